This is an optimization exercise on Yosys and OpenROAD, whose aim is small area, a short achievable clock period and few clock cycles per item, not a production implementation. Only simulation tests tie the RTL to the original design; equivalence was not proved. Runs are listed by start time; runs that overlapped did not see each other's results, and the first one shown may already differ from the original design. The series may have gaps, and a smaller design here may also do less where the tests do not look.

<file path="flow/design.v">
module fpu_s (
  input         clk,
  input         rst_n,
  input         req_valid,
  input  [6:0]  req_opcode,
  input  [6:0]  req_f7,
  input  [2:0]  req_rm,
  input  [4:0]  req_rs2,
  input  [31:0] req_v1,
  input  [31:0] req_v2,
  input  [31:0] req_v3,
  output        resp_valid,
  output [31:0] resp_value,
  output [4:0]  resp_fflags
);
  localparam K = 4;                  
  localparam NC = 6;                 
  localparam N = K * NC + 1;         
  localparam F = N + 1;              
  localparam WD = F + 3;
  wire [31:0] a = req_v1, b = req_v2, c = req_v3;
  wire op53 = req_opcode == 7'h53;
  wire is_fmadd = ~op53;
  wire d_add  = op53 & (req_f7 == 7'h00);
  wire d_sub  = op53 & (req_f7 == 7'h04);
  wire d_mul  = op53 & (req_f7 == 7'h08);
  wire d_div  = op53 & (req_f7 == 7'h0c);
  wire d_sqrt = op53 & (req_f7 == 7'h2c);
  wire d_i2f  = op53 & (req_f7 == 7'h68);
  wire d_f2i  = op53 & (req_f7 == 7'h60);
  wire d_addsub = d_add | d_sub;
  wire d_fma  = d_addsub | d_mul | is_fmadd | d_i2f;
  wire d_ds   = d_div | d_sqrt;
  wire d_misc = ~d_fma & ~d_ds;
  wire start = req_valid & rst_n;
  reg [2:0] brm;
  always @* case (req_rm) 3'd0: brm = 0; 3'd1: brm = 4; 3'd2: brm = 3; 3'd3: brm = 2; 3'd4: brm = 1; default: brm = 0; endcase
  reg        pend;           
  reg        slowm;          
  reg        v_misc;         
  reg [31:0] misc_res; reg [4:0] misc_fl;
  reg [WD-1:0] r_x, r_y;
  wire [27:0] f_x = r_x[27:0], f_y = r_y[27:0];
  reg f_abgt, f_eeq, f_sub;
  reg [7:0]  f_xe; reg [2:0] f_abfl; reg f_sgn, f_sgnc, f_acc, f_neg, f_spec, f_ssgn, f_snv;
  reg [1:0]  f_skind; reg [2:0] f_rm; reg [9:0] f_exp;
  reg        busy; reg [2:0] cnt; reg f_dmode;
  wire [WD-1:0] ds_ws = r_x, ds_wc = r_y; reg [N:0] ds_q, ds_qm; wire [N:0] ds_m; reg ds_sq; reg ds_s;
  wire [23:0] ds_d = misc_res[23:0];    
  wire [9:0]  ds_e = f_exp;             
  wire [31:0] oa = d_addsub ? {b[31] ^ d_sub, b[30:0]} : a;
  wire [31:0] ob = d_addsub ? 32'h3f800000 : b;
  wire acc = ~d_mul & ~d_i2f;
  wire [31:0] oc = d_addsub ? a : ~acc ? 32'd0 : {c[31] ^ req_opcode[2] ^ req_opcode[3], c[30:0]};
  wire neg = is_fmadd & req_opcode[3];
  wire [9:0] m_exp; wire m_sgn, m_spec, m_ssgn, m_snv, m_subab, m_zab; wire [1:0] m_skind;
  fma_spec u_spec (.a(oa), .b(ob), .c(oc), .acc(acc), .exp_ab(m_exp), .sgn_ab(m_sgn),
                   .spec(m_spec), .spec_kind(m_skind), .spec_sgn(m_ssgn), .spec_nv(m_snv),
                   .sub_ab(m_subab), .zero_ab(m_zab));
  wire [47:0] prod;
  mul24 u_prod (.a({a[30:23] != 0, a[22:0]}), .b({b[30:23] != 0, b[22:0]}), .p(prod));
  wire [31:0] cv_res, cv_norm; wire [4:0] cv_fl; wire [5:0] cv_lz; wire cv_neg, cv_rnd, cv_inc;
  fpu_cvt u_cvt (.a(a), .rm(req_rm), .uns(req_rs2[0]), .f2i(d_f2i), .i2f(d_i2f),
                 .f2i_res(cv_res), .f2i_fl(cv_fl), .f2i_rnd(cv_rnd), .f2i_inc(cv_inc),
                 .norm(cv_norm), .lz(cv_lz), .i2f_neg(cv_neg));
  wire [47:0] sp = {f_x, f_y[27:8]};
  wire signed [9:0] sx = f_exp;
  wire s_ovf46 = sx > 10'sd127;
  wire s_tiny = sx < -10'sd151;
  wire s_l = ~sp[47] & ~sp[46] & (sp != 0) & (sx > -10'sd126) & ~s_ovf46;
  wire s_r = (sp != 0) & ~s_tiny & (sp[47] ? (sx < -10'sd127) : (sx < -10'sd126));
  wire replay = slowm & ~s_l & ~s_r;
  wire [47:0] p_src = replay ? {f_x, f_y[27:8]} : d_i2f ? {1'b0, cv_norm, 15'd0}
                    : d_addsub ? {1'b0, b[30:23] != 0, b[22:0], 23'd0} : prod;
  wire [7:0]  xa_r = oa[30:23] | {7'd0, oa[30:23] == 0};
  wire [7:0]  xb_r = ob[30:23] | {7'd0, ob[30:23] == 0};
  wire [7:0]  xa_src = replay ? f_exp[7:0] + 8'd127 : xa_r;
  wire [7:0]  xb_src = replay ? 8'd127 : xb_r;
  wire [9:0]  e_src = replay ? f_exp : m_exp;
  wire [31:0] c_src = replay ? misc_res : oc;
  wire        a_src = replay ? f_acc : acc;
  wire [47:0] pr_dec; wire pr_ovf47, pr_ovf46, pr_tiny, pr_gt126, pr_r47, pr_r46;
  fma_pre u_pre (.xa(xa_src), .xb(xb_src), .ec(c_src[30:23]), .acc(a_src), .dec(pr_dec), .ovf47(pr_ovf47), .ovf46(pr_ovf46),
                 .tiny(pr_tiny), .gt126(pr_gt126), .r47(pr_r47), .r46(pr_r46));
  wire [27:0] al_x, al_y; wire al_abgt, al_eeq; wire [7:0] al_xe; wire [2:0] al_abfl;
  wire sub_src = replay ? (f_sgnc ^ f_sgn) : (oc[31] ^ m_sgn);
  wire i2f_now = start & d_i2f;
  fma_align u_align (.prod(p_src), .dec(pr_dec), .ovf47(pr_ovf47 & ~i2f_now), .ovf46(pr_ovf46 & ~i2f_now), .tiny(pr_tiny & ~i2f_now), .c(c_src),
                     .x(al_x), .y(al_y), .sub(sub_src), .ab_gt(al_abgt), .e_eq(al_eeq),
                     .xe(al_xe), .abfl(al_abfl));
  wire fma_go = (start & d_fma) | replay;
  wire go_slow = start & (d_mul | is_fmadd) & ~m_spec & ~m_zab & ~pr_tiny & (m_subab | pr_r46);
  wire [31:0] pf_res; wire [4:0] pf_fl;
  f2i_post u_post (.ip(cv_res), .inc(cv_inc), .s(a[31]), .uns(req_rs2[0]), .fl(cv_fl), .res(pf_res), .flags(pf_fl));
  wire [31:0] f2i_res = cv_rnd ? pf_res : cv_res;
  wire [4:0]  f2i_fl  = cv_rnd ? pf_fl : cv_fl;
  reg [2:0] msel;
  always @* begin
    case (req_f7)
      7'h10: msel = 3'd0;
      7'h14: msel = 3'd1;
      7'h50: msel = 3'd2;
      default: msel = 3'd4;
    endcase
  end
  wire [31:0] mi_res; wire [4:0] mi_fl;
  fpu_misc u_misc (.sel(msel), .rm(req_rm), .a(a), .b(b), .res(mi_res), .flags(mi_fl));
  wire [7:0] ea = a[30:23], eb = b[30:23];
  wire [23:0] sq_sig = (ea == 0) ? cv_norm[31:8] : {1'b1, a[22:0]};
  wire [9:0]  sq_e   = (ea == 0) ? -10'd127 - {4'd0, cv_lz} : {2'd0, ea} - 10'd127;
  wire        sq_odd = sq_e[0];
  wire [9:0]  sq_eh  = {sq_e[9], sq_e[9:1]};     
  wire        dv_lt  = a[22:0] < b[22:0];        
  wire [WD-1:0] ds_w0 = d_sqrt ? (({{(WD-24){1'b0}}, sq_sig} << (F - 26 + (sq_odd ? 1 : 0))) - ({{(WD-1){1'b0}}, 1'b1} << (F - 1)))
                               : ({{(WD-24){1'b0}}, 1'b1, a[22:0]} << (F - 25 + (dv_lt ? 1 : 0)));
  wire [WD-1:0] dd = {{(WD-24){1'b0}}, ds_d} << (F - 24);
  wire [WD-1:0] sws [0:K]; wire [WD-1:0] swc [0:K]; wire [N:0] qq [0:K]; wire [N:0] qm [0:K]; wire [N:0] mm [0:K];
  assign sws[0] = ds_ws; assign swc[0] = ds_wc; assign qq[0] = ds_q; assign qm[0] = ds_qm; assign mm[0] = ds_m;
  genvar g;
  generate for (g = 0; g <= N; g = g + 1) begin : mw
    if (g < N && (N - 1 - g) % K == 0) assign ds_m[g] = cnt == (N - 1 - g) / K;
    else assign ds_m[g] = 1'b0;
  end endgenerate
  generate for (g = 0; g < K; g = g + 1) begin : st
    srt_step #(.F(F), .N(N)) u (.sq(ds_sq), .ws(sws[g]), .wc(swc[g]), .q(qq[g]), .qm(qm[g]), .m(mm[g]), .d(dd),
                                .ws_n(sws[g+1]), .wc_n(swc[g+1]), .q_n(qq[g+1]), .qm_n(qm[g+1]), .m_n(mm[g+1]));
  end endgenerate
  wire ds_last = busy & (cnt == NC - 1);
  wire [WD-1:0] lws = sws[1], lwc = swc[1];      
  wire [N:0] lq = qq[1], lqm = qm[1];
  wire [WD-1:0] fw = lws + lwc;
  wire [WD-1:0] tend = ds_sq ? (({{(WD-N-1){1'b0}}, lqm} << (F - N)) | ({{(WD-1){1'b0}}, 1'b1} << (F - N - 1))) : dd;
  wire [WD-1:0] t3s = lws ^ lwc ^ tend;
  wire [WD-1:0] t3c = {((lws & lwc) | (lws & tend) | (lwc & tend)), 1'b0};
  wire [WD-1:0] o2 = {(lws[WD-2:0] | lwc[WD-2:0]), 1'b0};
  wire [WD-1:0] o3 = {(t3s[WD-2:0] | t3c[WD-2:0]), 1'b0};
  wire fw_z  = (lws ^ lwc) == o2;
  wire fw2_z = (t3s ^ t3c) == o3;
  wire fneg = fw[WD-1];
  wire [N:0] fq = fneg ? lqm : lq;
  wire ds_sticky = fneg ? ~fw2_z : ~fw_z;
  wire [47:0] pd = {1'b0, fq[N-1:0], ds_sticky, {(47-N-1){1'b0}}};
  always @(posedge clk) begin
    if (!rst_n) begin
      pend <= 1'b0; v_misc <= 1'b0; busy <= 1'b0; slowm <= 1'b0;
    end else begin
      v_misc <= start & d_misc;
      pend   <= (fma_go & ~go_slow) | ds_last;
      slowm  <= go_slow | (slowm & (s_l | s_r));
      if (start & d_ds) busy <= 1'b1;
      else if (ds_last) busy <= 1'b0;
    end
    misc_fl <= d_f2i ? f2i_fl : mi_fl;
    f_sub <= sub_src; f_abgt <= al_abgt; f_eeq <= al_eeq;
    f_xe <= (start & d_i2f) ? 8'd158 - {2'd0, cv_lz} : al_xe;
    if (start & d_ds) begin r_x <= ds_w0; r_y <= {WD{1'b0}}; end
    else if (busy) begin r_x <= sws[K]; r_y <= swc[K]; end
    else if (slowm & s_l) begin r_x <= {1'b0, sp[46:19]}; r_y <= {1'b0, sp[18:0], 1'b0, f_y[7:0]}; end
    else if (slowm & s_r) begin r_x <= {2'b00, sp[47:21]}; r_y <= {1'b0, sp[20:2], sp[1] | sp[0], f_y[7:0]}; end
    else if (go_slow) begin r_x <= {1'b0, p_src[47:20]}; r_y <= {1'b0, p_src[19:0], 8'd0}; end
    else begin r_x <= {1'b0, al_x}; r_y <= {1'b0, al_y}; end
    if (slowm & s_l) f_exp <= f_exp - 10'd1;
    else if (slowm & s_r) f_exp <= f_exp + 10'd1;
    else if (go_slow) f_exp <= e_src;
    if (start & ~d_fma) misc_res <= d_f2i ? f2i_res : mi_res;
    if (start & d_fma) begin
      f_sgn  <= d_i2f ? cv_neg : m_sgn;
      f_spec <= ~d_i2f & m_spec;
      f_skind <= m_skind; f_ssgn <= m_ssgn; f_snv <= m_snv;
      f_sgnc <= oc[31]; f_acc <= acc; f_neg <= neg; f_rm <= brm;
      misc_res <= oc;
    end
    if (fma_go & ~go_slow) f_abfl <= al_abfl;
    ds_q  <= start ? (d_sqrt ? {1'b1, {N{1'b0}}} : {(N+1){1'b0}}) : qq[K];
    ds_qm <= start ? {(N+1){1'b0}} : qm[K];
    if (start) begin
      cnt <= 3'd0;
      ds_sq <= d_sqrt;
      if (d_ds) begin
        misc_res <= {8'd0, 1'b1, b[22:0]};
        f_exp <= d_sqrt ? sq_eh : {2'd0, ea} - {2'd0, eb} - {9'd0, dv_lt};
      end
      ds_s <= d_sqrt ? 1'b0 : a[31] ^ b[31];
      f_dmode <= d_ds;
      if (d_ds) begin
        f_rm <= brm; f_abfl <= 3'd0; f_acc <= 1'b0; f_neg <= 1'b0; f_spec <= 1'b0;
      end
    end else if (busy) begin
      cnt <= cnt + 3'd1;
    end
  end
  wire [31:0] f_res; wire [4:0] f_fl;
  fma_add u_add (.x(f_x), .y(f_y), .sub(f_sub), .ab_gt(f_abgt), .e_eq(f_eeq),
                 .xe(f_xe), .abfl(f_abfl), .sgn_ab(f_sgn), .sgn_c(f_sgnc), .acc(f_acc), .rmode(f_rm),
                 .negres(f_neg), .spec(f_spec), .spec_kind(f_skind), .spec_sgn(f_ssgn), .spec_nv(f_snv),
                 .dmode(f_dmode), .d_e(ds_e[7:0] + 8'd127), .d_s(pd[45:23]), .d_g({pd[22], |pd[21:0]}), .d_sgn(ds_s),
                 .res(f_res), .flags(f_fl));
  assign resp_valid  = v_misc | pend;
  assign resp_value  = v_misc ? misc_res : f_res;
  assign resp_fflags = v_misc ? misc_fl : f_fl;
endmodule
module fma_spec (
  input  [31:0] a,           
  input  [31:0] b,           
  input  [31:0] c,           
  input         acc,         
  output [9:0]  exp_ab,      
  output        sgn_ab,
  output        spec,        
  output [1:0]  spec_kind,   
  output        spec_sgn,
  output        spec_nv,
  output        sub_ab,      
  output        zero_ab
);
  wire [7:0] ea = a[30:23], eb = b[30:23], ec = c[30:23];
  wire a_max = &ea, b_max = &eb, c_max = acc & (&ec);
  wire a_mz = a[22:0] == 0, b_mz = b[22:0] == 0, c_mz = c[22:0] == 0;
  wire a_nan = a_max & ~a_mz, b_nan = b_max & ~b_mz, c_nan = c_max & ~c_mz;
  wire a_inf = a_max & a_mz,  b_inf = b_max & b_mz,  c_inf = c_max & c_mz;
  wire a_zero = (ea == 0) & a_mz, b_zero = (eb == 0) & b_mz;
  wire c_zero = (ec == 0) & c_mz;
  wire sc = c[31];
  assign sgn_ab = a[31] ^ b[31];
  wire inf_ab = a_inf | b_inf;
  assign zero_ab = a_zero | b_zero;
  assign sub_ab = ~zero_ab & (((ea == 0) & ~a_mz) | ((eb == 0) & ~b_mz));
  wire any_nan = a_nan | b_nan | c_nan;
  wire inv = (a_inf & b_zero) | (a_zero & b_inf) | (c_inf & inf_ab & (sc != sgn_ab));
  assign spec_nv = (a_nan & ~a[22]) | (b_nan & ~b[22]) | (c_nan & ~c[22]) | (~any_nan & inv);
  assign spec = any_nan | inv | c_inf | inf_ab | (c_zero & zero_ab & (sc == sgn_ab));
  assign spec_kind = (any_nan | inv) ? 2'd2 : (c_inf | inf_ab) ? 2'd1 : 2'd0;
  assign spec_sgn = c_inf ? sc : inf_ab ? sgn_ab : sc;
  wire [9:0] xa = {2'b00, ea | {7'd0, ea == 0}};
  wire [9:0] xb = {2'b00, eb | {7'd0, eb == 0}};
  assign exp_ab = xa + xb - 10'd254;
endmodule
module fma_pre (
  input  [7:0]  xa, xb,
  input  [7:0]  ec,
  input         acc,
  output [47:0] dec,         
  output        ovf47, ovf46, tiny,
  output        gt126,       
  output        r47, r46     
);
  wire [8:0] s = {1'b0, xa} + {1'b0, xb};         
  assign ovf47 = s >= 9'd381;
  assign ovf46 = s > 9'd381;
  assign tiny  = s < 9'd103;
  assign gt126 = s > 9'd128;
  assign r47 = ~tiny & (s < 9'd127);
  assign r46 = ~tiny & (s < 9'd128);
  wire [7:0] ec1 = ec | {7'd0, ec == 0};
  wire [9:0] d46 = {2'b00, xa} + {2'b00, xb} - {2'b00, ec1} - 10'd127;
  wire [9:0] n46 = {2'b00, ec1} + 10'd127 - {2'b00, xa} - {2'b00, xb};
  wire [9:0] d47 = d46 + 10'd1;
  wire [9:0] n47 = n46 - 10'd1;
  wire [9:0] dhi = 10'd254 - {2'b00, ec1};
  wire [9:0] nhi = {2'b00, ec1} - 10'd254;
  wire [9:0] dlo = 10'd1 - {2'b00, ec1};
  wire [9:0] nlo = {2'b00, ec1} - 10'd1;
  function [15:0] cmp(input [7:0] ea1, input [9:0] d, input [9:0] n);
    reg gt, eq; reg [9:0] sh;
    begin
      eq = d == 0;
      gt = ~d[9] & ~eq;
      sh = gt ? d : n;
      cmp = {~acc | gt, eq & acc, sh >= 10'd28, sh[4:0], gt ? ea1 : ec1};
    end
  endfunction
  wire [15:0] c47 = ovf47 ? cmp(8'd254, dhi, nhi) : tiny ? cmp(8'd1, dlo, nlo) : cmp(s[7:0] - 8'd126, d47, n47);
  wire [15:0] c46 = ovf46 ? cmp(8'd254, dhi, nhi) : tiny ? cmp(8'd1, dlo, nlo) : cmp(s[7:0] - 8'd127, d46, n46);
  wire [15:0] c00 = ovf46 ? cmp(8'd254, dhi, nhi) : cmp(8'd1, dlo, nlo);
  assign dec = {c47, c46, c00};
endmodule
module fma_align (
  input  [47:0] prod,
  input  [47:0] dec,
  input         ovf47, ovf46, tiny,
  input  [31:0] c,           
  output [27:0] x,           
  output [27:0] y,           
  input         sub,
  output        ab_gt, e_eq,
  output [7:0]  xe,
  output [2:0]  abfl         
);
  wire p47 = prod[47], p46 = prod[46];
  wire [15:0] dk = p47 ? dec[47:32] : p46 ? dec[31:16] : dec[15:0];
  assign ab_gt = dk[15]; assign e_eq = dk[14];
  wire big = dk[13];
  wire [4:0] shamt = dk[12:8];
  assign xe = dk[7:0];
  wire ovf = p47 ? ovf47 : ovf46;
  wire pnz = prod != 0;
  wire [27:0] sab_p = p47 ? {1'b0, 1'b1, prod[46:24], prod[23], |prod[22:0], 1'b0}
                          : {1'b0, p46, prod[45:23], prod[22], |prod[21:0], 1'b0};
  wire [27:0] sab = ovf ? {2'b01, 23'h7fffff, 2'b11, 1'b0} : tiny ? {26'd0, pnz, 1'b0} : sab_p;
  wire ab0 = ~ovf & (tiny | (~p47 & ~p46));
  assign abfl = ovf ? 3'b101 : tiny ? {1'b0, pnz, pnz} : {1'b0, ab0 & (sab[2] | sab[1]), 1'b0};
  wire [27:0] sc = {1'b0, c[30:23] != 0, c[22:0], 3'b000};
  assign x = ab_gt ? sab : sc;
  wire [27:0] y0 = ab_gt ? sc : sab;
  wire [27:0] ysh = y0 >> shamt;
  wire yst = |(y0 & ~(28'hfffffff << shamt));
  wire [27:0] ya = big ? {27'd0, y0 != 0} : {ysh[27:1], ysh[0] | yst};
  assign y = sub ? ~ya : ya;
endmodule
module lzc32 (input [31:0] v, output [5:0] z);
  wire [15:0] v1; wire [15:0] z1;      
  genvar i;
  generate for (i = 0; i < 16; i = i + 1) begin : l1
    assign v1[i] = v[2*i+1] | v[2*i];
    assign z1[i] = ~v[2*i+1];
  end endgenerate
  wire [7:0] v2; wire [15:0] z2;       
  generate for (i = 0; i < 8; i = i + 1) begin : l2
    assign v2[i] = v1[2*i+1] | v1[2*i];
    assign z2[2*i+1 -: 2] = v1[2*i+1] ? {1'b0, z1[2*i+1]} : {1'b1, z1[2*i]};
  end endgenerate
  wire [3:0] v3; wire [11:0] z3;       
  generate for (i = 0; i < 4; i = i + 1) begin : l3
    assign v3[i] = v2[2*i+1] | v2[2*i];
    assign z3[3*i+2 -: 3] = v2[2*i+1] ? {1'b0, z2[4*i+3 -: 2]} : {1'b1, z2[4*i+1 -: 2]};
  end endgenerate
  wire [1:0] v4; wire [7:0] z4;        
  generate for (i = 0; i < 2; i = i + 1) begin : l4
    assign v4[i] = v3[2*i+1] | v3[2*i];
    assign z4[4*i+3 -: 4] = v3[2*i+1] ? {1'b0, z3[6*i+5 -: 3]} : {1'b1, z3[6*i+2 -: 3]};
  end endgenerate
  assign z = ~v4[1] & ~v4[0] ? 6'd32 : v4[1] ? {2'b00, z4[7:4]} : {2'b01, z4[3:0]};
endmodule
module fp_round2 (
  input  [2:0]  rmode,
  input         sgn,
  input  [7:0]  ein,
  input  [7:0]  ein1,        
  input  [22:0] sin,
  input  [1:0]  guard,
  output [30:0] res
);
  wire [24:0] s1 = {1'b0, ein != 0, sin} + 25'd1;
  reg [30:0] inc;
  always @* begin
    if (s1[24]) inc = (ein == 8'd254) ? 31'h7f800000 : {ein1, s1[23:1]};
    else inc = {(ein == 0) ? {7'd0, s1[23]} : ein, s1[22:0]};
  end
  reg up;
  always @* begin
    case (rmode)
      3'd0: up = guard[1] & (guard[0] | sin[0]);
      3'd1: up = guard != 0;
      3'd2: up = (guard != 0) & ~sgn;
      3'd3: up = (guard != 0) & sgn;
      default: up = 1'b0;
    endcase
  end
  assign res = up ? inc : {ein, sin};
endmodule
module fma_add (
  input  [27:0] x,
  input  [27:0] y,           
  input         sub,
  input         ab_gt, e_eq,
  input  [7:0]  xe,
  input  [2:0]  abfl,
  input         sgn_ab,
  input         sgn_c,
  input         acc,
  input  [2:0]  rmode,
  input         negres,
  input         spec,
  input  [1:0]  spec_kind,
  input         spec_sgn,
  input         spec_nv,
  input         dmode,       
  input  [7:0]  d_e,
  input  [22:0] d_s,
  input  [1:0]  d_g,
  input         d_sgn,
  output [31:0] res,
  output [4:0]  flags
);
  wire [28:0] mainsum = {1'b0, x} + {1'b0, y} + {28'd0, sub};
  wire borrow = sub & ~mainsum[28];
  wire [27:0] alt = ~(x + y);             
  wire swap = e_eq & borrow;
  wire [27:0] sum = swap ? alt : mainsum[27:0];
  wire xsgn = (ab_gt | swap) ? sgn_ab : sgn_c;
  wire [7:0] maxsh = xe - 8'd1;
  wire [7:0] xe1 = xe + 8'd1;
  wire [27:0] sent = (maxsh > 8'd26) ? 28'd0 : (28'd1 << (5'd26 - maxsh[4:0]));
  wire [5:0] zs;
  lzc32 u_lzc (.v({sum | sent, 4'b1111}), .z(zs));
  wire [28:0] slw = {1'b0, sum} << zs[4:0];
  wire [27:0] sl = slw[28:1];             
  wire szero = sum == 0;
  reg [7:0] ne, ne1; reg [22:0] ns; reg [1:0] ng; reg novf;
  always @* begin
    novf = 1'b0;
    if (sum[27]) begin
      novf = xe == 8'd254;
      ne = novf ? 8'd254 : xe1; ne1 = xe1 + 8'd1;
      ns = novf ? 23'h7fffff : sum[26:4];
      ng = novf ? 2'b11 : {sum[3], |sum[2:0]};
    end else if (sum[26]) begin
      ne = xe; ne1 = xe1; ns = sum[25:3]; ng = {sum[2], |sum[1:0]};
    end else begin
      ne = (sl[26] & ~szero) ? xe1 - {2'd0, zs} : 8'd0;
      ne1 = (sl[26] & ~szero) ? xe1 + 8'd1 - {2'd0, zs} : 8'd1;
      ns = sl[25:3]; ng = {sl[2], |sl[1:0]};
    end
  end
  wire [7:0] re = dmode ? d_e : ne;
  wire [7:0] re1 = dmode ? d_e + 8'd1 : ne1;
  wire [22:0] rs = dmode ? d_s : ns;
  wire [1:0] rg = dmode ? d_g : ng;
  wire rsgn = dmode ? d_sgn : xsgn;
  wire rovf = ~dmode & novf;
  wire [30:0] rr;
  fp_round2 rnd (.rmode(rmode), .sgn(rsgn), .ein(re), .ein1(re1), .sin(rs), .guard(rg), .res(rr));
  wire nx = abfl[0] | rovf | (rg != 0);
  wire is_inf = rr[30:23] == 8'hff;
  wire [4:0] fl = {2'b00, abfl[2] | rovf | is_inf, abfl[1] | ((re == 0) & (rg != 0)), nx};
  wire zrule = ~dmode & acc & sub & szero & ~abfl[0];
  wire zsgn = zrule ? (rmode == 3'd3) : rsgn;
  wire [31:0] sres = (spec_kind == 2'd2) ? 32'h7fc00000 :
                     {spec_sgn ^ negres, (spec_kind == 2'd1) ? 31'h7f800000 : 31'd0};
  assign res   = spec ? sres : {zsgn ^ negres, rr};
  assign flags = spec ? {spec_nv, 4'd0} : fl;
endmodule
module fpu_misc (
  input  [2:0]  sel,
  input  [2:0]  rm,
  input  [31:0] a,
  input  [31:0] b,
  output reg [31:0] res,
  output reg [4:0]  flags
);
  wire [7:0] ea = a[30:23], eb = b[30:23];
  wire a_max = &ea, b_max = &eb;
  wire a_nan = a_max & (a[22:0] != 0);
  wire b_nan = b_max & (b[22:0] != 0);
  wire a_q = a_max & a[22];
  wire b_q = b_max & b[22];
  wire a_snan = a_nan & ~a[22], b_snan = b_nan & ~b[22];
  wire a_inf = a_max & (a[22:0] == 0);
  wire a_zero = (a[30:0] == 0), b_zero = (b[30:0] == 0);
  wire [31:0] df = {1'b0, a[30:0]} - {1'b0, b[30:0]};
  wire mag_lt = df[31];
  wire mag_eq = a[30:0] == b[30:0];
  wire mag_gt = ~mag_lt & ~mag_eq;
  wire lt = ~(a_zero & b_zero) & ((a[31] & ~b[31]) | ((a[31] == b[31]) & (a[31] ? mag_gt : mag_lt)));
  wire eq = (mag_eq & (a[31] == b[31])) | (a_zero & b_zero);
  wire a_neg0 = a_zero & a[31], b_neg0 = b_zero & b[31];
  wire zz = a_zero & b_zero & (a[31] ^ b[31]);      
  reg [31:0] mm;
  always @* begin
    if (a_snan & b_snan) mm = 32'h7fc00000;
    else if (a_snan) mm = b;
    else if (b_snan) mm = a;
    else if (a_q & b_q) mm = 32'h7fc00000;
    else if (a_q) mm = b;
    else if (b_q) mm = a;
    else if (zz) mm = (a_neg0 ^ rm[0]) ? a : b;
    else mm = (lt ^ rm[0]) ? a : b;
  end
  wire [9:0] cls;
  wire a_sub = (ea == 0) & ~a_zero;
  wire a_nrm = (ea != 0) & ~a_max;
  assign cls = {a_q, a_nan & ~a[22], ~a[31] & a_inf, ~a[31] & a_nrm, ~a[31] & a_sub, ~a[31] & a_zero,
                a[31] & a_zero, a[31] & a_sub, a[31] & a_nrm, a[31] & a_inf};
  always @* begin
    res = 32'd0; flags = 5'd0;
    case (sel)
      3'd0: res = {rm[1] ? a[31] ^ b[31] : rm[0] ^ b[31], a[30:0]};
      3'd1: begin res = mm; flags = {a_snan | b_snan, 4'd0}; end
      3'd2: begin
        if (rm[1]) begin res = {31'd0, ~a_nan & ~b_nan & eq}; flags = {a_snan | b_snan, 4'd0}; end
        else begin res = {31'd0, ~a_nan & ~b_nan & (lt | (~rm[0] & eq))}; flags = {a_nan | b_nan, 4'd0}; end
      end
      default: res = rm[0] ? {22'd0, cls} : a;
    endcase
  end
endmodule
module fpu_cvt (
  input  [31:0] a,
  input  [2:0]  rm,
  input         uns,
  input         f2i,         
  input         i2f,         
  output reg [31:0] f2i_res,    
  output reg [4:0]  f2i_fl,
  output reg        f2i_rnd,    
  output            f2i_inc,
  output [31:0] norm,        
  output [5:0]  lz,          
  output        i2f_neg
);
  function [31:0] rev32(input [31:0] v);
    integer k;
    for (k = 0; k < 32; k = k + 1) rev32[k] = v[31-k];
  endfunction
  wire s = a[31];
  wire [7:0] e = a[30:23];
  assign i2f_neg = ~uns & s;
  wire [31:0] v = i2f ? (i2f_neg ? -a : a) : {a[22:0], 9'd0};
  wire [5:0] lzc;
  lzc32 u_lz (.v(v), .z(lzc));
  assign lz = lzc;
  wire [23:0] sig = {e != 0, a[22:0]};
  wire [8:0] rsh = 9'd158 - {1'b0, e};          
  wire [5:0] sh = f2i ? ((rsh > 9'd33) ? 6'd33 : rsh[5:0]) : lzc;
  wire [31:0] xin = f2i ? {sig, 8'd0} : rev32(v);
  wire [31:0] y = (sh >= 6'd32) ? 32'd0 : xin >> sh[4:0];
  assign norm = rev32(y);
  wire [63:0] xw = {32'd0, xin};
  wire [5:0] shm1 = sh - 6'd1;
  wire g1 = (sh != 0) & xw[shm1];
  wire [5:0] tz;      
  lzc32 u_tz (.v(rev32(xin)), .z(tz));
  wire g0 = (sh > 6'd1) & (tz < shm1);
  wire [31:0] ip = y;
  wire inexact = g1 | g0;
  reg minc;
  always @* begin
    case (rm)
      3'd1: minc = 1'b0;
      3'd2: minc = ~uns & s & inexact;
      3'd3: minc = ~s & inexact;
      3'd4: minc = ~uns & s & inexact;
      default: minc = g1 & (g0 | ip[0]);
    endcase
  end
  assign f2i_inc = minc;
  wire nan = (e == 8'hff) & (a[22:0] != 0);
  wire inf = (e == 8'hff) & (a[22:0] == 0);
  wire zero = (a[30:0] == 0);
  wire signed [8:0] sx = {1'b0, e} - 9'd127;
  always @* begin
    f2i_rnd = 1'b0;
    if (!uns) begin
      if (nan | (inf & ~s)) begin f2i_res = 32'h7fffffff; f2i_fl = 5'b10000; end
      else if (inf) begin f2i_res = 32'h80000000; f2i_fl = 5'b10000; end
      else if (zero) begin f2i_res = 32'd0; f2i_fl = 5'd0; end
      else if (sx == 9'sd31) begin
        if (s & (a[22:0] == 0)) begin f2i_res = 32'h80000000; f2i_fl = 5'd0; end
        else begin f2i_res = s ? 32'h80000000 : 32'h7fffffff; f2i_fl = 5'b10000; end
      end
      else if (sx > 9'sd31) begin f2i_res = s ? 32'h80000000 : 32'h7fffffff; f2i_fl = 5'b10000; end
      else if (sx < -9'sd2) begin f2i_res = 32'd0; f2i_fl = 5'b00001; end
      else begin f2i_res = ip; f2i_fl = {4'd0, inexact}; f2i_rnd = 1'b1; end
    end else begin
      if (nan | (inf & ~s)) begin f2i_res = 32'hffffffff; f2i_fl = 5'b10000; end
      else if (s) begin
        f2i_res = 32'd0;
        if (inf | zero | (sx > 9'sd31)) f2i_fl = 5'b10000;
        else if (sx < -9'sd1) f2i_fl = 5'b00001;
        else f2i_fl = inexact ? 5'b00001 : 5'b10000;
      end
      else if (zero) begin f2i_res = 32'd0; f2i_fl = 5'd0; end
      else if (sx > 9'sd31) begin f2i_res = 32'hffffffff; f2i_fl = 5'b10000; end
      else if (sx < -9'sd1) begin f2i_res = 32'd0; f2i_fl = 5'b00001; end
      else begin f2i_res = ip; f2i_fl = {4'd0, inexact}; f2i_rnd = 1'b1; end
    end
  end
endmodule
module f2i_post (
  input  [31:0] ip,
  input         inc,
  input         s,
  input         uns,
  input  [4:0]  fl,
  output [31:0] res,
  output [4:0]  flags
);
  wire [31:0] maxv = uns ? 32'hffffffff : 32'h7fffffff;
  wire ovr = ~s & inc & (ip == maxv);
  wire [31:0] sum = (s ? ~ip : ip) + {31'd0, s ? ~inc : inc};
  assign res = ovr ? maxv : sum;
  assign flags = ovr ? 5'b10001 : fl;
endmodule
module srt_step #(parameter F = 30, N = 28) (
  input             sq,
  input  [F+2:0]    ws, wc,
  input  [N:0]      q, qm, m,
  input  [F+2:0]    d,
  output [F+2:0]    ws_n, wc_n,
  output [N:0]      q_n, qm_n, m_n
);
  localparam WD = F + 3;
  wire [WD-1:0] a = {ws[WD-2:0], 1'b0};
  wire [WD-1:0] b = {wc[WD-2:0], 1'b0};
  wire [3:0] v = a[WD-1:WD-4] + b[WD-1:WD-4];
  wire pos = ~v[3];                  
  wire neg = v[3] & (v != 4'hf);     
  wire [WD-1:0] mf = {{(WD-N-1){1'b0}}, m} << (F - N);
  wire [WD-1:0] tq = ({{(WD-N-1){1'b0}}, pos ? q : qm} << (F - N)) | (mf >> 1) | (pos ? {WD{1'b0}} : mf);
  wire [WD-1:0] t = sq ? tq : d;
  wire [WD-1:0] c = pos ? ~t : neg ? t : {WD{1'b0}};
  assign ws_n = a ^ b ^ c;
  wire [WD-1:0] mj = (a & b) | (a & c) | (b & c);
  assign wc_n = {mj[WD-2:0], pos};
  assign q_n  = neg ? (qm | m) : pos ? (q | m) : q;
  assign qm_n = pos ? q : neg ? qm : (qm | m);
  assign m_n  = {1'b0, m[N:1]};
endmodule
module mul24 (
  input  [23:0] a,
  input  [23:0] b,
  output [47:0] p
);
  wire x0_0 = ~(a[0] & b[0]);
  wire x0_1 = ~(a[1] & b[0]);
  wire x0_2 = ~(a[2] & b[0]);
  wire x0_3 = ~(a[3] & b[0]);
  wire x0_4 = ~(a[4] & b[0]);
  wire x0_5 = ~(a[5] & b[0]);
  wire x0_6 = ~(a[6] & b[0]);
  wire x0_7 = ~(a[7] & b[0]);
  wire x0_8 = ~(a[8] & b[0]);
  wire x0_9 = ~(a[9] & b[0]);
  wire x0_10 = ~(a[10] & b[0]);
  wire x0_11 = ~(a[11] & b[0]);
  wire x0_12 = ~(a[12] & b[0]);
  wire x0_13 = ~(a[13] & b[0]);
  wire x0_14 = ~(a[14] & b[0]);
  wire x0_15 = ~(a[15] & b[0]);
  wire x0_16 = ~(a[16] & b[0]);
  wire x0_17 = ~(a[17] & b[0]);
  wire x0_18 = ~(a[18] & b[0]);
  wire x0_19 = ~(a[19] & b[0]);
  wire x0_20 = ~(a[20] & b[0]);
  wire x0_21 = ~(a[21] & b[0]);
  wire x0_22 = ~(a[22] & b[0]);
  wire x0_23 = ~(a[23] & b[0]);
  wire x1_0 = ~(a[0] & b[1]);
  wire x1_1 = ~(a[1] & b[1]);
  wire x1_2 = ~(a[2] & b[1]);
  wire x1_3 = ~(a[3] & b[1]);
  wire x1_4 = ~(a[4] & b[1]);
  wire x1_5 = ~(a[5] & b[1]);
  wire x1_6 = ~(a[6] & b[1]);
  wire x1_7 = ~(a[7] & b[1]);
  wire x1_8 = ~(a[8] & b[1]);
  wire x1_9 = ~(a[9] & b[1]);
  wire x1_10 = ~(a[10] & b[1]);
  wire x1_11 = ~(a[11] & b[1]);
  wire x1_12 = ~(a[12] & b[1]);
  wire x1_13 = ~(a[13] & b[1]);
  wire x1_14 = ~(a[14] & b[1]);
  wire x1_15 = ~(a[15] & b[1]);
  wire x1_16 = ~(a[16] & b[1]);
  wire x1_17 = ~(a[17] & b[1]);
  wire x1_18 = ~(a[18] & b[1]);
  wire x1_19 = ~(a[19] & b[1]);
  wire x1_20 = ~(a[20] & b[1]);
  wire x1_21 = ~(a[21] & b[1]);
  wire x1_22 = ~(a[22] & b[1]);
  wire x1_23 = ~(a[23] & b[1]);
  wire x2_0 = ~(a[0] & b[2]);
  wire x2_1 = ~(a[1] & b[2]);
  wire x2_2 = ~(a[2] & b[2]);
  wire x2_3 = ~(a[3] & b[2]);
  wire x2_4 = ~(a[4] & b[2]);
  wire x2_5 = ~(a[5] & b[2]);
  wire x2_6 = ~(a[6] & b[2]);
  wire x2_7 = ~(a[7] & b[2]);
  wire x2_8 = ~(a[8] & b[2]);
  wire x2_9 = ~(a[9] & b[2]);
  wire x2_10 = ~(a[10] & b[2]);
  wire x2_11 = ~(a[11] & b[2]);
  wire x2_12 = ~(a[12] & b[2]);
  wire x2_13 = ~(a[13] & b[2]);
  wire x2_14 = ~(a[14] & b[2]);
  wire x2_15 = ~(a[15] & b[2]);
  wire x2_16 = ~(a[16] & b[2]);
  wire x2_17 = ~(a[17] & b[2]);
  wire x2_18 = ~(a[18] & b[2]);
  wire x2_19 = ~(a[19] & b[2]);
  wire x2_20 = ~(a[20] & b[2]);
  wire x2_21 = ~(a[21] & b[2]);
  wire x2_22 = ~(a[22] & b[2]);
  wire x2_23 = ~(a[23] & b[2]);
  wire x3_0 = ~(a[0] & b[3]);
  wire x3_1 = ~(a[1] & b[3]);
  wire x3_2 = ~(a[2] & b[3]);
  wire x3_3 = ~(a[3] & b[3]);
  wire x3_4 = ~(a[4] & b[3]);
  wire x3_5 = ~(a[5] & b[3]);
  wire x3_6 = ~(a[6] & b[3]);
  wire x3_7 = ~(a[7] & b[3]);
  wire x3_8 = ~(a[8] & b[3]);
  wire x3_9 = ~(a[9] & b[3]);
  wire x3_10 = ~(a[10] & b[3]);
  wire x3_11 = ~(a[11] & b[3]);
  wire x3_12 = ~(a[12] & b[3]);
  wire x3_13 = ~(a[13] & b[3]);
  wire x3_14 = ~(a[14] & b[3]);
  wire x3_15 = ~(a[15] & b[3]);
  wire x3_16 = ~(a[16] & b[3]);
  wire x3_17 = ~(a[17] & b[3]);
  wire x3_18 = ~(a[18] & b[3]);
  wire x3_19 = ~(a[19] & b[3]);
  wire x3_20 = ~(a[20] & b[3]);
  wire x3_21 = ~(a[21] & b[3]);
  wire x3_22 = ~(a[22] & b[3]);
  wire x3_23 = ~(a[23] & b[3]);
  wire x4_0 = ~(a[0] & b[4]);
  wire x4_1 = ~(a[1] & b[4]);
  wire x4_2 = ~(a[2] & b[4]);
  wire x4_3 = ~(a[3] & b[4]);
  wire x4_4 = ~(a[4] & b[4]);
  wire x4_5 = ~(a[5] & b[4]);
  wire x4_6 = ~(a[6] & b[4]);
  wire x4_7 = ~(a[7] & b[4]);
  wire x4_8 = ~(a[8] & b[4]);
  wire x4_9 = ~(a[9] & b[4]);
  wire x4_10 = ~(a[10] & b[4]);
  wire x4_11 = ~(a[11] & b[4]);
  wire x4_12 = ~(a[12] & b[4]);
  wire x4_13 = ~(a[13] & b[4]);
  wire x4_14 = ~(a[14] & b[4]);
  wire x4_15 = ~(a[15] & b[4]);
  wire x4_16 = ~(a[16] & b[4]);
  wire x4_17 = ~(a[17] & b[4]);
  wire x4_18 = ~(a[18] & b[4]);
  wire x4_19 = ~(a[19] & b[4]);
  wire x4_20 = ~(a[20] & b[4]);
  wire x4_21 = ~(a[21] & b[4]);
  wire x4_22 = ~(a[22] & b[4]);
  wire x4_23 = ~(a[23] & b[4]);
  wire x5_0 = ~(a[0] & b[5]);
  wire x5_1 = ~(a[1] & b[5]);
  wire x5_2 = ~(a[2] & b[5]);
  wire x5_3 = ~(a[3] & b[5]);
  wire x5_4 = ~(a[4] & b[5]);
  wire x5_5 = ~(a[5] & b[5]);
  wire x5_6 = ~(a[6] & b[5]);
  wire x5_7 = ~(a[7] & b[5]);
  wire x5_8 = ~(a[8] & b[5]);
  wire x5_9 = ~(a[9] & b[5]);
  wire x5_10 = ~(a[10] & b[5]);
  wire x5_11 = ~(a[11] & b[5]);
  wire x5_12 = ~(a[12] & b[5]);
  wire x5_13 = ~(a[13] & b[5]);
  wire x5_14 = ~(a[14] & b[5]);
  wire x5_15 = ~(a[15] & b[5]);
  wire x5_16 = ~(a[16] & b[5]);
  wire x5_17 = ~(a[17] & b[5]);
  wire x5_18 = ~(a[18] & b[5]);
  wire x5_19 = ~(a[19] & b[5]);
  wire x5_20 = ~(a[20] & b[5]);
  wire x5_21 = ~(a[21] & b[5]);
  wire x5_22 = ~(a[22] & b[5]);
  wire x5_23 = ~(a[23] & b[5]);
  wire x6_0 = ~(a[0] & b[6]);
  wire x6_1 = ~(a[1] & b[6]);
  wire x6_2 = ~(a[2] & b[6]);
  wire x6_3 = ~(a[3] & b[6]);
  wire x6_4 = ~(a[4] & b[6]);
  wire x6_5 = ~(a[5] & b[6]);
  wire x6_6 = ~(a[6] & b[6]);
  wire x6_7 = ~(a[7] & b[6]);
  wire x6_8 = ~(a[8] & b[6]);
  wire x6_9 = ~(a[9] & b[6]);
  wire x6_10 = ~(a[10] & b[6]);
  wire x6_11 = ~(a[11] & b[6]);
  wire x6_12 = ~(a[12] & b[6]);
  wire x6_13 = ~(a[13] & b[6]);
  wire x6_14 = ~(a[14] & b[6]);
  wire x6_15 = ~(a[15] & b[6]);
  wire x6_16 = ~(a[16] & b[6]);
  wire x6_17 = ~(a[17] & b[6]);
  wire x6_18 = ~(a[18] & b[6]);
  wire x6_19 = ~(a[19] & b[6]);
  wire x6_20 = ~(a[20] & b[6]);
  wire x6_21 = ~(a[21] & b[6]);
  wire x6_22 = ~(a[22] & b[6]);
  wire x6_23 = ~(a[23] & b[6]);
  wire x7_0 = ~(a[0] & b[7]);
  wire x7_1 = ~(a[1] & b[7]);
  wire x7_2 = ~(a[2] & b[7]);
  wire x7_3 = ~(a[3] & b[7]);
  wire x7_4 = ~(a[4] & b[7]);
  wire x7_5 = ~(a[5] & b[7]);
  wire x7_6 = ~(a[6] & b[7]);
  wire x7_7 = ~(a[7] & b[7]);
  wire x7_8 = ~(a[8] & b[7]);
  wire x7_9 = ~(a[9] & b[7]);
  wire x7_10 = ~(a[10] & b[7]);
  wire x7_11 = ~(a[11] & b[7]);
  wire x7_12 = ~(a[12] & b[7]);
  wire x7_13 = ~(a[13] & b[7]);
  wire x7_14 = ~(a[14] & b[7]);
  wire x7_15 = ~(a[15] & b[7]);
  wire x7_16 = ~(a[16] & b[7]);
  wire x7_17 = ~(a[17] & b[7]);
  wire x7_18 = ~(a[18] & b[7]);
  wire x7_19 = ~(a[19] & b[7]);
  wire x7_20 = ~(a[20] & b[7]);
  wire x7_21 = ~(a[21] & b[7]);
  wire x7_22 = ~(a[22] & b[7]);
  wire x7_23 = ~(a[23] & b[7]);
  wire x8_0 = ~(a[0] & b[8]);
  wire x8_1 = ~(a[1] & b[8]);
  wire x8_2 = ~(a[2] & b[8]);
  wire x8_3 = ~(a[3] & b[8]);
  wire x8_4 = ~(a[4] & b[8]);
  wire x8_5 = ~(a[5] & b[8]);
  wire x8_6 = ~(a[6] & b[8]);
  wire x8_7 = ~(a[7] & b[8]);
  wire x8_8 = ~(a[8] & b[8]);
  wire x8_9 = ~(a[9] & b[8]);
  wire x8_10 = ~(a[10] & b[8]);
  wire x8_11 = ~(a[11] & b[8]);
  wire x8_12 = ~(a[12] & b[8]);
  wire x8_13 = ~(a[13] & b[8]);
  wire x8_14 = ~(a[14] & b[8]);
  wire x8_15 = ~(a[15] & b[8]);
  wire x8_16 = ~(a[16] & b[8]);
  wire x8_17 = ~(a[17] & b[8]);
  wire x8_18 = ~(a[18] & b[8]);
  wire x8_19 = ~(a[19] & b[8]);
  wire x8_20 = ~(a[20] & b[8]);
  wire x8_21 = ~(a[21] & b[8]);
  wire x8_22 = ~(a[22] & b[8]);
  wire x8_23 = ~(a[23] & b[8]);
  wire x9_0 = ~(a[0] & b[9]);
  wire x9_1 = ~(a[1] & b[9]);
  wire x9_2 = ~(a[2] & b[9]);
  wire x9_3 = ~(a[3] & b[9]);
  wire x9_4 = ~(a[4] & b[9]);
  wire x9_5 = ~(a[5] & b[9]);
  wire x9_6 = ~(a[6] & b[9]);
  wire x9_7 = ~(a[7] & b[9]);
  wire x9_8 = ~(a[8] & b[9]);
  wire x9_9 = ~(a[9] & b[9]);
  wire x9_10 = ~(a[10] & b[9]);
  wire x9_11 = ~(a[11] & b[9]);
  wire x9_12 = ~(a[12] & b[9]);
  wire x9_13 = ~(a[13] & b[9]);
  wire x9_14 = ~(a[14] & b[9]);
  wire x9_15 = ~(a[15] & b[9]);
  wire x9_16 = ~(a[16] & b[9]);
  wire x9_17 = ~(a[17] & b[9]);
  wire x9_18 = ~(a[18] & b[9]);
  wire x9_19 = ~(a[19] & b[9]);
  wire x9_20 = ~(a[20] & b[9]);
  wire x9_21 = ~(a[21] & b[9]);
  wire x9_22 = ~(a[22] & b[9]);
  wire x9_23 = ~(a[23] & b[9]);
  wire x10_0 = ~(a[0] & b[10]);
  wire x10_1 = ~(a[1] & b[10]);
  wire x10_2 = ~(a[2] & b[10]);
  wire x10_3 = ~(a[3] & b[10]);
  wire x10_4 = ~(a[4] & b[10]);
  wire x10_5 = ~(a[5] & b[10]);
  wire x10_6 = ~(a[6] & b[10]);
  wire x10_7 = ~(a[7] & b[10]);
  wire x10_8 = ~(a[8] & b[10]);
  wire x10_9 = ~(a[9] & b[10]);
  wire x10_10 = ~(a[10] & b[10]);
  wire x10_11 = ~(a[11] & b[10]);
  wire x10_12 = ~(a[12] & b[10]);
  wire x10_13 = ~(a[13] & b[10]);
  wire x10_14 = ~(a[14] & b[10]);
  wire x10_15 = ~(a[15] & b[10]);
  wire x10_16 = ~(a[16] & b[10]);
  wire x10_17 = ~(a[17] & b[10]);
  wire x10_18 = ~(a[18] & b[10]);
  wire x10_19 = ~(a[19] & b[10]);
  wire x10_20 = ~(a[20] & b[10]);
  wire x10_21 = ~(a[21] & b[10]);
  wire x10_22 = ~(a[22] & b[10]);
  wire x10_23 = ~(a[23] & b[10]);
  wire x11_0 = ~(a[0] & b[11]);
  wire x11_1 = ~(a[1] & b[11]);
  wire x11_2 = ~(a[2] & b[11]);
  wire x11_3 = ~(a[3] & b[11]);
  wire x11_4 = ~(a[4] & b[11]);
  wire x11_5 = ~(a[5] & b[11]);
  wire x11_6 = ~(a[6] & b[11]);
  wire x11_7 = ~(a[7] & b[11]);
  wire x11_8 = ~(a[8] & b[11]);
  wire x11_9 = ~(a[9] & b[11]);
  wire x11_10 = ~(a[10] & b[11]);
  wire x11_11 = ~(a[11] & b[11]);
  wire x11_12 = ~(a[12] & b[11]);
  wire x11_13 = ~(a[13] & b[11]);
  wire x11_14 = ~(a[14] & b[11]);
  wire x11_15 = ~(a[15] & b[11]);
  wire x11_16 = ~(a[16] & b[11]);
  wire x11_17 = ~(a[17] & b[11]);
  wire x11_18 = ~(a[18] & b[11]);
  wire x11_19 = ~(a[19] & b[11]);
  wire x11_20 = ~(a[20] & b[11]);
  wire x11_21 = ~(a[21] & b[11]);
  wire x11_22 = ~(a[22] & b[11]);
  wire x11_23 = ~(a[23] & b[11]);
  wire x12_0 = ~(a[0] & b[12]);
  wire x12_1 = ~(a[1] & b[12]);
  wire x12_2 = ~(a[2] & b[12]);
  wire x12_3 = ~(a[3] & b[12]);
  wire x12_4 = ~(a[4] & b[12]);
  wire x12_5 = ~(a[5] & b[12]);
  wire x12_6 = ~(a[6] & b[12]);
  wire x12_7 = ~(a[7] & b[12]);
  wire x12_8 = ~(a[8] & b[12]);
  wire x12_9 = ~(a[9] & b[12]);
  wire x12_10 = ~(a[10] & b[12]);
  wire x12_11 = ~(a[11] & b[12]);
  wire x12_12 = ~(a[12] & b[12]);
  wire x12_13 = ~(a[13] & b[12]);
  wire x12_14 = ~(a[14] & b[12]);
  wire x12_15 = ~(a[15] & b[12]);
  wire x12_16 = ~(a[16] & b[12]);
  wire x12_17 = ~(a[17] & b[12]);
  wire x12_18 = ~(a[18] & b[12]);
  wire x12_19 = ~(a[19] & b[12]);
  wire x12_20 = ~(a[20] & b[12]);
  wire x12_21 = ~(a[21] & b[12]);
  wire x12_22 = ~(a[22] & b[12]);
  wire x12_23 = ~(a[23] & b[12]);
  wire x13_0 = ~(a[0] & b[13]);
  wire x13_1 = ~(a[1] & b[13]);
  wire x13_2 = ~(a[2] & b[13]);
  wire x13_3 = ~(a[3] & b[13]);
  wire x13_4 = ~(a[4] & b[13]);
  wire x13_5 = ~(a[5] & b[13]);
  wire x13_6 = ~(a[6] & b[13]);
  wire x13_7 = ~(a[7] & b[13]);
  wire x13_8 = ~(a[8] & b[13]);
  wire x13_9 = ~(a[9] & b[13]);
  wire x13_10 = ~(a[10] & b[13]);
  wire x13_11 = ~(a[11] & b[13]);
  wire x13_12 = ~(a[12] & b[13]);
  wire x13_13 = ~(a[13] & b[13]);
  wire x13_14 = ~(a[14] & b[13]);
  wire x13_15 = ~(a[15] & b[13]);
  wire x13_16 = ~(a[16] & b[13]);
  wire x13_17 = ~(a[17] & b[13]);
  wire x13_18 = ~(a[18] & b[13]);
  wire x13_19 = ~(a[19] & b[13]);
  wire x13_20 = ~(a[20] & b[13]);
  wire x13_21 = ~(a[21] & b[13]);
  wire x13_22 = ~(a[22] & b[13]);
  wire x13_23 = ~(a[23] & b[13]);
  wire x14_0 = ~(a[0] & b[14]);
  wire x14_1 = ~(a[1] & b[14]);
  wire x14_2 = ~(a[2] & b[14]);
  wire x14_3 = ~(a[3] & b[14]);
  wire x14_4 = ~(a[4] & b[14]);
  wire x14_5 = ~(a[5] & b[14]);
  wire x14_6 = ~(a[6] & b[14]);
  wire x14_7 = ~(a[7] & b[14]);
  wire x14_8 = ~(a[8] & b[14]);
  wire x14_9 = ~(a[9] & b[14]);
  wire x14_10 = ~(a[10] & b[14]);
  wire x14_11 = ~(a[11] & b[14]);
  wire x14_12 = ~(a[12] & b[14]);
  wire x14_13 = ~(a[13] & b[14]);
  wire x14_14 = ~(a[14] & b[14]);
  wire x14_15 = ~(a[15] & b[14]);
  wire x14_16 = ~(a[16] & b[14]);
  wire x14_17 = ~(a[17] & b[14]);
  wire x14_18 = ~(a[18] & b[14]);
  wire x14_19 = ~(a[19] & b[14]);
  wire x14_20 = ~(a[20] & b[14]);
  wire x14_21 = ~(a[21] & b[14]);
  wire x14_22 = ~(a[22] & b[14]);
  wire x14_23 = ~(a[23] & b[14]);
  wire x15_0 = ~(a[0] & b[15]);
  wire x15_1 = ~(a[1] & b[15]);
  wire x15_2 = ~(a[2] & b[15]);
  wire x15_3 = ~(a[3] & b[15]);
  wire x15_4 = ~(a[4] & b[15]);
  wire x15_5 = ~(a[5] & b[15]);
  wire x15_6 = ~(a[6] & b[15]);
  wire x15_7 = ~(a[7] & b[15]);
  wire x15_8 = ~(a[8] & b[15]);
  wire x15_9 = ~(a[9] & b[15]);
  wire x15_10 = ~(a[10] & b[15]);
  wire x15_11 = ~(a[11] & b[15]);
  wire x15_12 = ~(a[12] & b[15]);
  wire x15_13 = ~(a[13] & b[15]);
  wire x15_14 = ~(a[14] & b[15]);
  wire x15_15 = ~(a[15] & b[15]);
  wire x15_16 = ~(a[16] & b[15]);
  wire x15_17 = ~(a[17] & b[15]);
  wire x15_18 = ~(a[18] & b[15]);
  wire x15_19 = ~(a[19] & b[15]);
  wire x15_20 = ~(a[20] & b[15]);
  wire x15_21 = ~(a[21] & b[15]);
  wire x15_22 = ~(a[22] & b[15]);
  wire x15_23 = ~(a[23] & b[15]);
  wire x16_0 = ~(a[0] & b[16]);
  wire x16_1 = ~(a[1] & b[16]);
  wire x16_2 = ~(a[2] & b[16]);
  wire x16_3 = ~(a[3] & b[16]);
  wire x16_4 = ~(a[4] & b[16]);
  wire x16_5 = ~(a[5] & b[16]);
  wire x16_6 = ~(a[6] & b[16]);
  wire x16_7 = ~(a[7] & b[16]);
  wire x16_8 = ~(a[8] & b[16]);
  wire x16_9 = ~(a[9] & b[16]);
  wire x16_10 = ~(a[10] & b[16]);
  wire x16_11 = ~(a[11] & b[16]);
  wire x16_12 = ~(a[12] & b[16]);
  wire x16_13 = ~(a[13] & b[16]);
  wire x16_14 = ~(a[14] & b[16]);
  wire x16_15 = ~(a[15] & b[16]);
  wire x16_16 = ~(a[16] & b[16]);
  wire x16_17 = ~(a[17] & b[16]);
  wire x16_18 = ~(a[18] & b[16]);
  wire x16_19 = ~(a[19] & b[16]);
  wire x16_20 = ~(a[20] & b[16]);
  wire x16_21 = ~(a[21] & b[16]);
  wire x16_22 = ~(a[22] & b[16]);
  wire x16_23 = ~(a[23] & b[16]);
  wire x17_0 = ~(a[0] & b[17]);
  wire x17_1 = ~(a[1] & b[17]);
  wire x17_2 = ~(a[2] & b[17]);
  wire x17_3 = ~(a[3] & b[17]);
  wire x17_4 = ~(a[4] & b[17]);
  wire x17_5 = ~(a[5] & b[17]);
  wire x17_6 = ~(a[6] & b[17]);
  wire x17_7 = ~(a[7] & b[17]);
  wire x17_8 = ~(a[8] & b[17]);
  wire x17_9 = ~(a[9] & b[17]);
  wire x17_10 = ~(a[10] & b[17]);
  wire x17_11 = ~(a[11] & b[17]);
  wire x17_12 = ~(a[12] & b[17]);
  wire x17_13 = ~(a[13] & b[17]);
  wire x17_14 = ~(a[14] & b[17]);
  wire x17_15 = ~(a[15] & b[17]);
  wire x17_16 = ~(a[16] & b[17]);
  wire x17_17 = ~(a[17] & b[17]);
  wire x17_18 = ~(a[18] & b[17]);
  wire x17_19 = ~(a[19] & b[17]);
  wire x17_20 = ~(a[20] & b[17]);
  wire x17_21 = ~(a[21] & b[17]);
  wire x17_22 = ~(a[22] & b[17]);
  wire x17_23 = ~(a[23] & b[17]);
  wire x18_0 = ~(a[0] & b[18]);
  wire x18_1 = ~(a[1] & b[18]);
  wire x18_2 = ~(a[2] & b[18]);
  wire x18_3 = ~(a[3] & b[18]);
  wire x18_4 = ~(a[4] & b[18]);
  wire x18_5 = ~(a[5] & b[18]);
  wire x18_6 = ~(a[6] & b[18]);
  wire x18_7 = ~(a[7] & b[18]);
  wire x18_8 = ~(a[8] & b[18]);
  wire x18_9 = ~(a[9] & b[18]);
  wire x18_10 = ~(a[10] & b[18]);
  wire x18_11 = ~(a[11] & b[18]);
  wire x18_12 = ~(a[12] & b[18]);
  wire x18_13 = ~(a[13] & b[18]);
  wire x18_14 = ~(a[14] & b[18]);
  wire x18_15 = ~(a[15] & b[18]);
  wire x18_16 = ~(a[16] & b[18]);
  wire x18_17 = ~(a[17] & b[18]);
  wire x18_18 = ~(a[18] & b[18]);
  wire x18_19 = ~(a[19] & b[18]);
  wire x18_20 = ~(a[20] & b[18]);
  wire x18_21 = ~(a[21] & b[18]);
  wire x18_22 = ~(a[22] & b[18]);
  wire x18_23 = ~(a[23] & b[18]);
  wire x19_0 = ~(a[0] & b[19]);
  wire x19_1 = ~(a[1] & b[19]);
  wire x19_2 = ~(a[2] & b[19]);
  wire x19_3 = ~(a[3] & b[19]);
  wire x19_4 = ~(a[4] & b[19]);
  wire x19_5 = ~(a[5] & b[19]);
  wire x19_6 = ~(a[6] & b[19]);
  wire x19_7 = ~(a[7] & b[19]);
  wire x19_8 = ~(a[8] & b[19]);
  wire x19_9 = ~(a[9] & b[19]);
  wire x19_10 = ~(a[10] & b[19]);
  wire x19_11 = ~(a[11] & b[19]);
  wire x19_12 = ~(a[12] & b[19]);
  wire x19_13 = ~(a[13] & b[19]);
  wire x19_14 = ~(a[14] & b[19]);
  wire x19_15 = ~(a[15] & b[19]);
  wire x19_16 = ~(a[16] & b[19]);
  wire x19_17 = ~(a[17] & b[19]);
  wire x19_18 = ~(a[18] & b[19]);
  wire x19_19 = ~(a[19] & b[19]);
  wire x19_20 = ~(a[20] & b[19]);
  wire x19_21 = ~(a[21] & b[19]);
  wire x19_22 = ~(a[22] & b[19]);
  wire x19_23 = ~(a[23] & b[19]);
  wire x20_0 = ~(a[0] & b[20]);
  wire x20_1 = ~(a[1] & b[20]);
  wire x20_2 = ~(a[2] & b[20]);
  wire x20_3 = ~(a[3] & b[20]);
  wire x20_4 = ~(a[4] & b[20]);
  wire x20_5 = ~(a[5] & b[20]);
  wire x20_6 = ~(a[6] & b[20]);
  wire x20_7 = ~(a[7] & b[20]);
  wire x20_8 = ~(a[8] & b[20]);
  wire x20_9 = ~(a[9] & b[20]);
  wire x20_10 = ~(a[10] & b[20]);
  wire x20_11 = ~(a[11] & b[20]);
  wire x20_12 = ~(a[12] & b[20]);
  wire x20_13 = ~(a[13] & b[20]);
  wire x20_14 = ~(a[14] & b[20]);
  wire x20_15 = ~(a[15] & b[20]);
  wire x20_16 = ~(a[16] & b[20]);
  wire x20_17 = ~(a[17] & b[20]);
  wire x20_18 = ~(a[18] & b[20]);
  wire x20_19 = ~(a[19] & b[20]);
  wire x20_20 = ~(a[20] & b[20]);
  wire x20_21 = ~(a[21] & b[20]);
  wire x20_22 = ~(a[22] & b[20]);
  wire x20_23 = ~(a[23] & b[20]);
  wire x21_0 = ~(a[0] & b[21]);
  wire x21_1 = ~(a[1] & b[21]);
  wire x21_2 = ~(a[2] & b[21]);
  wire x21_3 = ~(a[3] & b[21]);
  wire x21_4 = ~(a[4] & b[21]);
  wire x21_5 = ~(a[5] & b[21]);
  wire x21_6 = ~(a[6] & b[21]);
  wire x21_7 = ~(a[7] & b[21]);
  wire x21_8 = ~(a[8] & b[21]);
  wire x21_9 = ~(a[9] & b[21]);
  wire x21_10 = ~(a[10] & b[21]);
  wire x21_11 = ~(a[11] & b[21]);
  wire x21_12 = ~(a[12] & b[21]);
  wire x21_13 = ~(a[13] & b[21]);
  wire x21_14 = ~(a[14] & b[21]);
  wire x21_15 = ~(a[15] & b[21]);
  wire x21_16 = ~(a[16] & b[21]);
  wire x21_17 = ~(a[17] & b[21]);
  wire x21_18 = ~(a[18] & b[21]);
  wire x21_19 = ~(a[19] & b[21]);
  wire x21_20 = ~(a[20] & b[21]);
  wire x21_21 = ~(a[21] & b[21]);
  wire x21_22 = ~(a[22] & b[21]);
  wire x21_23 = ~(a[23] & b[21]);
  wire x22_0 = ~(a[0] & b[22]);
  wire x22_1 = ~(a[1] & b[22]);
  wire x22_2 = ~(a[2] & b[22]);
  wire x22_3 = ~(a[3] & b[22]);
  wire x22_4 = ~(a[4] & b[22]);
  wire x22_5 = ~(a[5] & b[22]);
  wire x22_6 = ~(a[6] & b[22]);
  wire x22_7 = ~(a[7] & b[22]);
  wire x22_8 = ~(a[8] & b[22]);
  wire x22_9 = ~(a[9] & b[22]);
  wire x22_10 = ~(a[10] & b[22]);
  wire x22_11 = ~(a[11] & b[22]);
  wire x22_12 = ~(a[12] & b[22]);
  wire x22_13 = ~(a[13] & b[22]);
  wire x22_14 = ~(a[14] & b[22]);
  wire x22_15 = ~(a[15] & b[22]);
  wire x22_16 = ~(a[16] & b[22]);
  wire x22_17 = ~(a[17] & b[22]);
  wire x22_18 = ~(a[18] & b[22]);
  wire x22_19 = ~(a[19] & b[22]);
  wire x22_20 = ~(a[20] & b[22]);
  wire x22_21 = ~(a[21] & b[22]);
  wire x22_22 = ~(a[22] & b[22]);
  wire x22_23 = ~(a[23] & b[22]);
  wire x23_0 = ~(a[0] & b[23]);
  wire x23_1 = ~(a[1] & b[23]);
  wire x23_2 = ~(a[2] & b[23]);
  wire x23_3 = ~(a[3] & b[23]);
  wire x23_4 = ~(a[4] & b[23]);
  wire x23_5 = ~(a[5] & b[23]);
  wire x23_6 = ~(a[6] & b[23]);
  wire x23_7 = ~(a[7] & b[23]);
  wire x23_8 = ~(a[8] & b[23]);
  wire x23_9 = ~(a[9] & b[23]);
  wire x23_10 = ~(a[10] & b[23]);
  wire x23_11 = ~(a[11] & b[23]);
  wire x23_12 = ~(a[12] & b[23]);
  wire x23_13 = ~(a[13] & b[23]);
  wire x23_14 = ~(a[14] & b[23]);
  wire x23_15 = ~(a[15] & b[23]);
  wire x23_16 = ~(a[16] & b[23]);
  wire x23_17 = ~(a[17] & b[23]);
  wire x23_18 = ~(a[18] & b[23]);
  wire x23_19 = ~(a[19] & b[23]);
  wire x23_20 = ~(a[20] & b[23]);
  wire x23_21 = ~(a[21] & b[23]);
  wire x23_22 = ~(a[22] & b[23]);
  wire x23_23 = ~(a[23] & b[23]);
  wire hs1 = ~(x0_19 ^ x1_18);
  wire hc2 = x0_19 | x1_18;
  wire fs3 = x0_20 ^ x1_19 ^ x2_18;
  wire fc4 = (x0_20 & x1_19) | (x0_20 & x2_18) | (x1_19 & x2_18);
  wire hs5 = ~(x3_17 ^ x4_16);
  wire hc6 = x3_17 | x4_16;
  wire fs7 = x0_21 ^ x1_20 ^ x2_19;
  wire fc8 = (x0_21 & x1_20) | (x0_21 & x2_19) | (x1_20 & x2_19);
  wire fs9 = x3_18 ^ x4_17 ^ x5_16;
  wire fc10 = (x3_18 & x4_17) | (x3_18 & x5_16) | (x4_17 & x5_16);
  wire hs11 = ~(x6_15 ^ x7_14);
  wire hc12 = x6_15 | x7_14;
  wire fs13 = x0_22 ^ x1_21 ^ x2_20;
  wire fc14 = (x0_22 & x1_21) | (x0_22 & x2_20) | (x1_21 & x2_20);
  wire fs15 = x3_19 ^ x4_18 ^ x5_17;
  wire fc16 = (x3_19 & x4_18) | (x3_19 & x5_17) | (x4_18 & x5_17);
  wire fs17 = x6_16 ^ x7_15 ^ x8_14;
  wire fc18 = (x6_16 & x7_15) | (x6_16 & x8_14) | (x7_15 & x8_14);
  wire hs19 = ~(x9_13 ^ x10_12);
  wire hc20 = x9_13 | x10_12;
  wire fs21 = x0_23 ^ x1_22 ^ x2_21;
  wire fc22 = (x0_23 & x1_22) | (x0_23 & x2_21) | (x1_22 & x2_21);
  wire fs23 = x3_20 ^ x4_19 ^ x5_18;
  wire fc24 = (x3_20 & x4_19) | (x3_20 & x5_18) | (x4_19 & x5_18);
  wire fs25 = x6_17 ^ x7_16 ^ x8_15;
  wire fc26 = (x6_17 & x7_16) | (x6_17 & x8_15) | (x7_16 & x8_15);
  wire fs27 = x9_14 ^ x10_13 ^ x11_12;
  wire fc28 = (x9_14 & x10_13) | (x9_14 & x11_12) | (x10_13 & x11_12);
  wire hs29 = ~(x12_11 ^ x13_10);
  wire hc30 = x12_11 | x13_10;
  wire fs31 = x1_23 ^ x2_22 ^ x3_21;
  wire fc32 = (x1_23 & x2_22) | (x1_23 & x3_21) | (x2_22 & x3_21);
  wire fs33 = x4_20 ^ x5_19 ^ x6_18;
  wire fc34 = (x4_20 & x5_19) | (x4_20 & x6_18) | (x5_19 & x6_18);
  wire fs35 = x7_17 ^ x8_16 ^ x9_15;
  wire fc36 = (x7_17 & x8_16) | (x7_17 & x9_15) | (x8_16 & x9_15);
  wire fs37 = x10_14 ^ x11_13 ^ x12_12;
  wire fc38 = (x10_14 & x11_13) | (x10_14 & x12_12) | (x11_13 & x12_12);
  wire hs39 = ~(x13_11 ^ x14_10);
  wire hc40 = x13_11 | x14_10;
  wire fs41 = x2_23 ^ x3_22 ^ x4_21;
  wire fc42 = (x2_23 & x3_22) | (x2_23 & x4_21) | (x3_22 & x4_21);
  wire fs43 = x5_20 ^ x6_19 ^ x7_18;
  wire fc44 = (x5_20 & x6_19) | (x5_20 & x7_18) | (x6_19 & x7_18);
  wire fs45 = x8_17 ^ x9_16 ^ x10_15;
  wire fc46 = (x8_17 & x9_16) | (x8_17 & x10_15) | (x9_16 & x10_15);
  wire fs47 = x11_14 ^ x12_13 ^ x13_12;
  wire fc48 = (x11_14 & x12_13) | (x11_14 & x13_12) | (x12_13 & x13_12);
  wire fs49 = x3_23 ^ x4_22 ^ x5_21;
  wire fc50 = (x3_23 & x4_22) | (x3_23 & x5_21) | (x4_22 & x5_21);
  wire fs51 = x6_20 ^ x7_19 ^ x8_18;
  wire fc52 = (x6_20 & x7_19) | (x6_20 & x8_18) | (x7_19 & x8_18);
  wire fs53 = x9_17 ^ x10_16 ^ x11_15;
  wire fc54 = (x9_17 & x10_16) | (x9_17 & x11_15) | (x10_16 & x11_15);
  wire fs55 = x4_23 ^ x5_22 ^ x6_21;
  wire fc56 = (x4_23 & x5_22) | (x4_23 & x6_21) | (x5_22 & x6_21);
  wire fs57 = x7_20 ^ x8_19 ^ x9_18;
  wire fc58 = (x7_20 & x8_19) | (x7_20 & x9_18) | (x8_19 & x9_18);
  wire fs59 = x5_23 ^ x6_22 ^ x7_21;
  wire fc60 = (x5_23 & x6_22) | (x5_23 & x7_21) | (x6_22 & x7_21);
  wire hs61 = ~(x0_13 ^ x1_12);
  wire hc62 = x0_13 | x1_12;
  wire fs63 = x0_14 ^ x1_13 ^ x2_12;
  wire fc64 = (x0_14 & x1_13) | (x0_14 & x2_12) | (x1_13 & x2_12);
  wire hs65 = ~(x3_11 ^ x4_10);
  wire hc66 = x3_11 | x4_10;
  wire fs67 = x0_15 ^ x1_14 ^ x2_13;
  wire fc68 = (x0_15 & x1_14) | (x0_15 & x2_13) | (x1_14 & x2_13);
  wire fs69 = x3_12 ^ x4_11 ^ x5_10;
  wire fc70 = (x3_12 & x4_11) | (x3_12 & x5_10) | (x4_11 & x5_10);
  wire hs71 = ~(x6_9 ^ x7_8);
  wire hc72 = x6_9 | x7_8;
  wire fs73 = x0_16 ^ x1_15 ^ x2_14;
  wire fc74 = (x0_16 & x1_15) | (x0_16 & x2_14) | (x1_15 & x2_14);
  wire fs75 = x3_13 ^ x4_12 ^ x5_11;
  wire fc76 = (x3_13 & x4_12) | (x3_13 & x5_11) | (x4_12 & x5_11);
  wire fs77 = x6_10 ^ x7_9 ^ x8_8;
  wire fc78 = (x6_10 & x7_9) | (x6_10 & x8_8) | (x7_9 & x8_8);
  wire hs79 = ~(x9_7 ^ x10_6);
  wire hc80 = x9_7 | x10_6;
  wire fs81 = x0_17 ^ x1_16 ^ x2_15;
  wire fc82 = (x0_17 & x1_16) | (x0_17 & x2_15) | (x1_16 & x2_15);
  wire fs83 = x3_14 ^ x4_13 ^ x5_12;
  wire fc84 = (x3_14 & x4_13) | (x3_14 & x5_12) | (x4_13 & x5_12);
  wire fs85 = x6_11 ^ x7_10 ^ x8_9;
  wire fc86 = (x6_11 & x7_10) | (x6_11 & x8_9) | (x7_10 & x8_9);
  wire fs87 = x9_8 ^ x10_7 ^ x11_6;
  wire fc88 = (x9_8 & x10_7) | (x9_8 & x11_6) | (x10_7 & x11_6);
  wire hs89 = ~(x12_5 ^ x13_4);
  wire hc90 = x12_5 | x13_4;
  wire fs91 = x0_18 ^ x1_17 ^ x2_16;
  wire fc92 = (x0_18 & x1_17) | (x0_18 & x2_16) | (x1_17 & x2_16);
  wire fs93 = x3_15 ^ x4_14 ^ x5_13;
  wire fc94 = (x3_15 & x4_14) | (x3_15 & x5_13) | (x4_14 & x5_13);
  wire fs95 = x6_12 ^ x7_11 ^ x8_10;
  wire fc96 = (x6_12 & x7_11) | (x6_12 & x8_10) | (x7_11 & x8_10);
  wire fs97 = x9_9 ^ x10_8 ^ x11_7;
  wire fc98 = (x9_9 & x10_8) | (x9_9 & x11_7) | (x10_8 & x11_7);
  wire fs99 = x12_6 ^ x13_5 ^ x14_4;
  wire fc100 = (x12_6 & x13_5) | (x12_6 & x14_4) | (x13_5 & x14_4);
  wire hs101 = ~(x15_3 ^ x16_2);
  wire hc102 = x15_3 | x16_2;
  wire fs103 = hs1 ^ x2_17 ^ x3_16;
  wire fc104 = (hs1 & x2_17) | (hs1 & x3_16) | (x2_17 & x3_16);
  wire fs105 = x4_15 ^ x5_14 ^ x6_13;
  wire fc106 = (x4_15 & x5_14) | (x4_15 & x6_13) | (x5_14 & x6_13);
  wire fs107 = x7_12 ^ x8_11 ^ x9_10;
  wire fc108 = (x7_12 & x8_11) | (x7_12 & x9_10) | (x8_11 & x9_10);
  wire fs109 = x10_9 ^ x11_8 ^ x12_7;
  wire fc110 = (x10_9 & x11_8) | (x10_9 & x12_7) | (x11_8 & x12_7);
  wire fs111 = x13_6 ^ x14_5 ^ x15_4;
  wire fc112 = (x13_6 & x14_5) | (x13_6 & x15_4) | (x14_5 & x15_4);
  wire fs113 = x16_3 ^ x17_2 ^ x18_1;
  wire fc114 = (x16_3 & x17_2) | (x16_3 & x18_1) | (x17_2 & x18_1);
  wire fs115 = hc2 ^ fs3 ^ hs5;
  wire fc116 = (hc2 & fs3) | (hc2 & hs5) | (fs3 & hs5);
  wire fs117 = x5_15 ^ x6_14 ^ x7_13;
  wire fc118 = (x5_15 & x6_14) | (x5_15 & x7_13) | (x6_14 & x7_13);
  wire fs119 = x8_12 ^ x9_11 ^ x10_10;
  wire fc120 = (x8_12 & x9_11) | (x8_12 & x10_10) | (x9_11 & x10_10);
  wire fs121 = x11_9 ^ x12_8 ^ x13_7;
  wire fc122 = (x11_9 & x12_8) | (x11_9 & x13_7) | (x12_8 & x13_7);
  wire fs123 = x14_6 ^ x15_5 ^ x16_4;
  wire fc124 = (x14_6 & x15_5) | (x14_6 & x16_4) | (x15_5 & x16_4);
  wire fs125 = x17_3 ^ x18_2 ^ x19_1;
  wire fc126 = (x17_3 & x18_2) | (x17_3 & x19_1) | (x18_2 & x19_1);
  wire fs127 = fc4 ^ hc6 ^ fs7;
  wire fc128 = (fc4 & hc6) | (fc4 & fs7) | (hc6 & fs7);
  wire fs129 = fs9 ^ hs11 ^ x8_13;
  wire fc130 = (fs9 & hs11) | (fs9 & x8_13) | (hs11 & x8_13);
  wire fs131 = x9_12 ^ x10_11 ^ x11_10;
  wire fc132 = (x9_12 & x10_11) | (x9_12 & x11_10) | (x10_11 & x11_10);
  wire fs133 = x12_9 ^ x13_8 ^ x14_7;
  wire fc134 = (x12_9 & x13_8) | (x12_9 & x14_7) | (x13_8 & x14_7);
  wire fs135 = x15_6 ^ x16_5 ^ x17_4;
  wire fc136 = (x15_6 & x16_5) | (x15_6 & x17_4) | (x16_5 & x17_4);
  wire fs137 = x18_3 ^ x19_2 ^ x20_1;
  wire fc138 = (x18_3 & x19_2) | (x18_3 & x20_1) | (x19_2 & x20_1);
  wire fs139 = fc8 ^ fc10 ^ hc12;
  wire fc140 = (fc8 & fc10) | (fc8 & hc12) | (fc10 & hc12);
  wire fs141 = fs13 ^ fs15 ^ fs17;
  wire fc142 = (fs13 & fs15) | (fs13 & fs17) | (fs15 & fs17);
  wire fs143 = hs19 ^ x11_11 ^ x12_10;
  wire fc144 = (hs19 & x11_11) | (hs19 & x12_10) | (x11_11 & x12_10);
  wire fs145 = x13_9 ^ x14_8 ^ x15_7;
  wire fc146 = (x13_9 & x14_8) | (x13_9 & x15_7) | (x14_8 & x15_7);
  wire fs147 = x16_6 ^ x17_5 ^ x18_4;
  wire fc148 = (x16_6 & x17_5) | (x16_6 & x18_4) | (x17_5 & x18_4);
  wire fs149 = x19_3 ^ x20_2 ^ x21_1;
  wire fc150 = (x19_3 & x20_2) | (x19_3 & x21_1) | (x20_2 & x21_1);
  wire fs151 = fc14 ^ fc16 ^ fc18;
  wire fc152 = (fc14 & fc16) | (fc14 & fc18) | (fc16 & fc18);
  wire fs153 = hc20 ^ fs21 ^ fs23;
  wire fc154 = (hc20 & fs21) | (hc20 & fs23) | (fs21 & fs23);
  wire fs155 = fs25 ^ fs27 ^ hs29;
  wire fc156 = (fs25 & fs27) | (fs25 & hs29) | (fs27 & hs29);
  wire fs157 = x14_9 ^ x15_8 ^ x16_7;
  wire fc158 = (x14_9 & x15_8) | (x14_9 & x16_7) | (x15_8 & x16_7);
  wire fs159 = x17_6 ^ x18_5 ^ x19_4;
  wire fc160 = (x17_6 & x18_5) | (x17_6 & x19_4) | (x18_5 & x19_4);
  wire fs161 = x20_3 ^ x21_2 ^ x22_1;
  wire fc162 = (x20_3 & x21_2) | (x20_3 & x22_1) | (x21_2 & x22_1);
  wire fs163 = fc22 ^ fc24 ^ fc26;
  wire fc164 = (fc22 & fc24) | (fc22 & fc26) | (fc24 & fc26);
  wire fs165 = fc28 ^ hc30 ^ fs31;
  wire fc166 = (fc28 & hc30) | (fc28 & fs31) | (hc30 & fs31);
  wire fs167 = fs33 ^ fs35 ^ fs37;
  wire fc168 = (fs33 & fs35) | (fs33 & fs37) | (fs35 & fs37);
  wire fs169 = hs39 ^ x15_9 ^ x16_8;
  wire fc170 = (hs39 & x15_9) | (hs39 & x16_8) | (x15_9 & x16_8);
  wire fs171 = x17_7 ^ x18_6 ^ x19_5;
  wire fc172 = (x17_7 & x18_6) | (x17_7 & x19_5) | (x18_6 & x19_5);
  wire fs173 = x20_4 ^ x21_3 ^ x22_2;
  wire fc174 = (x20_4 & x21_3) | (x20_4 & x22_2) | (x21_3 & x22_2);
  wire fs175 = fc32 ^ fc34 ^ fc36;
  wire fc176 = (fc32 & fc34) | (fc32 & fc36) | (fc34 & fc36);
  wire fs177 = fc38 ^ hc40 ^ fs41;
  wire fc178 = (fc38 & hc40) | (fc38 & fs41) | (hc40 & fs41);
  wire fs179 = fs43 ^ fs45 ^ fs47;
  wire fc180 = (fs43 & fs45) | (fs43 & fs47) | (fs45 & fs47);
  wire fs181 = x14_11 ^ x15_10 ^ x16_9;
  wire fc182 = (x14_11 & x15_10) | (x14_11 & x16_9) | (x15_10 & x16_9);
  wire fs183 = x17_8 ^ x18_7 ^ x19_6;
  wire fc184 = (x17_8 & x18_7) | (x17_8 & x19_6) | (x18_7 & x19_6);
  wire fs185 = x20_5 ^ x21_4 ^ x22_3;
  wire fc186 = (x20_5 & x21_4) | (x20_5 & x22_3) | (x21_4 & x22_3);
  wire fs187 = fc42 ^ fc44 ^ fc46;
  wire fc188 = (fc42 & fc44) | (fc42 & fc46) | (fc44 & fc46);
  wire fs189 = fc48 ^ fs49 ^ fs51;
  wire fc190 = (fc48 & fs49) | (fc48 & fs51) | (fs49 & fs51);
  wire fs191 = fs53 ^ x12_14 ^ x13_13;
  wire fc192 = (fs53 & x12_14) | (fs53 & x13_13) | (x12_14 & x13_13);
  wire fs193 = x14_12 ^ x15_11 ^ x16_10;
  wire fc194 = (x14_12 & x15_11) | (x14_12 & x16_10) | (x15_11 & x16_10);
  wire fs195 = x17_9 ^ x18_8 ^ x19_7;
  wire fc196 = (x17_9 & x18_8) | (x17_9 & x19_7) | (x18_8 & x19_7);
  wire fs197 = x20_6 ^ x21_5 ^ x22_4;
  wire fc198 = (x20_6 & x21_5) | (x20_6 & x22_4) | (x21_5 & x22_4);
  wire fs199 = fc50 ^ fc52 ^ fc54;
  wire fc200 = (fc50 & fc52) | (fc50 & fc54) | (fc52 & fc54);
  wire fs201 = fs55 ^ fs57 ^ x10_17;
  wire fc202 = (fs55 & fs57) | (fs55 & x10_17) | (fs57 & x10_17);
  wire fs203 = x11_16 ^ x12_15 ^ x13_14;
  wire fc204 = (x11_16 & x12_15) | (x11_16 & x13_14) | (x12_15 & x13_14);
  wire fs205 = x14_13 ^ x15_12 ^ x16_11;
  wire fc206 = (x14_13 & x15_12) | (x14_13 & x16_11) | (x15_12 & x16_11);
  wire fs207 = x17_10 ^ x18_9 ^ x19_8;
  wire fc208 = (x17_10 & x18_9) | (x17_10 & x19_8) | (x18_9 & x19_8);
  wire fs209 = x20_7 ^ x21_6 ^ x22_5;
  wire fc210 = (x20_7 & x21_6) | (x20_7 & x22_5) | (x21_6 & x22_5);
  wire fs211 = fc56 ^ fc58 ^ fs59;
  wire fc212 = (fc56 & fc58) | (fc56 & fs59) | (fc58 & fs59);
  wire fs213 = x8_20 ^ x9_19 ^ x10_18;
  wire fc214 = (x8_20 & x9_19) | (x8_20 & x10_18) | (x9_19 & x10_18);
  wire fs215 = x11_17 ^ x12_16 ^ x13_15;
  wire fc216 = (x11_17 & x12_16) | (x11_17 & x13_15) | (x12_16 & x13_15);
  wire fs217 = x14_14 ^ x15_13 ^ x16_12;
  wire fc218 = (x14_14 & x15_13) | (x14_14 & x16_12) | (x15_13 & x16_12);
  wire fs219 = x17_11 ^ x18_10 ^ x19_9;
  wire fc220 = (x17_11 & x18_10) | (x17_11 & x19_9) | (x18_10 & x19_9);
  wire fs221 = x20_8 ^ x21_7 ^ x22_6;
  wire fc222 = (x20_8 & x21_7) | (x20_8 & x22_6) | (x21_7 & x22_6);
  wire fs223 = fc60 ^ x6_23 ^ x7_22;
  wire fc224 = (fc60 & x6_23) | (fc60 & x7_22) | (x6_23 & x7_22);
  wire fs225 = x8_21 ^ x9_20 ^ x10_19;
  wire fc226 = (x8_21 & x9_20) | (x8_21 & x10_19) | (x9_20 & x10_19);
  wire fs227 = x11_18 ^ x12_17 ^ x13_16;
  wire fc228 = (x11_18 & x12_17) | (x11_18 & x13_16) | (x12_17 & x13_16);
  wire fs229 = x14_15 ^ x15_14 ^ x16_13;
  wire fc230 = (x14_15 & x15_14) | (x14_15 & x16_13) | (x15_14 & x16_13);
  wire fs231 = x17_12 ^ x18_11 ^ x19_10;
  wire fc232 = (x17_12 & x18_11) | (x17_12 & x19_10) | (x18_11 & x19_10);
  wire fs233 = x20_9 ^ x21_8 ^ x22_7;
  wire fc234 = (x20_9 & x21_8) | (x20_9 & x22_7) | (x21_8 & x22_7);
  wire fs235 = x7_23 ^ x8_22 ^ x9_21;
  wire fc236 = (x7_23 & x8_22) | (x7_23 & x9_21) | (x8_22 & x9_21);
  wire fs237 = x10_20 ^ x11_19 ^ x12_18;
  wire fc238 = (x10_20 & x11_19) | (x10_20 & x12_18) | (x11_19 & x12_18);
  wire fs239 = x13_17 ^ x14_16 ^ x15_15;
  wire fc240 = (x13_17 & x14_16) | (x13_17 & x15_15) | (x14_16 & x15_15);
  wire fs241 = x16_14 ^ x17_13 ^ x18_12;
  wire fc242 = (x16_14 & x17_13) | (x16_14 & x18_12) | (x17_13 & x18_12);
  wire fs243 = x19_11 ^ x20_10 ^ x21_9;
  wire fc244 = (x19_11 & x20_10) | (x19_11 & x21_9) | (x20_10 & x21_9);
  wire fs245 = x8_23 ^ x9_22 ^ x10_21;
  wire fc246 = (x8_23 & x9_22) | (x8_23 & x10_21) | (x9_22 & x10_21);
  wire fs247 = x11_20 ^ x12_19 ^ x13_18;
  wire fc248 = (x11_20 & x12_19) | (x11_20 & x13_18) | (x12_19 & x13_18);
  wire fs249 = x14_17 ^ x15_16 ^ x16_15;
  wire fc250 = (x14_17 & x15_16) | (x14_17 & x16_15) | (x15_16 & x16_15);
  wire fs251 = x17_14 ^ x18_13 ^ x19_12;
  wire fc252 = (x17_14 & x18_13) | (x17_14 & x19_12) | (x18_13 & x19_12);
  wire fs253 = x9_23 ^ x10_22 ^ x11_21;
  wire fc254 = (x9_23 & x10_22) | (x9_23 & x11_21) | (x10_22 & x11_21);
  wire fs255 = x12_20 ^ x13_19 ^ x14_18;
  wire fc256 = (x12_20 & x13_19) | (x12_20 & x14_18) | (x13_19 & x14_18);
  wire fs257 = x15_17 ^ x16_16 ^ x17_15;
  wire fc258 = (x15_17 & x16_16) | (x15_17 & x17_15) | (x16_16 & x17_15);
  wire fs259 = x10_23 ^ x11_22 ^ x12_21;
  wire fc260 = (x10_23 & x11_22) | (x10_23 & x12_21) | (x11_22 & x12_21);
  wire fs261 = x13_20 ^ x14_19 ^ x15_18;
  wire fc262 = (x13_20 & x14_19) | (x13_20 & x15_18) | (x14_19 & x15_18);
  wire fs263 = x11_23 ^ x12_22 ^ x13_21;
  wire fc264 = (x11_23 & x12_22) | (x11_23 & x13_21) | (x12_22 & x13_21);
  wire hs265 = ~(x0_9 ^ x1_8);
  wire hc266 = x0_9 | x1_8;
  wire fs267 = x0_10 ^ x1_9 ^ x2_8;
  wire fc268 = (x0_10 & x1_9) | (x0_10 & x2_8) | (x1_9 & x2_8);
  wire hs269 = ~(x3_7 ^ x4_6);
  wire hc270 = x3_7 | x4_6;
  wire fs271 = x0_11 ^ x1_10 ^ x2_9;
  wire fc272 = (x0_11 & x1_10) | (x0_11 & x2_9) | (x1_10 & x2_9);
  wire fs273 = x3_8 ^ x4_7 ^ x5_6;
  wire fc274 = (x3_8 & x4_7) | (x3_8 & x5_6) | (x4_7 & x5_6);
  wire hs275 = ~(x6_5 ^ x7_4);
  wire hc276 = x6_5 | x7_4;
  wire fs277 = x0_12 ^ x1_11 ^ x2_10;
  wire fc278 = (x0_12 & x1_11) | (x0_12 & x2_10) | (x1_11 & x2_10);
  wire fs279 = x3_9 ^ x4_8 ^ x5_7;
  wire fc280 = (x3_9 & x4_8) | (x3_9 & x5_7) | (x4_8 & x5_7);
  wire fs281 = x6_6 ^ x7_5 ^ x8_4;
  wire fc282 = (x6_6 & x7_5) | (x6_6 & x8_4) | (x7_5 & x8_4);
  wire hs283 = ~(x9_3 ^ x10_2);
  wire hc284 = x9_3 | x10_2;
  wire fs285 = hs61 ^ x2_11 ^ x3_10;
  wire fc286 = (hs61 & x2_11) | (hs61 & x3_10) | (x2_11 & x3_10);
  wire fs287 = x4_9 ^ x5_8 ^ x6_7;
  wire fc288 = (x4_9 & x5_8) | (x4_9 & x6_7) | (x5_8 & x6_7);
  wire fs289 = x7_6 ^ x8_5 ^ x9_4;
  wire fc290 = (x7_6 & x8_5) | (x7_6 & x9_4) | (x8_5 & x9_4);
  wire fs291 = x10_3 ^ x11_2 ^ x12_1;
  wire fc292 = (x10_3 & x11_2) | (x10_3 & x12_1) | (x11_2 & x12_1);
  wire fs293 = hc62 ^ fs63 ^ hs65;
  wire fc294 = (hc62 & fs63) | (hc62 & hs65) | (fs63 & hs65);
  wire fs295 = x5_9 ^ x6_8 ^ x7_7;
  wire fc296 = (x5_9 & x6_8) | (x5_9 & x7_7) | (x6_8 & x7_7);
  wire fs297 = x8_6 ^ x9_5 ^ x10_4;
  wire fc298 = (x8_6 & x9_5) | (x8_6 & x10_4) | (x9_5 & x10_4);
  wire fs299 = x11_3 ^ x12_2 ^ x13_1;
  wire fc300 = (x11_3 & x12_2) | (x11_3 & x13_1) | (x12_2 & x13_1);
  wire fs301 = fc64 ^ hc66 ^ fs67;
  wire fc302 = (fc64 & hc66) | (fc64 & fs67) | (hc66 & fs67);
  wire fs303 = fs69 ^ hs71 ^ x8_7;
  wire fc304 = (fs69 & hs71) | (fs69 & x8_7) | (hs71 & x8_7);
  wire fs305 = x9_6 ^ x10_5 ^ x11_4;
  wire fc306 = (x9_6 & x10_5) | (x9_6 & x11_4) | (x10_5 & x11_4);
  wire fs307 = x12_3 ^ x13_2 ^ x14_1;
  wire fc308 = (x12_3 & x13_2) | (x12_3 & x14_1) | (x13_2 & x14_1);
  wire fs309 = fc68 ^ fc70 ^ hc72;
  wire fc310 = (fc68 & fc70) | (fc68 & hc72) | (fc70 & hc72);
  wire fs311 = fs73 ^ fs75 ^ fs77;
  wire fc312 = (fs73 & fs75) | (fs73 & fs77) | (fs75 & fs77);
  wire fs313 = hs79 ^ x11_5 ^ x12_4;
  wire fc314 = (hs79 & x11_5) | (hs79 & x12_4) | (x11_5 & x12_4);
  wire fs315 = x13_3 ^ x14_2 ^ x15_1;
  wire fc316 = (x13_3 & x14_2) | (x13_3 & x15_1) | (x14_2 & x15_1);
  wire fs317 = fc74 ^ fc76 ^ fc78;
  wire fc318 = (fc74 & fc76) | (fc74 & fc78) | (fc76 & fc78);
  wire fs319 = hc80 ^ fs81 ^ fs83;
  wire fc320 = (hc80 & fs81) | (hc80 & fs83) | (fs81 & fs83);
  wire fs321 = fs85 ^ fs87 ^ hs89;
  wire fc322 = (fs85 & fs87) | (fs85 & hs89) | (fs87 & hs89);
  wire fs323 = x14_3 ^ x15_2 ^ x16_1;
  wire fc324 = (x14_3 & x15_2) | (x14_3 & x16_1) | (x15_2 & x16_1);
  wire fs325 = fc82 ^ fc84 ^ fc86;
  wire fc326 = (fc82 & fc84) | (fc82 & fc86) | (fc84 & fc86);
  wire fs327 = fc88 ^ hc90 ^ fs91;
  wire fc328 = (fc88 & hc90) | (fc88 & fs91) | (hc90 & fs91);
  wire fs329 = fs93 ^ fs95 ^ fs97;
  wire fc330 = (fs93 & fs95) | (fs93 & fs97) | (fs95 & fs97);
  wire fs331 = fs99 ^ hs101 ^ x17_1;
  wire fc332 = (fs99 & hs101) | (fs99 & x17_1) | (hs101 & x17_1);
  wire fs333 = fc92 ^ fc94 ^ fc96;
  wire fc334 = (fc92 & fc94) | (fc92 & fc96) | (fc94 & fc96);
  wire fs335 = fc98 ^ fc100 ^ hc102;
  wire fc336 = (fc98 & fc100) | (fc98 & hc102) | (fc100 & hc102);
  wire fs337 = fs103 ^ fs105 ^ fs107;
  wire fc338 = (fs103 & fs105) | (fs103 & fs107) | (fs105 & fs107);
  wire fs339 = fs109 ^ fs111 ^ fs113;
  wire fc340 = (fs109 & fs111) | (fs109 & fs113) | (fs111 & fs113);
  wire fs341 = fc104 ^ fc106 ^ fc108;
  wire fc342 = (fc104 & fc106) | (fc104 & fc108) | (fc106 & fc108);
  wire fs343 = fc110 ^ fc112 ^ fc114;
  wire fc344 = (fc110 & fc112) | (fc110 & fc114) | (fc112 & fc114);
  wire fs345 = fs115 ^ fs117 ^ fs119;
  wire fc346 = (fs115 & fs117) | (fs115 & fs119) | (fs117 & fs119);
  wire fs347 = fs121 ^ fs123 ^ fs125;
  wire fc348 = (fs121 & fs123) | (fs121 & fs125) | (fs123 & fs125);
  wire fs349 = fc116 ^ fc118 ^ fc120;
  wire fc350 = (fc116 & fc118) | (fc116 & fc120) | (fc118 & fc120);
  wire fs351 = fc122 ^ fc124 ^ fc126;
  wire fc352 = (fc122 & fc124) | (fc122 & fc126) | (fc124 & fc126);
  wire fs353 = fs127 ^ fs129 ^ fs131;
  wire fc354 = (fs127 & fs129) | (fs127 & fs131) | (fs129 & fs131);
  wire fs355 = fs133 ^ fs135 ^ fs137;
  wire fc356 = (fs133 & fs135) | (fs133 & fs137) | (fs135 & fs137);
  wire fs357 = fc128 ^ fc130 ^ fc132;
  wire fc358 = (fc128 & fc130) | (fc128 & fc132) | (fc130 & fc132);
  wire fs359 = fc134 ^ fc136 ^ fc138;
  wire fc360 = (fc134 & fc136) | (fc134 & fc138) | (fc136 & fc138);
  wire fs361 = fs139 ^ fs141 ^ fs143;
  wire fc362 = (fs139 & fs141) | (fs139 & fs143) | (fs141 & fs143);
  wire fs363 = fs145 ^ fs147 ^ fs149;
  wire fc364 = (fs145 & fs147) | (fs145 & fs149) | (fs147 & fs149);
  wire fs365 = fc140 ^ fc142 ^ fc144;
  wire fc366 = (fc140 & fc142) | (fc140 & fc144) | (fc142 & fc144);
  wire fs367 = fc146 ^ fc148 ^ fc150;
  wire fc368 = (fc146 & fc148) | (fc146 & fc150) | (fc148 & fc150);
  wire fs369 = fs151 ^ fs153 ^ fs155;
  wire fc370 = (fs151 & fs153) | (fs151 & fs155) | (fs153 & fs155);
  wire fs371 = fs157 ^ fs159 ^ fs161;
  wire fc372 = (fs157 & fs159) | (fs157 & fs161) | (fs159 & fs161);
  wire fs373 = fc152 ^ fc154 ^ fc156;
  wire fc374 = (fc152 & fc154) | (fc152 & fc156) | (fc154 & fc156);
  wire fs375 = fc158 ^ fc160 ^ fc162;
  wire fc376 = (fc158 & fc160) | (fc158 & fc162) | (fc160 & fc162);
  wire fs377 = fs163 ^ fs165 ^ fs167;
  wire fc378 = (fs163 & fs165) | (fs163 & fs167) | (fs165 & fs167);
  wire fs379 = fs169 ^ fs171 ^ fs173;
  wire fc380 = (fs169 & fs171) | (fs169 & fs173) | (fs171 & fs173);
  wire fs381 = fc164 ^ fc166 ^ fc168;
  wire fc382 = (fc164 & fc166) | (fc164 & fc168) | (fc166 & fc168);
  wire fs383 = fc170 ^ fc172 ^ fc174;
  wire fc384 = (fc170 & fc172) | (fc170 & fc174) | (fc172 & fc174);
  wire fs385 = fs175 ^ fs177 ^ fs179;
  wire fc386 = (fs175 & fs177) | (fs175 & fs179) | (fs177 & fs179);
  wire fs387 = fs181 ^ fs183 ^ fs185;
  wire fc388 = (fs181 & fs183) | (fs181 & fs185) | (fs183 & fs185);
  wire fs389 = fc176 ^ fc178 ^ fc180;
  wire fc390 = (fc176 & fc178) | (fc176 & fc180) | (fc178 & fc180);
  wire fs391 = fc182 ^ fc184 ^ fc186;
  wire fc392 = (fc182 & fc184) | (fc182 & fc186) | (fc184 & fc186);
  wire fs393 = fs187 ^ fs189 ^ fs191;
  wire fc394 = (fs187 & fs189) | (fs187 & fs191) | (fs189 & fs191);
  wire fs395 = fs193 ^ fs195 ^ fs197;
  wire fc396 = (fs193 & fs195) | (fs193 & fs197) | (fs195 & fs197);
  wire fs397 = fc188 ^ fc190 ^ fc192;
  wire fc398 = (fc188 & fc190) | (fc188 & fc192) | (fc190 & fc192);
  wire fs399 = fc194 ^ fc196 ^ fc198;
  wire fc400 = (fc194 & fc196) | (fc194 & fc198) | (fc196 & fc198);
  wire fs401 = fs199 ^ fs201 ^ fs203;
  wire fc402 = (fs199 & fs201) | (fs199 & fs203) | (fs201 & fs203);
  wire fs403 = fs205 ^ fs207 ^ fs209;
  wire fc404 = (fs205 & fs207) | (fs205 & fs209) | (fs207 & fs209);
  wire fs405 = fc200 ^ fc202 ^ fc204;
  wire fc406 = (fc200 & fc202) | (fc200 & fc204) | (fc202 & fc204);
  wire fs407 = fc206 ^ fc208 ^ fc210;
  wire fc408 = (fc206 & fc208) | (fc206 & fc210) | (fc208 & fc210);
  wire fs409 = fs211 ^ fs213 ^ fs215;
  wire fc410 = (fs211 & fs213) | (fs211 & fs215) | (fs213 & fs215);
  wire fs411 = fs217 ^ fs219 ^ fs221;
  wire fc412 = (fs217 & fs219) | (fs217 & fs221) | (fs219 & fs221);
  wire fs413 = fc212 ^ fc214 ^ fc216;
  wire fc414 = (fc212 & fc214) | (fc212 & fc216) | (fc214 & fc216);
  wire fs415 = fc218 ^ fc220 ^ fc222;
  wire fc416 = (fc218 & fc220) | (fc218 & fc222) | (fc220 & fc222);
  wire fs417 = fs223 ^ fs225 ^ fs227;
  wire fc418 = (fs223 & fs225) | (fs223 & fs227) | (fs225 & fs227);
  wire fs419 = fs229 ^ fs231 ^ fs233;
  wire fc420 = (fs229 & fs231) | (fs229 & fs233) | (fs231 & fs233);
  wire fs421 = fc224 ^ fc226 ^ fc228;
  wire fc422 = (fc224 & fc226) | (fc224 & fc228) | (fc226 & fc228);
  wire fs423 = fc230 ^ fc232 ^ fc234;
  wire fc424 = (fc230 & fc232) | (fc230 & fc234) | (fc232 & fc234);
  wire fs425 = fs235 ^ fs237 ^ fs239;
  wire fc426 = (fs235 & fs237) | (fs235 & fs239) | (fs237 & fs239);
  wire fs427 = fs241 ^ fs243 ^ x22_8;
  wire fc428 = (fs241 & fs243) | (fs241 & x22_8) | (fs243 & x22_8);
  wire fs429 = fc236 ^ fc238 ^ fc240;
  wire fc430 = (fc236 & fc238) | (fc236 & fc240) | (fc238 & fc240);
  wire fs431 = fc242 ^ fc244 ^ fs245;
  wire fc432 = (fc242 & fc244) | (fc242 & fs245) | (fc244 & fs245);
  wire fs433 = fs247 ^ fs249 ^ fs251;
  wire fc434 = (fs247 & fs249) | (fs247 & fs251) | (fs249 & fs251);
  wire fs435 = x20_11 ^ x21_10 ^ x22_9;
  wire fc436 = (x20_11 & x21_10) | (x20_11 & x22_9) | (x21_10 & x22_9);
  wire fs437 = fc246 ^ fc248 ^ fc250;
  wire fc438 = (fc246 & fc248) | (fc246 & fc250) | (fc248 & fc250);
  wire fs439 = fc252 ^ fs253 ^ fs255;
  wire fc440 = (fc252 & fs253) | (fc252 & fs255) | (fs253 & fs255);
  wire fs441 = fs257 ^ x18_14 ^ x19_13;
  wire fc442 = (fs257 & x18_14) | (fs257 & x19_13) | (x18_14 & x19_13);
  wire fs443 = x20_12 ^ x21_11 ^ x22_10;
  wire fc444 = (x20_12 & x21_11) | (x20_12 & x22_10) | (x21_11 & x22_10);
  wire fs445 = fc254 ^ fc256 ^ fc258;
  wire fc446 = (fc254 & fc256) | (fc254 & fc258) | (fc256 & fc258);
  wire fs447 = fs259 ^ fs261 ^ x16_17;
  wire fc448 = (fs259 & fs261) | (fs259 & x16_17) | (fs261 & x16_17);
  wire fs449 = x17_16 ^ x18_15 ^ x19_14;
  wire fc450 = (x17_16 & x18_15) | (x17_16 & x19_14) | (x18_15 & x19_14);
  wire fs451 = x20_13 ^ x21_12 ^ x22_11;
  wire fc452 = (x20_13 & x21_12) | (x20_13 & x22_11) | (x21_12 & x22_11);
  wire fs453 = fc260 ^ fc262 ^ fs263;
  wire fc454 = (fc260 & fc262) | (fc260 & fs263) | (fc262 & fs263);
  wire fs455 = x14_20 ^ x15_19 ^ x16_18;
  wire fc456 = (x14_20 & x15_19) | (x14_20 & x16_18) | (x15_19 & x16_18);
  wire fs457 = x17_17 ^ x18_16 ^ x19_15;
  wire fc458 = (x17_17 & x18_16) | (x17_17 & x19_15) | (x18_16 & x19_15);
  wire fs459 = x20_14 ^ x21_13 ^ x22_12;
  wire fc460 = (x20_14 & x21_13) | (x20_14 & x22_12) | (x21_13 & x22_12);
  wire fs461 = fc264 ^ x12_23 ^ x13_22;
  wire fc462 = (fc264 & x12_23) | (fc264 & x13_22) | (x12_23 & x13_22);
  wire fs463 = x14_21 ^ x15_20 ^ x16_19;
  wire fc464 = (x14_21 & x15_20) | (x14_21 & x16_19) | (x15_20 & x16_19);
  wire fs465 = x17_18 ^ x18_17 ^ x19_16;
  wire fc466 = (x17_18 & x18_17) | (x17_18 & x19_16) | (x18_17 & x19_16);
  wire fs467 = x20_15 ^ x21_14 ^ x22_13;
  wire fc468 = (x20_15 & x21_14) | (x20_15 & x22_13) | (x21_14 & x22_13);
  wire fs469 = x13_23 ^ x14_22 ^ x15_21;
  wire fc470 = (x13_23 & x14_22) | (x13_23 & x15_21) | (x14_22 & x15_21);
  wire fs471 = x16_20 ^ x17_19 ^ x18_18;
  wire fc472 = (x16_20 & x17_19) | (x16_20 & x18_18) | (x17_19 & x18_18);
  wire fs473 = x19_17 ^ x20_16 ^ x21_15;
  wire fc474 = (x19_17 & x20_16) | (x19_17 & x21_15) | (x20_16 & x21_15);
  wire fs475 = x14_23 ^ x15_22 ^ x16_21;
  wire fc476 = (x14_23 & x15_22) | (x14_23 & x16_21) | (x15_22 & x16_21);
  wire fs477 = x17_20 ^ x18_19 ^ x19_18;
  wire fc478 = (x17_20 & x18_19) | (x17_20 & x19_18) | (x18_19 & x19_18);
  wire fs479 = x15_23 ^ x16_22 ^ x17_21;
  wire fc480 = (x15_23 & x16_22) | (x15_23 & x17_21) | (x16_22 & x17_21);
  wire hs481 = ~(x0_6 ^ x1_5);
  wire hc482 = x0_6 | x1_5;
  wire fs483 = x0_7 ^ x1_6 ^ x2_5;
  wire fc484 = (x0_7 & x1_6) | (x0_7 & x2_5) | (x1_6 & x2_5);
  wire hs485 = ~(x3_4 ^ x4_3);
  wire hc486 = x3_4 | x4_3;
  wire fs487 = x0_8 ^ x1_7 ^ x2_6;
  wire fc488 = (x0_8 & x1_7) | (x0_8 & x2_6) | (x1_7 & x2_6);
  wire fs489 = x3_5 ^ x4_4 ^ x5_3;
  wire fc490 = (x3_5 & x4_4) | (x3_5 & x5_3) | (x4_4 & x5_3);
  wire hs491 = ~(x6_2 ^ x7_1);
  wire hc492 = x6_2 | x7_1;
  wire fs493 = hs265 ^ x2_7 ^ x3_6;
  wire fc494 = (hs265 & x2_7) | (hs265 & x3_6) | (x2_7 & x3_6);
  wire fs495 = x4_5 ^ x5_4 ^ x6_3;
  wire fc496 = (x4_5 & x5_4) | (x4_5 & x6_3) | (x5_4 & x6_3);
  wire fs497 = x7_2 ^ x8_1 ^ x9_0;
  wire fc498 = (x7_2 & x8_1) | (x7_2 & x9_0) | (x8_1 & x9_0);
  wire fs499 = hc266 ^ fs267 ^ hs269;
  wire fc500 = (hc266 & fs267) | (hc266 & hs269) | (fs267 & hs269);
  wire fs501 = x5_5 ^ x6_4 ^ x7_3;
  wire fc502 = (x5_5 & x6_4) | (x5_5 & x7_3) | (x6_4 & x7_3);
  wire fs503 = x8_2 ^ x9_1 ^ x10_0;
  wire fc504 = (x8_2 & x9_1) | (x8_2 & x10_0) | (x9_1 & x10_0);
  wire fs505 = fc268 ^ hc270 ^ fs271;
  wire fc506 = (fc268 & hc270) | (fc268 & fs271) | (hc270 & fs271);
  wire fs507 = fs273 ^ hs275 ^ x8_3;
  wire fc508 = (fs273 & hs275) | (fs273 & x8_3) | (hs275 & x8_3);
  wire fs509 = x9_2 ^ x10_1 ^ x11_0;
  wire fc510 = (x9_2 & x10_1) | (x9_2 & x11_0) | (x10_1 & x11_0);
  wire fs511 = fc272 ^ fc274 ^ hc276;
  wire fc512 = (fc272 & fc274) | (fc272 & hc276) | (fc274 & hc276);
  wire fs513 = fs277 ^ fs279 ^ fs281;
  wire fc514 = (fs277 & fs279) | (fs277 & fs281) | (fs279 & fs281);
  wire fs515 = hs283 ^ x11_1 ^ x12_0;
  wire fc516 = (hs283 & x11_1) | (hs283 & x12_0) | (x11_1 & x12_0);
  wire fs517 = fc278 ^ fc280 ^ fc282;
  wire fc518 = (fc278 & fc280) | (fc278 & fc282) | (fc280 & fc282);
  wire fs519 = hc284 ^ fs285 ^ fs287;
  wire fc520 = (hc284 & fs285) | (hc284 & fs287) | (fs285 & fs287);
  wire fs521 = fs289 ^ fs291 ^ x13_0;
  wire fc522 = (fs289 & fs291) | (fs289 & x13_0) | (fs291 & x13_0);
  wire fs523 = fc286 ^ fc288 ^ fc290;
  wire fc524 = (fc286 & fc288) | (fc286 & fc290) | (fc288 & fc290);
  wire fs525 = fc292 ^ fs293 ^ fs295;
  wire fc526 = (fc292 & fs293) | (fc292 & fs295) | (fs293 & fs295);
  wire fs527 = fs297 ^ fs299 ^ x14_0;
  wire fc528 = (fs297 & fs299) | (fs297 & x14_0) | (fs299 & x14_0);
  wire fs529 = fc294 ^ fc296 ^ fc298;
  wire fc530 = (fc294 & fc296) | (fc294 & fc298) | (fc296 & fc298);
  wire fs531 = fc300 ^ fs301 ^ fs303;
  wire fc532 = (fc300 & fs301) | (fc300 & fs303) | (fs301 & fs303);
  wire fs533 = fs305 ^ fs307 ^ x15_0;
  wire fc534 = (fs305 & fs307) | (fs305 & x15_0) | (fs307 & x15_0);
  wire fs535 = fc302 ^ fc304 ^ fc306;
  wire fc536 = (fc302 & fc304) | (fc302 & fc306) | (fc304 & fc306);
  wire fs537 = fc308 ^ fs309 ^ fs311;
  wire fc538 = (fc308 & fs309) | (fc308 & fs311) | (fs309 & fs311);
  wire fs539 = fs313 ^ fs315 ^ x16_0;
  wire fc540 = (fs313 & fs315) | (fs313 & x16_0) | (fs315 & x16_0);
  wire fs541 = fc310 ^ fc312 ^ fc314;
  wire fc542 = (fc310 & fc312) | (fc310 & fc314) | (fc312 & fc314);
  wire fs543 = fc316 ^ fs317 ^ fs319;
  wire fc544 = (fc316 & fs317) | (fc316 & fs319) | (fs317 & fs319);
  wire fs545 = fs321 ^ fs323 ^ x17_0;
  wire fc546 = (fs321 & fs323) | (fs321 & x17_0) | (fs323 & x17_0);
  wire fs547 = fc318 ^ fc320 ^ fc322;
  wire fc548 = (fc318 & fc320) | (fc318 & fc322) | (fc320 & fc322);
  wire fs549 = fc324 ^ fs325 ^ fs327;
  wire fc550 = (fc324 & fs325) | (fc324 & fs327) | (fs325 & fs327);
  wire fs551 = fs329 ^ fs331 ^ x18_0;
  wire fc552 = (fs329 & fs331) | (fs329 & x18_0) | (fs331 & x18_0);
  wire fs553 = fc326 ^ fc328 ^ fc330;
  wire fc554 = (fc326 & fc328) | (fc326 & fc330) | (fc328 & fc330);
  wire fs555 = fc332 ^ fs333 ^ fs335;
  wire fc556 = (fc332 & fs333) | (fc332 & fs335) | (fs333 & fs335);
  wire fs557 = fs337 ^ fs339 ^ x19_0;
  wire fc558 = (fs337 & fs339) | (fs337 & x19_0) | (fs339 & x19_0);
  wire fs559 = fc334 ^ fc336 ^ fc338;
  wire fc560 = (fc334 & fc336) | (fc334 & fc338) | (fc336 & fc338);
  wire fs561 = fc340 ^ fs341 ^ fs343;
  wire fc562 = (fc340 & fs341) | (fc340 & fs343) | (fs341 & fs343);
  wire fs563 = fs345 ^ fs347 ^ x20_0;
  wire fc564 = (fs345 & fs347) | (fs345 & x20_0) | (fs347 & x20_0);
  wire fs565 = fc342 ^ fc344 ^ fc346;
  wire fc566 = (fc342 & fc344) | (fc342 & fc346) | (fc344 & fc346);
  wire fs567 = fc348 ^ fs349 ^ fs351;
  wire fc568 = (fc348 & fs349) | (fc348 & fs351) | (fs349 & fs351);
  wire fs569 = fs353 ^ fs355 ^ x21_0;
  wire fc570 = (fs353 & fs355) | (fs353 & x21_0) | (fs355 & x21_0);
  wire fs571 = fc350 ^ fc352 ^ fc354;
  wire fc572 = (fc350 & fc352) | (fc350 & fc354) | (fc352 & fc354);
  wire fs573 = fc356 ^ fs357 ^ fs359;
  wire fc574 = (fc356 & fs357) | (fc356 & fs359) | (fs357 & fs359);
  wire fs575 = fs361 ^ fs363 ^ x22_0;
  wire fc576 = (fs361 & fs363) | (fs361 & x22_0) | (fs363 & x22_0);
  wire fs577 = fc358 ^ fc360 ^ fc362;
  wire fc578 = (fc358 & fc360) | (fc358 & fc362) | (fc360 & fc362);
  wire fs579 = fc364 ^ fs365 ^ fs367;
  wire fc580 = (fc364 & fs365) | (fc364 & fs367) | (fs365 & fs367);
  wire fs581 = fs369 ^ fs371 ^ x23_0;
  wire fc582 = (fs369 & fs371) | (fs369 & x23_0) | (fs371 & x23_0);
  wire fs583 = fc366 ^ fc368 ^ fc370;
  wire fc584 = (fc366 & fc368) | (fc366 & fc370) | (fc368 & fc370);
  wire fs585 = fc372 ^ fs373 ^ fs375;
  wire fc586 = (fc372 & fs373) | (fc372 & fs375) | (fs373 & fs375);
  wire fs587 = fs377 ^ fs379 ^ x23_1;
  wire fc588 = (fs377 & fs379) | (fs377 & x23_1) | (fs379 & x23_1);
  wire fs589 = fc374 ^ fc376 ^ fc378;
  wire fc590 = (fc374 & fc376) | (fc374 & fc378) | (fc376 & fc378);
  wire fs591 = fc380 ^ fs381 ^ fs383;
  wire fc592 = (fc380 & fs381) | (fc380 & fs383) | (fs381 & fs383);
  wire fs593 = fs385 ^ fs387 ^ x23_2;
  wire fc594 = (fs385 & fs387) | (fs385 & x23_2) | (fs387 & x23_2);
  wire fs595 = fc382 ^ fc384 ^ fc386;
  wire fc596 = (fc382 & fc384) | (fc382 & fc386) | (fc384 & fc386);
  wire fs597 = fc388 ^ fs389 ^ fs391;
  wire fc598 = (fc388 & fs389) | (fc388 & fs391) | (fs389 & fs391);
  wire fs599 = fs393 ^ fs395 ^ x23_3;
  wire fc600 = (fs393 & fs395) | (fs393 & x23_3) | (fs395 & x23_3);
  wire fs601 = fc390 ^ fc392 ^ fc394;
  wire fc602 = (fc390 & fc392) | (fc390 & fc394) | (fc392 & fc394);
  wire fs603 = fc396 ^ fs397 ^ fs399;
  wire fc604 = (fc396 & fs397) | (fc396 & fs399) | (fs397 & fs399);
  wire fs605 = fs401 ^ fs403 ^ x23_4;
  wire fc606 = (fs401 & fs403) | (fs401 & x23_4) | (fs403 & x23_4);
  wire fs607 = fc398 ^ fc400 ^ fc402;
  wire fc608 = (fc398 & fc400) | (fc398 & fc402) | (fc400 & fc402);
  wire fs609 = fc404 ^ fs405 ^ fs407;
  wire fc610 = (fc404 & fs405) | (fc404 & fs407) | (fs405 & fs407);
  wire fs611 = fs409 ^ fs411 ^ x23_5;
  wire fc612 = (fs409 & fs411) | (fs409 & x23_5) | (fs411 & x23_5);
  wire fs613 = fc406 ^ fc408 ^ fc410;
  wire fc614 = (fc406 & fc408) | (fc406 & fc410) | (fc408 & fc410);
  wire fs615 = fc412 ^ fs413 ^ fs415;
  wire fc616 = (fc412 & fs413) | (fc412 & fs415) | (fs413 & fs415);
  wire fs617 = fs417 ^ fs419 ^ x23_6;
  wire fc618 = (fs417 & fs419) | (fs417 & x23_6) | (fs419 & x23_6);
  wire fs619 = fc414 ^ fc416 ^ fc418;
  wire fc620 = (fc414 & fc416) | (fc414 & fc418) | (fc416 & fc418);
  wire fs621 = fc420 ^ fs421 ^ fs423;
  wire fc622 = (fc420 & fs421) | (fc420 & fs423) | (fs421 & fs423);
  wire fs623 = fs425 ^ fs427 ^ x23_7;
  wire fc624 = (fs425 & fs427) | (fs425 & x23_7) | (fs427 & x23_7);
  wire fs625 = fc422 ^ fc424 ^ fc426;
  wire fc626 = (fc422 & fc424) | (fc422 & fc426) | (fc424 & fc426);
  wire fs627 = fc428 ^ fs429 ^ fs431;
  wire fc628 = (fc428 & fs429) | (fc428 & fs431) | (fs429 & fs431);
  wire fs629 = fs433 ^ fs435 ^ x23_8;
  wire fc630 = (fs433 & fs435) | (fs433 & x23_8) | (fs435 & x23_8);
  wire fs631 = fc430 ^ fc432 ^ fc434;
  wire fc632 = (fc430 & fc432) | (fc430 & fc434) | (fc432 & fc434);
  wire fs633 = fc436 ^ fs437 ^ fs439;
  wire fc634 = (fc436 & fs437) | (fc436 & fs439) | (fs437 & fs439);
  wire fs635 = fs441 ^ fs443 ^ x23_9;
  wire fc636 = (fs441 & fs443) | (fs441 & x23_9) | (fs443 & x23_9);
  wire fs637 = fc438 ^ fc440 ^ fc442;
  wire fc638 = (fc438 & fc440) | (fc438 & fc442) | (fc440 & fc442);
  wire fs639 = fc444 ^ fs445 ^ fs447;
  wire fc640 = (fc444 & fs445) | (fc444 & fs447) | (fs445 & fs447);
  wire fs641 = fs449 ^ fs451 ^ x23_10;
  wire fc642 = (fs449 & fs451) | (fs449 & x23_10) | (fs451 & x23_10);
  wire fs643 = fc446 ^ fc448 ^ fc450;
  wire fc644 = (fc446 & fc448) | (fc446 & fc450) | (fc448 & fc450);
  wire fs645 = fc452 ^ fs453 ^ fs455;
  wire fc646 = (fc452 & fs453) | (fc452 & fs455) | (fs453 & fs455);
  wire fs647 = fs457 ^ fs459 ^ x23_11;
  wire fc648 = (fs457 & fs459) | (fs457 & x23_11) | (fs459 & x23_11);
  wire fs649 = fc454 ^ fc456 ^ fc458;
  wire fc650 = (fc454 & fc456) | (fc454 & fc458) | (fc456 & fc458);
  wire fs651 = fc460 ^ fs461 ^ fs463;
  wire fc652 = (fc460 & fs461) | (fc460 & fs463) | (fs461 & fs463);
  wire fs653 = fs465 ^ fs467 ^ x23_12;
  wire fc654 = (fs465 & fs467) | (fs465 & x23_12) | (fs467 & x23_12);
  wire fs655 = fc462 ^ fc464 ^ fc466;
  wire fc656 = (fc462 & fc464) | (fc462 & fc466) | (fc464 & fc466);
  wire fs657 = fc468 ^ fs469 ^ fs471;
  wire fc658 = (fc468 & fs469) | (fc468 & fs471) | (fs469 & fs471);
  wire fs659 = fs473 ^ x22_14 ^ x23_13;
  wire fc660 = (fs473 & x22_14) | (fs473 & x23_13) | (x22_14 & x23_13);
  wire fs661 = fc470 ^ fc472 ^ fc474;
  wire fc662 = (fc470 & fc472) | (fc470 & fc474) | (fc472 & fc474);
  wire fs663 = fs475 ^ fs477 ^ x20_17;
  wire fc664 = (fs475 & fs477) | (fs475 & x20_17) | (fs477 & x20_17);
  wire fs665 = x21_16 ^ x22_15 ^ x23_14;
  wire fc666 = (x21_16 & x22_15) | (x21_16 & x23_14) | (x22_15 & x23_14);
  wire fs667 = fc476 ^ fc478 ^ fs479;
  wire fc668 = (fc476 & fc478) | (fc476 & fs479) | (fc478 & fs479);
  wire fs669 = x18_20 ^ x19_19 ^ x20_18;
  wire fc670 = (x18_20 & x19_19) | (x18_20 & x20_18) | (x19_19 & x20_18);
  wire fs671 = x21_17 ^ x22_16 ^ x23_15;
  wire fc672 = (x21_17 & x22_16) | (x21_17 & x23_15) | (x22_16 & x23_15);
  wire fs673 = fc480 ^ x16_23 ^ x17_22;
  wire fc674 = (fc480 & x16_23) | (fc480 & x17_22) | (x16_23 & x17_22);
  wire fs675 = x18_21 ^ x19_20 ^ x20_19;
  wire fc676 = (x18_21 & x19_20) | (x18_21 & x20_19) | (x19_20 & x20_19);
  wire fs677 = x21_18 ^ x22_17 ^ x23_16;
  wire fc678 = (x21_18 & x22_17) | (x21_18 & x23_16) | (x22_17 & x23_16);
  wire fs679 = x17_23 ^ x18_22 ^ x19_21;
  wire fc680 = (x17_23 & x18_22) | (x17_23 & x19_21) | (x18_22 & x19_21);
  wire fs681 = x20_20 ^ x21_19 ^ x22_18;
  wire fc682 = (x20_20 & x21_19) | (x20_20 & x22_18) | (x21_19 & x22_18);
  wire fs683 = x18_23 ^ x19_22 ^ x20_21;
  wire fc684 = (x18_23 & x19_22) | (x18_23 & x20_21) | (x19_22 & x20_21);
  wire hs685 = ~(x0_4 ^ x1_3);
  wire hc686 = x0_4 | x1_3;
  wire fs687 = x0_5 ^ x1_4 ^ x2_3;
  wire fc688 = (x0_5 & x1_4) | (x0_5 & x2_3) | (x1_4 & x2_3);
  wire hs689 = ~(x3_2 ^ x4_1);
  wire hc690 = x3_2 | x4_1;
  wire fs691 = hs481 ^ x2_4 ^ x3_3;
  wire fc692 = (hs481 & x2_4) | (hs481 & x3_3) | (x2_4 & x3_3);
  wire fs693 = x4_2 ^ x5_1 ^ x6_0;
  wire fc694 = (x4_2 & x5_1) | (x4_2 & x6_0) | (x5_1 & x6_0);
  wire fs695 = hc482 ^ fs483 ^ hs485;
  wire fc696 = (hc482 & fs483) | (hc482 & hs485) | (fs483 & hs485);
  wire fs697 = x5_2 ^ x6_1 ^ x7_0;
  wire fc698 = (x5_2 & x6_1) | (x5_2 & x7_0) | (x6_1 & x7_0);
  wire fs699 = fc484 ^ hc486 ^ fs487;
  wire fc700 = (fc484 & hc486) | (fc484 & fs487) | (hc486 & fs487);
  wire fs701 = fs489 ^ hs491 ^ x8_0;
  wire fc702 = (fs489 & hs491) | (fs489 & x8_0) | (hs491 & x8_0);
  wire fs703 = fc488 ^ fc490 ^ hc492;
  wire fc704 = (fc488 & fc490) | (fc488 & hc492) | (fc490 & hc492);
  wire fs705 = fs493 ^ fs495 ^ fs497;
  wire fc706 = (fs493 & fs495) | (fs493 & fs497) | (fs495 & fs497);
  wire fs707 = fc494 ^ fc496 ^ fc498;
  wire fc708 = (fc494 & fc496) | (fc494 & fc498) | (fc496 & fc498);
  wire fs709 = fs499 ^ fs501 ^ fs503;
  wire fc710 = (fs499 & fs501) | (fs499 & fs503) | (fs501 & fs503);
  wire fs711 = fc500 ^ fc502 ^ fc504;
  wire fc712 = (fc500 & fc502) | (fc500 & fc504) | (fc502 & fc504);
  wire fs713 = fs505 ^ fs507 ^ fs509;
  wire fc714 = (fs505 & fs507) | (fs505 & fs509) | (fs507 & fs509);
  wire fs715 = fc506 ^ fc508 ^ fc510;
  wire fc716 = (fc506 & fc508) | (fc506 & fc510) | (fc508 & fc510);
  wire fs717 = fs511 ^ fs513 ^ fs515;
  wire fc718 = (fs511 & fs513) | (fs511 & fs515) | (fs513 & fs515);
  wire fs719 = fc512 ^ fc514 ^ fc516;
  wire fc720 = (fc512 & fc514) | (fc512 & fc516) | (fc514 & fc516);
  wire fs721 = fs517 ^ fs519 ^ fs521;
  wire fc722 = (fs517 & fs519) | (fs517 & fs521) | (fs519 & fs521);
  wire fs723 = fc518 ^ fc520 ^ fc522;
  wire fc724 = (fc518 & fc520) | (fc518 & fc522) | (fc520 & fc522);
  wire fs725 = fs523 ^ fs525 ^ fs527;
  wire fc726 = (fs523 & fs525) | (fs523 & fs527) | (fs525 & fs527);
  wire fs727 = fc524 ^ fc526 ^ fc528;
  wire fc728 = (fc524 & fc526) | (fc524 & fc528) | (fc526 & fc528);
  wire fs729 = fs529 ^ fs531 ^ fs533;
  wire fc730 = (fs529 & fs531) | (fs529 & fs533) | (fs531 & fs533);
  wire fs731 = fc530 ^ fc532 ^ fc534;
  wire fc732 = (fc530 & fc532) | (fc530 & fc534) | (fc532 & fc534);
  wire fs733 = fs535 ^ fs537 ^ fs539;
  wire fc734 = (fs535 & fs537) | (fs535 & fs539) | (fs537 & fs539);
  wire fs735 = fc536 ^ fc538 ^ fc540;
  wire fc736 = (fc536 & fc538) | (fc536 & fc540) | (fc538 & fc540);
  wire fs737 = fs541 ^ fs543 ^ fs545;
  wire fc738 = (fs541 & fs543) | (fs541 & fs545) | (fs543 & fs545);
  wire fs739 = fc542 ^ fc544 ^ fc546;
  wire fc740 = (fc542 & fc544) | (fc542 & fc546) | (fc544 & fc546);
  wire fs741 = fs547 ^ fs549 ^ fs551;
  wire fc742 = (fs547 & fs549) | (fs547 & fs551) | (fs549 & fs551);
  wire fs743 = fc548 ^ fc550 ^ fc552;
  wire fc744 = (fc548 & fc550) | (fc548 & fc552) | (fc550 & fc552);
  wire fs745 = fs553 ^ fs555 ^ fs557;
  wire fc746 = (fs553 & fs555) | (fs553 & fs557) | (fs555 & fs557);
  wire fs747 = fc554 ^ fc556 ^ fc558;
  wire fc748 = (fc554 & fc556) | (fc554 & fc558) | (fc556 & fc558);
  wire fs749 = fs559 ^ fs561 ^ fs563;
  wire fc750 = (fs559 & fs561) | (fs559 & fs563) | (fs561 & fs563);
  wire fs751 = fc560 ^ fc562 ^ fc564;
  wire fc752 = (fc560 & fc562) | (fc560 & fc564) | (fc562 & fc564);
  wire fs753 = fs565 ^ fs567 ^ fs569;
  wire fc754 = (fs565 & fs567) | (fs565 & fs569) | (fs567 & fs569);
  wire fs755 = fc566 ^ fc568 ^ fc570;
  wire fc756 = (fc566 & fc568) | (fc566 & fc570) | (fc568 & fc570);
  wire fs757 = fs571 ^ fs573 ^ fs575;
  wire fc758 = (fs571 & fs573) | (fs571 & fs575) | (fs573 & fs575);
  wire fs759 = fc572 ^ fc574 ^ fc576;
  wire fc760 = (fc572 & fc574) | (fc572 & fc576) | (fc574 & fc576);
  wire fs761 = fs577 ^ fs579 ^ fs581;
  wire fc762 = (fs577 & fs579) | (fs577 & fs581) | (fs579 & fs581);
  wire fs763 = fc578 ^ fc580 ^ fc582;
  wire fc764 = (fc578 & fc580) | (fc578 & fc582) | (fc580 & fc582);
  wire fs765 = fs583 ^ fs585 ^ fs587;
  wire fc766 = (fs583 & fs585) | (fs583 & fs587) | (fs585 & fs587);
  wire fs767 = fc584 ^ fc586 ^ fc588;
  wire fc768 = (fc584 & fc586) | (fc584 & fc588) | (fc586 & fc588);
  wire fs769 = fs589 ^ fs591 ^ fs593;
  wire fc770 = (fs589 & fs591) | (fs589 & fs593) | (fs591 & fs593);
  wire fs771 = fc590 ^ fc592 ^ fc594;
  wire fc772 = (fc590 & fc592) | (fc590 & fc594) | (fc592 & fc594);
  wire fs773 = fs595 ^ fs597 ^ fs599;
  wire fc774 = (fs595 & fs597) | (fs595 & fs599) | (fs597 & fs599);
  wire fs775 = fc596 ^ fc598 ^ fc600;
  wire fc776 = (fc596 & fc598) | (fc596 & fc600) | (fc598 & fc600);
  wire fs777 = fs601 ^ fs603 ^ fs605;
  wire fc778 = (fs601 & fs603) | (fs601 & fs605) | (fs603 & fs605);
  wire fs779 = fc602 ^ fc604 ^ fc606;
  wire fc780 = (fc602 & fc604) | (fc602 & fc606) | (fc604 & fc606);
  wire fs781 = fs607 ^ fs609 ^ fs611;
  wire fc782 = (fs607 & fs609) | (fs607 & fs611) | (fs609 & fs611);
  wire fs783 = fc608 ^ fc610 ^ fc612;
  wire fc784 = (fc608 & fc610) | (fc608 & fc612) | (fc610 & fc612);
  wire fs785 = fs613 ^ fs615 ^ fs617;
  wire fc786 = (fs613 & fs615) | (fs613 & fs617) | (fs615 & fs617);
  wire fs787 = fc614 ^ fc616 ^ fc618;
  wire fc788 = (fc614 & fc616) | (fc614 & fc618) | (fc616 & fc618);
  wire fs789 = fs619 ^ fs621 ^ fs623;
  wire fc790 = (fs619 & fs621) | (fs619 & fs623) | (fs621 & fs623);
  wire fs791 = fc620 ^ fc622 ^ fc624;
  wire fc792 = (fc620 & fc622) | (fc620 & fc624) | (fc622 & fc624);
  wire fs793 = fs625 ^ fs627 ^ fs629;
  wire fc794 = (fs625 & fs627) | (fs625 & fs629) | (fs627 & fs629);
  wire fs795 = fc626 ^ fc628 ^ fc630;
  wire fc796 = (fc626 & fc628) | (fc626 & fc630) | (fc628 & fc630);
  wire fs797 = fs631 ^ fs633 ^ fs635;
  wire fc798 = (fs631 & fs633) | (fs631 & fs635) | (fs633 & fs635);
  wire fs799 = fc632 ^ fc634 ^ fc636;
  wire fc800 = (fc632 & fc634) | (fc632 & fc636) | (fc634 & fc636);
  wire fs801 = fs637 ^ fs639 ^ fs641;
  wire fc802 = (fs637 & fs639) | (fs637 & fs641) | (fs639 & fs641);
  wire fs803 = fc638 ^ fc640 ^ fc642;
  wire fc804 = (fc638 & fc640) | (fc638 & fc642) | (fc640 & fc642);
  wire fs805 = fs643 ^ fs645 ^ fs647;
  wire fc806 = (fs643 & fs645) | (fs643 & fs647) | (fs645 & fs647);
  wire fs807 = fc644 ^ fc646 ^ fc648;
  wire fc808 = (fc644 & fc646) | (fc644 & fc648) | (fc646 & fc648);
  wire fs809 = fs649 ^ fs651 ^ fs653;
  wire fc810 = (fs649 & fs651) | (fs649 & fs653) | (fs651 & fs653);
  wire fs811 = fc650 ^ fc652 ^ fc654;
  wire fc812 = (fc650 & fc652) | (fc650 & fc654) | (fc652 & fc654);
  wire fs813 = fs655 ^ fs657 ^ fs659;
  wire fc814 = (fs655 & fs657) | (fs655 & fs659) | (fs657 & fs659);
  wire fs815 = fc656 ^ fc658 ^ fc660;
  wire fc816 = (fc656 & fc658) | (fc656 & fc660) | (fc658 & fc660);
  wire fs817 = fs661 ^ fs663 ^ fs665;
  wire fc818 = (fs661 & fs663) | (fs661 & fs665) | (fs663 & fs665);
  wire fs819 = fc662 ^ fc664 ^ fc666;
  wire fc820 = (fc662 & fc664) | (fc662 & fc666) | (fc664 & fc666);
  wire fs821 = fs667 ^ fs669 ^ fs671;
  wire fc822 = (fs667 & fs669) | (fs667 & fs671) | (fs669 & fs671);
  wire fs823 = fc668 ^ fc670 ^ fc672;
  wire fc824 = (fc668 & fc670) | (fc668 & fc672) | (fc670 & fc672);
  wire fs825 = fs673 ^ fs675 ^ fs677;
  wire fc826 = (fs673 & fs675) | (fs673 & fs677) | (fs675 & fs677);
  wire fs827 = fc674 ^ fc676 ^ fc678;
  wire fc828 = (fc674 & fc676) | (fc674 & fc678) | (fc676 & fc678);
  wire fs829 = fs679 ^ fs681 ^ x23_17;
  wire fc830 = (fs679 & fs681) | (fs679 & x23_17) | (fs681 & x23_17);
  wire fs831 = fc680 ^ fc682 ^ fs683;
  wire fc832 = (fc680 & fc682) | (fc680 & fs683) | (fc682 & fs683);
  wire fs833 = x21_20 ^ x22_19 ^ x23_18;
  wire fc834 = (x21_20 & x22_19) | (x21_20 & x23_18) | (x22_19 & x23_18);
  wire fs835 = fc684 ^ x19_23 ^ x20_22;
  wire fc836 = (fc684 & x19_23) | (fc684 & x20_22) | (x19_23 & x20_22);
  wire fs837 = x21_21 ^ x22_20 ^ x23_19;
  wire fc838 = (x21_21 & x22_20) | (x21_21 & x23_19) | (x22_20 & x23_19);
  wire fs839 = x20_23 ^ x21_22 ^ x22_21;
  wire fc840 = (x20_23 & x21_22) | (x20_23 & x22_21) | (x21_22 & x22_21);
  wire hs841 = ~(x0_3 ^ x1_2);
  wire hc842 = x0_3 | x1_2;
  wire fs843 = hs685 ^ x2_2 ^ x3_1;
  wire fc844 = (hs685 & x2_2) | (hs685 & x3_1) | (x2_2 & x3_1);
  wire fs845 = hc686 ^ fs687 ^ hs689;
  wire fc846 = (hc686 & fs687) | (hc686 & hs689) | (fs687 & hs689);
  wire fs847 = fc688 ^ hc690 ^ fs691;
  wire fc848 = (fc688 & hc690) | (fc688 & fs691) | (hc690 & fs691);
  wire fs849 = fc692 ^ fc694 ^ fs695;
  wire fc850 = (fc692 & fc694) | (fc692 & fs695) | (fc694 & fs695);
  wire fs851 = fc696 ^ fc698 ^ fs699;
  wire fc852 = (fc696 & fc698) | (fc696 & fs699) | (fc698 & fs699);
  wire fs853 = fc700 ^ fc702 ^ fs703;
  wire fc854 = (fc700 & fc702) | (fc700 & fs703) | (fc702 & fs703);
  wire fs855 = fc704 ^ fc706 ^ fs707;
  wire fc856 = (fc704 & fc706) | (fc704 & fs707) | (fc706 & fs707);
  wire fs857 = fc708 ^ fc710 ^ fs711;
  wire fc858 = (fc708 & fc710) | (fc708 & fs711) | (fc710 & fs711);
  wire fs859 = fc712 ^ fc714 ^ fs715;
  wire fc860 = (fc712 & fc714) | (fc712 & fs715) | (fc714 & fs715);
  wire fs861 = fc716 ^ fc718 ^ fs719;
  wire fc862 = (fc716 & fc718) | (fc716 & fs719) | (fc718 & fs719);
  wire fs863 = fc720 ^ fc722 ^ fs723;
  wire fc864 = (fc720 & fc722) | (fc720 & fs723) | (fc722 & fs723);
  wire fs865 = fc724 ^ fc726 ^ fs727;
  wire fc866 = (fc724 & fc726) | (fc724 & fs727) | (fc726 & fs727);
  wire fs867 = fc728 ^ fc730 ^ fs731;
  wire fc868 = (fc728 & fc730) | (fc728 & fs731) | (fc730 & fs731);
  wire fs869 = fc732 ^ fc734 ^ fs735;
  wire fc870 = (fc732 & fc734) | (fc732 & fs735) | (fc734 & fs735);
  wire fs871 = fc736 ^ fc738 ^ fs739;
  wire fc872 = (fc736 & fc738) | (fc736 & fs739) | (fc738 & fs739);
  wire fs873 = fc740 ^ fc742 ^ fs743;
  wire fc874 = (fc740 & fc742) | (fc740 & fs743) | (fc742 & fs743);
  wire fs875 = fc744 ^ fc746 ^ fs747;
  wire fc876 = (fc744 & fc746) | (fc744 & fs747) | (fc746 & fs747);
  wire fs877 = fc748 ^ fc750 ^ fs751;
  wire fc878 = (fc748 & fc750) | (fc748 & fs751) | (fc750 & fs751);
  wire fs879 = fc752 ^ fc754 ^ fs755;
  wire fc880 = (fc752 & fc754) | (fc752 & fs755) | (fc754 & fs755);
  wire fs881 = fc756 ^ fc758 ^ fs759;
  wire fc882 = (fc756 & fc758) | (fc756 & fs759) | (fc758 & fs759);
  wire fs883 = fc760 ^ fc762 ^ fs763;
  wire fc884 = (fc760 & fc762) | (fc760 & fs763) | (fc762 & fs763);
  wire fs885 = fc764 ^ fc766 ^ fs767;
  wire fc886 = (fc764 & fc766) | (fc764 & fs767) | (fc766 & fs767);
  wire fs887 = fc768 ^ fc770 ^ fs771;
  wire fc888 = (fc768 & fc770) | (fc768 & fs771) | (fc770 & fs771);
  wire fs889 = fc772 ^ fc774 ^ fs775;
  wire fc890 = (fc772 & fc774) | (fc772 & fs775) | (fc774 & fs775);
  wire fs891 = fc776 ^ fc778 ^ fs779;
  wire fc892 = (fc776 & fc778) | (fc776 & fs779) | (fc778 & fs779);
  wire fs893 = fc780 ^ fc782 ^ fs783;
  wire fc894 = (fc780 & fc782) | (fc780 & fs783) | (fc782 & fs783);
  wire fs895 = fc784 ^ fc786 ^ fs787;
  wire fc896 = (fc784 & fc786) | (fc784 & fs787) | (fc786 & fs787);
  wire fs897 = fc788 ^ fc790 ^ fs791;
  wire fc898 = (fc788 & fc790) | (fc788 & fs791) | (fc790 & fs791);
  wire fs899 = fc792 ^ fc794 ^ fs795;
  wire fc900 = (fc792 & fc794) | (fc792 & fs795) | (fc794 & fs795);
  wire fs901 = fc796 ^ fc798 ^ fs799;
  wire fc902 = (fc796 & fc798) | (fc796 & fs799) | (fc798 & fs799);
  wire fs903 = fc800 ^ fc802 ^ fs803;
  wire fc904 = (fc800 & fc802) | (fc800 & fs803) | (fc802 & fs803);
  wire fs905 = fc804 ^ fc806 ^ fs807;
  wire fc906 = (fc804 & fc806) | (fc804 & fs807) | (fc806 & fs807);
  wire fs907 = fc808 ^ fc810 ^ fs811;
  wire fc908 = (fc808 & fc810) | (fc808 & fs811) | (fc810 & fs811);
  wire fs909 = fc812 ^ fc814 ^ fs815;
  wire fc910 = (fc812 & fc814) | (fc812 & fs815) | (fc814 & fs815);
  wire fs911 = fc816 ^ fc818 ^ fs819;
  wire fc912 = (fc816 & fc818) | (fc816 & fs819) | (fc818 & fs819);
  wire fs913 = fc820 ^ fc822 ^ fs823;
  wire fc914 = (fc820 & fc822) | (fc820 & fs823) | (fc822 & fs823);
  wire fs915 = fc824 ^ fc826 ^ fs827;
  wire fc916 = (fc824 & fc826) | (fc824 & fs827) | (fc826 & fs827);
  wire fs917 = fc828 ^ fc830 ^ fs831;
  wire fc918 = (fc828 & fc830) | (fc828 & fs831) | (fc830 & fs831);
  wire fs919 = fc832 ^ fc834 ^ fs835;
  wire fc920 = (fc832 & fc834) | (fc832 & fs835) | (fc834 & fs835);
  wire fs921 = fc836 ^ fc838 ^ fs839;
  wire fc922 = (fc836 & fc838) | (fc836 & fs839) | (fc838 & fs839);
  wire fs923 = fc840 ^ x21_23 ^ x22_22;
  wire fc924 = (fc840 & x21_23) | (fc840 & x22_22) | (x21_23 & x22_22);
  wire hs925 = ~(x0_2 ^ x1_1);
  wire hc926 = x0_2 | x1_1;
  wire fs927 = hs841 ^ x2_1 ^ x3_0;
  wire fc928 = (hs841 & x2_1) | (hs841 & x3_0) | (x2_1 & x3_0);
  wire fs929 = hc842 ^ fs843 ^ x4_0;
  wire fc930 = (hc842 & fs843) | (hc842 & x4_0) | (fs843 & x4_0);
  wire fs931 = fc844 ^ fs845 ^ x5_0;
  wire fc932 = (fc844 & fs845) | (fc844 & x5_0) | (fs845 & x5_0);
  wire fs933 = fc846 ^ fs847 ^ fs693;
  wire fc934 = (fc846 & fs847) | (fc846 & fs693) | (fs847 & fs693);
  wire fs935 = fc848 ^ fs849 ^ fs697;
  wire fc936 = (fc848 & fs849) | (fc848 & fs697) | (fs849 & fs697);
  wire fs937 = fc850 ^ fs851 ^ fs701;
  wire fc938 = (fc850 & fs851) | (fc850 & fs701) | (fs851 & fs701);
  wire fs939 = fc852 ^ fs853 ^ fs705;
  wire fc940 = (fc852 & fs853) | (fc852 & fs705) | (fs853 & fs705);
  wire fs941 = fc854 ^ fs855 ^ fs709;
  wire fc942 = (fc854 & fs855) | (fc854 & fs709) | (fs855 & fs709);
  wire fs943 = fc856 ^ fs857 ^ fs713;
  wire fc944 = (fc856 & fs857) | (fc856 & fs713) | (fs857 & fs713);
  wire fs945 = fc858 ^ fs859 ^ fs717;
  wire fc946 = (fc858 & fs859) | (fc858 & fs717) | (fs859 & fs717);
  wire fs947 = fc860 ^ fs861 ^ fs721;
  wire fc948 = (fc860 & fs861) | (fc860 & fs721) | (fs861 & fs721);
  wire fs949 = fc862 ^ fs863 ^ fs725;
  wire fc950 = (fc862 & fs863) | (fc862 & fs725) | (fs863 & fs725);
  wire fs951 = fc864 ^ fs865 ^ fs729;
  wire fc952 = (fc864 & fs865) | (fc864 & fs729) | (fs865 & fs729);
  wire fs953 = fc866 ^ fs867 ^ fs733;
  wire fc954 = (fc866 & fs867) | (fc866 & fs733) | (fs867 & fs733);
  wire fs955 = fc868 ^ fs869 ^ fs737;
  wire fc956 = (fc868 & fs869) | (fc868 & fs737) | (fs869 & fs737);
  wire fs957 = fc870 ^ fs871 ^ fs741;
  wire fc958 = (fc870 & fs871) | (fc870 & fs741) | (fs871 & fs741);
  wire fs959 = fc872 ^ fs873 ^ fs745;
  wire fc960 = (fc872 & fs873) | (fc872 & fs745) | (fs873 & fs745);
  wire fs961 = fc874 ^ fs875 ^ fs749;
  wire fc962 = (fc874 & fs875) | (fc874 & fs749) | (fs875 & fs749);
  wire fs963 = fc876 ^ fs877 ^ fs753;
  wire fc964 = (fc876 & fs877) | (fc876 & fs753) | (fs877 & fs753);
  wire fs965 = fc878 ^ fs879 ^ fs757;
  wire fc966 = (fc878 & fs879) | (fc878 & fs757) | (fs879 & fs757);
  wire fs967 = fc880 ^ fs881 ^ fs761;
  wire fc968 = (fc880 & fs881) | (fc880 & fs761) | (fs881 & fs761);
  wire fs969 = fc882 ^ fs883 ^ fs765;
  wire fc970 = (fc882 & fs883) | (fc882 & fs765) | (fs883 & fs765);
  wire fs971 = fc884 ^ fs885 ^ fs769;
  wire fc972 = (fc884 & fs885) | (fc884 & fs769) | (fs885 & fs769);
  wire fs973 = fc886 ^ fs887 ^ fs773;
  wire fc974 = (fc886 & fs887) | (fc886 & fs773) | (fs887 & fs773);
  wire fs975 = fc888 ^ fs889 ^ fs777;
  wire fc976 = (fc888 & fs889) | (fc888 & fs777) | (fs889 & fs777);
  wire fs977 = fc890 ^ fs891 ^ fs781;
  wire fc978 = (fc890 & fs891) | (fc890 & fs781) | (fs891 & fs781);
  wire fs979 = fc892 ^ fs893 ^ fs785;
  wire fc980 = (fc892 & fs893) | (fc892 & fs785) | (fs893 & fs785);
  wire fs981 = fc894 ^ fs895 ^ fs789;
  wire fc982 = (fc894 & fs895) | (fc894 & fs789) | (fs895 & fs789);
  wire fs983 = fc896 ^ fs897 ^ fs793;
  wire fc984 = (fc896 & fs897) | (fc896 & fs793) | (fs897 & fs793);
  wire fs985 = fc898 ^ fs899 ^ fs797;
  wire fc986 = (fc898 & fs899) | (fc898 & fs797) | (fs899 & fs797);
  wire fs987 = fc900 ^ fs901 ^ fs801;
  wire fc988 = (fc900 & fs901) | (fc900 & fs801) | (fs901 & fs801);
  wire fs989 = fc902 ^ fs903 ^ fs805;
  wire fc990 = (fc902 & fs903) | (fc902 & fs805) | (fs903 & fs805);
  wire fs991 = fc904 ^ fs905 ^ fs809;
  wire fc992 = (fc904 & fs905) | (fc904 & fs809) | (fs905 & fs809);
  wire fs993 = fc906 ^ fs907 ^ fs813;
  wire fc994 = (fc906 & fs907) | (fc906 & fs813) | (fs907 & fs813);
  wire fs995 = fc908 ^ fs909 ^ fs817;
  wire fc996 = (fc908 & fs909) | (fc908 & fs817) | (fs909 & fs817);
  wire fs997 = fc910 ^ fs911 ^ fs821;
  wire fc998 = (fc910 & fs911) | (fc910 & fs821) | (fs911 & fs821);
  wire fs999 = fc912 ^ fs913 ^ fs825;
  wire fc1000 = (fc912 & fs913) | (fc912 & fs825) | (fs913 & fs825);
  wire fs1001 = fc914 ^ fs915 ^ fs829;
  wire fc1002 = (fc914 & fs915) | (fc914 & fs829) | (fs915 & fs829);
  wire fs1003 = fc916 ^ fs917 ^ fs833;
  wire fc1004 = (fc916 & fs917) | (fc916 & fs833) | (fs917 & fs833);
  wire fs1005 = fc918 ^ fs919 ^ fs837;
  wire fc1006 = (fc918 & fs919) | (fc918 & fs837) | (fs919 & fs837);
  wire fs1007 = fc920 ^ fs921 ^ x23_20;
  wire fc1008 = (fc920 & fs921) | (fc920 & x23_20) | (fs921 & x23_20);
  wire fs1009 = fc922 ^ fs923 ^ x23_21;
  wire fc1010 = (fc922 & fs923) | (fc922 & x23_21) | (fs923 & x23_21);
  wire fs1011 = fc924 ^ x22_23 ^ x23_22;
  wire fc1012 = (fc924 & x22_23) | (fc924 & x23_22) | (x22_23 & x23_22);
  wire [47:0] r0 = {1'b1, fc1012, fc1010, fc1008, fc1006, fc1004, fc1002, fc1000, fc998, fc996, fc994, fc992, fc990, fc988, fc986, fc984, fc982, fc980, fc978, fc976, fc974, fc972, fc970, fc968, fc966, fc964, fc962, fc960, fc958, fc956, fc954, fc952, fc950, fc948, fc946, fc944, fc942, fc940, fc938, fc936, fc934, fc932, fc930, fc928, hc926, hs925, x0_1, x0_0};
  wire [47:0] r1 = {1'b1, x23_23, fs1011, fs1009, fs1007, fs1005, fs1003, fs1001, fs999, fs997, fs995, fs993, fs991, fs989, fs987, fs985, fs983, fs981, fs979, fs977, fs975, fs973, fs971, fs969, fs967, fs965, fs963, fs961, fs959, fs957, fs955, fs953, fs951, fs949, fs947, fs945, fs943, fs941, fs939, fs937, fs935, fs933, fs931, fs929, fs927, x2_0, x1_0, 1'b1};
  assign p = ~(r0 + r1 + 48'd1);
endmodule
</file>
<file path="flow/flow/run.sh">
#!/bin/bash
# Layout flow: the standard synthesis unchanged, then the standard ORFS
# steps (floorplan to finish) with timing repair aimed at a setup margin of
# 7.5 ns. The clock period and all constraints stay the design's.
# Each step's full output goes to a log file in this folder.
set -euo pipefail
bash standard.sh synth > synth.log 2>&1
bash standard.sh SETUP_SLACK_MARGIN=7.5 finish > layout.log 2>&1
</file>
<file path="flow/standard.sh">
#!/bin/bash
# synth_recipe.tcl (not shown) runs the flow's synth.tcl, then flattens the netlist and writes it again
# the make line also repeats each setting of config.mk as NAME=value (left out here)
make -C /OpenROAD-flow-scripts/flow DESIGN_CONFIG=/design/flow/config.mk WORK_HOME=/design/flow/orfs CLKGATE_MAP_FILE= SYNTH_SCRIPT=/design/flow/synth_recipe.tcl "${@:-finish}"
</file>
<file path="flow/config.mk">
export PLATFORM = sky130hd
export DESIGN_NAME = fpu_s
export DESIGN_NICKNAME = fpu_s
export VERILOG_FILES = /design/flow/design.v
export SDC_FILE = /design/flow/constraint.sdc
export NUM_CORES = 8
export LEC_CHECK = 0
export ABC_AREA = 1
export CAP_MARGIN = 20
export CORE_MARGIN = 2
export CORE_UTILIZATION = 50
export SLEW_MARGIN = 20
</file>
<file path="flow/constraint.sdc">
create_clock -name core_clock -period 20.0 [get_ports {clk}]
set_input_delay 4.0000 -clock core_clock [delete_from_list [all_inputs] [get_ports {clk}]]
set_output_delay 4.0000 -clock core_clock [all_outputs]
set_load 0.01 [all_outputs]
</file>
==> notes.md, run 1 <==
status=timing/DRC/antenna clean; unrepaired setup endpoints after global routing=true; crit end category=flip-flop; ys async rst share=0%; Inserted Clock Buffers=17; startpoint types=primary input; Crit Path Max Fanout=12; initial drt markers=13842; core outline area=137300 um^2; CP max-delay cell=a21oi_1; initial antenna violation count=32; Post-Syn Instances=11624; clock latency (worst-skew pair)=0.54 ns; Reg clk slew, reported paths=0.09 ns; drt first pass iters=10; PortBufs=153; setup violators final=0; fmax=78.51 MHz; synthesized area per cell=5.945 um^2; Syn-to-layout area delta=12.36%; maxcap violations=0; gr ovfl total=0; antenna-violating nets left=0; WP data required=20.39 ns; commonest register cell after synthesis=dfxtp_1; EDFF count, synth=9; TritonCTS Sinks=188; vias in the first global route=79760; worst slew pin tran=1.189 ns; top flop regs=misc_res (32), r_x (28), r_y (28); Layout Nets=12739; number of core rows=136; setup TNS=0 ns; Ports=159; Yosys cell types=86; #FFs+latches synth=188; crit-path max cell delay=0.67 ns; height of the die=375.8 um; CTS max path bufs=2; max reg flops=32; Max Clock Skew=0.02971 ns; Slew Limit Fails=0; global-route wire length before repair=534.3 mm; sequential share of the synthesized area=5.576%; final WL=377.2 mm; post-layout min period=12.74 ns; die width=375.8 um; DR vias/cell=6.361; Arr. time, crit path=13.13 ns; most used cell, CP=nand2_1; Top reg by flops=misc_res; Synth Warn #=6; DRC violations left=0; CTS HTree Levels=4; slew margin rel.=18.69%; WL/cell=27.99 um; CTS root buf=clkbuf_16; GPL Wtd Cong=1.144; Fin. Hold Viols=0; Worst Hold Class=flip-flop to flip-flop; die area=141200 um^2; Cell Area, Synth=69110 um^2; via count=85715; CTS Hold Bufs=0; largest net degree at the start of global routing=83; Initial Util=50.32%; share of layout cells above drive strength 1=10.38%; CTS tree=done; dpl hpwl=278.1 mm; kind of critical path=primary input to flip-flop; GRT Total Usage=51.31%; Tcrit/Tclk final=63.68%
==> worst paths after layout <==
check | slack (ns) | from | cells past startpoint | to
worst max-delay path | 7.26 | req_v1[29] | 45 | r_y[0]
worst min-delay path | 0.52 | f_neg | 2 | f_neg
worst max register to register | 8.06 | r_x[26] | 53 | r_x[12]
worst min register to register | 0.52 | f_neg | 2 | f_neg
==> kinds of logic (layout without fill, tap and decap cells) <==
| group | after synthesis | after routing | share of synthesized area, % |
|---|---|---|---|
| adder cells (fa/ha/maj) | 977 | 977 | 24.52 |
| AND/OR/NAND/NOR | 5140 | 5148 | 31.55 |
| XOR/XNOR | 259 | 259 | 3.283 |
| multiplexers | 14 | 14 | 0.2064 |
| other | 1 | 28 | 0.005426 |
| AO/OA/AOI/OAI | 2404 | 2404 | 19.84 |
| buffers and inverters | 2641 | 2663 | 15.02 |
| flip-flops | 188 | 188 | 5.576 |
==> critical path: cells and delay by family <==
family / cells / cell delay [ns]
xor gates and xnor gates: 1 / 0.19
buffers and inverters: 9 / 1.29
and+or+nand+nor: 22 / 2.69
AOI/OAI and AO/OA: 5 / 1.26
adders and majority gates: 8 / 3.66
==> synth_stat cells, types with 151 or more instances <==
master    count  share of area [%]
nand2_1    3053                 17
inv_1      1965                 11
o21ai_0    1037                7.5
nand3_1     838                6.1
nor2_1      758                4.1
a21oi_1     673                4.9
fa_1        629                 18
clkbuf_1    389                2.1
ha_1        348                6.3
xor2_1      187                2.4
dfxtp_1     179                5.2
o211ai_1    151                1.6
==> cell type report <==
class,instances,area [um^2]
antenna,27,67.56
sequential,188,3881
clock buffer,19,432.9
timing repair inverter,6,38.79
tap,1794,2245
fill,13764,59670
timing repair buffer,587,5628
clock inverter,13,111.4
inverter,2038,7839
multi-input combinational,8803,57400
==> what timing repair did <==
item / CTS / global route
gates cloned: 16 / 15
endpoints found under the setup margin: 194 / 117
hold endpoints to repair: 0 / 0
setup buffers: 122 / 95
pin swaps: 99 / 148
gates resized for setup: 405 / 460
==> cells in the final DEF, fill, tap and decap left out, types with 120 or more instances in the layout <==
master,count
a21oi_1,620
o21ai_0,927
nor2_1,728
xor2_1,178
inv_1,1930
nand4_1,120
o21ai_1,133
nand3_1,799
ha_1,319
buf_4,342
fa_1,601
o211ai_1,151
clkdlybuf4s50_1,125
dfxtp_1,163
nand2_1,2950
==> routing by layer <==
metal | vias up | global-route usage [%] | share of wire [%]
met5 | - | 0.6861 | 0.088
met4 | 24 | 43.11 | 11
met3 | 1938 | 16.17 | 14
met2 | 6856 | 75.66 | 41
met1 | 39562 | 60.63 | 34
li1 | 37335 | - | -
==> stage by stage <==
stage	worst slack, ns	util (%)	std cells	hold slack (ns)	instance area [um^2]
3_3_place_gp	4.098	52.25	13168	0.4864	71740
2_1_floorplan	7.809	-	11624	0.4440	69110
6_report	7.263	56.54	13475	0.5238	77650
3_5_place_dp	3.994	52.25	13168	0.5070	71740
4_1_cts	7.485	54.58	13338	0.5181	74950
5_1_grt	7.190	56.52	13460	0.5458	77610
Testbench counts, summed over its fixed seeds: cycles 3,250, ops 2,400.
Power of run 1 is left out: the tool's default activity adds up to more than one toggle a clock period on the data nets, which glitch-free logic cannot reach.
==> inputs of run 2 (changes only) <==
==> flow/flow/run.sh (replaced) <==
#!/bin/bash
# Layout flow: the standard synthesis unchanged, then the standard ORFS
# steps (floorplan to finish) with timing repair aimed at a setup margin of
# 7 ns. The clock period and all constraints stay the design's.
# Each step's full output goes to a log file in this folder.
set -euo pipefail
bash standard.sh synth > synth.log 2>&1
bash standard.sh SETUP_SLACK_MARGIN=7 finish > layout.log 2>&1
--- a/flow/config.mk
+++ b/flow/config.mk
@@ -10,3 +10,3 @@
 export CORE_MARGIN = 2
-export CORE_UTILIZATION = 50
+export CORE_UTILIZATION = 55
 export SLEW_MARGIN = 20
==> run 2 against run 1 <==
Effect of this change:
- register-to-register slack worse by 0.73 ns
- non-clock buffer count down 108
- worst setup slack lost 0.46 ns
- synthesized area is the same
- clock-buffer cell count grew 1
- die area shrank 9.0%
- flip-flop and latch count did not move
- global-route usage is 4.4 points higher
- routed wire length down 1.1%
- clock skew shrank 0.0097 ns
==> notes.md, run 2 <==
status=timing/DRC/antenna clean; crit-path max cell delay=0.56 ns; Layout Nets=12628; Initial Util=55.25%; CTS HTree Levels=4; adder-cell area share of the yosys netlist=24.52%; height of the die=358.5 um; Synth Warn #=6; share of the synthesized area in the top cell type=18.22%; Inserted Clock Buffers=17; synthesized area per cell=5.945 um^2; ys async rst share=0%; crit end category=flip-flop; setup TNS=0 ns; Tcrit/Tclk final=65.98%; Max Clock Skew=0.01996 ns; max reg flops=32; Crit Path Max Fanout=40; Post-Syn Instances=11624; met3 Usage GRT=21.17%; CTS Hold Bufs=0; startpoint types=primary input; maxcap violations=0; gr ovfl total=0; GPL Wtd Cong=1.139; sequential share of the synthesized area=5.576%; grt peak-use layer=met2; M2 GR Usage=79.46%; multiplexer area fraction after synthesis=0.2064%; DR vias/cell=6.610; EDFF count, synth=9; Yosys top cell by area=fa_1; WL/cell=28.21 um; Fin. Hold Viols=0; top flop regs=misc_res (32), r_x (28), r_y (28); die width=358.5 um; post-layout min period=13.20 ns; largest cells by area after synthesis=fa_1 (18%), nand2_1 (17%), inv_1 (11%), o21ai_0 (7.5%), ha_1 (6.3%); fmax=75.78 MHz; commonest non-fill, non-tap cell in the layout=nand2_1; Synth Area in Compound Gates=19.84%; Cell Area, Synth=69110 um^2; antenna-violating nets left=0; CP Buf/Inv Count=14; die area=128500 um^2; commonest register cell after synthesis=dfxtp_1; Worst Hold Class=flip-flop to flip-flop; final WL=373.0 mm; top post-synthesis cells by count=nand2_1 (3053), inv_1 (1965), o21ai_0 (1037), nand3_1 (838), nor2_1 (758); setup violators final=0; CP max-delay cell=fa_1; GRT met1 Usage=63.60%; share of layout cells above drive strength 1=8.022%; cell with the most instances after synthesis=nand2_1; TritonCTS Sinks=188; kind of critical path=primary input to flip-flop; dpl hpwl=276.0 mm; Arr. time, crit path=13.58 ns; DRC violations left=0; global-route wire length before repair=525.8 mm; clock latency (worst-skew pair)=0.54 ns; Slew Limit Fails=0; drt first pass iters=12; Crit path max-delay family=buffers and inverters; vias in the first global route=80999; core outline area=125100 um^2; Syn-to-layout area delta=9.071%; PortBufs=153; via count=87402; slew margin rel.=15.46%; worst slew pin tran=1.256 ns; Synth Area in XOR/XNOR=3.283%; most used cell, CP=inv_1; commonest cells after routing, fill and taps aside=nand2_1 (2992), inv_1 (1943), o21ai_0 (965), nand3_1 (821), nor2_1 (732); Reg clk slew, reported paths=0.09 ns; Top reg by flops=misc_res; CTS tree=done; largest family of logic cells by synthesized area=simple AND/OR/NAND/NOR gates; CTS root buf=clkbuf_16; # fillers=11842; Ports=159; Yosys cell types=86; largest net degree at the start of global routing=85; WP data required=20.38 ns; CTS max path bufs=2; initial antenna violation count=38; number of core rows=130; post-synthesis simple-gate area fraction=31.55%; initial drt markers=15415; GRT Total Usage=55.70%; #FFs+latches synth=188; unrepaired setup endpoints after global routing=true
-- run 2: per-layer routing --
| metal | up-vias | part of all wire [%] |
|---|---|---|
| li1 | 37112 | - |
| met1 | 39923 | 33 |
| met2 | 7739 | 39 |
| met3 | 2608 | 15 |
| met4 | 20 | 13 |
| met5 | - | 0.035 |
-- run 2: metrics by stage --
stage	cell area (um^2)	instances	hold WS, ns	worst slack [ns]	utilization [%]
final	75370	13222	0.5259	6.804	60.26
after floorplan	69110	11624	0.4440	7.809	-
after global routing	75330	13203	0.5484	6.615	60.22
after detailed placement	71440	13005	0.5008	3.725	57.11
after global placement	71440	13005	0.4904	3.901	57.11
after CTS	73610	13113	0.5143	7.001	58.85
-- run 2: path summary, 6_finish.rpt --
path,startpoint,endpoint,slack [ns],depth (start not counted)
setup / recovery,req_f7[1],r_y[25],6.80,46
hold / removal,f_acc,f_acc,0.53,2
setup reg to reg,r_y[26],r_x[19],7.33,59
hold reg to reg,f_acc,f_acc,0.53,2
-- run 2: cell type report --
| class | instances | area [um^2] | share of cell area [%] |
|---|---|---|---|
| Sequential cell | 188 | 3876 | 5.143 |
| Inverter | 2038 | 7759 | 10.29 |
| Timing Repair inverter | 2 | 12.51 | 0.01660 |
| Clock inverter | 12 | 100.1 | 0.1328 |
| Antenna cell | 29 | 72.57 | 0.09628 |
| Multi-Input combinational cell | 8804 | 56490 | 74.94 |
| Timing Repair Buffer | 479 | 4534 | 6.016 |
| Clock buffer | 20 | 467.9 | 0.6208 |
| Tap cell | 1650 | 2064 | 2.739 |
-- run 2: repair_timing --
item	4_1_cts	5_1_grt
pin swaps	34	78
setup buffers	62	73
setup endpoints to repair	144	115
cloned	14	7
resized for setup	244	284
-- run 2: tightest hold or removal path, delay by kind of cell (launching register included) --
| family | cells | cell delay (ns) |
|---|---|---|
| buf+inv | 1 | 0.10 |
| flops | 1 | 0.30 |
| compound gates | 1 | 0.08 |
-- run 2: logic make-up after synthesis --
| family | Yosys count |
|---|---|
| buffers and inverters | 2641 |
| multiplexers | 14 |
| AO/OA/AOI/OAI | 2404 |
| flip-flops | 188 |
| AND/OR/NAND/NOR | 5140 |
| XOR/XNOR | 259 |
| adder cells (fa/ha/maj) | 977 |
| other | 1 |
Power of run 2 is left out for the same reason.
==> inputs of run 3 (changes only) <==
--- a/flow/config.mk
+++ b/flow/config.mk
@@ -10,3 +10,3 @@
 export CORE_MARGIN = 2
-export CORE_UTILIZATION = 55
+export CORE_UTILIZATION = 45
 export SLEW_MARGIN = 20
==> run 3 against run 2 <==
Effect of this change:
- flip-flop and latch count is the same
- synthesized area is the same
- fmax grew 2.2%
- global-route usage shrank 8.8 points
- utilization shrank 10 points
- largest cell class unchanged
- synthesized cell count is the same
- highest routed layer unchanged
- cell count grew 2.8%
- hold slack gained 0.0058 ns
- clock-buffer cell count is the same
- critical path depth shrank 4
- final area grew 0.76%
==> notes.md, run 3 <==
slew margin rel.=12.74%; Initial Util=45.39%; crit end category=flip-flop; GRT Total Usage=46.91%; antenna-violating nets left=0; Yosys cell types=86; EDFF count, synth=9; cell count after placement=13404; WL/cell=28.00 um; kind of critical path=primary input to flip-flop; CTS tree=done; clock latency (worst-skew pair)=0.53 ns; maxcap violations=0; Arr. time, crit path=13.33 ns; DR vias/cell=6.134; sequential share of the synthesized area=5.576%; Slew Limit Fails=0; die area=156700 um^2; GPL Wtd Cong=1.100; gr ovfl total=0; startpoint types=primary input; Ports=159; crit-path max cell delay=1.14 ns; Seq. cell area=3881 um^2; commonest non-fill, non-tap cell in the layout=nand2_1; initial drt markers=11700; # fillers=16049; Reg clk slew, reported paths=0.09 ns; unrepaired setup endpoints after global routing=true; DRC violations left=0; initial antenna violation count=27; dpl hpwl=288.3 mm; status=timing/DRC/antenna clean; Fin. Hold Viols=0; Max Clock Skew=0.02559 ns; final std cells w/o fill=13592; max reg flops=32; final WL=380.6 mm; share of the synthesized area in the top cell type=18.22%; placed inst area=72030 um^2; ys async rst share=0%; global-route wire length before repair=537.8 mm; top flop regs=misc_res (32), r_x (28), r_y (28); height of the die=395.9 um; Multi-input gate area=56420 um^2; setup violators final=0; Crit Path Max Fanout=32; CTS max path bufs=2; Post-Syn Instances=11624; commonest cells after routing, fill and taps aside=nand2_1 (2999), inv_1 (1941), o21ai_0 (951), nand3_1 (818), nor2_1 (736); Tcrit/Tclk final=64.57%; WP data required=20.41 ns; number of core rows=143; vias in the first global route=77958; Inserted Clock Buffers=17; largest net degree at the start of global routing=67; top post-synthesis cells by count=nand2_1 (3053), inv_1 (1965), o21ai_0 (1037), nand3_1 (838), nor2_1 (758); CP max-delay cell=nor2_1; worst slew pin tran=1.304 ns; Top reg by flops=misc_res; cell with the most instances after synthesis=nand2_1; drt first pass iters=12; Yosys top cell by area=fa_1; fmax=77.43 MHz; Worst Hold Class=flip-flop to flip-flop; Layout Nets=12631; PortBufs=153; TritonCTS Sinks=188; CTS root buf=clkbuf_16; Syn-to-layout area delta=9.898%; setup TNS=0 ns; #FFs+latches synth=188; die width=395.9 um; share of layout cells above drive strength 1=8.220%; pre-CTS setup slack=3.838 ns; post-layout min period=12.91 ns; commonest register cell after synthesis=dfxtp_1; Synth Warn #=6; CTS HTree Levels=4; synthesized area per cell=5.945 um^2; largest cells by area after synthesis=fa_1 (18%), nand2_1 (17%), inv_1 (11%), o21ai_0 (7.5%), ha_1 (6.3%); via count=83368; Cell Area, Synth=69110 um^2; most used cell, CP=nand2_1; final worst setup slack=7.085 ns; core outline area=152300 um^2; design area=75950 um^2
## run 3: cell type report
cell class	instances	area share [%]
repair inverters	4	0.03954
clock inverters	11	0.1713
well taps	2030	3.344
clock buffers	20	0.6162
diodes	17	0.05601
repair buffers	485	6.076
multi-input cells	8799	74.29
inverters	2038	10.29
flip-flops and latches	188	5.110
## run 3: path summary, 6_finish.rpt
check	from	endpoint	slack, ns	cells past startpoint
min reg2reg	f_neg	f_neg	0.53	2
max reg2reg	r_x[27]	r_x[11]	7.51	57
max	req_v1[1]	misc_res[14]	7.09	42
min	f_neg	f_neg	0.53	2
## run 3: layer usage
layer | GRT usage [%] | routed length (um) | vias up
li1 | - | - | 37096
met4 | 36.70 | 38420 | 18
met5 | 0.7697 | 288 | -
met1 | 56.85 | 137800 | 39109
met2 | 70.37 | 157300 | 5721
met3 | 12.48 | 46750 | 1424
## run 3: repair_timing
| item | in CTS | in global routing |
|---|---|---|
| setup endpoints to repair | 177 | 119 |
| pin swaps | 38 | 78 |
| buffers inserted | 54 | 65 |
| hold buffers | 0 | 0 |
| cloned | 9 | 12 |
| resized for setup | 271 | 278 |
## run 3: critical path, delay by kind of cell
family	cells	cell delay, ns
AO/OA/AOI/OAI	4	1.51
AND/OR/NAND/NOR	26	5.04
adder cells (fa/ha/maj)	5	1.16
buffers and inverters	7	1.55
## run 3: cells by family after synthesis
family / share of synthesized area (%)
compound gates: 19.84
other cells: 0.005426
xor+xnor: 3.283
simple gates: 31.55
flops: 5.576
mux: 0.2064
fa+ha+maj: 24.52
buf+inv: 15.02
## run 3: metrics by stage
step | util (%) | hold WS (ns)
3_5_place_dp | 47.31 | 0.5138
2_1_floorplan | - | 0.4440
4_1_cts | 48.71 | 0.5275
5_1_grt | 49.86 | 0.5538
6_report | 49.88 | 0.5318
3_3_place_gp | 47.31 | 0.4925
Power of run 3 is left out for the same reason.
==> inputs of run 4 (changes only) <==
--- a/flow/config.mk
+++ b/flow/config.mk
@@ -11,2 +11,3 @@
 export CORE_UTILIZATION = 45
+export PLACE_DENSITY = 0.7
 export SLEW_MARGIN = 20
==> run 4 against run 3 <==
Effect of this change:
- register-to-register slack lost 0.06 ns
- final area grew 2.4%
- utilization grew 1.2 points
- clock-buffer cell count shrank 2
- largest cell class unchanged
- synthesized area is the same
- die area is the same
- critical endpoint is now r_y[0]
- worst setup slack lost 0.050 ns
==> notes.md, run 4 <==
status=timing/DRC/antenna clean; Tcrit/Tclk final=64.82%; Crit. Startpoint=req_v1[28]; Top reg by flops=misc_res; setup violators final=0; cell count after placement=13427; commonest non-fill, non-tap cell in the layout=nand2_1; Reg clk slew, reported paths=0.08 ns; global-route wire length before repair=553.3 mm; WP data required=20.49 ns; Worst Hold Class=flip-flop to flip-flop; via count=85724; antenna-violating nets left=0; largest net degree at the start of global routing=75; clock latency (worst-skew pair)=0.58 ns; CP Buf/Inv Count=10; GPL Wtd Cong=1.104; cell with the most instances after synthesis=nand2_1; Min-Delay Startpoint=f_abfl[1]; max reg flops=32; Crit path max-delay family=simple AND/OR/NAND/NOR gates; sequential share of the synthesized area=5.576%; slew margin rel.=13.35%; crit-path max cell delay=0.94 ns; setup TNS=0 ns; core outline area=152300 um^2; EDFF count, synth=9; number of core rows=143; # fillers=15842; Fin Hold WS=0.5101 ns; DR vias/cell=6.251; crit end category=flip-flop; CTS tree=done; Yosys cell types=86; Slew Limit Fails=0; gr ovfl total=0; Arr. time, crit path=13.45 ns; WP depth=49; maxcap violations=0; CTS max path bufs=2; share of the synthesized area in the top cell type=18.22%; GRT Total Usage=48.37%; Max Clock Skew=0.03002 ns; die width=395.9 um; vias in the first global route=79484; kind of critical path=primary input to flip-flop; FF-to-FF Start=r_x[26]; worst slew pin tran=1.286 ns; PortBufs=153; unrepaired setup endpoints after global routing=true; initial antenna violation count=27; Layout Nets=12744; commonest cells after routing, fill and taps aside=nand2_1 (2971), inv_1 (1937), o21ai_0 (954), nand3_1 (802), nor2_1 (721); most used cell, CP=nand2_2; DRC violations left=0; startpoint types=primary input; die area=156700 um^2; final WL=396.4 mm; hold path depth=2; share of layout cells above drive strength 1=10.06%; final std cells w/o fill=13714; Initial Util=45.39%; WL/cell=28.91 um; Synth Warn #=6; top flop regs=misc_res (32), r_x (28), r_y (28); CP max-delay cell=clkdlybuf4s50_1; fmax=77.13 MHz; utilization after layout=51.07%; TritonCTS Sinks=188; initial drt markers=12268; R2R cell count=55; Ports=159; Crit Path Max Fanout=10; CTS HTree Levels=4; synthesized area per cell=5.945 um^2; Cell Area, Synth=69110 um^2; largest cells by area after synthesis=fa_1 (18%), nand2_1 (17%), inv_1 (11%), o21ai_0 (7.5%), ha_1 (6.3%); top post-synthesis cells by count=nand2_1 (3053), inv_1 (1965), o21ai_0 (1037), nand3_1 (838), nor2_1 (758); Syn-to-layout area delta=12.52%; Inserted Clock Buffers=17; Yosys top cell by area=fa_1; Fin. Hold Viols=0; Post-Syn Instances=11624; dpl hpwl=300.2 mm; #FFs+latches synth=188; post-layout min period=12.96 ns; CTS root buf=clkbuf_16; commonest register cell after synthesis=dfxtp_1; drt first pass iters=10; height of the die=395.9 um; ys async rst share=0%; CTS Hold Bufs=0
[run 4: cell types whose count changed in the layout (fill, tap and decap cells not counted), moves of 12 or more]
cell,change
a21oi_1,-23
nand2_1,-28
buf_4,+90
buf_12,+15
nand3_2,+13
nor2_1,-15
a21oi_4,+12
nand3_1,-16
nand2_2,+16
[run 4: layout make-up]
class / instances / area, um^2 / area share, %
tap: 2030 / 2540 / 3.267
clock inverter: 14 / 161.4 / 0.2076
sequential: 188 / 3905 / 5.022
multi-input combinational: 8800 / 57080 / 73.42
timing repair inverter: 5 / 35.03 / 0.04506
antenna: 25 / 62.56 / 0.08046
timing repair buffer: 596 / 5727 / 7.365
inverter: 2038 / 7790 / 10.02
clock buffer: 18 / 450.4 / 0.5793
[run 4: metal layers]
layer  track usage (%)  vias up  wire (um)
met5                 0        -         87
met4             37.98       12      41030
met3             14.27     1751      50240
met2             71.68     6380     162800
met1             58.52    40244     142200
li1                  -    37337          -
[run 4: cells by family (layout without fill, tap and decap cells)]
family | count (synthesis) | in the layout | synth area share [%]
buffers and inverters | 2641 | 2671 | 15.02
XOR/XNOR | 259 | 259 | 3.283
AO/OA/AOI/OAI | 2404 | 2404 | 19.84
AND/OR/NAND/NOR | 5140 | 5145 | 31.55
flip-flops | 188 | 188 | 5.576
multiplexers | 14 | 14 | 0.2064
adder cells (fa/ha/maj) | 977 | 977 | 24.52
other | 1 | 26 | 0.005426
[run 4: worst paths after layout]
path	end	slack [ns]
worst max-delay path	r_y[0]	7.04
worst min-delay path	f_abfl[1]	0.51
worst max register to register	r_x[8]	7.45
worst min register to register	f_abfl[1]	0.51
[run 4: what timing repair did]
item / in CTS / in global routing
setup endpoints to repair: 153 / 115
gates cloned: 10 / 15
endpoints found under the hold margin: 0 / 0
setup buffers: 87 / 116
pin swaps: 40 / 112
resized for setup: 314 / 422
[run 4: stage by stage]
step / setup WS (ns) / instance area [um^2]
2_1_floorplan: 7.809 / 69110
3_3_place_gp: 3.973 / 72240
3_5_place_dp: 3.885 / 72240
4_1_cts: 6.997 / 74940
5_1_grt: 6.749 / 77720
6_report: 7.035 / 77760
[run 4: worst reg2reg max path: cells and delay by family, from the launching register on]
kind | cells | cell delay (ns)
fa+ha+maj | 8 | 3.53
buf+inv | 16 | 2.74
compound gates | 12 | 2.55
xor+xnor | 3 | 0.52
flops | 1 | 0.40
mux | 1 | 0.35
simple gates | 15 | 2.33
Power of run 4 is left out for the same reason.
==> inputs of run 5 (changes only) <==
--- a/flow/config.mk
+++ b/flow/config.mk
@@ -10,4 +10,3 @@
 export CORE_MARGIN = 2
-export CORE_UTILIZATION = 45
-export PLACE_DENSITY = 0.7
+export CORE_UTILIZATION = 48
 export SLEW_MARGIN = 20
==> run 5 against run 4 <==
Effect of this change:
- global-route usage is 1.5 points higher
- non-clock buffer count is 97 lower
- via count is 0.79% lower
==> notes.md, run 5 <==
clock latency (worst-skew pair)=0.55 ns; commonest register cell after synthesis=dfxtp_1; worst slew pin tran=1.406 ns; global-route wire length before repair=537.9 mm; crit end category=output pin; EDFF count, synth=9; post-layout min period=13.03 ns; Yosys top cell by area=fa_1; Syn-to-layout area delta=10.45%; Crit Path Max Fanout=41; crit-path max cell delay=0.60 ns; share of the synthesized area in the top cell type=18.22%; top post-synthesis cells by count=nand2_1 (3053), inv_1 (1965), o21ai_0 (1037), nand3_1 (838), nor2_1 (758); antenna-violating nets left=0; # fillers=14840; Yosys cell types=86; Fin. Hold Viols=0; largest net degree at the start of global routing=85; Initial Util=48.22%; ys async rst share=0%; synthesized area per cell=5.945 um^2; fmax=76.73 MHz; share of layout cells above drive strength 1=8.569%; maxcap violations=0; #FFs+latches synth=188; unrepaired setup endpoints after global routing=true; initial drt markers=12860; Post-Syn Instances=11624; startpoint types=flip-flop; vias in the first global route=79478; sequential share of the synthesized area=5.576%; commonest non-fill, non-tap cell in the layout=nand2_1; Reg clk slew, reported paths=0.10 ns; CTS HTree Levels=4; WL/cell=28.33 um; final std cells w/o fill=13484; slew margin rel.=5.305%; CTS root buf=clkbuf_16; commonest cells after routing, fill and taps aside=nand2_1 (2980), inv_1 (1943), o21ai_0 (952), nand3_1 (820), nor2_1 (737); Max Clock Skew=0.03098 ns; TritonCTS Sinks=188; max reg flops=32; setup TNS=0 ns; Synth Warn #=6; PortBufs=153; height of the die=383.4 um; die area=147000 um^2; WP data required=16.00 ns; setup violators final=0; cell with the most instances after synthesis=nand2_1; top flop regs=misc_res (32), r_x (28), r_y (28); number of core rows=139; Ports=159; die width=383.4 um; drt first pass iters=10; Cell Area, Synth=69110 um^2; dpl hpwl=285.5 mm; gr ovfl total=0; CP max-delay cell=clkdlybuf4s50_1; kind of critical path=flip-flop to output pin; CTS max path bufs=2; core outline area=143300 um^2; DRC violations left=0; Worst Hold Class=flip-flop to flip-flop; largest cells by area after synthesis=fa_1 (18%), nand2_1 (17%), inv_1 (11%), o21ai_0 (7.5%), ha_1 (6.3%); GPL Wtd Cong=1.093; Slew Limit Fails=0; via count=85047; Layout Nets=12650; final WL=382.0 mm; CTS Hold Bufs=0; Tcrit/Tclk final=65.16%; Top reg by flops=misc_res; GRT Total Usage=49.85%; Inserted Clock Buffers=17; initial antenna violation count=28; DR vias/cell=6.307; most used cell, CP=nand2_1; cell count after placement=13275; Arr. time, crit path=9.03 ns; CTS tree=done; status=timing/DRC/antenna clean
==> run 5: cell counts after synthesis <==
No cell type changed its count.
==> run 5: kinds of logic (layout without fill, tap and decap cells) <==
kind of cell	after synthesis	count (layout)	share of synthesized area, %
buffers and inverters	2641	2573	15.02
adders and majority gates	977	977	24.52
xor gates and xnor gates	259	259	3.283
muxes	14	14	0.2064
and+or+nand+nor	5140	5149	31.55
AOI/OAI and AO/OA	2404	2404	19.84
other	1	17	0.005426
DFF	188	188	5.576
==> run 5: path summary, 6_finish.rpt <==
kind | from | endpoint | slack [ns] | cells after the start
hold reg to reg | f_acc | f_acc | 0.50 | 2
setup / recovery | r_y[25] | resp_fflags[2] | 6.97 | 41
hold / removal | f_acc | f_acc | 0.50 | 2
setup reg to reg | r_y[25] | r_x[12] | 7.43 | 63
==> run 5: critical path: cells and delay by family (launching register included) <==
family | cells | cell delay (ns)
AO/OA/AOI/OAI | 7 | 1.64
adder cells (fa/ha/maj) | 3 | 1.27
buffers and inverters | 12 | 2.56
flip-flops | 1 | 0.46
AND/OR/NAND/NOR | 19 | 2.45
==> run 5: per-layer routing <==
| metal | track usage, % | vias to the layer above | wire, um |
|---|---|---|---|
| li1 | - | 37129 | - |
| met1 | 59.53 | 39694 | 133100 |
| met2 | 74.24 | 6419 | 157000 |
| met3 | 14.08 | 1785 | 50130 |
| met4 | 41.49 | 20 | 41600 |
| met5 | 0.3899 | - | 199 |
==> run 5: timing repair <==
action	in CTS	in global routing
gates cloned	12	21
pin swaps	33	89
endpoints found under the setup margin	178	118
buffers inserted	55	73
resized for setup	269	333
==> run 5: layout make-up <==
cell class	instances	area, um^2	share of cell area (%)
Antenna cell	16	40.04	0.05245
Clock buffer	17	425.4	0.5573
Clock inverter	15	222.7	0.2918
Inverter	2038	7792	10.21
Multi-Input combinational cell	8804	56680	74.25
Sequential cell	188	3872	5.073
Tap cell	1903	2381	3.119
Timing Repair Buffer	499	4891	6.408
Timing Repair inverter	4	27.53	0.03606
==> run 5: metrics by stage <==
| stage | area, um^2 | hold WS (ns) | util (%) | worst slack (ns) |
|---|---|---|---|---|
| final | 76330 | 0.5000 | 53.26 | 6.968 |
| after global routing | 76310 | 0.5234 | 53.25 | 6.810 |
| after CTS | 74130 | 0.4987 | 51.73 | 7.000 |
| after detailed placement | 71870 | 0.4838 | 50.15 | 3.938 |
| after global placement | 71850 | 0.4790 | 50.14 | 4.019 |
| after floorplan | 69110 | 0.4440 | - | 7.809 |
Power of run 5 is left out for the same reason.
==> inputs of run 6 (changes only) <==
==> flow/flow/run.sh (replaced) <==
#!/bin/bash
# Layout flow: the standard synthesis unchanged, then the standard ORFS
# steps (floorplan to finish) with timing repair aimed at a setup margin of
# 7.25 ns. The clock period and all constraints stay the design's.
# Each step's full output goes to a log file in this folder.
set -euo pipefail
bash standard.sh synth > synth.log 2>&1
bash standard.sh SETUP_SLACK_MARGIN=7.25 finish > layout.log 2>&1
--- a/flow/config.mk
+++ b/flow/config.mk
@@ -10,3 +10,3 @@
 export CORE_MARGIN = 2
-export CORE_UTILIZATION = 48
+export CORE_UTILIZATION = 45
 export SLEW_MARGIN = 20
==> run 6 against run 5 <==
Effect of this change:
- via count decreased by 1.5%
- clock skew increased by 0.0030 ns
- still clean on timing, DRC and antenna
- clock-buffer cell count rose by 3
- largest cell class unchanged
- hold slack improved by 0.030 ns
- worst setup slack better by 0.37 ns
- highest routed layer unchanged
==> notes.md, run 6 <==
Initial Util=45.39%; Inserted Clock Buffers=17; Ports=159; fmax=78.99 MHz; DRC violations left=0; GPL Wtd Cong=1.100; share of the synthesized area in the top cell type=18.22%; sequential share of the synthesized area=5.576%; share of layout cells above drive strength 1=9.601%; Yosys cell types=86; core outline area=152300 um^2; number of core rows=143; initial drt markers=11789; WP data required=16.00 ns; Tcrit/Tclk final=63.30%; initial antenna violation count=28; most used cell, CP=nand2_1; final WL=383.1 mm; slew margin rel.=15.06%; CTS root buf=clkbuf_16; Syn-to-layout area delta=11.63%; GRT Total Usage=47.08%; ys async rst share=0%; commonest non-fill, non-tap cell in the layout=nand2_1; Synth Warn #=6; unrepaired setup endpoints after global routing=false; commonest register cell after synthesis=dfxtp_1; largest net degree at the start of global routing=67; final worst setup slack=7.340 ns; pre-CTS setup slack=3.838 ns; worst slew pin tran=1.261 ns; CTS max path bufs=2; EDFF count, synth=9; # fillers=15961; height of the die=395.9 um; CTS tree=done; gr ovfl total=0; startpoint types=flip-flop; Arr. time, crit path=8.66 ns; Fin. Hold Viols=0; global-route wire length before repair=539.9 mm; CP max-delay cell=clkdlybuf4s50_1; top flop regs=misc_res (32), r_x (28), r_y (28); utilization after layout=50.66%; largest cells by area after synthesis=fa_1 (18%), nand2_1 (17%), inv_1 (11%), o21ai_0 (7.5%), ha_1 (6.3%); Fin Hold WS=0.5302 ns; setup TNS=0 ns; dpl hpwl=288.3 mm; die width=395.9 um; WL/cell=28.09 um; Cell Area, Synth=69110 um^2; DR vias/cell=6.144; Layout Nets=12678; PortBufs=153; crit-path max cell delay=0.57 ns; TritonCTS Sinks=188; CTS HTree Levels=4; commonest cells after routing, fill and taps aside=nand2_1 (2976), inv_1 (1933), o21ai_0 (938), nand3_1 (809), nor2_1 (721); cell with the most instances after synthesis=nand2_1; antenna-violating nets left=0; Max Clock Skew=0.03397 ns; Worst Hold Class=flip-flop to flip-flop; status=timing/DRC/antenna clean; Post-Syn Instances=11624; vias in the first global route=78323; kind of critical path=flip-flop to output pin; Yosys top cell by area=fa_1; Top reg by flops=misc_res; max reg flops=32; clock latency (worst-skew pair)=0.54 ns; setup violators final=0; Reg clk slew, reported paths=0.08 ns; drt first pass iters=9; crit end category=output pin; die area=156700 um^2; synthesized area per cell=5.945 um^2; post-layout min period=12.66 ns; maxcap violations=0; #FFs+latches synth=188; via count=83785; top post-synthesis cells by count=nand2_1 (3053), inv_1 (1965), o21ai_0 (1037), nand3_1 (838), nor2_1 (758); Slew Limit Fails=0; Crit Path Max Fanout=47
run 6: repair_timing:
item,CTS,global route
endpoints found under the setup margin,187,118
cloned,13,13
gates resized for setup,353,402
pin swaps,63,121
hold buffers,0,0
buffers inserted,74,86
run 6: critical path: cells and delay by family, from the launching register on:
kind | cells | cell delay, ns
buffers and inverters | 11 | 2.38
AND/OR/NAND/NOR | 17 | 2.17
AO/OA/AOI/OAI | 9 | 1.84
adder cells (fa/ha/maj) | 3 | 1.21
flip-flops | 1 | 0.36
run 6: routing by layer:
layer  GRT usage [%]  part of all wire (%)
met5          0.7697                 0.071
met3           12.83                    12
met4           37.03                    10
met1           56.82                    36
met2           70.59                    41
run 6: path summary, 6_finish.rpt:
check	start	end	slack (ns)	cells after the start
min reg2reg	f_neg	f_neg	0.53	2
max reg2reg	r_x[26]	r_x[11]	7.71	61
min	f_neg	f_neg	0.53	2
max	r_x[26]	resp_fflags[2]	7.34	40
run 6: per-stage QoR:
stage,area [um^2],instances
2_1_floorplan,69110,11624
3_3_place_gp,72030,13404
3_5_place_dp,72030,13404
4_1_cts,74690,13522
5_1_grt,77120,13628
6_report,77140,13637
run 6: logic make-up (layout without fill, tap and decap cells):
group                      after synthesis  in the layout  share of synthesized area [%]
AOI/OAI and AO/OA                     2404           2404                          19.84
xor gates and xnor gates               259            259                          3.283
adders and majority gates              977            977                          24.52
buffers and inverters                 2641           2600                          15.02
DFF                                    188            188                          5.576
muxes                                   14             14                         0.2064
other                                    1             16                       0.005426
and+or+nand+nor                       5140           5149                          31.55
run 6: area by class of cell:
type	instances	area, um^2	area share (%)
antenna	15	37.54	0.04866
clock buffer	20	467.9	0.6066
clock inverter	11	130.1	0.1687
inverter	2038	7844	10.17
multi-input combinational	8804	57140	74.07
sequential	188	3882	5.033
tap	2030	2540	3.293
timing repair buffer	527	5070	6.572
timing repair inverter	4	30.03	0.03893
Power of run 6 is left out for the same reason.
==> inputs of run 7 (changes only) <==
==> flow/flow/run.sh (replaced) <==
#!/bin/bash
# Layout flow: the standard synthesis unchanged, then the standard ORFS
# steps (floorplan to finish) with timing repair aimed at a setup margin of
# 7.5 ns. The clock period and all constraints stay the design's.
# Each step's full output goes to a log file in this folder.
set -euo pipefail
bash standard.sh synth > synth.log 2>&1
bash standard.sh SETUP_SLACK_MARGIN=7.5 finish > layout.log 2>&1
==> run 7 against run 6 <==
Effect of this change:
- via count is 0.79% higher
- utilization increased by 1.1 points
- critical path type is now primary input to flip-flop
- global-route usage increased by 0.18 points
- sequential share of layout area is 0.11 points lower
- hold slack hardly changed
- non-clock buffer count is 57 higher
- clock-buffer cell count unchanged
- flip-flop and latch count stayed put
==> notes.md, run 7 <==
status=timing/DRC/antenna clean; Inserted Clock Buffers=17; gr ovfl total=0; initial antenna violation count=27; max reg flops=32; crit-path max cell delay=0.57 ns; top post-synthesis cells by count=nand2_1 (3053), inv_1 (1965), o21ai_0 (1037), nand3_1 (838), nor2_1 (758); setup violators final=0; Fin. Hold Viols=0; slew margin rel.=12.15%; dpl hpwl=288.3 mm; Yosys top cell by area=fa_1; post-layout min period=12.42 ns; Post-Syn Instances=11624; Tcrit/Tclk final=62.12%; startpoint types=primary input; TritonCTS Sinks=188; crit end category=flip-flop; FF-to-FF Start=r_y[24]; EDFF count, synth=9; Crit Path Max Fanout=22; FF-to-FF End=r_x[14]; Seq. cell area=3882 um^2; antenna-violating nets left=0; initial drt markers=11753; kind of critical path=primary input to flip-flop; ys async rst share=0%; sequential share of the synthesized area=5.576%; worst slew pin tran=1.304 ns; synthesized area per cell=5.945 um^2; Multi-input gate area=58010 um^2; largest cells by area after synthesis=fa_1 (18%), nand2_1 (17%), inv_1 (11%), o21ai_0 (7.5%), ha_1 (6.3%); Layout Nets=12740; hold path depth=2; final WL=388.2 mm; global-route wire length before repair=541.8 mm; largest net degree at the start of global routing=67; DRC violations left=0; via count=84443; CTS root buf=clkbuf_16; Syn-to-layout area delta=14.07%; R2R cell count=53; Min-Delay Startpoint=f_neg; Max Clock Skew=0.03069 ns; share of layout cells above drive strength 1=11.41%; WHS Endpoint=f_neg; # fillers=15812; GRT Total Usage=47.25%; CTS HTree Levels=4; Yosys cell types=86; most used cell, CP=nand2_1; top flop regs=misc_res (32), r_x (28), r_y (28); CTS max path bufs=2; CTS Hold Bufs=0; Synth Warn #=6; drt first pass iters=9; Ports=159; Reg clk slew, reported paths=0.07 ns; commonest register cell after synthesis=dfxtp_1; Cell Area, Synth=69110 um^2; Initial Util=45.39%; clock latency (worst-skew pair)=0.54 ns; DR vias/cell=6.162; WP data required=20.37 ns; commonest cells after routing, fill and taps aside=nand2_1 (2942), inv_1 (1923), o21ai_0 (919), nand3_1 (785), nor2_1 (712); commonest non-fill, non-tap cell in the layout=nand2_1; vias in the first global route=78488; CP max-delay cell=a21oi_1; GPL Wtd Cong=1.100; height of the die=395.9 um; share of the synthesized area in the top cell type=18.22%; Arr. time, crit path=12.80 ns; R2R setup slack=8.05 ns; PortBufs=153; cell with the most instances after synthesis=nand2_1; WL/cell=28.33 um; die width=395.9 um; number of core rows=143; maxcap violations=0; die area=156700 um^2; fmax=80.49 MHz; #FFs+latches synth=188; core outline area=152300 um^2; setup TNS=0 ns; Top reg by flops=misc_res; Slew Limit Fails=0; CTS tree=done; Worst Hold Class=flip-flop to flip-flop; unrepaired setup endpoints after global routing=true
-- run 7: cell counts after synthesis --
No cell type changed its count.
-- run 7: timing repair --
action,in CTS,in global routing
pin swaps,96,233
buffers inserted,95,118
cloned,15,21
endpoints found under the setup margin,197,121
gates resized for setup,457,605
-- run 7: area by class of cell --
class	count	area share [%]
timing repair buffer	584	7.420
inverter	2038	9.958
timing repair inverter	7	0.07143
antenna	19	0.06031
multi-input combinational	8806	73.58
sequential	188	4.925
clock inverter	11	0.1651
clock buffer	20	0.5936
tap	2030	3.222
-- run 7: logic make-up after synthesis --
family / Yosys count / share of synthesized area, %
muxes: 14 / 0.2064
buffers and inverters: 2641 / 15.02
adders and majority gates: 977 / 24.52
AOI/OAI and AO/OA: 2404 / 19.84
xor gates and xnor gates: 259 / 3.283
DFF: 188 / 5.576
other: 1 / 0.005426
and+or+nand+nor: 5140 / 31.55
-- run 7: metrics by stage --
stage	instances	instance area, um^2	hold WS (ns)	util, %	setup WS [ns]
after global placement	13404	72030	0.4925	47.31	3.898
after floorplan	11624	69110	0.4440	-	7.809
after CTS	13545	75290	0.5275	49.45	7.500
after detailed placement	13404	72030	0.5138	47.31	3.838
after global routing	13690	78800	0.5536	51.75	7.263
final	13703	78830	0.5306	51.77	7.577
-- run 7: worst max-delay path by stage --
| stage | start | end | depth (start not counted) |
|---|---|---|---|
| 6_report | req_v1[9] | r_y[0] | 39 |
| 5_1_grt | req_opcode[1] | r_y[17] | 59 |
| 4_1_cts | req_v1[23] | r_y[21] | 46 |
| 3_5_place_dp | req_v1[24] | r_y[15] | 45 |
| 3_3_place_gp | req_v1[24] | r_y[15] | 45 |
| 2_1_floorplan | req_v1[23] | r_y[15] | 47 |
-- run 7: layer usage --
| metal | up-vias | part of all wire [%] | track usage, % |
|---|---|---|---|
| li1 | 37325 | - | - |
| met1 | 39783 | 36 | 57.46 |
| met2 | 5812 | 41 | 70.66 |
| met3 | 1507 | 12 | 12.23 |
| met4 | 16 | 10 | 37.54 |
| met5 | - | 0.073 | 0.7697 |
-- run 7: critical path: cells and delay by family --
kind	cells	cell delay [ns]
buffers and inverters	5	1.24
AND/OR/NAND/NOR	21	2.80
XOR/XNOR	1	0.14
AO/OA/AOI/OAI	5	1.17
adder cells (fa/ha/maj)	7	3.37
Power of run 7 is left out for the same reason.
==> inputs of run 8 (changes only) <==
==> flow/flow/run.sh (replaced) <==
#!/bin/bash
# Layout flow: the standard synthesis unchanged, then the standard ORFS
# steps (floorplan to finish) with timing repair aimed at a setup margin of
# 7.25 ns. The clock period and all constraints stay the design's.
# Each step's full output goes to a log file in this folder.
set -euo pipefail
bash standard.sh synth > synth.log 2>&1
bash standard.sh SETUP_SLACK_MARGIN=7.25 finish > layout.log 2>&1
--- a/flow/config.mk
+++ b/flow/config.mk
@@ -10,3 +10,3 @@
 export CORE_MARGIN = 2
-export CORE_UTILIZATION = 45
+export CORE_UTILIZATION = 42
 export SLEW_MARGIN = 20
==> run 8 against run 7 <==
Effect of this change:
- register-to-register slack worse by 0.32 ns
- cell count up 1.0%
- non-clock buffer count down 9
- synthesized cell count unchanged
- highest routed layer unchanged
- still clean
- utilization down 4.3 points
==> notes.md, run 8 <==
R2R setup slack=7.73 ns; Initial Util=42.36%; vias in the first global route=78739; number of core rows=148; die width=409.6 um; Layout Nets=12726; Syn-to-layout area delta=12.17%; largest net degree at the start of global routing=76; EDFF count, synth=9; DR vias/cell=6.111; PortBufs=153; clock latency (worst-skew pair)=0.54 ns; sequential share of the synthesized area=5.576%; setup TNS=0 ns; maxcap violations=0; cell with the most instances after synthesis=nand2_1; core outline area=163100 um^2; fmax=77.97 MHz; Tcrit/Tclk final=64.13%; CTS root buf=clkbuf_16; CP Buf/Inv Count=13; Yosys top cell by area=fa_1; Crit path max-delay family=adder cells; #FFs+latches synth=188; Inserted Clock Buffers=17; global-route wire length before repair=559.2 mm; max reg flops=32; slew margin rel.=12.82%; commonest register cell after synthesis=dfxtp_1; DRC violations left=0; commonest non-fill, non-tap cell in the layout=nand2_1; TritonCTS Sinks=188; crit end category=flip-flop; Cell Area, Synth=69110 um^2; status=timing/DRC/antenna clean; CTS HTree Levels=4; Crit Path Max Fanout=6; top post-synthesis cells by count=nand2_1 (3053), inv_1 (1965), o21ai_0 (1037), nand3_1 (838), nor2_1 (758); height of the die=409.6 um; dpl hpwl=301.8 mm; share of the synthesized area in the top cell type=18.22%; Slew Limit Fails=0; synthesized area per cell=5.945 um^2; ys async rst share=0%; Ports=159; GPL Wtd Cong=1.103; CP max-delay cell=fa_1; drt first pass iters=9; Fin. Hold Viols=0; kind of critical path=primary input to flip-flop; Max Clock Skew=0.01946 ns; gr ovfl total=0; antenna-violating nets left=0; CTS tree=done; unrepaired setup endpoints after global routing=true; most used cell, CP=inv_1; top flop regs=misc_res (32), r_x (28), r_y (28); initial drt markers=12439; Arr. time, crit path=13.20 ns; initial antenna violation count=45; final WL=399.3 mm; post-layout min period=12.83 ns; startpoint types=primary input; Yosys cell types=86; setup violators final=0; die area=167800 um^2; Synth Warn #=6; commonest cells after routing, fill and taps aside=nand2_1 (2997), inv_1 (1938), o21ai_0 (951), nand3_1 (823), nor2_1 (729); # fillers=17531; GRT Total Usage=45.78%; CTS max path bufs=2; Worst Hold Class=flip-flop to flip-flop; largest cells by area after synthesis=fa_1 (18%), nand2_1 (17%), inv_1 (11%), o21ai_0 (7.5%), ha_1 (6.3%); via count=84577; crit-path max cell delay=0.56 ns; WL/cell=28.85 um; worst slew pin tran=1.294 ns; Post-Syn Instances=11624; WP data required=20.38 ns; Reg clk slew, reported paths=0.08 ns; share of layout cells above drive strength 1=9.389%; Top reg by flops=misc_res
-- run 8: cell counts after synthesis --
No cell type changed its count.
-- run 8: metal layers --
layer	vias up	global-route usage, %	wire length (um)
met5	-	0	142
met4	22	34.66	37790
met3	1404	11.27	46320
met2	5678	68.76	167500
met1	40162	56.40	147600
li1	37311	-	-
-- run 8: cell families after synthesis --
| kind of cell | Yosys count | synth area share, % |
|---|---|---|
| other | 1 | 0.005426 |
| adders and majority gates | 977 | 24.52 |
| buffers and inverters | 2641 | 15.02 |
| AOI/OAI and AO/OA | 2404 | 19.84 |
| xor gates and xnor gates | 259 | 3.283 |
| muxes | 14 | 0.2064 |
| and+or+nand+nor | 5140 | 31.55 |
| DFF | 188 | 5.576 |
-- run 8: worst min-delay path, stage by stage, from the launching register on --
cell      delay, ns
dfxtp_1        0.30
inv_1          0.08
a211oi_1       0.08
-- run 8: final cells by class --
type | count | area, um^2 | share of cell area [%]
multi-input combinational | 8802 | 56760 | 73.23
inverter | 2038 | 7828 | 10.10
timing repair buffer | 575 | 5564 | 7.178
sequential | 188 | 3894 | 5.023
tap | 2175 | 2721 | 3.511
clock buffer | 17 | 425.4 | 0.5488
clock inverter | 15 | 209.0 | 0.2696
antenna | 24 | 60.06 | 0.07748
timing repair inverter | 6 | 51.30 | 0.06618
-- run 8: stage by stage --
step | area [um^2] | hold WS, ns | utilization (%) | setup WS (ns) | cells
after floorplan | 69110 | 0.4440 | - | 7.809 | 11624
after global placement | 72380 | 0.4782 | 44.37 | 3.584 | 13570
after detailed placement | 72390 | 0.4936 | 44.37 | 3.501 | 13570
after CTS | 75540 | 0.5048 | 46.30 | 7.205 | 13727
after global routing | 77480 | 0.5375 | 47.49 | 6.930 | 13827
final | 77510 | 0.5063 | 47.51 | 7.174 | 13840
-- run 8: what timing repair did --
| item | CTS | global route |
|---|---|---|
| hold buffers | 0 | 0 |
| resized for setup | 373 | 300 |
| pin swaps | 62 | 100 |
| setup endpoints to repair | 183 | 114 |
| gates cloned | 15 | 15 |
| setup buffers | 110 | 74 |
-- run 8: worst paths after layout --
kind	start	depth (start not counted)	endpoint
setup / recovery	req_v1[23]	54	r_y[0]
hold / removal	f_acc	2	f_acc
setup reg to reg	r_y[26]	62	r_x[19]
hold reg to reg	f_acc	2	f_acc
Power of run 8 is left out for the same reason.
==> inputs of run 9 (changes only) <==
--- a/flow/config.mk
+++ b/flow/config.mk
@@ -10,3 +10,3 @@
 export CORE_MARGIN = 2
-export CORE_UTILIZATION = 42
+export CORE_UTILIZATION = 46
 export SLEW_MARGIN = 20
==> run 9 against run 8 <==
Effect of this change:
- register-to-register slack better by 0.05 ns
- via count is 0.41% lower
- hold slack better by 0.011 ns
- global-route usage is 2.5 points higher
- synthesized area stayed put
- fmax is 0.70% higher
- clock skew is 0.0046 ns higher
- utilization is 4.5 points higher
- worst setup slack better by 0.089 ns
- final area is 0.21% higher
- still clean on timing, DRC and antenna
- cell count is 1.2% lower
==> notes.md, run 9 <==
core outline area=149400 um^2; EDFF count, synth=9; ys async rst share=0%; CP Buf/Inv Count=12; hold path depth=2; kind of critical path=flip-flop to output pin; Yosys top cell by area=fa_1; DR vias/cell=6.160; TritonCTS Sinks=188; CP max-delay cell=o211ai_1; Layout Nets=12725; commonest non-fill, non-tap cell in the layout=nand2_1; Fin. Hold Viols=0; PortBufs=153; placed inst area=72100 um^2; final worst setup slack=7.263 ns; post-layout min period=12.74 ns; largest family of logic cells by synthesized area=simple AND/OR/NAND/NOR gates; Reg clk slew, reported paths=0.09 ns; startpoint types=flip-flop; Worst Hold Class=flip-flop to flip-flop; WP data required=16.00 ns; fmax=78.51 MHz; adder-cell area share of the yosys netlist=24.52%; global-route wire length before repair=539.3 mm; Crit Path Max Fanout=29; setup TNS=0 ns; CTS tree=done; CTS HTree Levels=4; Top reg by flops=misc_res; Inserted Clock Buffers=17; vias in the first global route=78732; initial drt markers=11452; drt first pass iters=9; Arr. time, crit path=8.74 ns; Syn-to-layout area delta=12.40%; Synth Area in XOR/XNOR=3.283%; cell with the most instances after synthesis=nand2_1; post-synthesis simple-gate area fraction=31.55%; top flop regs=misc_res (32), r_x (28), r_y (28); Ports=159; design area=77680 um^2; Slew Limit Fails=0; Post-Syn Instances=11624; WL/cell=27.90 um; dpl hpwl=283.1 mm; Fin Hold WS=0.5168 ns; GRT Total Usage=48.27%; number of core rows=142; slew margin rel.=11.13%; R2R cell count=61; crit-path max cell delay=0.93 ns; #FFs+latches synth=188; DRC violations left=0; worst slew pin tran=1.323 ns; GPL Wtd Cong=1.133; CTS root buf=clkbuf_16; setup violators final=0; via count=84232; crit end category=output pin; clock latency (worst-skew pair)=0.54 ns; unrepaired setup endpoints after global routing=true; Yosys cell types=86; final WL=381.5 mm; Tcrit/Tclk final=63.68%; die width=391.6 um; die area=153300 um^2; top post-synthesis cells by count=nand2_1 (3053), inv_1 (1965), o21ai_0 (1037), nand3_1 (838), nor2_1 (758); antenna-violating nets left=0; Crit path max-delay family=compound AO/OA/AOI/OAI gates; Max Clock Skew=0.02409 ns; largest net degree at the start of global routing=85; sequential share of the synthesized area=5.576%; Seq. cell area=3881 um^2; gr ovfl total=0; WP depth=39; share of layout cells above drive strength 1=9.846%; height of the die=391.6 um; Initial Util=46.25%; Synth Warn #=6; max reg flops=32; CTS Hold Bufs=0; multiplexer area fraction after synthesis=0.2064%; share of the synthesized area in the top cell type=18.22%; pre-CTS setup slack=3.945 ns; R2R setup slack=7.78 ns; initial antenna violation count=31; status=timing/DRC/antenna clean; commonest cells after routing, fill and taps aside=nand2_1 (2977), inv_1 (1931), o21ai_0 (940), nand3_1 (807), nor2_1 (730); Cell Area, Synth=69110 um^2; # fillers=15676; CTS max path bufs=2; Synth Area in Compound Gates=19.84%; commonest register cell after synthesis=dfxtp_1; synthesized area per cell=5.945 um^2; Multi-input gate area=57060 um^2; largest cells by area after synthesis=fa_1 (18%), nand2_1 (17%), inv_1 (11%), o21ai_0 (7.5%), ha_1 (6.3%); maxcap violations=0
[run 9: metrics by stage]
stage	instances	util, %
after floorplan	11624	-
after global placement	13400	48.25
after detailed placement	13401	48.25
after CTS	13541	50.10
after global routing	13660	51.96
final	13674	51.99
[run 9: kinds of logic (layout without fill, tap and decap cells)]
| group | Yosys count | after routing |
|---|---|---|
| AOI/OAI and AO/OA | 2404 | 2405 |
| xor gates and xnor gates | 259 | 259 |
| adders and majority gates | 977 | 977 |
| buffers and inverters | 2641 | 2646 |
| DFF | 188 | 188 |
| muxes | 14 | 14 |
| other | 1 | 20 |
| and+or+nand+nor | 5140 | 5149 |
[run 9: final timing paths]
path | endpoint | start
worst max-delay path | resp_value[4] | r_x[26]
worst min-delay path | f_neg | f_neg
worst max register to register | r_x[12] | r_x[26]
worst min register to register | f_neg | f_neg
[run 9: final cells by class]
type	instances	area share [%]
inverters	2038	10.06
clock inverters	10	0.1337
repair inverters	5	0.05477
clock buffers	21	0.6073
flip-flops and latches	188	4.997
diodes	19	0.06121
multi-input cells	8805	73.46
repair buffers	572	7.382
well taps	2016	3.247
[run 9: metal layers]
metal  global-route usage (%)  wire length, um
met5                   0.7656              196
met4                    40.47            41520
met3                    14.81            49260
met2                    71.30           156100
met1                    57.19           134400
[run 9: repair_timing]
| item | 4_1_cts | 5_1_grt |
|---|---|---|
| setup endpoints to repair | 185 | 117 |
| pin swaps | 49 | 143 |
| buffers inserted | 91 | 98 |
| resized for setup | 313 | 491 |
| cloned | 18 | 16 |
[run 9: worst register-to-register path: cells and delay by family, from the launching register on]
kind	cells	cell delay, ns
multiplexers	1	0.17
flip-flops	1	0.39
adder cells (fa/ha/maj)	8	3.37
AND/OR/NAND/NOR	16	2.41
AO/OA/AOI/OAI	12	2.19
buffers and inverters	21	3.24
XOR/XNOR	3	0.36
Power of run 9 is left out for the same reason.
--- run 10: outline of the changes from run 9 ---
flow/design.v: 2205 -> 1577 lines; modules unchanged: 11
  mul24: edited, 1597 -> 969 lines, shown in part
==> module mul24 as of run 10, first 39 of 969 lines <==
module mul24 (
  input  [23:0] a,
  input  [23:0] b,
  output [47:0] p
);
  wire [26:0] bx = {2'b00, b, 1'b0};
  wire one0 = bx[1] ^ bx[0];
  wire two0 = (bx[2] & ~bx[1] & ~bx[0]) | (~bx[2] & bx[1] & bx[0]);
  wire s0 = bx[2];
  wire x0_0 = ((one0 & a[0]) | (two0 & 1'b0)) ^ s0;
  wire x0_1 = ((one0 & a[1]) | (two0 & a[0])) ^ s0;
  wire x0_2 = ((one0 & a[2]) | (two0 & a[1])) ^ s0;
  wire x0_3 = ((one0 & a[3]) | (two0 & a[2])) ^ s0;
  wire x0_4 = ((one0 & a[4]) | (two0 & a[3])) ^ s0;
  wire x0_5 = ((one0 & a[5]) | (two0 & a[4])) ^ s0;
  wire x0_6 = ((one0 & a[6]) | (two0 & a[5])) ^ s0;
  wire x0_7 = ((one0 & a[7]) | (two0 & a[6])) ^ s0;
  wire x0_8 = ((one0 & a[8]) | (two0 & a[7])) ^ s0;
  wire x0_9 = ((one0 & a[9]) | (two0 & a[8])) ^ s0;
  wire x0_10 = ((one0 & a[10]) | (two0 & a[9])) ^ s0;
  wire x0_11 = ((one0 & a[11]) | (two0 & a[10])) ^ s0;
  wire x0_12 = ((one0 & a[12]) | (two0 & a[11])) ^ s0;
  wire x0_13 = ((one0 & a[13]) | (two0 & a[12])) ^ s0;
  wire x0_14 = ((one0 & a[14]) | (two0 & a[13])) ^ s0;
  wire x0_15 = ((one0 & a[15]) | (two0 & a[14])) ^ s0;
  wire x0_16 = ((one0 & a[16]) | (two0 & a[15])) ^ s0;
  wire x0_17 = ((one0 & a[17]) | (two0 & a[16])) ^ s0;
  wire x0_18 = ((one0 & a[18]) | (two0 & a[17])) ^ s0;
  wire x0_19 = ((one0 & a[19]) | (two0 & a[18])) ^ s0;
  wire x0_20 = ((one0 & a[20]) | (two0 & a[19])) ^ s0;
  wire x0_21 = ((one0 & a[21]) | (two0 & a[20])) ^ s0;
  wire x0_22 = ((one0 & a[22]) | (two0 & a[21])) ^ s0;
  wire x0_23 = ((one0 & a[23]) | (two0 & a[22])) ^ s0;
  wire x0_24 = ((one0 & 1'b0) | (two0 & a[23])) ^ s0;
  wire one1 = bx[3] ^ bx[2];
  wire two1 = (bx[4] & ~bx[3] & ~bx[2]) | (~bx[4] & bx[3] & bx[2]);
  wire s1 = bx[4];
  wire x1_0 = ((one1 & a[0]) | (two1 & 1'b0)) ^ s1;
  wire x1_1 = ((one1 & a[1]) | (two1 & a[0])) ^ s1;
--- a/flow/config.mk
+++ b/flow/config.mk
@@ -10,3 +10,3 @@
 export CORE_MARGIN = 2
-export CORE_UTILIZATION = 46
+export CORE_UTILIZATION = 45
 export SLEW_MARGIN = 20
==> run 10 against run 9 <==
Effect of this change:
- synthesized cell count decreased by 5.9%
- critical endpoint is now resp_fflags[2]
- synthesized area is 7.2% lower
- first-iteration DRC count grew 3.2%
- via count shrank 2.6%
- clock-buffer cell count is the same
==> notes.md, run 10 <==
setup TNS=0 ns; sequential share of the synthesized area=6.007%; CTS max path bufs=2; Crit path max-delay family=buffers and inverters; WL/cell=28.46 um; vias in the first global route=74386; share of layout cells above drive strength 1=8.636%; CTS Hold Bufs=0; global-route wire length before repair=510.0 mm; initial antenna violation count=21; status=timing/DRC/antenna clean; unrepaired setup endpoints after global routing=true; kind of critical path=flip-flop to output pin; die area=145600 um^2; Top reg by flops=misc_res; worst slew pin tran=1.210 ns; CP Buf/Inv Count=15; setup violators final=0; Post-Syn Instances=10939; multiplexer area fraction after synthesis=0.1580%; largest cells by area after synthesis=nand2_1 (15%), fa_1 (12%), o21ai_0 (9.1%), inv_1 (8.1%), ha_1 (6.7%); Arr. time, crit path=8.79 ns; Slew Limit Fails=0; Crit. Startpoint=r_x[26]; post-synthesis simple-gate area fraction=29.97%; share of the synthesized area in the top cell type=14.93%; maxcap violations=0; post-layout min period=12.79 ns; largest net degree at the start of global routing=82; Ports=159; startpoint types=flip-flop; die width=381.6 um; Max Clock Skew=0.03773 ns; CTS tree=done; Reg clk slew, reported paths=0.08 ns; commonest non-fill, non-tap cell in the layout=nand2_1; Syn-to-layout area delta=11.80%; gr ovfl total=0; crit-path max cell delay=0.88 ns; most used cell, CP=nand2_1; EDFF count, synth=9; Synth Warn #=6; Inserted Clock Buffers=17; Worst Hold Class=flip-flop to flip-flop; Tcrit/Tclk final=63.93%; largest family of logic cells by synthesized area=simple AND/OR/NAND/NOR gates; CTS root buf=clkbuf_16; FF-to-FF End=r_x[10]; Cell Area, Synth=64150 um^2; crit end category=output pin; max reg flops=32; dpl hpwl=269.3 mm; DR vias/cell=6.404; critical path endpoint=resp_fflags[2]; via count=82026; CTS HTree Levels=4; fmax=78.21 MHz; #FFs+latches synth=188; number of core rows=138; antenna-violating nets left=0; top flop regs=misc_res (32), r_x (28), r_y (28); Synth Area in XOR/XNOR=7.782%; TritonCTS Sinks=188; ys async rst share=0%; clock latency (worst-skew pair)=0.56 ns; R2R setup slack=7.61 ns; slew margin rel.=18.50%; Crit Path Max Fanout=34; Yosys cell types=80; adder-cell area share of the yosys netlist=18.85%; core outline area=141600 um^2; initial drt markers=11818; R2R cell count=61; WP depth=45; Synth Area in Compound Gates=24.53%; Yosys top cell by area=nand2_1; PortBufs=153; top post-synthesis cells by count=nand2_1 (2552), inv_1 (1379), o21ai_0 (1166), nand3_1 (829), nor2_1 (813); Layout Nets=11748; cell with the most instances after synthesis=nand2_1; drt first pass iters=9; GPL Wtd Cong=1.095; CP max-delay cell=o211ai_1; DRC violations left=0; commonest register cell after synthesis=dfxtp_1; height of the die=381.6 um; GRT Total Usage=47.14%; FF-to-FF Start=r_x[26]; Initial Util=45.31%; synthesized area per cell=5.864 um^2; Fin. Hold Viols=0; commonest cells after routing, fill and taps aside=nand2_1 (2513), inv_1 (1333), o21ai_0 (1097), nand3_1 (816), nor2_1 (770); WP data required=16.00 ns; final WL=364.5 mm
-- run 10: cell count changes in the layout (fill, tap and decap cells not counted), moves of 20 or more --
cell / before / now
nand2_2: 87 / 38
o22ai_1: 64 / 338
nand3_2: 43 / 16
nand2_1: 2977 / 2513
o211ai_1: 151 / 102
fa_1: 599 / 372
nor2_1: 730 / 770
o21ai_1: 125 / 105
o21ai_0: 940 / 1097
a21oi_1: 624 / 656
o221ai_1: 42 / 71
inv_1: 1931 / 1333
xor2_1: 179 / 483
-- run 10: area by class of cell --
cell class,count,area (um^2)
well taps,1890,2365
clock buffers,21,460.4
repair inverters,2,15.01
diodes,11,27.53
inverters,1454,5645
clock inverters,11,91.34
fillers,14970,69870
multi-input cells,8683,53820
repair buffers,549,5401
flip-flops and latches,188,3896
-- run 10: stage by stage --
step,util [%],instances,setup WS (ns),area (um^2),hold slack [ns]
2_1_floorplan,-,10939,7.836,64150,0.4436
3_3_place_gp,47.36,12554,4.024,67060,0.4634
3_5_place_dp,47.37,12555,3.984,67070,0.4706
4_1_cts,48.99,12673,7.251,69370,0.4812
5_1_grt,50.63,12798,7.011,71690,0.5365
6_report,50.65,12809,7.215,71720,0.4829
-- run 10: kinds of logic after synthesis --
logic type | Yosys count
simple gates | 4583
compound gates | 2767
buf+inv | 2085
fa+ha+maj | 735
xor+xnor | 570
flops | 188
mux | 10
other cells | 1
-- run 10: what timing repair did --
item                       4_1_cts  5_1_grt
setup endpoints to repair      186      102
buffers inserted                67      104
hold endpoints to repair         0        0
gates cloned                    19       20
pin swaps                       36       51
resized for setup              286      343
-- run 10: worst min-delay path by stage --
stage / depth (start not counted) / endpoint / start
final: 2 / f_acc / f_acc
after global routing: 2 / f_acc / f_acc
after CTS: 2 / f_acc / f_acc
after detailed placement: 2 / f_acc / f_acc
after global placement: 2 / f_acc / f_acc
after floorplan: 2 / f_abfl[2] / f_abfl[2]
-- run 10: tightest hold or removal path, delay by kind of cell (launching register included) --
| family | cells | cell delay [ns] |
|---|---|---|
| compound gates | 1 | 0.06 |
| buf+inv | 1 | 0.08 |
| flops | 1 | 0.30 |
-- run 10: metal layers --
layer | share of wire (%) | vias to the layer above | track usage [%]
met2 | 41 | 6096 | 69.15
met1 | 37 | 38214 | 58.90
met4 | 9.6 | 18 | 34.49
met5 | 0.047 | - | 0.1984
met3 | 13 | 1442 | 13.18
li1 | - | 36256 | -
Testbench counts for the RTL of run 10, summed over its fixed seeds: cycles 3,250, ops 2,400.
Power of run 10 is left out for the same reason.
==> inputs of run 11 (changes only) <==
==> flow/flow/run.sh (replaced) <==
#!/bin/bash
# Layout flow: the standard synthesis unchanged, then the standard ORFS
# steps (floorplan to finish) with timing repair aimed at a setup margin of
# 7 ns. The clock period and all constraints stay the design's.
# Each step's full output goes to a log file in this folder.
set -euo pipefail
bash standard.sh synth > synth.log 2>&1
bash standard.sh SETUP_SLACK_MARGIN=7 finish > layout.log 2>&1
==> run 11 against run 10 <==
Effect of this change:
- cell count fell by 0.55%
- final area decreased by 1.6%
- fmax is 0.76% lower
- clock-buffer cell count unchanged
- worst setup slack worse by 0.098 ns
- non-clock buffer count down 68
- highest routed layer unchanged
==> notes.md, run 11 <==
worst slew pin tran=1.201 ns; number of core rows=138; GPL Wtd Cong=1.095; Initial Util=45.31%; commonest non-fill, non-tap cell in the layout=nand2_1; dpl hpwl=269.3 mm; ys async rst share=0%; grt peak-use layer=met2; M2 GR Usage=68.86%; synthesized area per cell=5.864 um^2; CTS root buf=clkbuf_16; WL/cell=28.28 um; Syn-to-layout area delta=10.05%; CTS max path bufs=2; commonest register cell after synthesis=dfxtp_1; Worst Hold Class=flip-flop to flip-flop; fmax=77.62 MHz; #FFs+latches synth=188; WP data required=16.00 ns; gr ovfl total=0; Inserted Clock Buffers=17; sequential share of the synthesized area=6.007%; Yosys top cell by area=nand2_1; adder-cell area share of the yosys netlist=18.85%; Synth Area in XOR/XNOR=7.782%; Tcrit/Tclk final=64.42%; crit end category=output pin; DRC violations left=0; CTS HTree Levels=4; Slew Limit Fails=0; multiplexer area fraction after synthesis=0.1580%; commonest cells after routing, fill and taps aside=nand2_1 (2521), inv_1 (1339), o21ai_0 (1109), nand3_1 (821), nor2_1 (779); DR vias/cell=6.400; initial drt markers=11771; share of the synthesized area in the top cell type=14.93%; CTS tree=done; CTS Hold Bufs=0; startpoint types=flip-flop; PortBufs=153; max reg flops=32; antenna-violating nets left=0; Reg clk slew, reported paths=0.09 ns; Fin. Hold Viols=0; Max Clock Skew=0.03061 ns; setup violators final=0; TritonCTS Sinks=188; via count=81526; top post-synthesis cells by count=nand2_1 (2552), inv_1 (1379), o21ai_0 (1166), nand3_1 (829), nor2_1 (813); height of the die=381.6 um; largest cells by area after synthesis=nand2_1 (15%), fa_1 (12%), o21ai_0 (9.1%), inv_1 (8.1%), ha_1 (6.7%); drt first pass iters=9; CP Buf/Inv Count=17; global-route wire length before repair=507.9 mm; met3 Usage GRT=12.56%; Yosys cell types=80; Layout Nets=11678; GRT Total Usage=46.92%; setup TNS=0 ns; Crit Path Max Fanout=34; maxcap violations=0; kind of critical path=flip-flop to output pin; die area=145600 um^2; Post-Syn Instances=10939; Arr. time, crit path=8.88 ns; core outline area=141600 um^2; EDFF count, synth=9; slew margin rel.=19.63%; largest family of logic cells by synthesized area=simple AND/OR/NAND/NOR gates; unrepaired setup endpoints after global routing=true; Synth Area in Compound Gates=24.53%; Ports=159; GRT met1 Usage=58.93%; status=timing/DRC/antenna clean; clock latency (worst-skew pair)=0.55 ns; vias in the first global route=74157; die width=381.6 um; post-synthesis simple-gate area fraction=29.97%; Cell Area, Synth=64150 um^2; cell with the most instances after synthesis=nand2_1; CP max-delay cell=clkdlybuf4s50_1; largest net degree at the start of global routing=82; Crit path max-delay family=buffers and inverters; initial antenna violation count=20; top flop regs=misc_res (32), r_x (28), r_y (28); post-layout min period=12.88 ns; final WL=360.2 mm; crit-path max cell delay=0.60 ns; Synth Warn #=6; Top reg by flops=misc_res; share of layout cells above drive strength 1=7.557%
[run 11: worst paths after layout]
path                start              to  slack [ns]  cells after the start
setup / recovery  r_x[27]  resp_value[14]        7.12                     43
hold reg to reg     f_acc           f_acc        0.48                      2
setup reg to reg  r_x[27]         r_x[10]        7.42                     59
hold / removal      f_acc           f_acc        0.48                      2
[run 11: tightest hold or removal path: stages (launching register included)]
cell	delay, ns
dfxtp_1	0.30
inv_1	0.07
a21oi_1	0.06
[run 11: cell families (layout without fill, tap and decap cells)]
kind of cell	Yosys count	count (layout)
AO/OA/AOI/OAI	2767	2769
XOR/XNOR	570	570
adder cells (fa/ha/maj)	735	735
buffers and inverters	2085	1969
flip-flops	188	188
multiplexers	10	10
other	1	11
AND/OR/NAND/NOR	4583	4596
[run 11: final cells by class]
cell class | count | area (um^2)
Clock buffer | 21 | 460.4
Inverter | 1454 | 5607
Tap cell | 1890 | 2365
Timing Repair Buffer | 481 | 4639
Antenna cell | 10 | 25.02
Clock inverter | 11 | 91.34
Timing Repair inverter | 2 | 15.01
Multi-Input combinational cell | 8681 | 53500
Sequential cell | 188 | 3899
Fill cell | 15058 | 70990
[run 11: repair_timing]
action / CTS / global route
setup endpoints to repair: 184 / 97
setup buffers: 52 / 60
gates resized for setup: 236 / 258
endpoints found under the hold margin: 0 / 0
gates cloned: 14 / 15
pin swaps: 30 / 33
[run 11: layer usage]
metal,share of wire (%),wire length (um),vias up
met1,37,132100,37937
met2,41,146600,6087
met5,0.037,133,-
met3,13,47980,1410
li1,-,-,36076
met4,9.3,33340,16
[run 11: through the flow]
step | area [um^2] | cells | worst slack (ns) | util [%] | hold WS [ns]
floorplan | 64150 | 10939 | 7.836 | - | 0.4436
global placement | 67060 | 12554 | 4.024 | 47.36 | 0.4634
detailed placement | 67070 | 12555 | 3.984 | 47.37 | 0.4706
CTS | 69010 | 12653 | 7.007 | 48.74 | 0.4812
global route | 70580 | 12730 | 6.903 | 49.85 | 0.5364
finish | 70600 | 12738 | 7.117 | 49.86 | 0.4817
Power of run 11 is left out for the same reason.
==> inputs of run 12 (changes only) <==
--- a/flow/config.mk
+++ b/flow/config.mk
@@ -10,3 +10,3 @@
 export CORE_MARGIN = 2
-export CORE_UTILIZATION = 45
+export CORE_UTILIZATION = 50
 export SLEW_MARGIN = 20
==> run 12 against run 11 <==
Effect of this change:
- register-to-register slack got worse by 0.14 ns
- utilization grew 5.3 points
- largest cell class unchanged
- via count up 1.9%
- critical path type unchanged
- still clean
- critical path depth fell by 7
- clock skew decreased by 0.0091 ns
- synthesized area did not move
- sequential share of layout area barely moved
- cell count decreased by 1.7%
- final area down 0.39%
- worst setup slack got worse by 0.11 ns
- routed wire length is 1.8% lower
==> notes.md, run 12 <==
Reg clk slew, reported paths=0.09 ns; die width=362.2 um; Ports=159; status=timing/DRC/antenna clean; commonest cells after routing, fill and taps aside=nand2_1 (2529), inv_1 (1340), o21ai_0 (1111), nand3_1 (821), nor2_1 (784); Max Clock Skew=0.02147 ns; Synth Warn #=6; CTS HTree Levels=4; crit end category=output pin; DR vias/cell=6.635; number of core rows=131; clock latency (worst-skew pair)=0.55 ns; height of the die=362.2 um; largest net degree at the start of global routing=85; #FFs+latches synth=188; hold path depth=2; Syn-to-layout area delta=9.623%; Inserted Clock Buffers=17; synthesized area per cell=5.864 um^2; setup violators final=0; CTS max path bufs=2; startpoint types=flip-flop; final WL=353.6 mm; WP data required=16.00 ns; vias in the first global route=75249; initial drt markers=14132; commonest register cell after synthesis=dfxtp_1; setup TNS=0 ns; DRC violations left=0; Crit Path Max Fanout=36; Layout Nets=11695; Post-Syn Instances=10939; unrepaired setup endpoints after global routing=true; core outline area=127500 um^2; commonest non-fill, non-tap cell in the layout=nand2_1; crit-path max cell delay=1.02 ns; fmax=76.95 MHz; top flop regs=misc_res (32), r_x (28), r_y (28); GPL Wtd Cong=1.113; PortBufs=153; largest cells by area after synthesis=nand2_1 (15%), fa_1 (12%), o21ai_0 (9.1%), inv_1 (8.1%), ha_1 (6.7%); pre-CTS setup slack=3.640 ns; initial antenna violation count=20; via count=83092; slew margin rel.=14.70%; CTS root buf=clkbuf_16; # fillers=13182; Cell Area, Synth=64150 um^2; most used cell, CP=nand2_1; maxcap violations=0; gr ovfl total=0; post-layout min period=13.00 ns; drt first pass iters=20; R2R cell count=57; ys async rst share=0%; Yosys cell types=80; GRT Total Usage=51.05%; Worst Hold Class=flip-flop to flip-flop; EDFF count, synth=9; worst slew pin tran=1.274 ns; CP max-delay cell=o211ai_1; Yosys top cell by area=nand2_1; TritonCTS Sinks=188; share of layout cells above drive strength 1=7.370%; dpl hpwl=260.5 mm; CTS tree=done; Arr. time, crit path=9.00 ns; die area=131200 um^2; max reg flops=32; kind of critical path=flip-flop to output pin; share of the synthesized area in the top cell type=14.93%; Slew Limit Fails=0; cell with the most instances after synthesis=nand2_1; sequential share of the synthesized area=6.007%; design area=70320 um^2; Tcrit/Tclk final=64.98%; global-route wire length before repair=499.5 mm; top post-synthesis cells by count=nand2_1 (2552), inv_1 (1379), o21ai_0 (1166), nand3_1 (829), nor2_1 (813); final worst setup slack=7.005 ns; antenna-violating nets left=0; WL/cell=28.24 um; Top reg by flops=misc_res; placed inst area=66790 um^2; Initial Util=50.31%; Fin. Hold Viols=0
-- run 12: worst paths after layout --
check | from | end | slack, ns
worst max-delay path | r_x[27] | resp_value[15] | 7.00
worst min register to register | f_acc | f_acc | 0.49
worst max register to register | r_x[27] | r_x[10] | 7.28
worst min-delay path | f_acc | f_acc | 0.49
-- run 12: routing by layer --
layer / part of all wire, % / global-route usage (%) / up-vias
met3: 15 / 15.91 / 1820
met2: 39 / 72.55 / 7018
met1: 36 / 63.22 / 38131
li1: - / - / 36105
met5: 0.035 / 0 / -
met4: 11 / 41.41 / 18
-- run 12: kinds of logic (layout without fill, tap and decap cells) --
kind of cell / Yosys count / count (layout) / synth area share, %
DFF: 188 / 188 / 6.007
AOI/OAI and AO/OA: 2767 / 2768 / 24.53
other: 1 / 7 / 0.005846
adders and majority gates: 735 / 735 / 18.85
and+or+nand+nor: 4583 / 4593 / 29.97
muxes: 10 / 10 / 0.1580
xor gates and xnor gates: 570 / 570 / 7.782
buffers and inverters: 2085 / 1990 / 12.70
-- run 12: cell type report --
type / instances / area, um^2 / area share [%]
Clock buffer: 20 / 467.9 / 0.6654
Sequential cell: 188 / 3887 / 5.528
Tap cell: 1662 / 2079 / 2.957
Clock inverter: 12 / 116.4 / 0.1655
Inverter: 1454 / 5628 / 8.003
Timing Repair inverter: 6 / 46.29 / 0.06583
Multi-Input combinational cell: 8677 / 53270 / 75.75
Timing Repair Buffer: 498 / 4815 / 6.846
Antenna cell: 6 / 15.01 / 0.02135
-- run 12: critical path: cells and delay by family, from the launching register on --
kind	cells	cell delay, ns
buf+inv	12	2.16
flops	1	0.52
xor+xnor	1	0.19
fa+ha+maj	4	1.51
simple gates	11	1.39
compound gates	8	2.65
-- run 12: repair_timing --
item                       4_1_cts  5_1_grt
cloned                          11       19
pin swaps                       22       45
resized for setup              197      270
setup endpoints to repair      162      103
buffers inserted                43       84
hold buffers                     0        0
-- run 12: metrics by stage --
| step | hold WS [ns] | instances | util [%] |
|---|---|---|---|
| after floorplan | 0.4436 | 10939 | - |
| after global placement | 0.4640 | 12328 | 52.38 |
| after detailed placement | 0.4677 | 12328 | 52.38 |
| after CTS | 0.4801 | 12414 | 53.67 |
| after global routing | 0.5364 | 12517 | 55.14 |
| final | 0.4851 | 12523 | 55.15 |
Power of run 12 is left out for the same reason.
==> inputs of run 13 (changes only) <==
--- a/flow/config.mk
+++ b/flow/config.mk
@@ -10,3 +10,3 @@
 export CORE_MARGIN = 2
-export CORE_UTILIZATION = 50
+export CORE_UTILIZATION = 40
 export SLEW_MARGIN = 20
==> run 13 against run 12 <==
Effect of this change:
- clock-buffer cell count fell by 2
- critical path depth rose by 4
- die area rose by 25%
- register-to-register slack improved by 0.34 ns
- fmax rose by 1.3%
- still clean
- flip-flop and latch count did not move
- sequential share of layout area fell by 0.053 points
- critical endpoint is now r_y[8]
- synthesized area did not move
- global-route usage fell by 9.5 points
==> notes.md, run 13 <==
status=timing/DRC/antenna clean; initial antenna violation count=17; Synth Warn #=6; initial drt markers=11655; Inserted Clock Buffers=17; die area=163600 um^2; Yosys top cell by area=nand2_1; global-route wire length before repair=505.6 mm; crit-path max cell delay=0.84 ns; final std cells w/o fill=12922; largest cells by area after synthesis=nand2_1 (15%), fa_1 (12%), o21ai_0 (9.1%), inv_1 (8.1%), ha_1 (6.7%); GPL Wtd Cong=1.097; Tcrit/Tclk final=64.17%; Arr. time, crit path=13.31 ns; EDFF count, synth=9; slew margin rel.=16.67%; DRC violations left=0; startpoint types=primary input; CTS HTree Levels=4; largest net degree at the start of global routing=77; unrepaired setup endpoints after global routing=true; Crit Path Max Fanout=28; synthesized area per cell=5.864 um^2; CP max-delay cell=clkdlybuf4s50_1; vias in the first global route=74567; CTS max path bufs=2; die width=404.5 um; antenna-violating nets left=0; Crit path max-delay family=adder cells; top flop regs=misc_res (32), r_x (28), r_y (28); setup violators final=0; Initial Util=40.41%; Ports=159; gr ovfl total=0; kind of critical path=primary input to flip-flop; final WL=358.6 mm; Layout Nets=11686; maxcap violations=0; height of the die=404.5 um; ys async rst share=0%; crit end category=flip-flop; max reg flops=32; CTS tree=done; dpl hpwl=266.6 mm; TritonCTS Sinks=188; Top reg by flops=misc_res; WP data required=20.48 ns; Reg clk slew, reported paths=0.08 ns; Slew Limit Fails=0; via count=81526; Fin. Hold Viols=0; setup TNS=0 ns; CTS root buf=clkbuf_16; share of layout cells above drive strength 1=7.551%; most used cell, CP=nand2_1; number of core rows=146; Max Clock Skew=0.02256 ns; sequential share of the synthesized area=6.007%; #FFs+latches synth=188; PortBufs=153; commonest non-fill, non-tap cell in the layout=nand2_1; cell with the most instances after synthesis=nand2_1; Post-Syn Instances=10939; WL/cell=27.75 um; share of the synthesized area in the top cell type=14.93%; fmax=77.92 MHz; worst slew pin tran=1.237 ns; Syn-to-layout area delta=10.50%; post-layout min period=12.83 ns; commonest cells after routing, fill and taps aside=nand2_1 (2526), inv_1 (1345), o21ai_0 (1100), nand3_1 (820), nor2_1 (777); cell count after placement=12731; Cell Area, Synth=64150 um^2; top post-synthesis cells by count=nand2_1 (2552), inv_1 (1379), o21ai_0 (1166), nand3_1 (829), nor2_1 (813); clock latency (worst-skew pair)=0.56 ns; drt first pass iters=9; Yosys cell types=80; GRT Total Usage=41.54%; DR vias/cell=6.309; Worst Hold Class=flip-flop to flip-flop; core outline area=158700 um^2; CP Buf/Inv Count=8; commonest register cell after synthesis=dfxtp_1
-- run 13: per-stage QoR --
stage          cell area [um^2]  setup slack [ns]  hold WS [ns]  util (%)
6_report                  70890             7.166        0.4990     44.66
5_1_grt                   70880             6.709        0.5527     44.65
4_1_cts                   69050             7.004        0.4919     43.50
3_5_place_dp              67260             4.196        0.4788     42.37
3_3_place_gp              67250             4.305        0.4791     42.37
2_1_floorplan             64150             7.836        0.4436         -
-- run 13: cell families after synthesis --
| group | count (synthesis) | synth area share, % |
|---|---|---|
| and+or+nand+nor | 4583 | 29.97 |
| AOI/OAI and AO/OA | 2767 | 24.53 |
| buffers and inverters | 2085 | 12.70 |
| adders and majority gates | 735 | 18.85 |
| xor gates and xnor gates | 570 | 7.782 |
| DFF | 188 | 6.007 |
| muxes | 10 | 0.1580 |
| other | 1 | 0.005846 |
-- run 13: path summary, 6_finish.rpt --
check,from,endpoint,slack [ns],cells after the start
worst max-delay path,req_v1[7],r_y[8],7.17,40
worst min-delay path,f_acc,f_acc,0.50,2
worst max register to register,r_x[27],r_x[9],7.62,55
worst min register to register,f_acc,f_acc,0.50,2
-- run 13: layout make-up --
type / instances / area [um^2]
Multi-Input combinational cell: 8683 / 53530
Clock inverter: 14 / 200.2
Sequential cell: 188 / 3881
Fill cell: 17200 / 87860
Inverter: 1454 / 5618
Tap cell: 2072 / 2592
Timing Repair Buffer: 484 / 4583
Clock buffer: 18 / 439.2
Timing Repair inverter: 5 / 36.28
Antenna cell: 4 / 10.01
-- run 13: tightest hold or removal path, stage by stage, from the launching register on --
cell and delay (ns):
dfxtp_1 0.30, inv_1 0.08, a21oi_1 0.07
-- run 13: timing repair --
action                                  4_1_cts  5_1_grt
cloned                                       13       20
endpoints found under the hold margin         0        0
endpoints found under the setup margin      177      104
hold buffers                                  0        0
pin swaps                                    25       57
resized for setup                           190      293
setup buffers                                46       76
-- run 13: routing by layer --
layer | track usage, % | wire length [um] | share of wire [%]
met5 | 0 | 103 | 0.029
met4 | 28.10 | 30070 | 8.4
met3 | 10.71 | 46520 | 13
met2 | 61.21 | 146700 | 41
met1 | 53.08 | 135200 | 38
Power of run 13 is left out for the same reason.
==> inputs of run 14 (changes only) <==
==> flow/flow/run.sh (replaced) <==
#!/bin/bash
# Layout flow: the standard synthesis unchanged, then the standard ORFS
# steps (floorplan to finish) with timing repair aimed at a setup margin of
# 7.5 ns. The clock period and all constraints stay the design's.
# Each step's full output goes to a log file in this folder.
set -euo pipefail
bash standard.sh synth > synth.log 2>&1
bash standard.sh SETUP_SLACK_MARGIN=7.5 finish > layout.log 2>&1
--- a/flow/config.mk
+++ b/flow/config.mk
@@ -10,3 +10,3 @@
 export CORE_MARGIN = 2
-export CORE_UTILIZATION = 40
+export CORE_UTILIZATION = 45
 export SLEW_MARGIN = 20
==> run 14 against run 13 <==
Effect of this change:
- still clean
- die area down 11%
- via count up 1.3%
- worst setup slack better by 0.31 ns
- hold slack worse by 0.0096 ns
- first-iteration DRC count up 5.1%
==> notes.md, run 14 <==
status=timing/DRC/antenna clean; TritonCTS Sinks=188; R2R setup slack=7.81 ns; commonest non-fill, non-tap cell in the layout=nand2_1; placed inst area=67070 um^2; kind of critical path=flip-flop to output pin; maxcap violations=0; sequential share of the synthesized area=6.007%; Layout Nets=11797; Cell Area, Synth=64150 um^2; max reg flops=32; WP data required=16.00 ns; CTS root buf=clkbuf_16; commonest cells after routing, fill and taps aside=nand2_1 (2498), inv_1 (1331), o21ai_0 (1092), nand3_1 (814), nor2_1 (764); CTS HTree Levels=4; ys async rst share=0%; worst slew pin tran=1.261 ns; commonest register cell after synthesis=dfxtp_1; # fillers=14925; Syn-to-layout area delta=13.14%; height of the die=381.6 um; slew margin rel.=15.07%; CP Buf/Inv Count=12; DRC violations left=0; synthesized area per cell=5.864 um^2; CP max-delay cell=o211ai_1; cell with the most instances after synthesis=nand2_1; top post-synthesis cells by count=nand2_1 (2552), inv_1 (1379), o21ai_0 (1166), nand3_1 (829), nor2_1 (813); Synth Warn #=6; CTS tree=done; WP depth=38; Crit Path Max Fanout=16; largest cells by area after synthesis=nand2_1 (15%), fa_1 (12%), o21ai_0 (9.1%), inv_1 (8.1%), ha_1 (6.7%); startpoint types=flip-flop; final WL=366.7 mm; die width=381.6 um; share of the synthesized area in the top cell type=14.93%; Inserted Clock Buffers=17; Ports=159; grt peak-use layer=met2; crit-path max cell delay=0.89 ns; M2 GR Usage=69.46%; Yosys cell types=80; GRT met1 Usage=58.71%; design area=72580 um^2; critical path endpoint=resp_value[21]; largest net degree at the start of global routing=82; Multi-input gate area=54180 um^2; fmax=79.87 MHz; global-route wire length before repair=512.6 mm; dpl hpwl=269.3 mm; initial drt markers=12247; FF-to-FF Start=r_x[27]; #FFs+latches synth=188; initial antenna violation count=27; vias in the first global route=74766; top flop regs=misc_res (32), r_x (28), r_y (28); met3 Usage GRT=13.76%; Max Clock Skew=0.03147 ns; Slew Limit Fails=0; PortBufs=153; Crit. Startpoint=r_x[26]; setup TNS=0 ns; EDFF count, synth=9; number of core rows=138; Tcrit/Tclk final=62.60%; Arr. time, crit path=8.52 ns; gr ovfl total=0; WL/cell=28.52 um; CTS max path bufs=2; Reg clk slew, reported paths=0.08 ns; GPL Wtd Cong=1.095; share of layout cells above drive strength 1=9.784%; Post-Syn Instances=10939; Fin. Hold Viols=0; core outline area=141600 um^2; R2R cell count=58; unrepaired setup endpoints after global routing=true; Crit path max-delay family=compound AO/OA/AOI/OAI gates; Initial Util=45.31%; antenna-violating nets left=0; Yosys top cell by area=nand2_1; drt first pass iters=9; DR vias/cell=6.423; post-layout min period=12.52 ns; die area=145600 um^2; Worst Hold Class=flip-flop to flip-flop; Top reg by flops=misc_res; GRT Total Usage=47.42%; Seq. cell area=3910 um^2; crit end category=output pin; setup violators final=0; FF-to-FF End=r_x[9]; via count=82601; clock latency (worst-skew pair)=0.55 ns
## run 14: worst register-to-register path, delay by kind of cell (launching register included)
family                     cells  cell delay [ns]
adders and majority gates      8             3.63
buffers and inverters         23             3.33
and+or+nand+nor               14             2.28
AOI/OAI and AO/OA             10             1.97
xor gates and xnor gates       3             0.44
DFF                            1             0.35
## run 14: cell type report
type | instances | share of cell area [%]
clock buffers | 21 | 0.6344
clock inverters | 11 | 0.1258
repair buffers | 596 | 8.075
well taps | 1890 | 3.258
multi-input cells | 8685 | 74.65
repair inverters | 2 | 0.02069
flip-flops and latches | 188 | 5.387
diodes | 13 | 0.04482
inverters | 1454 | 7.808
## run 14: worst min-delay path by stage
| stage | from | to | depth (start not counted) |
|---|---|---|---|
| global placement | f_acc | f_acc | 2 |
| global route | f_acc | f_acc | 2 |
| detailed placement | f_acc | f_acc | 2 |
| CTS | f_acc | f_acc | 2 |
| floorplan | f_abfl[2] | f_abfl[2] | 2 |
| finish | f_acc | f_acc | 2 |
## run 14: cells by family (layout without fill, tap and decap cells)
family,count (synthesis),count (layout),synth area share (%)
adder cells (fa/ha/maj),735,735,18.85
other,1,14,0.005846
AO/OA/AOI/OAI,2767,2769,24.53
XOR/XNOR,570,570,7.782
flip-flops,188,188,6.007
buffers and inverters,2085,2084,12.70
multiplexers,10,10,0.1580
AND/OR/NAND/NOR,4583,4600,29.97
## run 14: layer usage
metal | wire length, um | up-vias
met5 | 271 | -
met4 | 34390 | 27
met3 | 49850 | 1491
met2 | 149200 | 6445
met1 | 133000 | 38267
li1 | - | 36371
## run 14: per-stage QoR
step / setup slack, ns / std cells / hold WS (ns) / utilization [%]
finish: 7.480 / 12860 / 0.4895 / 51.26
floorplan: 7.836 / 10939 / 0.4436 / -
detailed placement: 3.984 / 12555 / 0.4706 / 47.37
global route: 7.299 / 12847 / 0.5367 / 51.24
CTS: 7.330 / 12695 / 0.4812 / 49.43
global placement: 4.024 / 12554 / 0.4634 / 47.36
## run 14: timing repair
action | in CTS | in global routing
pin swaps | 46 | 76
hold buffers | 0 | 0
buffers inserted | 84 | 134
cloned | 24 | 18
endpoints found under the setup margin | 187 | 98
gates resized for setup | 394 | 404
Power of run 14 is left out for the same reason.
==> inputs of run 15 (changes only) <==
==> flow/flow/run.sh (replaced) <==
#!/bin/bash
# Layout flow: the standard synthesis unchanged, then the standard ORFS
# steps (floorplan to finish) with timing repair aimed at a setup margin of
# 7.75 ns. The clock period and all constraints stay the design's.
# Each step's full output goes to a log file in this folder.
set -euo pipefail
bash standard.sh synth > synth.log 2>&1
bash standard.sh SETUP_SLACK_MARGIN=7.75 finish > layout.log 2>&1
==> run 15 against run 14 <==
Effect of this change:
- synthesized area stayed put
- global-route usage is 0.55 points higher
- via count is 1.4% higher
- critical path depth is 5 higher
- cell count is 0.69% higher
- synthesized cell count stayed put
- flip-flop and latch count stayed put
- register-to-register slack better by 0.52 ns
- critical path type unchanged
- largest cell class unchanged
==> notes.md, run 15 <==
ys async rst share=0%; setup TNS=0 ns; most used cell, CP=nand2_2; cell count after placement=12555; Yosys cell types=80; via count=83765; drt first pass iters=10; GRT Total Usage=47.96%; top flop regs=misc_res (32), r_x (28), r_y (28); Syn-to-layout area delta=15.68%; placed inst area=67070 um^2; CTS root buf=clkbuf_16; Arr. time, crit path=8.18 ns; Reg clk slew, reported paths=0.08 ns; final WL=372.5 mm; dpl hpwl=269.3 mm; status=timing/DRC/antenna clean; largest net degree at the start of global routing=82; WL/cell=28.77 um; sequential share of the synthesized area=6.007%; Crit Path Max Fanout=17; largest cells by area after synthesis=nand2_1 (15%), fa_1 (12%), o21ai_0 (9.1%), inv_1 (8.1%), ha_1 (6.7%); maxcap violations=0; initial antenna violation count=28; CP max-delay cell=o211ai_1; final std cells w/o fill=12949; WP data required=16.00 ns; synthesized area per cell=5.864 um^2; Ports=159; Slew Limit Fails=0; max reg flops=32; design area=74210 um^2; Top reg by flops=misc_res; share of layout cells above drive strength 1=11.46%; CTS HTree Levels=4; TritonCTS Sinks=188; kind of critical path=flip-flop to output pin; Synth Warn #=6; commonest register cell after synthesis=dfxtp_1; Layout Nets=11883; GPL Wtd Cong=1.095; Cell Area, Synth=64150 um^2; DR vias/cell=6.469; gr ovfl total=0; slew margin rel.=9.223%; pre-CTS setup slack=3.984 ns; startpoint types=flip-flop; commonest cells after routing, fill and taps aside=nand2_1 (2476), inv_1 (1321), o21ai_0 (1064), nand3_1 (804), nor2_1 (754); final worst setup slack=7.818 ns; core outline area=141600 um^2; die area=145600 um^2; crit end category=output pin; Inserted Clock Buffers=17; cell with the most instances after synthesis=nand2_1; Post-Syn Instances=10939; CTS max path bufs=2; DRC violations left=0; number of core rows=138; initial drt markers=12358; height of the die=381.6 um; Worst Hold Class=flip-flop to flip-flop; #FFs+latches synth=188; top post-synthesis cells by count=nand2_1 (2552), inv_1 (1379), o21ai_0 (1166), nand3_1 (829), nor2_1 (813); antenna-violating nets left=0; EDFF count, synth=9; Max Clock Skew=0.03664 ns; crit-path max cell delay=0.87 ns; Initial Util=45.31%; post-layout min period=12.18 ns; worst slew pin tran=1.347 ns; Fin. Hold Viols=0; Yosys top cell by area=nand2_1; clock latency (worst-skew pair)=0.56 ns; CTS tree=done; global-route wire length before repair=518.1 mm; fmax=82.09 MHz; share of the synthesized area in the top cell type=14.93%; unrepaired setup endpoints after global routing=true; PortBufs=153; vias in the first global route=75431; Tcrit/Tclk final=60.91%; setup violators final=0; commonest non-fill, non-tap cell in the layout=nand2_1; die width=381.6 um
[run 15: cell counts after synthesis]
No cell type changed its count.
[run 15: final cells by class]
| type | instances | area [um^2] |
|---|---|---|
| Inverter | 1454 | 5708 |
| Multi-Input combinational cell | 8686 | 54720 |
| Fill cell | 14828 | 67380 |
| Sequential cell | 188 | 3934 |
| Clock inverter | 11 | 91.34 |
| Tap cell | 1890 | 2365 |
| Antenna cell | 16 | 40.04 |
| Clock buffer | 21 | 460.4 |
| Timing Repair Buffer | 680 | 6873 |
| Timing Repair inverter | 3 | 20.02 |
[run 15: path summary, 6_finish.rpt]
kind | startpoint | to | slack (ns) | depth (start not counted)
min | f_acc | f_acc | 0.49 | 2
min reg2reg | f_acc | f_acc | 0.49 | 2
max | r_x[26] | resp_value[23] | 7.82 | 43
max reg2reg | r_x[26] | r_x[10] | 8.33 | 56
[run 15: metrics by stage]
stage,hold WS (ns),utilization [%]
CTS,0.4812,50.08
finish,0.4868,52.41
global placement,0.4634,47.36
detailed placement,0.4706,47.37
global route,0.5365,52.39
floorplan,0.4436,-
[run 15: cell families after synthesis]
group	share of synthesized area [%]
simple gates	29.97
xor+xnor	7.782
mux	0.1580
flops	6.007
compound gates	24.53
buf+inv	12.70
other cells	0.005846
fa+ha+maj	18.85
[run 15: timing repair]
action	4_1_cts	5_1_grt
gates cloned	32	22
gates resized for setup	549	489
hold buffers	0	0
pin swaps	83	123
buffers inserted	123	169
setup endpoints to repair	187	109
[run 15: worst max-delay path: cells and delay by family, from the launching register on]
kind	cells	cell delay, ns
simple gates	15	1.67
fa+ha+maj	3	1.26
flops	1	0.32
compound gates	8	2.07
buf+inv	17	2.26
[run 15: routing by layer]
| metal | up-vias | GRT usage (%) | wire length, um |
|---|---|---|---|
| met2 | 6656 | 70.34 | 151000 |
| met5 | - | 0.1984 | 391 |
| met4 | 30 | 36.35 | 35730 |
| li1 | 36566 | - | - |
| met1 | 38842 | 59.30 | 134900 |
| met3 | 1671 | 13.69 | 50520 |
Power of run 15 is left out for the same reason.
==> inputs of run 16 (changes only) <==
==> flow/flow/run.sh (replaced) <==
#!/bin/bash
# Layout flow: the standard synthesis unchanged, then the standard ORFS
# steps (floorplan to finish) with timing repair aimed at a setup margin of
# 7.5 ns. The clock period and all constraints stay the design's.
# Each step's full output goes to a log file in this folder.
set -euo pipefail
bash standard.sh synth > synth.log 2>&1
bash standard.sh SETUP_SLACK_MARGIN=7.5 finish > layout.log 2>&1
--- a/flow/config.mk
+++ b/flow/config.mk
@@ -10,3 +10,3 @@
 export CORE_MARGIN = 2
-export CORE_UTILIZATION = 45
+export CORE_UTILIZATION = 50
 export SLEW_MARGIN = 20
==> run 16 against run 15 <==
Effect of this change:
- utilization is 4.4 points higher
- via count is 0.42% higher
- clock skew is 0.015 ns lower
- worst setup slack worse by 0.39 ns
- routed wire length is 2.6% lower
- clock-buffer cell count is 1 lower
- non-clock buffer count is 83 lower
- flip-flop and latch count stayed put
- die area is 9.9% lower
- hold slack worse by 0.0075 ns
- global-route usage is 3.3 points higher
- synthesized area stayed put
- largest cell class unchanged
==> notes.md, run 16 <==
commonest register cell after synthesis=dfxtp_1; slew margin rel.=8.298%; clock latency (worst-skew pair)=0.54 ns; pre-CTS setup slack=3.640 ns; final WL=363.0 mm; number of core rows=131; Yosys cell types=80; core outline area=127500 um^2; Syn-to-layout area delta=12.96%; Fin. Hold Viols=0; initial drt markers=14689; commonest non-fill, non-tap cell in the layout=nand2_1; TritonCTS Sinks=188; antenna-violating nets left=0; maxcap violations=0; CTS HTree Levels=4; EDFF count, synth=9; largest family of logic cells by synthesized area=simple AND/OR/NAND/NOR gates; final std cells w/o fill=12630; gr ovfl total=0; Max Clock Skew=0.02195 ns; commonest cells after routing, fill and taps aside=nand2_1 (2503), inv_1 (1332), o21ai_0 (1073), nand3_1 (809), nor2_1 (767); die width=362.2 um; dpl hpwl=260.5 mm; vias in the first global route=75849; status=timing/DRC/antenna clean; crit end category=output pin; cell with the most instances after synthesis=nand2_1; cell count after placement=12328; Crit Path Max Fanout=29; Reg clk slew, reported paths=0.09 ns; PortBufs=153; Layout Nets=11798; multiplexer area fraction after synthesis=0.1580%; max reg flops=32; WL/cell=28.74 um; Inserted Clock Buffers=17; synthesized area per cell=5.864 um^2; GRT Total Usage=51.31%; top post-synthesis cells by count=nand2_1 (2552), inv_1 (1379), o21ai_0 (1166), nand3_1 (829), nor2_1 (813); CTS root buf=clkbuf_16; Worst Hold Class=flip-flop to flip-flop; largest cells by area after synthesis=nand2_1 (15%), fa_1 (12%), o21ai_0 (9.1%), inv_1 (8.1%), ha_1 (6.7%); utilization after layout=56.83%; worst slew pin tran=1.376 ns; # fillers=12952; Synth Warn #=6; Top reg by flops=misc_res; Ports=159; final worst setup slack=7.425 ns; setup violators final=0; Slew Limit Fails=0; Arr. time, crit path=8.57 ns; Synth Area in Compound Gates=24.53%; CTS Hold Bufs=0; crit-path max cell delay=0.93 ns; initial antenna violation count=23; height of the die=362.2 um; fmax=79.52 MHz; kind of critical path=flip-flop to output pin; adder-cell area share of the yosys netlist=18.85%; hold path depth=2; startpoint types=flip-flop; ys async rst share=0%; setup TNS=0 ns; Yosys top cell by area=nand2_1; share of layout cells above drive strength 1=9.628%; post-synthesis simple-gate area fraction=29.97%; Initial Util=50.31%; die area=131200 um^2; drt first pass iters=12; Post-Syn Instances=10939; CTS max path bufs=2; via count=84113; largest net degree at the start of global routing=85; unrepaired setup endpoints after global routing=false; sequential share of the synthesized area=6.007%; DRC violations left=0; WP data required=16.00 ns; GPL Wtd Cong=1.113; top flop regs=misc_res (32), r_x (28), r_y (28); CTS tree=done; global-route wire length before repair=502.7 mm; post-layout min period=12.57 ns; share of the synthesized area in the top cell type=14.93%; Synth Area in XOR/XNOR=7.782%; R2R cell count=58; Cell Area, Synth=64150 um^2; DR vias/cell=6.660; Tcrit/Tclk final=62.87%; CP max-delay cell=o211ai_1; #FFs+latches synth=188
[run 16: final timing paths]
kind	startpoint	endpoint	slack (ns)
setup / recovery	r_y[25]	resp_value[0]	7.43
hold / removal	f_acc	f_acc	0.48
setup reg to reg	r_y[25]	r_x[14]	7.81
hold reg to reg	f_acc	f_acc	0.48
[run 16: critical path: cells and delay by family (launching register included)]
kind	cells	cell delay, ns
AOI/OAI and AO/OA	10	2.27
adders and majority gates	4	1.41
buffers and inverters	15	2.19
DFF	1	0.54
and+or+nand+nor	13	1.58
[run 16: cell families (layout without fill, tap and decap cells)]
logic type / after synthesis / after routing
flip-flops: 188 / 188
AO/OA/AOI/OAI: 2767 / 2768
AND/OR/NAND/NOR: 4583 / 4597
adder cells (fa/ha/maj): 735 / 735
other: 1 / 11
multiplexers: 10 / 10
buffers and inverters: 2085 / 2089
XOR/XNOR: 570 / 570
[run 16: per-layer routing]
metal  track usage, %  up-vias  part of all wire, %
li1                 -    36371                    -
met1            63.18    38522                   35
met2            73.21     7189                   39
met3            16.07     2013                   15
met4            41.83       18                   11
met5                0        -                0.030
[run 16: final cells by class]
class                   instances  area (um^2)  share of cell area (%)
clock buffers                  20        467.9                  0.6458
multi-input cells            8681        54050                   74.59
inverters                    1454         5647                   7.792
well taps                    1662         2079                   2.870
flip-flops and latches        188         3901                   5.384
diodes                         10        25.02                 0.03453
clock inverters                12        116.4                  0.1606
repair inverters                6        52.55                 0.07252
repair buffers                597         6122                   8.448
[run 16: through the flow]
stage	hold slack [ns]	area, um^2
2_1_floorplan	0.4436	64150
3_3_place_gp	0.4640	66790
3_5_place_dp	0.4677	66790
4_1_cts	0.4801	69400
5_1_grt	0.5362	72450
6_report	0.4793	72470
[run 16: repair_timing]
item | in CTS | in global routing
gates cloned | 17 | 35
setup buffers | 83 | 125
resized for setup | 365 | 457
pin swaps | 52 | 93
endpoints found under the setup margin | 178 | 110
endpoints found under the hold margin | 0 | 0
Power of run 16 is left out for the same reason.

[separate check: timing with driven ports]
How much do the figures lean on ideal ports? The routed layouts below were timed once more, with nothing changed but the port constraints. Step 1: set_driving_cell puts a clkbuf_16 on clk and a buf_2 on each other input, an assumption about the parent block. Step 2 times the ports against the registers' clock, not the clock port: input delays grow and output delays shrink by t, the midpoint of the rising clock arrivals with the driver on. a / b / c = no drivers / after step 1 / after step 2; a / b = the first two.
| run | shift t [ns] | slack for setup (ns) | latest minus earliest clock arrival (ns) | worst data-port slew with drivers (ns) | cell pins on the clock port's net |
|---|---|---|---|---|---|
| run 1 | 0.599 | 7.263 / 7.308 / 6.708 | 0.034 / 0.035 | 0.13 | 1 |
| run 2 | 0.612 | 6.804 / 6.860 / 6.248 | 0.022 / 0.022 | 0.15 | 1 |
| run 3 | 0.597 | 7.085 / 7.091 / 6.543 | 0.028 / 0.028 | 0.21 | 1 |
| run 4 | 0.641 | 7.035 / 7.007 / 6.367 | 0.031 / 0.031 | 0.19 | 1 |
| run 5 | 0.615 | 6.968 / 6.892 / 6.459 | 0.031 / 0.031 | 0.21 | 1 |
| run 6 | 0.604 | 7.340 / 7.262 / 6.778 | 0.034 / 0.034 | 0.22 | 1 |
| run 7 | 0.599 | 7.577 / 7.507 / 6.946 | 0.031 / 0.031 | 0.22 | 1 |
| run 8 | 0.601 | 7.174 / 7.133 / 6.532 | 0.020 / 0.020 | 0.25 | 1 |
| run 9 | 0.595 | 7.263 / 7.192 / 6.670 | 0.025 / 0.025 | 0.20 | 1 |
| run 10 | 0.607 | 7.215 / 7.146 / 6.930 | 0.039 / 0.039 | 0.26 | 1 |
| run 11 | 0.599 | 7.117 / 7.047 / 6.634 | 0.031 / 0.031 | 0.25 | 1 |
| run 12 | 0.613 | 7.005 / 6.927 / 6.562 | 0.023 / 0.023 | 0.06 | 1 |
| run 13 | 0.616 | 7.166 / 7.141 / 6.592 | 0.023 / 0.022 | 0.21 | 1 |
| run 14 | 0.603 | 7.480 / 7.412 / 7.035 | 0.032 / 0.032 | 0.25 | 1 |
| run 15 | 0.607 | 7.818 / 7.750 / 7.290 | 0.037 / 0.037 | 0.26 | 1 |
| run 16 | 0.605 | 7.425 / 7.352 / 7.045 | 0.024 / 0.023 | 0.05 | 1 |
After both steps every run listed still meets setup and hold. For run 4, which loses most, drivers alone change the setup slack by -0.028 ns; drivers and shift together by -0.668 ns.
